This design comes from an exercise in tuning for small area on the open sky130 flow, not from production work. At most, simulation tests tie the RTL to the original design; equivalence was not proved. Order is by start time. A run may have started before the one above it ended, and the first run may already hold edits. Not every run is shown, and edits may drop behaviour that the tests do not exercise. Only the layout flow was run in run 1; the RTL was not checked for function there. Power and IR drop assume default switching activity.

==> flow/design.v <==
module coin_rom (
    input wire [9:0] a,
    output wire [11:0] spo
);
  reg [11:0] mem [0:1023];
  initial $readmemh("coin_rom.hex", mem);
  assign spo = mem[a];
endmodule
module mario_rom (
    input wire [7:0] a,
    output wire [11:0] spo
);
  reg [11:0] mem [0:255];
  initial $readmemh("mario_rom.hex", mem);
  assign spo = mem[a];
endmodule
module mario_up_rom (
    input wire [7:0] a,
    output wire [11:0] spo
);
  reg [11:0] mem [0:255];
  initial $readmemh("mario_up_rom.hex", mem);
  assign spo = mem[a];
endmodule
module mode_rom (
    input wire [11:0] a,
    output wire [11:0] spo
);
  reg [11:0] mem [0:4095];
  initial $readmemh("mode_rom.hex", mem);
  assign spo = mem[a];
endmodule
module pipe_body_rom (
    input wire [5:0] a,
    output wire [11:0] spo
);
  reg [11:0] mem [0:63];
  initial $readmemh("pipe_body_rom.hex", mem);
  assign spo = mem[a];
endmodule
module pipe_head_rom (
    input wire [10:0] a,
    output wire [11:0] spo
);
  reg [11:0] mem [0:2047];
  initial $readmemh("pipe_head_rom.hex", mem);
  assign spo = mem[a];
endmodule
module title_rom (
    input wire [11:0] a,
    output wire [11:0] spo
);
  reg [11:0] mem [0:4095];
  initial $readmemh("title_rom.hex", mem);
  assign spo = mem[a];
endmodule
`timescale 1ps/1ps
module clk_div(
    input clk,
    input rst,
    output reg[31:0]clk_div
);
    always @(posedge clk) begin
        if(rst)
            clk_div<=32'd0;
        else
            clk_div[19:0]<=clk_div[19:0]+1;
    end
endmodule
module clkdiv (
    input clk,
    input rst,
    output reg [31:0] clkdiv
);
  always @(posedge clk) begin
    if (rst) clkdiv <= 0;
    else clkdiv <= clkdiv + 1'b1;
  end
endmodule
`timescale 1ps/1ps
module clk_100ms(clk,rst,clk_100ms,tick);
    parameter LIMIT = 32'd2047;
    input wire clk;
    input wire rst;
    output reg clk_100ms;
    output wire tick;
    reg[31:0]cnt;
    assign tick = (cnt >= LIMIT) && !clk_100ms;
    always@(posedge clk)begin
    if(rst)begin
        cnt<=0;
        clk_100ms<=0;
    end else if(cnt<LIMIT)begin
        cnt<=cnt+1'b1;
    end else begin
        cnt<=0;
        clk_100ms<=~clk_100ms;
        end
    end
endmodule
`timescale 1ns / 1ps
module vga_sync (vga_clk,rst,d_in,row_addr,col_addr,rdn,r,g,b,hs,vs);  
   input     [11:0] d_in;      
   input            vga_clk;   
   input            rst;
   output reg [8:0] row_addr;  
   output reg [9:0] col_addr;  
   output reg [3:0] r,g,b;  
   output reg       rdn;       
   output reg       hs,vs;     
   reg [9:0] h_count;  
   always @ (posedge vga_clk) begin
       if (rst) begin
           h_count <= 10'h0;
       end else if (h_count == 10'd799) begin
           h_count <= 10'h0;
       end else begin 
           h_count <= h_count + 10'h1;
       end
   end
   reg [9:0] v_count;  
   always @ (posedge vga_clk) begin
       if (rst) begin
           v_count <= 10'h0;
       end else if (h_count == 10'd799) begin
           if (v_count == 10'd524) begin
               v_count <= 10'h0;
           end else begin
               v_count <= v_count + 10'h1;
           end
       end
   end
    wire  [9:0] row    =  v_count - 10'd35;      
    wire  [9:0] col    =  h_count - 10'd143;     
    wire        h_sync = (h_count > 10'd95);     
    wire        v_sync = (v_count > 10'd1);      
    wire        read   = (h_count > 10'd142) &&  
                         (h_count < 10'd783) &&  
                         (v_count > 10'd34)  &&  
                         (v_count < 10'd515);    
    always @ (posedge vga_clk) begin
      if (rst) begin
        row_addr <= 9'h0;
        col_addr <= 10'h0;
        rdn      <= 1'b1;
        hs       <= 1'b0;
        vs       <= 1'b0;
        r        <= 4'h0;
        g        <= 4'h0;
        b        <= 4'h0;
      end else begin
        row_addr <=  row[8:0];  
        col_addr <=  col;       
        rdn      <= ~read;      
        hs       <=  h_sync;    
        vs       <=  v_sync;    
        r        <=  rdn ? 4'h0 : d_in[3:0];  
        g        <=  rdn ? 4'h0 : d_in[7:4];  
        b        <=  rdn ? 4'h0 : d_in[11:8];  
      end
    end
endmodule
module dispsync (
    input [15:0] Hexs,
    input [1:0] Scan,
    input [3:0] Point,
    input [3:0] Les,
    output reg [3:0] Hex,
    output reg p,
    output reg LE,
    output reg [3:0] AN
);
  always @* begin
    case (Scan)
      2'b00: begin
        Hex <= Hexs[3:0];
        AN  <= 4'b1110;
        p   <= Point[0];
        LE  <= Les[0];
      end
      2'b01: begin
        Hex <= Hexs[7:4];
        AN  <= 4'b1101;
        p   <= Point[1];
        LE  <= Les[1];
      end
      2'b10: begin
        Hex <= Hexs[11:8];
        AN  <= 4'b1011;
        p   <= Point[2];
        LE  <= Les[2];
      end
      2'b11: begin
        Hex <= Hexs[15:12];
        AN  <= 4'b0111;
        p   <= Point[3];
        LE  <= Les[3];
      end
    endcase
  end
endmodule
module MyMC14495 (
    D0,
    D1,
    D2,
    D3,
    point,
    LE,
    a,
    b,
    c,
    d,
    e,
    f,
    g,
    p
);
  input wire D0, D1, D2, D3, point, LE;
  output wire a, b, c, d, e, f, g, p;
  wire D0_N, D1_N, D2_N, D3_N;
  assign p = ~point;
  assign D0_N = ~D0;
  assign D1_N = ~D1;
  assign D2_N = ~D2;
  assign D3_N = ~D3;
  assign a = (D3_N & D2_N & D1_N & D0 | D3_N & D2 & D1_N & D0_N | D3 & D2_N & D1 & D0 | D3 & D2 & D1_N & D0)|LE;
  assign b = (D3_N & D2 & D1_N & D0 | D2 & D1 & D0_N | D3 & D2 & D0_N | D3 & D1 & D0) | LE;
  assign c = (D3_N & D2_N & D1 & D0_N | D3 & D2 & D0_N | D3 & D2 & D1) | LE;
  assign d = (D3_N & D2_N & D1_N& D0 | D3_N & D2 & D1_N & D0_N | D2 & D1 & D0 | D3 & D2_N & D1 & D0_N)|LE;
  assign e = (D3_N & D0 | D3_N & D2 & D1_N | D2_N & D1_N & D0) | LE;
  assign f = (D3_N & D2_N & D0 | D3_N & D2_N & D1 | D3_N & D1 & D0 | D3 & D2 & D1_N & D0) | LE;
  assign g = (D3_N & D2_N & D1_N | D3_N & D2 & D1 & D0 | D3 & D2 & D1_N & D0_N) | LE;
endmodule
`timescale 1ns / 1ps
module DispNum(
clk,
HEXS,
LES,
points,
RST,
AN,
Segment
    );
    input wire clk,RST;
    input wire[3:0]LES,points;
    output wire[3:0]AN;
    input wire[15:0] HEXS;
    output wire[7:0] Segment;
    wire[31:0]clkd;
    wire [3:0]HEX;
    wire point,LE;
    clkdiv d0(clk,RST,clkd);
    dispsync d1(HEXS,clkd[17:16],points,LES,HEX,point,LE,AN);
    MyMC14495 d2(HEX[0],HEX[1],HEX[2],HEX[3],point,LE,Segment[0],Segment[1],Segment[2],Segment[3],Segment[4],Segment[5],Segment[6],Segment[7]);
endmodule
module keyboard (
    input wire clk,   
    input wire rst,   
    input wire kb_clk,   
    input wire data,   
    output reg [7:0] keycode,   
    output reg sign   
);
  reg [1:0] state;
  reg [7:0] code_temp;
  reg [2:0] cnt;
  reg confirm;
  reg [2:0] kb_clk_old;
  always @(posedge clk) begin   
   if (rst) begin
    state <= 0;
    code_temp <= 0;
    cnt <= 0;
    confirm <= 0;
    kb_clk_old <= 0;
    keycode <= 8'h00;
    sign <= 0;
   end else begin
    kb_clk_old <= {kb_clk_old[1:0], kb_clk};   
    case (state)   
      2'b00: begin   
        if (kb_clk_old[2] & ~kb_clk_old[1]) begin
          if (!data) begin
            if ((&code_temp[7:4]) && ~(|code_temp[3:0])) begin
              sign <= 0;
            end else begin
              sign <= 1;
            end
            state   <= 2'b01;   
            confirm <= 0;
          end
        end
        keycode <= 8'h00;   
      end
      2'b01: begin   
        if (kb_clk_old[2] & ~kb_clk_old[1]) begin
          if (&cnt) begin
            state <= 2'b10;   
            cnt   <= 0;
          end else begin
            cnt <= cnt + 1;   
          end
          if (data) begin
            confirm <= ~confirm;   
          end
          code_temp <= {code_temp[6:0], data};   
        end
        keycode <= 8'h00;   
      end
      2'b10: begin   
        if (kb_clk_old[2] & ~kb_clk_old[1]) begin
          if ((confirm ^ data)) begin
            state <= 2'b11;   
          end else begin
            state <= 2'b00;   
            code_temp <= 8'h00;   
          end
        end
        keycode <= 8'h00;   
      end
      2'b11: begin   
        state <= 2'b00;   
        {keycode[0],keycode[1],keycode[2],keycode[3],keycode[4],keycode[5],keycode[6],keycode[7]} <= code_temp;  
        {code_temp[0],code_temp[1],code_temp[2],code_temp[3],code_temp[4],code_temp[5],code_temp[6],code_temp[7]} <= code_temp;  
      end
    endcase
   end
  end
endmodule
module kb_decoder (
    clk,
    rst,
    kb_clk,   
    data,   
    up,   
    down,   
    space   
);
  input wire clk;
  input wire rst;
  input wire kb_clk;
  input wire data;
  output reg up;
  output reg down;
  output reg space;
  wire [7:0] keycode;   
  wire sign;
  keyboard d_1 (   
      .clk(clk),
      .rst(rst),
      .kb_clk(kb_clk),
      .data(data),
      .keycode(keycode),
      .sign(sign)
  );
  always @(posedge clk) begin   
   if (rst) begin
    up <= 0;
    down <= 0;
    space <= 0;
   end else
    case (keycode)   
      8'h29:  
    begin
        space <= sign;   
      end
      8'h75:  
    begin
        up <= sign;   
      end
      8'h72:  
    begin
        down <= sign;   
      end
    endcase
  end
endmodule
`timescale 1ps / 1ps
module control (
    input wire clk,   
    input wire sys_rst,   
    input wire rst,   
    input up,   
    input pipe_up,
    input pipe_down,
    output reg [1:0]status,  
    output reg [15:0]score,   
    output reg [15:0]bird_y,  
    output reg [31:0]pipe1, 
    output reg [31:0]pipe2, 
    output reg [31:0]pipe3, 
    output reg [31:0]coin 
);
  wire [31:0] clk_div;
  reg [1:0]cnt;
  reg fail; 
  reg longpress;
  reg [9:0] pipe1_x;   
  reg [9:0] pipe1_y;   
  reg [9:0] pipe2_x;   
  reg [9:0] pipe2_y;   
  reg [9:0] pipe3_x;   
  reg [9:0] pipe3_y;   
  wire [9:0] bird_x = 10'd70;   
  wire [9:0] bird_width = 10'd16;   
  wire [9:0] bird_height = 10'd16;   
  wire [9:0] pipe_width = 10'd50;   
  wire [7:0] pipe_head=8'd40;
  wire [7:0] coin_length=8'd16;
  reg [7:0]gap1;   
  reg [7:0]gap2;   
  reg [7:0]gap3;   
  reg [15:0] bird_flying;   
  reg old;
  wire clk_100ms;
  wire tick;
  clk_div m0 (
      .clk(clk),
      .rst(sys_rst),
      .clk_div(clk_div)
  );   
  clk_100ms m2 (
      .clk(clk),
      .rst(sys_rst),
      .clk_100ms(clk_100ms),
      .tick(tick)
  );   
  always @(posedge clk) begin
    if (sys_rst) begin
      status <= 2'b01;
      old <= 0;
      bird_y <= 16'd240;
      pipe1_x <= 10'd210;
      pipe2_x <= 10'd420;
      pipe3_x <= 10'd630;
      cnt <= 3;
      longpress <= 0;
      fail <= 0;
      score <= 16'd0;
      bird_flying <= 16'd0;
      coin <= {1'b1, 11'd0, 10'd70, 10'd700};
      pipe1_y <= 10'd40;
      pipe2_y <= 10'd50;
      pipe3_y <= 10'd60;
      gap1 <= 8'd100;
      gap2 <= 8'd110;
      gap3 <= 8'd120;
      pipe1 <= {4'd0, 8'd100, 10'd210, 10'd40};
      pipe2 <= {4'd0, 8'd110, 10'd420, 10'd50};
      pipe3 <= {4'd0, 8'd120, 10'd630, 10'd60};
    end else if (!tick) begin
    end else if (!rst) begin
      if(status==0||status==3)status<=1;
      if(pipe_up||pipe_down) begin
        if(old==0)begin
          if(status==1)status <= 2'b10;
          else status <= 2'b01;
        end
        old <= 1;
      end
      else old <= 0;
      bird_y[14:0] <= 16'd240;   
      bird_y[15] <= 1'b0;
      pipe1_x <= 20'd210;
      pipe2_x <= 20'd420;
      pipe3_x <= 20'd630;
      cnt <= 3;
      longpress <= 0;
      fail <= 0;
      score <= 16'd0;
      bird_flying <= 16'b0000;   
      coin[31] <= 1'b1;
      coin[9:0] <= 10'd650+pipe_width+clk_div % 20;
      coin[19:10] <= 20+(clk_div+50)%(440-coin_length);
      pipe1_y <= pipe_head + clk_div % (310-pipe_head-pipe_head);   
      pipe2_y <= pipe_head + (clk_div+10) % (310-pipe_head-pipe_head);   
      pipe3_y <= pipe_head + (clk_div+20) % (310-pipe_head-pipe_head);   
      gap1 <= 100 + clk_div % 50;
      gap2 <= 100 + (clk_div+10) % 50;
      gap3 <= 100 + (clk_div+20) % 50;
      pipe1 <= {gap1,pipe1_x, pipe1_y};
      pipe2 <= {gap2,pipe2_x, pipe2_y};
      pipe3 <= {gap3,pipe3_x, pipe3_y};
    end else begin
      if(status==1)status <= 2'b00;
      if(status==2)status <= 2'b11;
      if  (pipe_up&&!fail&&status==3)begin
        case(cnt)
          1:if(pipe1_y>=pipe_head)pipe1_y<=pipe1_y-1;
          2:if(pipe2_y>=pipe_head)pipe2_y<=pipe2_y-1;
          3:if(pipe3_y>=pipe_head)pipe3_y<=pipe3_y-1;
        endcase
      end
      if (pipe_down&&!fail&&status==3)begin
        case(cnt)
          1:if(pipe1_y+pipe_head<=330)pipe1_y<=pipe1_y+1;
          2:if(pipe2_y+pipe_head<=330)pipe2_y<=pipe2_y+1;
          3:if(pipe3_y+pipe_head<=330)pipe3_y<=pipe3_y+1;
        endcase
      end
      if (up && !fail &&!longpress) begin   
        bird_flying <= 16'd10;
        bird_y[15]   <= 1'b1;
        longpress <= 1;
      end
      if ((bird_flying<=0)||fail) begin   
        bird_y[14:0] <= bird_y[14:0] + 4;
        bird_y[15] <= 1'b0;
      end
      if ((bird_flying>0)&&(!fail)) begin   
        bird_y[14:0] <= bird_y[14:0] - bird_flying;
        bird_flying <= bird_flying - 1;
        bird_y[15] <= 1'b1;
      end
      if (!up) begin
        longpress <= 0;
      end
      if (!fail) begin   
        pipe1_x <= pipe1_x - 2;
        pipe2_x <= pipe2_x - 2;
        pipe3_x <= pipe3_x - 2;
        coin[9:0] <= coin[9:0] - 2;
      end
      if (pipe1_x<= 2) begin   
        pipe1_x <= 20'd640;
        pipe1_y <= pipe_head + clk_div % (310-pipe_head-pipe_head);   
        gap1 <= 120 + clk_div % 50;
        cnt <= 1;
      end
      if (pipe2_x<= 2) begin   
        pipe2_x <= 20'd640;
        pipe2_y <= pipe_head + clk_div % (310-pipe_head-pipe_head);   
        gap2 <= 120 + clk_div % 50;
        cnt <= 2;
      end
      if (pipe3_x<= 2) begin   
        pipe3_x <= 20'd640;
        pipe3_y <= pipe_head + clk_div % (310-pipe_head-pipe_head);   
        gap3 <= 120 + clk_div % 50;
        cnt <= 3;
      end
      if(coin[31]==0||coin[9:0]<=0) begin
        coin[31] <= 1'b1;
        case(cnt)
          1:coin[9:0] <= pipe1_x+pipe_width+clk_div % 20;
          2:coin[9:0] <= pipe2_x+pipe_width+clk_div % 20;
          3:coin[9:0] <= pipe3_x+pipe_width+clk_div % 20;
        endcase 
        coin[19:10] <= 20+(clk_div+50)%(440-coin_length);
      end
      if ((((bird_y[14:0] <= pipe1_y)||(bird_y[14:0]+bird_height>=pipe1_y+gap1))&&(bird_x<=pipe1_x+pipe_width)&&(bird_x+bird_width>=pipe1_x))
                ||(((bird_y[14:0] <= pipe2_y)||(bird_y[14:0]+bird_height>=pipe2_y+gap2))&&(bird_x<=pipe2_x+pipe_width)&&(bird_x+bird_width>=pipe2_x))
                ||(((bird_y[14:0] <= pipe3_y)||(bird_y[14:0]+bird_height>=pipe3_y+gap3))&&(bird_x<=pipe3_x+pipe_width)&&(bird_x+bird_width>=pipe3_x))) begin
        fail <= 1;
      end
      if (!fail) begin
        if(bird_x==pipe1_x+pipe_width) begin
          score <= score + 1;
        end
        if(bird_x==pipe2_x+pipe_width) begin
          score <= score + 1;
        end
        if(bird_x==pipe3_x+pipe_width) begin
          score <= score + 1;
        end
      end
      if(coin[31]&&((bird_y[14:0]<=coin[19:10]+coin_length)&&(bird_y[14:0]+bird_height>=coin[19:10])&&(bird_x<=coin[9:0]+coin_length)&&(bird_x+bird_width>=coin[9:0]))) begin
        coin[31] <= 1'b0;
        score <= score + 2;
      end
      pipe1 <= {gap1,pipe1_x, pipe1_y};
      pipe2 <= {gap2,pipe2_x, pipe2_y};
      pipe3 <= {gap3,pipe3_x, pipe3_y};
    end
  end
endmodule
`timescale 1ps / 1ps
module display (
    input wire clk,   
    input wire rst,   
    input wire [1:0] status,   
    input wire [15:0] score,   
    input wire [15:0] mario,   
    input wire [31:0] pipe_1,   
    input wire [31:0] pipe_2,   
    input wire [31:0] pipe_3,   
    input wire [31:0] coin,   
    output wire [6:0] seg,   
    output wire dp,   
    output wire [3:0] AN,   
    output wire [11:0] rgb,   
    output wire hs,   
    output wire vs   
);
  wire [31:0] clk_extend;   
  wire [11:0] color_mario, color_pipe_head, color_pipe_body, color_mario_down, color_mario_up,color_coin,color_start,color_title,color_mode;   
  wire [11:0] color_back;   
  localparam [11:0] ignore = 12'h00f;
  wire [ 9:0] x;   
  wire [ 9:0] y;   
  wire video_on, rdn, f_tick;   
  wire [9:0] pipe_height, pipe_address, pipe_gap;   
  wire ishead, ispipe, isbody;   
  wire ismario, iscoin;   
  wire isstart, istitle, ishighlight, ismode;   
  wire [11:0] rgb_temp;   
  wire [16:0] score_d;   
  localparam integer
      back_width = 256,
      back_height = 192,
      display_width = 640,
      display_height = 480;   
  localparam integer
      character_width = 16,
      character_height = 16,
      character_address = 70;   
  localparam integer pipes_width = 50, pipes_head_height = 23;
  localparam integer
      coin_width = 16,
      coin_height = 16;
  reg [1:0] coin_status;
  localparam integer
      title_width = 183,   
      title_height = 14,   
      title_width_start = 45,   
      title_height_start = 80,   
      title_multi = 3;   
  localparam integer
      mode_width = 112,   
      mode_height = 32,   
      mode_width_start = 208,   
      mode_height_start = 340,   
      mode_line_height = 14,   
      mode_multi = 2;   
  assign y[9] = 1'b0;   
  assign pipe_gap[9:8] = 0;   
  DispNum d_0 (
      .clk(clk),
      .RST(rst),
      .LES(4'b0000),
      .points(4'b0000),
      .AN(AN),
      .Segment({dp, seg}),
      .HEXS(score_d)
  );
  clkdiv d_1 (
      .clk(clk),
      .rst(rst),
      .clkdiv(clk_extend)
  );
  assign color_back = 12'h08c;
  mario_rom d_3 (
      .a  (((y - mario[9:0]) * character_width + (x - character_address))),
      .spo(color_mario_down)
  );
  mario_up_rom d_6 (
      .a  (((y - mario[9:0]) * character_width + (x - character_address))),
      .spo(color_mario_up)
  );
  pipe_head_rom d_4 (
      .a((((y>=pipe_height-pipes_head_height&&y<pipe_height)?
    y-pipe_height+pipes_head_height:pipe_height+pipe_gap+pipes_head_height-2-y)*pipes_width
    +(x - pipe_address))),
      .spo(color_pipe_head)
  );
  pipe_body_rom d_5 (
      .spo(color_pipe_body),
      .a  (x - pipe_address)
  );
  coin_rom d_7 (
      .spo(color_coin),
      .a  ((y - coin[19:10]) * coin_width * 4 + coin_width * coin_status + x - coin[9:0])
  );
  title_rom d_8 (
      .spo(color_title),
      .a  ((y - title_height_start)/title_multi * title_width + (x-title_width_start)/title_multi)
  );
  mode_rom d_9 (
      .spo(color_mode),
      .a  ((y - mode_height_start) / mode_multi * mode_width + (x - mode_width_start) / mode_multi)
  );
  vga_sync vga_sync (
      .vga_clk(clk),
      .rst(rst),
      .d_in(rgb_temp),
      .hs(hs),
      .vs(vs),
      .r(rgb[11:8]),
      .g(rgb[7:4]),
      .b(rgb[3:0]),
      .rdn(rdn),
      .col_addr(x),
      .row_addr(y[8:0])
  );
  always @(posedge clk) begin
    if (rst) begin
      coin_status <= 0;
    end else if (clk_extend[17:0] != 18'h3ffff) begin
    end else if (coin_status[0] && coin_status[1]) begin
      coin_status <= 0;
    end else begin
      coin_status <= coin_status + 1;
    end
  end
  assign score_d[3:0] = score % 10;
  assign score_d[7:4] = score / 10 % 10;
  assign score_d[11:8] = score / 100 % 10;
  assign score_d[15:12] = score / 1000 % 10;
  assign isstart = (status[0] && ~status[1]) || (~status && status[1]);
  assign istitle = (x >= title_width_start && x < title_width_start + title_multi * title_width) 
                 && (y >= title_height_start && y < title_height_start + title_multi * title_height)&&(|(color_title^ignore));
  assign ismode = (x >= mode_width_start && x < mode_width_start + mode_multi * mode_width) 
                && (y >= mode_height_start && y < mode_height_start + mode_multi * mode_height)&&(|(color_mode^ignore));
  assign ishighlight = (status[0] && ~status[1] && ((x >= mode_width_start && x < mode_width_start + mode_multi * mode_width) 
                                                  && (y >= mode_height_start && y < mode_height_start + mode_line_height * mode_multi)))
                     || (~status[0] && status[1] && ((x >= mode_width_start && x < mode_width_start + mode_multi * mode_width) 
                                                      && (y >= mode_height_start + mode_multi * (mode_height - mode_line_height) 
                                                          && y < mode_height_start + mode_multi * mode_height)));
  assign {ispipe, pipe_gap[7:0], pipe_address, pipe_height} = 
    ((0 <= x - pipe_1[19:10]) && (x - pipe_1[19:10] < pipes_width)) ? {1'b1, pipe_1[27:20], pipe_1[19:10], pipe_1[9:0]} :
    ((0 <= x - pipe_2[19:10]) && (x - pipe_2[19:10] < pipes_width)) ? {1'b1, pipe_2[27:20], pipe_2[19:10], pipe_2[9:0]} :
    ((0 <= x - pipe_3[19:10]) && (x - pipe_3[19:10] < pipes_width)) ? {1'b1, pipe_3[27:20], pipe_3[19:10], pipe_3[9:0]} :
    {1'b0, 28'b0};
  assign color_mario = mario[15] ? color_mario_up : color_mario_down;
  assign ishead = (((y >= pipe_height - pipes_head_height) && (y < pipe_height)) 
                 || ((-y + pipe_height + pipe_gap + pipes_head_height - 2 >= 10'd0) 
                     && (-y + pipe_height + pipe_gap - 2 + pipes_head_height < pipes_head_height)) 
                 && (|(color_pipe_head ^ ignore))) ? 1'b1 : 1'b0;
  assign isbody = (y < pipe_height - pipes_head_height) 
                || (pipe_height + pipe_gap + pipes_head_height - 2 < y) 
                && (|(color_pipe_body ^ ignore)) ? 1'b1 : 1'b0;
  assign ismario = ((character_address <= x) && (x < character_address + character_width) 
                  && (y >= mario[9:0]) && (y < mario[9:0] + character_height) 
                  && (|(color_mario ^ ignore))) ? 1'b1 : 1'b0;
  assign iscoin = coin[31] && ((|(color_coin ^ ignore)) 
                             && (x - coin[9:0] < coin_width) 
                             && (y - coin[19:10] < coin_height) 
                             && (x - coin[9:0] >= 0) 
                             && (y - coin[19:0] >= 0));
  assign color_start = istitle ? color_title : ismode ? color_mode : ishighlight ? 12'h888 : 12'h000;
  assign rgb_temp = 
    rdn ? 12'h000 :
    isstart ? color_start :
    ismario ? color_mario :
    iscoin ? color_coin :
    ispipe && ishead ? color_pipe_head :
    ispipe && isbody ? color_pipe_body :
    color_back;
endmodule
module flappy_top (
    input wire clk,   
    input wire rst,   
    input wire clr,   
    input wire kb_clk,  
    input wire data,  
    output wire [6:0] seg,  
    output wire dp,  
    output wire [3:0] AN,  
    output wire [11:0] rgb,  
    output wire hs,  
    output wire vs
);
    wire [1:0]status;  
    wire [15:0] score;  
    wire [15:0] mario;  
    wire [31:0] pipe_1;  
    wire [31:0] pipe_2;  
    wire [31:0] pipe_3;  
    wire [31:0] coin;  
    wire space,up,down;  
    kb_decoder kb_decoder (  
        .clk(clk),
        .rst(rst),
        .kb_clk(kb_clk),
        .data(data),
        .up(up),
        .down(down),
        .space(space)
    );
    control control (  
        .clk(clk),
        .sys_rst(rst),
        .rst(clr),
        .up(space),
        .coin(coin),
        .status(status),
        .score(score),
        .bird_y(mario),
        .pipe1(pipe_1),
        .pipe2(pipe_2),
        .pipe3(pipe_3),
        .pipe_up(up),
        .pipe_down(down)
    );
    display display (  
        .clk(clk),
        .rst(rst),
        .score(score),
        .status(status),
        .mario(mario),
        .pipe_1(pipe_1),
        .pipe_2(pipe_2),
        .pipe_3(pipe_3),
        .seg(seg),
        .dp(dp),
        .AN(AN),
        .rgb(rgb),
        .hs(hs),
        .vs(vs),
        .coin(coin)
    );
endmodule
==> flow/coin_rom.hex <==
00f
00f
00f
00f
00f
00f
000
000
000
000
00f
00f
00f
00f
00f
00f
00f
00f
00f
00f
00f
00f
00f
000
000
00f
00f
00f
00f
00f
00f
00f
00f
00f
00f
00f
00f
00f
00f
000
000
00f
00f
00f
00f
00f
00f
00f
00f
00f
00f
00f
00f
00f
00f
000
000
00f
00f
00f
00f
00f
00f
00f
00f
00f
00f
00f
000
000
eef
eef
eef
eef
000
000
00f
00f
00f
00f
00f
00f
00f
00f
00f
00f
000
eef
eef
000
00f
00f
00f
00f
00f
00f
00f
00f
00f
00f
00f
00f
000
eef
eef
000
00f
00f
00f
00f
00f
00f
00f
00f
00f
00f
00f
00f
000
eef
eef
000
00f
00f
00f
00f
00f
00f
00f
00f
00f
000
eef
eef
fd1
fd1
fd1
fd1
fd1
d92
000
00f
00f
00f
00f
00f
00f
00f
00f
000
eef
ff0
eef
fd1
000
00f
00f
00f
00f
00f
00f
00f
00f
00f
00f
00f
000
fd1
fd1
000
00f
00f
00f
00f
00f
00f
00f
00f
00f
00f
00f
000
eef
fd1
fd1
d92
000
00f
00f
00f
00f
00f
00f
00f
00f
000
eef
fd1
ff0
eef
eef
ff0
fd1
d92
000
00f
00f
00f
00f
00f
00f
00f
00f
000
eef
eef
ff0
fd1
000
00f
00f
00f
00f
00f
00f
00f
00f
00f
00f
00f
000
ff0
ff0
000
00f
00f
00f
00f
00f
00f
00f
00f
00f
00f
00f
000
eef
ff0
ff0
d92
000
00f
00f
00f
00f
00f
00f
00f
000
eef
fd1
ff0
eef
ff0
fd1
000
ff0
fd1
d92
000
00f
00f
00f
00f
00f
00f
000
eef
eef
ff0
eef
ff0
fd1
000
00f
00f
00f
00f
00f
00f
00f
00f
00f
000
ff0
ff0
fd1
d92
000
00f
00f
00f
00f
00f
00f
00f
00f
00f
000
eef
fd1
eef
000
fd1
d92
000
00f
00f
00f
00f
00f
00f
000
eef
fd1
ff0
eef
ff0
fd1
000
ff0
fd1
d92
000
00f
00f
00f
00f
00f
00f
000
eef
ff0
eef
ff0
eef
fd1
000
00f
00f
00f
00f
00f
00f
00f
00f
00f
000
eef
ff0
fd1
d92
000
00f
00f
00f
00f
00f
00f
00f
00f
00f
000
eef
fd1
eef
000
fd1
d92
000
00f
00f
00f
00f
00f
00f
000
eef
fd1
ff0
eef
ff0
fd1
000
ff0
fd1
d92
000
00f
00f
00f
00f
00f
00f
000
eef
eef
ff0
eef
ff0
fd1
000
00f
00f
00f
00f
00f
00f
00f
00f
00f
000
eef
ff0
fd1
d92
000
00f
00f
00f
00f
00f
00f
00f
00f
00f
000
eef
fd1
eef
000
fd1
d92
000
00f
00f
00f
00f
00f
00f
000
eef
fd1
ff0
eef
ff0
fd1
000
ff0
fd1
d92
000
00f
00f
00f
00f
00f
00f
000
eef
ff0
eef
ff0
eef
fd1
000
00f
00f
00f
00f
00f
00f
00f
00f
00f
000
eef
ff0
fd1
d92
000
00f
00f
00f
00f
00f
00f
00f
00f
00f
000
eef
fd1
eef
000
fd1
d92
000
00f
00f
00f
00f
00f
00f
000
eef
fd1
ff0
eef
ff0
fd1
000
ff0
fd1
d92
000
00f
00f
00f
00f
00f
00f
000
eef
eef
ff0
eef
ff0
fd1
000
00f
00f
00f
00f
00f
00f
00f
00f
00f
000
eef
ff0
fd1
d92
000
00f
00f
00f
00f
00f
00f
00f
00f
00f
000
eef
fd1
eef
000
fd1
d92
000
00f
00f
00f
00f
00f
00f
000
eef
fd1
ff0
eef
ff0
fd1
000
ff0
fd1
d92
000
00f
00f
00f
00f
00f
00f
000
eef
ff0
eef
ff0
eef
fd1
000
00f
00f
00f
00f
00f
00f
00f
00f
00f
000
eef
ff0
fd1
d92
000
00f
00f
00f
00f
00f
00f
00f
00f
00f
000
eef
fd1
eef
000
fd1
d92
000
00f
00f
00f
00f
00f
00f
000
eef
fd1
ff0
eef
fd1
fd1
000
ff0
fd1
d92
000
00f
00f
00f
00f
00f
00f
000
eef
eef
ff0
eef
ff0
fd1
000
00f
00f
00f
00f
00f
00f
00f
00f
00f
000
eef
ff0
fd1
d92
000
00f
00f
00f
00f
00f
00f
00f
00f
00f
000
eef
fd1
eef
000
fd1
d92
000
00f
00f
00f
00f
00f
00f
000
eef
fd1
ff0
eef
fd1
fd1
000
ff0
fd1
d92
000
00f
00f
00f
00f
00f
00f
000
eef
ff0
eef
ff0
eef
fd1
000
00f
00f
00f
00f
00f
00f
00f
00f
00f
000
eef
ff0
fd1
d92
000
00f
00f
00f
00f
00f
00f
00f
00f
00f
000
eef
fd1
eef
000
fd1
d92
000
00f
00f
00f
00f
00f
00f
00f
000
fd1
ff0
ff0
000
000
ff0
fd1
d92
000
00f
00f
00f
00f
00f
00f
00f
00f
000
eef
ff0
eef
fd1
000
00f
00f
00f
00f
00f
00f
00f
00f
00f
00f
00f
000
ff0
ff0
000
00f
00f
00f
00f
00f
00f
00f
00f
00f
00f
00f
000
fd1
ff0
ff0
d92
000
00f
00f
00f
00f
00f
00f
00f
00f
000
fd1
fd1
fd1
fd1
fd1
fd1
d92
d92
000
00f
00f
00f
00f
00f
00f
00f
00f
000
ff0
eef
ff0
fd1
000
00f
00f
00f
00f
00f
00f
00f
00f
00f
00f
00f
000
fd1
fd1
000
00f
00f
00f
00f
00f
00f
00f
00f
00f
00f
00f
000
fd1
fd1
fd1
d92
000
00f
00f
00f
00f
00f
00f
00f
00f
00f
000
000
d92
d92
d92
d92
000
000
00f
00f
00f
00f
00f
00f
00f
00f
00f
00f
000
fd1
fd1
000
00f
00f
00f
00f
00f
00f
00f
00f
00f
00f
00f
00f
000
d92
d92
000
00f
00f
00f
00f
00f
00f
00f
00f
00f
00f
00f
00f
000
d92
d92
000
00f
00f
00f
00f
00f
00f
00f
00f
00f
00f
00f
00f
000
000
000
000
00f
00f
00f
00f
00f
00f
00f
00f
00f
00f
00f
00f
00f
000
000
00f
00f
00f
00f
00f
00f
00f
00f
00f
00f
00f
00f
00f
00f
000
000
00f
00f
00f
00f
00f
00f
00f
00f
00f
00f
00f
00f
00f
00f
000
000
00f
00f
00f
00f
00f
00f
00f
==> flow/mario_rom.hex <==
00f
00f
00f
00f
00f
00f
00f
b50
942
00f
00f
00f
00f
00f
00f
00f
00f
00f
00f
00f
00f
db1
ed0
fe0
fe0
db1
b91
00f
00f
00f
00f
00f
00f
00f
00f
00f
fd1
ff0
ff0
ff0
ff0
ff0
ff0
ed0
00f
00f
00f
00f
00f
00f
00f
fa6
fe2
ff0
ff0
ff0
ff0
ff0
ff0
ff0
ec0
00f
00f
00f
00f
00f
e85
ea7
ea6
fd2
ff0
ff0
ff0
ff0
ff0
ff0
ff0
b72
00f
00f
00f
00f
fa6
e95
e97
ea6
ec3
fe1
ff1
ed0
c90
b80
da0
da0
00f
00f
00f
c65
c65
00f
b66
e97
ea7
eb6
c83
940
810
b01
d64
e72
726
00f
00f
a43
633
00f
00f
d86
ea7
c76
812
800
b00
c12
c78
a54
612
00f
00f
621
620
212
00f
946
e96
932
922
a01
900
501
333
222
100
005
324
730
631
257
00f
613
c63
911
a23
701
000
000
211
110
000
002
215
532
269
09f
16a
843
b64
b32
a32
200
321
766
976
766
00f
00f
00f
00f
07c
18c
9aa
ecc
da9
c42
a74
110
a75
edb
b87
ca9
00f
00f
00f
00f
00f
367
dba
ffe
edd
b53
a42
211
965
b97
a74
d97
e96
00f
00f
00f
00f
059
677
ba9
a77
834
922
753
a75
642
642
863
741
105
00f
00f
00f
00f
059
468
469
16b
147
754
d96
964
321
210
003
008
00f
00f
00f
00f
00f
00f
28b
06a
00f
00f
944
b62
a52
735
00f
00f
==> flow/mario_up_rom.hex <==
00f
00f
00f
00f
00f
00f
b50
a51
00f
00f
00f
00f
00f
00f
00f
00f
00f
00f
00f
952
ec0
fe0
ff0
ff0
fe0
eb0
00f
00f
00f
00f
00f
00f
00f
00f
c81
ff0
ff0
ff0
ff0
ff0
ed0
b60
b60
832
705
815
00f
00f
00f
00f
e95
fe2
ff0
ff0
ff0
c90
810
700
800
d00
f33
fba
825
00f
00f
b54
ea7
e97
eb5
fd3
d94
810
830
a44
b01
800
100
011
000
000
00f
e84
ea7
a43
921
c76
b43
710
a44
c34
400
000
000
110
000
000
00f
e85
d75
710
730
820
910
820
a10
811
100
754
aa9
c97
78a
00f
00f
e85
a32
720
830
730
00f
00f
746
964
000
fb9
cba
853
bab
00f
00f
a35
a42
720
830
524
00f
00f
00f
b73
321
a75
a74
d96
fb8
b61
00f
727
d64
820
830
513
00f
903
a00
643
d96
753
000
110
210
103
00f
00f
c43
930
720
578
00f
c10
e00
b00
d74
d95
975
865
007
00f
00f
00f
00f
911
567
788
abc
57b
812
437
348
821
00f
00f
00f
00f
00f
00f
00f
00f
00f
610
234
09f
08f
1af
6cf
19f
00f
00f
00f
00f
00f
00f
00f
00f
211
930
257
07e
08e
4af
adf
1ae
00f
00f
00f
00f
00f
00f
00f
00f
311
853
035
00f
07b
07c
07b
00f
00f
00f
00f
00f
00f
00f
00f
00f
00f
00f
00f
00f
00f
00f
00f
00f
00f
00f
00f
00f
==> flow/mode_rom.hex <==
00f
00f
00f
00f
00f
eee
eee
eee
eee
00f
00f
00f
00f
00f
00f
00f
00f
eee
eee
eee
eee
eee
eee
eee
eee
eee
eee
eee
eee
00f
00f
00f
00f
eee
eee
eee
eee
00f
00f
00f
00f
00f
00f
00f
00f
00f
00f
00f
00f
00f
00f
eee
eee
eee
eee
eee
eee
eee
eee
eee
eee
00f
00f
00f
00f
eee
eee
eee
eee
00f
00f
00f
00f
00f
00f
eee
eee
eee
eee
00f
00f
00f
00f
00f
eee
eee
eee
eee
eee
eee
eee
eee
eee
eee
eee
eee
00f
00f
eee
eee
eee
eee
eee
eee
eee
eee
eee
eee
eee
eee
00f
00f
00f
00f
00f
00f
00f
eee
eee
eee
eee
00f
00f
00f
00f
00f
00f
00f
00f
eee
eee
eee
eee
eee
eee
eee
eee
eee
eee
eee
eee
00f
00f
00f
00f
eee
eee
eee
eee
00f
00f
00f
00f
00f
00f
00f
00f
00f
00f
00f
00f
00f
00f
eee
eee
eee
eee
eee
eee
eee
eee
eee
eee
00f
00f
00f
00f
eee
eee
eee
eee
00f
00f
00f
00f
00f
00f
eee
eee
eee
eee
00f
00f
00f
00f
00f
eee
eee
eee
eee
eee
eee
eee
eee
eee
eee
eee
eee
00f
00f
eee
eee
eee
eee
eee
eee
eee
eee
eee
eee
eee
eee
00f
00f
00f
00f
00f
eee
eee
eee
eee
eee
eee
00f
00f
00f
00f
00f
00f
00f
00f
eee
eee
eee
eee
00f
00f
00f
00f
00f
00f
eee
eee
eee
eee
00f
00f
eee
eee
eee
eee
00f
00f
00f
00f
00f
00f
00f
00f
00f
00f
00f
00f
eee
eee
eee
eee
00f
00f
00f
00f
00f
00f
eee
eee
eee
eee
00f
00f
eee
eee
eee
eee
00f
00f
00f
00f
00f
00f
eee
eee
eee
eee
00f
00f
00f
eee
eee
eee
eee
00f
00f
00f
00f
00f
00f
00f
00f
00f
00f
00f
00f
eee
eee
eee
eee
00f
00f
00f
00f
00f
00f
eee
eee
eee
eee
00f
00f
00f
eee
eee
eee
eee
eee
eee
00f
00f
00f
00f
00f
00f
00f
00f
eee
eee
eee
eee
00f
00f
00f
00f
00f
00f
eee
eee
eee
eee
00f
00f
eee
eee
eee
eee
00f
00f
00f
00f
00f
00f
00f
00f
00f
00f
00f
00f
eee
eee
eee
eee
00f
00f
00f
00f
00f
00f
eee
eee
eee
eee
00f
00f
eee
eee
eee
eee
00f
00f
00f
00f
00f
00f
eee
eee
eee
eee
00f
00f
00f
eee
eee
eee
eee
00f
00f
00f
00f
00f
00f
00f
00f
00f
00f
00f
00f
eee
eee
eee
eee
00f
00f
00f
00f
00f
00f
eee
eee
eee
eee
00f
00f
00f
00f
00f
eee
eee
eee
eee
00f
00f
00f
00f
00f
00f
00f
00f
eee
eee
eee
eee
00f
00f
00f
00f
00f
00f
eee
eee
eee
eee
00f
00f
eee
eee
eee
eee
00f
00f
00f
00f
00f
00f
00f
00f
00f
00f
00f
00f
eee
eee
eee
eee
00f
00f
00f
00f
00f
00f
eee
eee
eee
eee
00f
00f
eee
eee
eee
eee
00f
00f
00f
00f
00f
00f
eee
eee
eee
eee
00f
00f
00f
eee
eee
eee
eee
00f
00f
00f
00f
00f
00f
00f
00f
00f
00f
00f
00f
eee
eee
eee
eee
00f
00f
00f
00f
00f
00f
eee
eee
eee
eee
00f
00f
00f
00f
00f
eee
eee
eee
eee
00f
00f
00f
00f
00f
00f
00f
00f
eee
eee
eee
eee
00f
00f
00f
00f
00f
00f
eee
eee
eee
eee
00f
00f
eee
eee
eee
eee
00f
00f
00f
00f
00f
00f
00f
00f
00f
00f
00f
00f
eee
eee
eee
eee
00f
00f
00f
00f
00f
00f
eee
eee
eee
eee
00f
00f
eee
eee
eee
eee
00f
00f
00f
00f
00f
00f
eee
eee
eee
eee
00f
00f
00f
eee
eee
eee
eee
00f
00f
00f
00f
00f
00f
00f
00f
00f
00f
00f
00f
eee
eee
eee
eee
00f
00f
00f
00f
00f
00f
eee
eee
eee
eee
00f
00f
00f
00f
00f
eee
eee
eee
eee
00f
00f
00f
00f
00f
00f
00f
00f
eee
eee
eee
eee
eee
eee
eee
eee
eee
eee
eee
eee
00f
00f
00f
00f
eee
eee
eee
eee
00f
00f
00f
00f
00f
00f
00f
00f
00f
00f
00f
00f
eee
eee
eee
eee
eee
eee
eee
eee
eee
eee
eee
eee
eee
eee
00f
00f
00f
00f
eee
eee
eee
eee
eee
eee
eee
eee
eee
eee
eee
eee
00f
00f
00f
eee
eee
eee
eee
eee
eee
eee
eee
eee
eee
00f
00f
00f
00f
00f
00f
eee
eee
eee
eee
eee
eee
eee
eee
eee
eee
eee
eee
00f
00f
00f
00f
00f
00f
00f
eee
eee
eee
eee
00f
00f
00f
00f
00f
00f
00f
00f
eee
eee
eee
eee
eee
eee
eee
eee
eee
eee
eee
eee
00f
00f
00f
00f
eee
eee
eee
eee
00f
00f
00f
00f
00f
00f
00f
00f
00f
00f
00f
00f
eee
eee
eee
eee
eee
eee
eee
eee
eee
eee
eee
eee
eee
eee
00f
00f
00f
00f
eee
eee
eee
eee
eee
eee
eee
eee
eee
eee
eee
eee
00f
00f
00f
eee
eee
eee
eee
eee
eee
eee
eee
eee
eee
00f
00f
00f
00f
00f
00f
eee
eee
eee
eee
eee
eee
eee
eee
eee
eee
eee
eee
00f
00f
00f
00f
00f
00f
00f
eee
eee
eee
eee
00f
00f
00f
00f
00f
00f
00f
00f
eee
eee
eee
eee
00f
00f
00f
00f
00f
00f
00f
00f
00f
00f
00f
00f
eee
eee
eee
eee
00f
00f
00f
00f
00f
00f
00f
00f
00f
00f
00f
00f
eee
eee
eee
eee
00f
00f
00f
00f
00f
00f
eee
eee
eee
eee
00f
00f
00f
00f
00f
00f
00f
00f
00f
00f
00f
00f
eee
eee
eee
eee
00f
00f
00f
eee
eee
eee
eee
00f
00f
00f
00f
00f
00f
00f
00f
00f
00f
00f
00f
eee
eee
eee
eee
00f
00f
00f
00f
00f
00f
eee
eee
eee
eee
00f
00f
00f
00f
00f
eee
eee
eee
eee
00f
00f
00f
00f
00f
00f
00f
00f
eee
eee
eee
eee
00f
00f
00f
00f
00f
00f
00f
00f
00f
00f
00f
00f
eee
eee
eee
eee
00f
00f
00f
00f
00f
00f
00f
00f
00f
00f
00f
00f
eee
eee
eee
eee
00f
00f
00f
00f
00f
00f
eee
eee
eee
eee
00f
00f
00f
00f
00f
00f
00f
00f
00f
00f
00f
00f
eee
eee
eee
eee
00f
00f
00f
eee
eee
eee
eee
00f
00f
00f
00f
00f
00f
00f
00f
00f
00f
00f
00f
eee
eee
eee
eee
00f
00f
00f
00f
00f
00f
eee
eee
eee
eee
00f
00f
00f
00f
00f
eee
eee
eee
eee
00f
00f
00f
00f
00f
00f
00f
00f
eee
eee
eee
eee
00f
00f
00f
00f
00f
00f
00f
00f
00f
00f
00f
00f
eee
eee
eee
eee
00f
00f
00f
00f
00f
00f
00f
00f
00f
00f
00f
00f
eee
eee
eee
eee
00f
00f
00f
00f
00f
00f
eee
eee
eee
eee
00f
00f
00f
00f
00f
00f
00f
00f
00f
00f
00f
00f
eee
eee
eee
eee
00f
00f
00f
eee
eee
eee
eee
00f
00f
00f
00f
00f
00f
00f
00f
00f
00f
00f
00f
eee
eee
eee
eee
00f
00f
00f
00f
00f
00f
eee
eee
eee
eee
00f
00f
00f
00f
00f
eee
eee
eee
eee
00f
00f
00f
00f
00f
00f
00f
00f
eee
eee
eee
eee
00f
00f
00f
00f
00f
00f
00f
00f
00f
00f
00f
00f
eee
eee
eee
eee
00f
00f
00f
00f
00f
00f
00f
00f
00f
00f
00f
00f
eee
eee
eee
eee
00f
00f
00f
00f
00f
00f
eee
eee
eee
eee
00f
00f
00f
00f
00f
00f
00f
00f
00f
00f
00f
00f
eee
eee
eee
eee
00f
00f
00f
eee
eee
eee
eee
00f
00f
00f
00f
00f
00f
00f
00f
00f
00f
00f
00f
eee
eee
eee
eee
00f
00f
00f
00f
00f
00f
eee
eee
eee
eee
00f
00f
00f
00f
00f
eee
eee
eee
eee
00f
00f
00f
00f
00f
00f
00f
00f
eee
eee
eee
eee
00f
00f
00f
00f
00f
00f
00f
00f
00f
00f
00f
00f
00f
00f
eee
eee
eee
eee
eee
eee
eee
eee
eee
eee
eee
eee
00f
00f
eee
eee
eee
eee
00f
00f
00f
00f
00f
00f
eee
eee
eee
eee
00f
00f
00f
00f
eee
eee
eee
eee
eee
eee
eee
eee
eee
eee
00f
00f
00f
00f
00f
00f
00f
eee
eee
eee
eee
eee
eee
eee
eee
eee
eee
eee
eee
00f
00f
eee
eee
eee
eee
00f
00f
00f
00f
00f
00f
eee
eee
eee
eee
00f
00f
00f
00f
00f
eee
eee
eee
eee
00f
00f
00f
00f
00f
00f
00f
00f
eee
eee
eee
eee
00f
00f
00f
00f
00f
00f
00f
00f
00f
00f
00f
00f
00f
00f
eee
eee
eee
eee
eee
eee
eee
eee
eee
eee
eee
eee
00f
00f
eee
eee
eee
eee
00f
00f
00f
00f
00f
00f
eee
eee
eee
eee
00f
00f
00f
00f
eee
eee
eee
eee
eee
eee
eee
eee
eee
eee
00f
00f
00f
00f
00f
00f
00f
eee
eee
eee
eee
eee
eee
eee
eee
eee
eee
eee
eee
00f
00f
eee
eee
eee
eee
00f
00f
00f
00f
00f
00f
eee
eee
eee
eee
00f
00f
00f
00f
00f
00f
00f
00f
00f
00f
00f
00f
00f
00f
00f
00f
00f
00f
00f
00f
00f
00f
00f
00f
00f
00f
00f
00f
00f
00f
00f
00f
00f
00f
00f
00f
00f
00f
00f
00f
00f
00f
00f
00f
00f
00f
00f
00f
00f
00f
00f
00f
00f
00f
00f
00f
00f
00f
00f
00f
00f
00f
00f
00f
00f
00f
00f
00f
00f
00f
00f
00f
00f
00f
00f
00f
00f
00f
00f
00f
00f
00f
00f
00f
00f
00f
00f
00f
00f
00f
00f
00f
00f
00f
00f
00f
00f
00f
00f
00f
00f
00f
00f
00f
00f
00f
00f
00f
00f
00f
00f
00f
00f
00f
00f
00f
00f
00f
00f
00f
00f
00f
00f
00f
00f
00f
00f
00f
00f
00f
00f
00f
00f
00f
00f
00f
00f
00f
00f
00f
00f
00f
00f
00f
00f
00f
00f
00f
00f
00f
00f
00f
00f
00f
00f
00f
00f
00f
00f
00f
00f
00f
00f
00f
00f
00f
00f
00f
00f
00f
00f
00f
00f
00f
00f
00f
00f
00f
00f
00f
00f
00f
00f
00f
00f
00f
00f
00f
00f
00f
00f
00f
00f
00f
00f
00f
00f
00f
00f
00f
00f
00f
00f
00f
00f
00f
00f
00f
00f
00f
00f
00f
00f
00f
00f
00f
00f
00f
00f
00f
00f
00f
00f
00f
00f
00f
00f
00f
00f
00f
00f
00f
00f
00f
00f
00f
00f
00f
00f
00f
00f
00f
00f
00f
00f
00f
00f
00f
00f
00f
00f
00f
00f
00f
00f
00f
00f
00f
00f
00f
00f
00f
00f
00f
00f
00f
00f
00f
00f
00f
00f
00f
00f
00f
00f
00f
00f
00f
00f
00f
00f
00f
00f
00f
00f
00f
00f
00f
00f
00f
00f
00f
00f
00f
00f
00f
00f
00f
00f
00f
00f
00f
00f
00f
00f
00f
00f
00f
00f
00f
00f
00f
00f
00f
00f
00f
00f
00f
00f
00f
00f
00f
00f
00f
00f
00f
00f
00f
00f
00f
00f
00f
00f
00f
00f
00f
00f
00f
00f
00f
00f
00f
00f
00f
00f
00f
00f
00f
00f
00f
00f
00f
00f
00f
00f
00f
00f
00f
00f
00f
00f
00f
00f
00f
00f
00f
00f
00f
00f
00f
00f
00f
00f
00f
00f
00f
00f
00f
00f
00f
00f
00f
00f
00f
00f
00f
00f
00f
00f
00f
00f
00f
00f
00f
00f
00f
00f
00f
00f
00f
00f
00f
00f
00f
00f
00f
00f
00f
00f
00f
00f
00f
00f
00f
00f
00f
00f
00f
00f
00f
00f
00f
00f
00f
00f
00f
00f
00f
00f
00f
00f
00f
00f
00f
00f
00f
00f
00f
00f
00f
00f
00f
00f
00f
00f
00f
00f
00f
00f
eee
eee
eee
eee
eee
eee
eee
eee
eee
eee
00f
00f
00f
00f
00f
00f
eee
eee
eee
eee
eee
eee
eee
eee
eee
eee
eee
eee
00f
00f
00f
00f
eee
eee
eee
eee
00f
00f
00f
00f
00f
00f
00f
00f
00f
00f
00f
00f
00f
00f
eee
eee
eee
eee
eee
eee
eee
eee
eee
eee
00f
00f
00f
00f
eee
eee
eee
eee
00f
00f
00f
00f
00f
00f
eee
eee
eee
eee
00f
00f
00f
00f
00f
eee
eee
eee
eee
eee
eee
eee
eee
eee
eee
eee
eee
00f
00f
eee
eee
eee
eee
eee
eee
eee
eee
eee
eee
eee
eee
00f
00f
00f
eee
eee
eee
eee
eee
eee
eee
eee
eee
eee
00f
00f
00f
00f
00f
00f
eee
eee
eee
eee
eee
eee
eee
eee
eee
eee
eee
eee
00f
00f
00f
00f
eee
eee
eee
eee
00f
00f
00f
00f
00f
00f
00f
00f
00f
00f
00f
00f
00f
00f
eee
eee
eee
eee
eee
eee
eee
eee
eee
eee
00f
00f
00f
00f
eee
eee
eee
eee
00f
00f
00f
00f
00f
00f
eee
eee
eee
eee
00f
00f
00f
00f
00f
eee
eee
eee
eee
eee
eee
eee
eee
eee
eee
eee
eee
00f
00f
eee
eee
eee
eee
eee
eee
eee
eee
eee
eee
eee
eee
00f
00f
00f
00f
00f
00f
00f
00f
00f
00f
00f
eee
eee
eee
eee
00f
00f
00f
00f
eee
eee
eee
eee
00f
00f
00f
00f
00f
00f
eee
eee
eee
eee
00f
00f
eee
eee
eee
eee
00f
00f
00f
00f
00f
00f
00f
00f
00f
00f
00f
00f
eee
eee
eee
eee
00f
00f
00f
00f
00f
00f
eee
eee
eee
eee
00f
00f
eee
eee
eee
eee
00f
00f
00f
00f
00f
00f
eee
eee
eee
eee
00f
00f
00f
eee
eee
eee
eee
00f
00f
00f
00f
00f
00f
00f
00f
00f
00f
00f
00f
eee
eee
eee
eee
00f
00f
00f
00f
00f
00f
eee
eee
eee
eee
00f
00f
00f
00f
00f
00f
00f
00f
00f
eee
eee
eee
eee
00f
00f
00f
00f
eee
eee
eee
eee
00f
00f
00f
00f
00f
00f
eee
eee
eee
eee
00f
00f
eee
eee
eee
eee
00f
00f
00f
00f
00f
00f
00f
00f
00f
00f
00f
00f
eee
eee
eee
eee
00f
00f
00f
00f
00f
00f
eee
eee
eee
eee
00f
00f
eee
eee
eee
eee
00f
00f
00f
00f
00f
00f
eee
eee
eee
eee
00f
00f
00f
eee
eee
eee
eee
00f
00f
00f
00f
00f
00f
00f
00f
00f
00f
00f
00f
eee
eee
eee
eee
00f
00f
00f
00f
00f
00f
eee
eee
eee
eee
00f
00f
00f
00f
00f
00f
00f
00f
00f
eee
eee
eee
eee
00f
00f
00f
00f
eee
eee
eee
eee
00f
00f
00f
00f
00f
00f
eee
eee
eee
eee
00f
00f
eee
eee
eee
eee
00f
00f
00f
00f
00f
00f
00f
00f
00f
00f
00f
00f
eee
eee
eee
eee
00f
00f
00f
00f
00f
00f
eee
eee
eee
eee
00f
00f
eee
eee
eee
eee
00f
00f
00f
00f
00f
00f
eee
eee
eee
eee
00f
00f
00f
eee
eee
eee
eee
00f
00f
00f
00f
00f
00f
00f
00f
00f
00f
00f
00f
eee
eee
eee
eee
00f
00f
00f
00f
00f
00f
eee
eee
eee
eee
00f
00f
00f
00f
00f
00f
00f
00f
00f
eee
eee
eee
eee
00f
00f
00f
00f
eee
eee
eee
eee
00f
00f
00f
00f
00f
00f
eee
eee
eee
eee
00f
00f
eee
eee
eee
eee
00f
00f
00f
00f
00f
00f
00f
00f
00f
00f
00f
00f
eee
eee
eee
eee
00f
00f
00f
00f
00f
00f
eee
eee
eee
eee
00f
00f
eee
eee
eee
eee
00f
00f
00f
00f
00f
00f
eee
eee
eee
eee
00f
00f
00f
eee
eee
eee
eee
00f
00f
00f
00f
00f
00f
00f
00f
00f
00f
00f
00f
eee
eee
eee
eee
00f
00f
00f
00f
00f
00f
eee
eee
eee
eee
00f
eee
eee
eee
eee
eee
eee
eee
eee
eee
eee
00f
00f
00f
00f
00f
00f
eee
eee
eee
eee
eee
eee
eee
eee
eee
eee
eee
eee
00f
00f
00f
00f
eee
eee
eee
eee
00f
00f
00f
00f
00f
00f
00f
00f
00f
00f
00f
00f
eee
eee
eee
eee
eee
eee
eee
eee
eee
eee
eee
eee
eee
eee
00f
00f
00f
00f
eee
eee
eee
eee
eee
eee
eee
eee
eee
eee
eee
eee
00f
00f
00f
eee
eee
eee
eee
eee
eee
eee
eee
eee
eee
00f
00f
00f
00f
00f
00f
eee
eee
eee
eee
eee
eee
eee
eee
eee
eee
eee
eee
00f
00f
00f
eee
eee
eee
eee
eee
eee
eee
eee
eee
eee
00f
00f
00f
00f
00f
00f
eee
eee
eee
eee
eee
eee
eee
eee
eee
eee
eee
eee
00f
00f
00f
00f
eee
eee
eee
eee
00f
00f
00f
00f
00f
00f
00f
00f
00f
00f
00f
00f
eee
eee
eee
eee
eee
eee
eee
eee
eee
eee
eee
eee
eee
eee
00f
00f
00f
00f
eee
eee
eee
eee
eee
eee
eee
eee
eee
eee
eee
eee
00f
00f
00f
eee
eee
eee
eee
eee
eee
eee
eee
eee
eee
00f
00f
00f
00f
00f
00f
eee
eee
eee
eee
eee
eee
eee
eee
eee
eee
eee
eee
00f
00f
eee
eee
eee
00f
00f
00f
00f
00f
00f
00f
00f
00f
00f
00f
00f
00f
00f
eee
eee
eee
eee
00f
00f
00f
00f
00f
00f
00f
00f
00f
00f
00f
00f
eee
eee
eee
eee
00f
00f
00f
00f
00f
00f
00f
00f
00f
00f
00f
00f
eee
eee
eee
eee
00f
00f
00f
00f
00f
00f
eee
eee
eee
eee
00f
00f
00f
00f
00f
00f
00f
00f
00f
00f
00f
00f
eee
eee
eee
eee
00f
00f
00f
eee
eee
eee
eee
00f
00f
00f
00f
00f
00f
00f
00f
00f
00f
00f
00f
eee
eee
eee
eee
00f
00f
00f
00f
00f
00f
eee
eee
eee
eee
eee
eee
eee
00f
00f
00f
00f
00f
00f
00f
00f
00f
00f
00f
00f
00f
00f
eee
eee
eee
eee
00f
00f
00f
00f
00f
00f
00f
00f
00f
00f
00f
00f
eee
eee
eee
eee
00f
00f
00f
00f
00f
00f
00f
00f
00f
00f
00f
00f
eee
eee
eee
eee
00f
00f
00f
00f
00f
00f
eee
eee
eee
eee
00f
00f
00f
00f
00f
00f
00f
00f
00f
00f
00f
00f
eee
eee
eee
eee
00f
00f
00f
eee
eee
eee
eee
00f
00f
00f
00f
00f
00f
00f
00f
00f
00f
00f
00f
eee
eee
eee
eee
00f
00f
00f
00f
00f
00f
eee
eee
eee
eee
eee
eee
eee
00f
00f
00f
00f
00f
00f
00f
00f
00f
00f
00f
00f
00f
00f
eee
eee
eee
eee
00f
00f
00f
00f
00f
00f
00f
00f
00f
00f
00f
00f
eee
eee
eee
eee
00f
00f
00f
00f
00f
00f
00f
00f
00f
00f
00f
00f
eee
eee
eee
eee
00f
00f
00f
00f
00f
00f
eee
eee
eee
eee
00f
00f
00f
00f
00f
00f
00f
00f
00f
00f
00f
00f
eee
eee
eee
eee
00f
00f
00f
eee
eee
eee
eee
00f
00f
00f
00f
00f
00f
00f
00f
00f
00f
00f
00f
eee
eee
eee
eee
00f
00f
00f
00f
00f
00f
eee
eee
eee
eee
eee
eee
eee
00f
00f
00f
00f
00f
00f
00f
00f
00f
00f
00f
00f
00f
00f
eee
eee
eee
eee
00f
00f
00f
00f
00f
00f
00f
00f
00f
00f
00f
00f
eee
eee
eee
eee
00f
00f
00f
00f
00f
00f
00f
00f
00f
00f
00f
00f
eee
eee
eee
eee
00f
00f
00f
00f
00f
00f
eee
eee
eee
eee
00f
00f
00f
00f
00f
00f
00f
00f
00f
00f
00f
00f
eee
eee
eee
eee
00f
00f
00f
eee
eee
eee
eee
00f
00f
00f
00f
00f
00f
00f
00f
00f
00f
00f
00f
eee
eee
eee
eee
00f
00f
00f
00f
00f
00f
eee
eee
eee
eee
00f
eee
eee
eee
eee
eee
eee
eee
eee
eee
eee
eee
eee
00f
00f
00f
00f
eee
eee
eee
eee
00f
00f
00f
00f
00f
00f
00f
00f
00f
00f
00f
00f
00f
00f
eee
eee
eee
eee
eee
eee
eee
eee
eee
eee
eee
eee
00f
00f
eee
eee
eee
eee
00f
00f
00f
00f
00f
00f
eee
eee
eee
eee
00f
00f
00f
00f
eee
eee
eee
eee
eee
eee
eee
eee
eee
eee
00f
00f
00f
00f
00f
00f
00f
eee
eee
eee
eee
eee
eee
eee
eee
eee
eee
eee
eee
00f
00f
eee
eee
eee
eee
00f
00f
00f
00f
00f
00f
eee
eee
eee
eee
00f
eee
eee
eee
eee
eee
eee
eee
eee
eee
eee
eee
eee
00f
00f
00f
00f
eee
eee
eee
eee
00f
00f
00f
00f
00f
00f
00f
00f
00f
00f
00f
00f
00f
00f
eee
eee
eee
eee
eee
eee
eee
eee
eee
eee
eee
eee
00f
00f
eee
eee
eee
eee
00f
00f
00f
00f
00f
00f
eee
eee
eee
eee
00f
00f
00f
00f
eee
eee
eee
eee
eee
eee
eee
eee
eee
eee
00f
00f
00f
00f
00f
00f
00f
eee
eee
eee
eee
eee
eee
eee
eee
eee
eee
eee
eee
00f
00f
eee
eee
eee
eee
00f
00f
00f
00f
00f
00f
eee
eee
eee
eee
000
000
000
000
000
000
000
000
000
000
000
000
000
000
000
000
000
000
000
000
000
000
000
000
000
000
000
000
000
000
000
000
000
000
000
000
000
000
000
000
000
000
000
000
000
000
000
000
000
000
000
000
000
000
000
000
000
000
000
000
000
000
000
000
000
000
000
000
000
000
000
000
000
000
000
000
000
000
000
000
000
000
000
000
000
000
000
000
000
000
000
000
000
000
000
000
000
000
000
000
000
000
000
000
000
000
000
000
000
000
000
000
000
000
000
000
000
000
000
000
000
000
000
000
000
000
000
000
000
000
000
000
000
000
000
000
000
000
000
000
000
000
000
000
000
000
000
000
000
000
000
000
000
000
000
000
000
000
000
000
000
000
000
000
000
000
000
000
000
000
000
000
000
000
000
000
000
000
000
000
000
000
000
000
000
000
000
000
000
000
000
000
000
000
000
000
000
000
000
000
000
000
000
000
000
000
000
000
000
000
000
000
000
000
000
000
000
000
000
000
000
000
000
000
000
000
000
000
000
000
000
000
000
000
000
000
000
000
000
000
000
000
000
000
000
000
000
000
000
000
000
000
000
000
000
000
000
000
000
000
000
000
000
000
000
000
000
000
000
000
000
000
000
000
000
000
000
000
000
000
000
000
000
000
000
000
000
000
000
000
000
000
000
000
000
000
000
000
000
000
000
000
000
000
000
000
000
000
000
000
000
000
000
000
000
000
000
000
000
000
000
000
000
000
000
000
000
000
000
000
000
000
000
000
000
000
000
000
000
000
000
000
000
000
000
000
000
000
000
000
000
000
000
000
000
000
000
000
000
000
000
000
000
000
000
000
000
000
000
000
000
000
000
000
000
000
000
000
000
000
000
000
000
000
000
000
000
000
000
000
000
000
000
000
000
000
000
000
000
000
000
000
000
000
000
000
000
000
000
000
000
000
000
000
000
000
000
000
000
000
000
000
000
000
000
000
000
000
000
000
000
000
000
000
000
000
000
000
000
000
000
000
000
000
000
000
000
000
000
000
000
000
000
000
000
000
000
000
000
000
000
000
000
000
000
000
000
000
000
000
000
000
000
000
000
000
000
000
000
000
000
000
000
000
000
000
000
000
000
000
000
000
000
000
000
000
000
000
000
000
000
000
000
000
000
000
000
000
000
000
000
000
==> flow/pipe_body_rom.hex <==
00f
028
010
050
080
080
070
090
0b0
0c0
0d0
0f0
0f0
2f2
bfb
fef
fff
fff
9fa
1f1
0f0
0f0
0f0
0f0
0f0
0f0
0e0
0c0
0c0
0c0
0c0
0c0
0a0
080
0a0
0b0
080
070
070
080
080
080
080
050
000
000
000
000
038
00f
000
000
000
000
000
000
000
000
000
000
000
000
000
000
==> flow/pipe_head_rom.hex <==
00f
038
000
000
000
000
000
000
000
000
000
000
000
000
000
000
000
000
000
000
000
000
000
000
000
000
000
000
000
000
000
000
000
000
000
000
000
000
000
000
000
000
000
000
000
000
000
000
000
000
038
044
060
060
060
070
070
272
777
879
778
777
677
677
677
778
878
878
878
878
878
878
878
878
878
878
878
879
879
575
070
070
070
070
070
070
060
070
070
060
060
060
060
060
060
060
060
040
010
000
000
050
0b0
0c0
0d0
0e0
0f0
3f4
afb
dfd
cfd
eff
eff
eff
eff
dfe
cfd
cfd
cfd
cfd
cfd
cfd
cfd
cfd
cfd
cfd
cfd
cfd
cfd
7f8
0f0
0f0
0f0
0f0
0f0
0e0
0c0
0d0
0e0
0c0
0b0
0b0
0b0
0b0
0b0
0c0
0a0
070
020
000
000
040
090
0a0
0b0
0d0
0e0
1e1
3f3
4f4
6f7
dfe
fff
fff
fff
afb
4f4
4f4
4f4
4f4
4f4
4f4
4f4
4f4
4f4
4f4
4f4
4f4
4f4
2f2
0e0
0d0
0e0
0e0
0e0
0c0
0a0
0b0
0d0
0b0
090
090
090
090
090
0a0
070
030
000
000
000
030
070
070
090
0b0
0c0
0d0
0f0
0f0
2f2
bfc
fef
fff
fff
7f8
0f0
0f0
0f0
0f0
0f0
0f0
0f0
0f0
0f0
0f0
0f0
0f0
0f0
0e0
0c0
0c0
0c0
0c0
0c0
0a0
080
090
0b0
090
070
070
070
070
070
080
050
000
000
000
000
030
070
080
090
0c0
0c0
0d0
0f0
0f0
3f3
cfc
fef
fff
fff
8f8
0f0
0f0
0f0
0f0
0f0
0f0
0f0
0f0
0f0
0f0
0f0
0f0
0f0
0e0
0c0
0c0
0c0
0c0
0c0
0b0
080
0a0
0b0
090
070
070
070
070
080
080
050
000
000
000
000
030
070
080
090
0c0
0c0
0d0
0f0
0f0
3f3
cfc
fef
fff
fff
8f9
0f0
0f0
0f0
0f0
0f0
0f0
0f0
0f0
0f0
0f0
0f0
0f0
0f0
0e0
0c0
0c0
0c0
0c0
0c0
0b0
080
0a0
0b0
090
070
070
080
080
080
080
050
010
000
000
000
030
070
080
090
0c0
0c0
0d0
0f0
0f0
3f3
cfc
fef
fff
fff
8f9
0f0
0f0
0f0
0f0
0f0
0f0
0f0
0f0
0f0
0f0
0f0
0f0
0f0
0e0
0c0
0c0
0c0
0c0
0c0
0b0
080
0a0
0b0
090
070
070
080
080
080
080
050
010
000
000
000
030
070
080
090
0c0
0c0
0d0
0f0
0f0
3f3
cfc
fef
fff
fff
8f9
0f0
0f0
0f0
0f0
0f0
0f0
0f0
0f0
0f0
0f0
0f0
0f0
0f0
0e0
0c0
0c0
0c0
0c0
0c0
0b0
080
0a0
0b0
090
070
070
080
080
080
080
050
010
000
000
000
030
070
080
090
0c0
0c0
0d0
0f0
0f0
3f3
cfc
fef
fff
fff
8f9
0f0
0f0
0f0
0f0
0f0
0f0
0f0
0f0
0f0
0f0
0f0
0f0
0f0
0e0
0c0
0c0
0c0
0c0
0c0
0b0
080
0a0
0b0
090
070
070
080
080
080
080
050
010
000
000
000
030
070
080
090
0c0
0c0
0d0
0f0
0f0
3f3
cfc
fef
fff
fff
8f9
0f0
0f0
0f0
0f0
0f0
0f0
0f0
0f0
0f0
0f0
0f0
0f0
0f0
0e0
0c0
0c0
0c0
0c0
0c0
0b0
080
0a0
0b0
090
070
070
080
080
080
080
050
010
000
000
000
030
070
080
090
0c0
0c0
0d0
0f0
0f0
3f3
cfc
fef
fff
fff
8f9
0f0
0f0
0f0
0f0
0f0
0f0
0f0
0f0
0f0
0f0
0f0
0f0
0f0
0e0
0c0
0c0
0c0
0c0
0c0
0b0
080
0a0
0b0
090
070
070
080
080
080
080
050
010
000
000
000
030
070
080
090
0c0
0c0
0d0
0f0
0f0
3f3
cfc
fef
fff
fff
8f9
0f0
0f0
0f0
0f0
0f0
0f0
0f0
0f0
0f0
0f0
0f0
0f0
0f0
0e0
0c0
0c0
0c0
0c0
0c0
0b0
080
0a0
0b0
090
070
070
080
080
080
080
050
010
000
000
000
030
070
080
090
0c0
0c0
0d0
0f0
0f0
3f3
cfc
fef
fff
fff
8f9
0f0
0f0
0f0
0f0
0f0
0f0
0f0
0f0
0f0
0f0
0f0
0f0
0f0
0e0
0c0
0c0
0c0
0c0
0c0
0b0
080
0a0
0b0
090
070
070
080
080
080
080
050
010
000
000
000
030
070
080
090
0c0
0c0
0d0
0f0
0f0
3f3
cfc
fef
fff
fff
8f9
0f0
0f0
0f0
0f0
0f0
0f0
0f0
0f0
0f0
0f0
0f0
0f0
0f0
0e0
0c0
0c0
0c0
0c0
0c0
0b0
080
0a0
0b0
090
070
070
080
080
080
080
050
010
000
000
000
030
070
080
090
0c0
0c0
0d0
0f0
0f0
3f3
cfc
fef
fff
fff
8f9
0f0
0f0
0f0
0f0
0f0
0f0
0f0
0f0
0f0
0f0
0f0
0f0
0f0
0e0
0c0
0c0
0c0
0c0
0c0
0b0
080
0a0
0b0
090
070
070
080
080
080
080
050
010
000
000
000
030
070
080
090
0c0
0c0
0d0
0f0
0f0
3f3
cfc
fef
fff
fff
8f9
0f0
0f0
0f0
0f0
0f0
0f0
0f0
0f0
0f0
0f0
0f0
0f0
0f0
0e0
0c0
0c0
0c0
0c0
0c0
0b0
080
0a0
0b0
090
070
070
080
080
080
080
050
010
000
000
000
030
070
080
090
0c0
0c0
0d0
0f0
0f0
3f3
cfd
fef
fff
fff
8f9
0f0
0f0
0f0
0f0
0f0
0f0
0f0
0f0
0f0
0f0
0f0
0f0
0f0
0e0
0c0
0c0
0c0
0c0
0c0
0b0
080
0a0
0b0
090
070
080
080
080
080
080
050
010
000
000
000
040
080
080
0a0
0c0
0d0
0d0
0f0
0f0
3f3
dfe
fef
fef
fef
9f9
0f0
0f0
0f0
0f0
0f0
0f0
0f0
0f0
0f0
0f0
0f0
0f0
0f0
0e0
0d0
0c0
0c0
0c0
0d0
0b0
090
0a0
0c0
090
080
080
080
080
080
090
060
010
000
000
000
020
060
060
080
0b0
0c0
0d0
0f0
0f0
2f2
9fa
cfc
bfc
bfc
6f6
0f0
0f0
0f0
0f0
0f0
0f0
0f0
0f0
0f0
0f0
0f0
0f0
0f0
0e0
0c0
0b0
0b0
0c0
0c0
0a0
070
090
0a0
070
050
060
060
060
060
060
040
000
000
000
000
000
010
010
040
080
080
0a0
0c0
0d0
0d0
1f2
2f2
2f2
2f2
1e1
0d0
0c0
0d0
0d0
0d0
0d0
0d0
0d0
0d0
0d0
0d0
0d0
0d0
0b0
090
080
080
080
090
060
020
050
070
030
010
010
010
010
010
010
000
000
000
000
000
000
000
000
000
030
030
040
050
050
060
070
070
070
070
060
050
050
050
050
050
050
050
050
050
050
050
050
050
040
030
030
030
030
030
020
000
010
020
000
000
000
000
000
000
000
000
000
014
038
000
000
000
000
000
000
000
000
000
000
000
000
000
000
000
000
000
000
000
000
000
000
000
000
000
000
000
000
000
000
000
000
000
000
000
000
000
000
000
000
000
000
000
000
000
000
000
000
038
00f
000
000
000
000
000
000
000
000
000
000
000
000
000
000
000
000
000
000
000
000
000
000
000
000
000
000
000
000
000
000
000
000
000
000
000
000
000
000
000
000
000
000
000
000
000
000
000
000
000
000
000
000
000
000
000
000
000
000
000
000
000
000
000
000
000
000
000
000
000
000
000
000
000
000
000
000
000
000
000
000
000
000
000
000
000
000
000
000
000
000
000
000
000
000
000
000
000
000
000
000
000
000
000
000
000
000
000
000
000
000
000
000
000
000
000
000
000
000
000
000
000
000
000
000
000
000
000
000
000
000
000
000
000
000
000
000
000
000
000
000
000
000
000
000
000
000
000
000
000
000
000
000
000
000
000
000
000
000
000
000
000
000
000
000
000
000
000
000
000
000
000
000
000
000
000
000
000
000
000
000
000
000
000
000
000
000
000
000
000
000
000
000
000
000
000
000
000
000
000
000
000
000
000
000
000
000
000
000
000
000
000
000
000
000
000
000
000
000
000
000
000
000
000
000
000
000
000
000
000
000
000
000
000
000
000
000
000
000
000
000
000
000
000
000
000
000
000
000
000
000
000
000
000
000
000
000
000
000
000
000
000
000
000
000
000
000
000
000
000
000
000
000
000
000
000
000
000
000
000
000
000
000
000
000
000
000
000
000
000
000
000
000
000
000
000
000
000
000
000
000
000
000
000
000
000
000
000
000
000
000
000
000
000
000
000
000
000
000
000
000
000
000
000
000
000
000
000
000
000
000
000
000
000
000
000
000
000
000
000
000
000
000
000
000
000
000
000
000
000
000
000
000
000
000
000
000
000
000
000
000
000
000
000
000
000
000
000
000
000
000
000
000
000
000
000
000
000
000
000
000
000
000
000
000
000
000
000
000
000
000
000
000
000
000
000
000
000
000
000
000
000
000
000
000
000
000
000
000
000
000
000
000
000
000
000
000
000
000
000
000
000
000
000
000
000
000
000
000
000
000
000
000
000
000
000
000
000
000
000
000
000
000
000
000
000
000
000
000
000
000
000
000
000
000
000
000
000
000
000
000
000
000
000
000
000
000
000
000
000
000
000
000
000
000
000
000
000
000
000
000
000
000
000
000
000
000
000
000
000
000
000
000
000
000
000
000
000
000
000
000
000
000
000
000
000
000
000
000
000
000
000
000
000
000
000
000
000
000
000
000
000
000
000
000
000
000
000
000
000
000
000
000
000
000
000
000
000
000
000
000
000
000
000
000
000
000
000
000
000
000
000
000
000
000
000
000
000
000
000
000
000
000
000
000
000
000
000
000
000
000
000
000
000
000
000
000
000
000
000
000
000
000
000
000
000
000
000
000
000
000
000
000
000
000
000
000
000
000
000
000
000
000
000
000
000
000
000
000
000
000
000
000
000
000
000
000
000
000
000
000
000
000
000
000
000
000
000
000
000
000
000
000
000
000
000
000
000
000
000
000
000
000
000
000
000
000
000
000
000
000
000
000
000
000
000
000
000
000
000
000
000
000
000
000
000
000
000
000
000
000
000
000
000
000
000
000
000
000
000
000
000
000
000
000
000
000
000
000
000
000
000
000
000
000
000
000
000
000
000
000
000
000
000
000
000
000
000
000
000
000
000
000
000
000
000
000
000
000
000
000
000
000
000
000
000
000
000
000
000
000
000
000
000
000
000
000
000
000
000
000
000
000
000
000
000
000
000
000
000
000
000
000
000
000
000
000
000
000
000
000
000
000
000
000
000
000
000
000
000
000
000
000
000
000
000
000
000
000
000
000
000
000
000
000
000
000
000
000
000
000
000
000
000
000
000
000
000
000
000
000
000
000
000
000
000
000
000
000
000
000
000
000
000
000
000
000
000
000
000
000
000
000
000
000
000
000
000
000
000
000
000
000
000
000
000
000
000
000
000
000
000
000
000
000
000
000
000
000
000
000
000
000
000
000
000
000
000
000
000
000
000
000
000
000
000
000
000
000
000
000
000
000
000
000
000
000
000
000
000
000
000
000
000
000
000
000
000
000
000
000
000
000
000
000
000
000
000
000
==> flow/title_rom.hex <==
000
000
eee
eee
eee
eee
eee
eee
eee
eee
eee
eee
eee
eee
000
000
eee
eee
eee
eee
000
000
000
000
000
000
000
000
000
000
000
000
000
000
eee
eee
eee
eee
eee
eee
eee
eee
eee
eee
000
000
000
000
eee
eee
eee
eee
eee
eee
eee
eee
eee
eee
eee
eee
000
000
000
000
eee
eee
eee
eee
eee
eee
eee
eee
eee
eee
eee
eee
000
000
000
000
eee
eee
eee
eee
000
000
000
000
000
000
eee
eee
eee
eee
000
000
000
000
000
000
000
000
000
000
000
000
000
eee
eee
eee
eee
000
000
000
000
000
000
eee
eee
eee
eee
000
000
000
000
eee
eee
eee
eee
eee
eee
eee
eee
eee
eee
000
000
000
000
eee
eee
eee
eee
eee
eee
eee
eee
eee
eee
eee
eee
000
000
000
000
eee
eee
eee
eee
eee
eee
eee
eee
eee
eee
eee
eee
000
000
000
000
eee
eee
eee
eee
eee
eee
eee
eee
eee
eee
000
000
000
000
eee
eee
eee
eee
eee
eee
eee
eee
eee
eee
eee
eee
000
000
eee
eee
eee
eee
000
000
000
000
000
000
000
000
000
000
000
000
000
000
eee
eee
eee
eee
eee
eee
eee
eee
eee
eee
000
000
000
000
eee
eee
eee
eee
eee
eee
eee
eee
eee
eee
eee
eee
000
000
000
000
eee
eee
eee
eee
eee
eee
eee
eee
eee
eee
eee
eee
000
000
000
000
eee
eee
eee
eee
000
000
000
000
000
000
eee
eee
eee
eee
000
000
000
000
000
000
000
000
000
000
000
000
000
eee
eee
eee
eee
000
000
000
000
000
000
eee
eee
eee
eee
000
000
000
000
eee
eee
eee
eee
eee
eee
eee
eee
eee
eee
000
000
000
000
eee
eee
eee
eee
eee
eee
eee
eee
eee
eee
eee
eee
000
000
000
000
eee
eee
eee
eee
eee
eee
eee
eee
eee
eee
eee
eee
000
000
000
000
eee
eee
eee
eee
eee
eee
eee
eee
eee
eee
000
000
eee
eee
eee
eee
000
000
000
000
000
000
000
000
000
000
000
000
eee
eee
eee
eee
000
000
000
000
000
000
000
000
000
000
000
000
eee
eee
eee
eee
000
000
000
000
000
000
eee
eee
eee
eee
000
000
eee
eee
eee
eee
000
000
000
000
000
000
eee
eee
eee
eee
000
000
eee
eee
eee
eee
000
000
000
000
000
000
eee
eee
eee
eee
000
000
eee
eee
eee
eee
000
000
000
000
000
000
eee
eee
eee
eee
000
000
000
000
000
000
000
000
000
000
000
000
000
eee
eee
eee
eee
eee
eee
000
000
eee
eee
eee
eee
eee
eee
000
000
eee
eee
eee
eee
000
000
000
000
000
000
eee
eee
eee
eee
000
000
eee
eee
eee
eee
000
000
000
000
000
000
eee
eee
eee
eee
000
000
000
000
000
000
eee
eee
eee
eee
000
000
000
000
000
000
eee
eee
eee
eee
000
000
000
000
000
000
eee
eee
eee
eee
eee
eee
eee
eee
000
000
000
000
000
000
000
000
000
000
000
000
eee
eee
eee
eee
000
000
000
000
000
000
000
000
000
000
000
000
eee
eee
eee
eee
000
000
000
000
000
000
eee
eee
eee
eee
000
000
eee
eee
eee
eee
000
000
000
000
000
000
eee
eee
eee
eee
000
000
eee
eee
eee
eee
000
000
000
000
000
000
eee
eee
eee
eee
000
000
eee
eee
eee
eee
000
000
000
000
000
000
eee
eee
eee
eee
000
000
000
000
000
000
000
000
000
000
000
000
000
eee
eee
eee
eee
eee
eee
000
000
eee
eee
eee
eee
eee
eee
000
000
eee
eee
eee
eee
000
000
000
000
000
000
eee
eee
eee
eee
000
000
eee
eee
eee
eee
000
000
000
000
000
000
eee
eee
eee
eee
000
000
000
000
000
000
eee
eee
eee
eee
000
000
000
000
000
000
eee
eee
eee
eee
000
000
000
000
000
000
eee
eee
eee
eee
eee
eee
eee
eee
000
000
000
000
000
000
000
000
000
000
000
000
eee
eee
eee
eee
000
000
000
000
000
000
000
000
000
000
000
000
eee
eee
eee
eee
000
000
000
000
000
000
eee
eee
eee
eee
000
000
eee
eee
eee
eee
000
000
000
000
000
000
eee
eee
eee
eee
000
000
eee
eee
eee
eee
000
000
000
000
000
000
eee
eee
eee
eee
000
000
eee
eee
eee
eee
000
000
000
000
000
000
eee
eee
eee
eee
000
000
000
000
000
000
000
000
000
000
000
000
000
eee
eee
eee
eee
eee
eee
eee
eee
eee
eee
eee
eee
eee
eee
000
000
eee
eee
eee
eee
000
000
000
000
000
000
eee
eee
eee
eee
000
000
eee
eee
eee
eee
000
000
000
000
000
000
eee
eee
eee
eee
000
000
000
000
000
000
eee
eee
eee
eee
000
000
000
000
000
000
eee
eee
eee
eee
000
000
000
000
000
000
eee
eee
eee
eee
eee
eee
eee
eee
000
000
000
000
000
000
000
000
000
000
000
000
eee
eee
eee
eee
000
000
000
000
000
000
000
000
000
000
000
000
eee
eee
eee
eee
000
000
000
000
000
000
eee
eee
eee
eee
000
000
eee
eee
eee
eee
000
000
000
000
000
000
eee
eee
eee
eee
000
000
eee
eee
eee
eee
000
000
000
000
000
000
eee
eee
eee
eee
000
000
eee
eee
eee
eee
000
000
000
000
000
000
eee
eee
eee
eee
000
000
000
000
000
000
000
000
000
000
000
000
000
eee
eee
eee
eee
eee
eee
eee
eee
eee
eee
eee
eee
eee
eee
000
000
eee
eee
eee
eee
000
000
000
000
000
000
eee
eee
eee
eee
000
000
eee
eee
eee
eee
000
000
000
000
000
000
eee
eee
eee
eee
000
000
000
000
000
000
eee
eee
eee
eee
000
000
000
000
000
000
eee
eee
eee
eee
000
000
000
000
000
000
eee
eee
eee
eee
eee
eee
eee
eee
eee
eee
eee
eee
eee
eee
000
000
000
000
000
000
eee
eee
eee
eee
000
000
000
000
000
000
000
000
000
000
000
000
eee
eee
eee
eee
eee
eee
eee
eee
eee
eee
eee
eee
eee
eee
000
000
eee
eee
eee
eee
eee
eee
eee
eee
eee
eee
eee
eee
000
000
000
000
eee
eee
eee
eee
eee
eee
eee
eee
eee
eee
eee
eee
000
000
000
000
000
000
eee
eee
eee
eee
eee
eee
eee
eee
eee
eee
eee
eee
000
000
000
000
000
000
000
000
000
000
000
000
000
eee
eee
eee
eee
000
000
eee
eee
000
000
eee
eee
eee
eee
000
000
eee
eee
eee
eee
eee
eee
eee
eee
eee
eee
eee
eee
eee
eee
000
000
eee
eee
eee
eee
eee
eee
eee
eee
eee
eee
eee
eee
000
000
000
000
000
000
000
000
eee
eee
eee
eee
000
000
000
000
000
000
eee
eee
eee
eee
000
000
000
000
000
000
eee
eee
eee
eee
eee
eee
eee
eee
eee
eee
eee
eee
eee
eee
000
000
000
000
000
000
eee
eee
eee
eee
000
000
000
000
000
000
000
000
000
000
000
000
eee
eee
eee
eee
eee
eee
eee
eee
eee
eee
eee
eee
eee
eee
000
000
eee
eee
eee
eee
eee
eee
eee
eee
eee
eee
eee
eee
000
000
000
000
eee
eee
eee
eee
eee
eee
eee
eee
eee
eee
eee
eee
000
000
000
000
000
000
eee
eee
eee
eee
eee
eee
eee
eee
eee
eee
eee
eee
000
000
000
000
000
000
000
000
000
000
000
000
000
eee
eee
eee
eee
000
000
eee
eee
000
000
eee
eee
eee
eee
000
000
eee
eee
eee
eee
eee
eee
eee
eee
eee
eee
eee
eee
eee
eee
000
000
eee
eee
eee
eee
eee
eee
eee
eee
eee
eee
eee
eee
000
000
000
000
000
000
000
000
eee
eee
eee
eee
000
000
000
000
000
000
eee
eee
eee
eee
000
000
000
000
000
000
eee
eee
eee
eee
eee
eee
eee
eee
000
000
000
000
000
000
000
000
000
000
000
000
eee
eee
eee
eee
000
000
000
000
000
000
000
000
000
000
000
000
eee
eee
eee
eee
000
000
000
000
000
000
eee
eee
eee
eee
000
000
eee
eee
eee
eee
000
000
000
000
000
000
000
000
000
000
000
000
eee
eee
eee
eee
000
000
000
000
000
000
000
000
000
000
000
000
000
000
000
000
000
000
000
000
000
000
eee
eee
eee
eee
000
000
000
000
000
000
000
000
000
000
000
000
000
eee
eee
eee
eee
000
000
000
000
000
000
eee
eee
eee
eee
000
000
eee
eee
eee
eee
000
000
000
000
000
000
eee
eee
eee
eee
000
000
eee
eee
eee
eee
000
000
000
000
000
000
eee
eee
eee
eee
000
000
000
000
000
000
eee
eee
eee
eee
000
000
000
000
000
000
eee
eee
eee
eee
000
000
000
000
000
000
eee
eee
eee
eee
eee
eee
eee
eee
000
000
000
000
000
000
000
000
000
000
000
000
eee
eee
eee
eee
000
000
000
000
000
000
000
000
000
000
000
000
eee
eee
eee
eee
000
000
000
000
000
000
eee
eee
eee
eee
000
000
eee
eee
eee
eee
000
000
000
000
000
000
000
000
000
000
000
000
eee
eee
eee
eee
000
000
000
000
000
000
000
000
000
000
000
000
000
000
000
000
000
000
000
000
000
000
eee
eee
eee
eee
000
000
000
000
000
000
000
000
000
000
000
000
000
eee
eee
eee
eee
000
000
000
000
000
000
eee
eee
eee
eee
000
000
eee
eee
eee
eee
000
000
000
000
000
000
eee
eee
eee
eee
000
000
eee
eee
eee
eee
000
000
000
000
000
000
eee
eee
eee
eee
000
000
000
000
000
000
eee
eee
eee
eee
000
000
000
000
000
000
eee
eee
eee
eee
000
000
000
000
000
000
eee
eee
eee
eee
eee
eee
eee
eee
000
000
000
000
000
000
000
000
000
000
000
000
eee
eee
eee
eee
000
000
000
000
000
000
000
000
000
000
000
000
eee
eee
eee
eee
000
000
000
000
000
000
eee
eee
eee
eee
000
000
eee
eee
eee
eee
000
000
000
000
000
000
000
000
000
000
000
000
eee
eee
eee
eee
000
000
000
000
000
000
000
000
000
000
000
000
000
000
000
000
000
000
000
000
000
000
eee
eee
eee
eee
000
000
000
000
000
000
000
000
000
000
000
000
000
eee
eee
eee
eee
000
000
000
000
000
000
eee
eee
eee
eee
000
000
eee
eee
eee
eee
000
000
000
000
000
000
eee
eee
eee
eee
000
000
eee
eee
eee
eee
000
000
000
000
000
000
eee
eee
eee
eee
000
000
000
000
000
000
eee
eee
eee
eee
000
000
000
000
000
000
eee
eee
eee
eee
000
000
000
000
000
000
eee
eee
eee
eee
eee
eee
eee
eee
000
000
000
000
000
000
000
000
000
000
000
000
eee
eee
eee
eee
000
000
000
000
000
000
000
000
000
000
000
000
eee
eee
eee
eee
000
000
000
000
000
000
eee
eee
eee
eee
000
000
eee
eee
eee
eee
000
000
000
000
000
000
000
000
000
000
000
000
eee
eee
eee
eee
000
000
000
000
000
000
000
000
000
000
000
000
000
000
000
000
000
000
000
000
000
000
eee
eee
eee
eee
000
000
000
000
000
000
000
000
000
000
000
000
000
eee
eee
eee
eee
000
000
000
000
000
000
eee
eee
eee
eee
000
000
eee
eee
eee
eee
000
000
000
000
000
000
eee
eee
eee
eee
000
000
eee
eee
eee
eee
000
000
000
000
000
000
eee
eee
eee
eee
000
000
000
000
000
000
eee
eee
eee
eee
000
000
000
000
000
000
eee
eee
eee
eee
000
000
000
000
000
000
eee
eee
eee
eee
eee
eee
eee
eee
000
000
000
000
000
000
000
000
000
000
000
000
000
000
eee
eee
eee
eee
eee
eee
eee
eee
eee
eee
eee
eee
000
000
eee
eee
eee
eee
000
000
000
000
000
000
eee
eee
eee
eee
000
000
eee
eee
eee
eee
000
000
000
000
000
000
000
000
000
000
000
000
eee
eee
eee
eee
000
000
000
000
000
000
000
000
000
000
000
000
000
000
eee
eee
eee
eee
eee
eee
eee
eee
eee
eee
000
000
000
000
000
000
000
000
000
000
000
000
000
000
000
eee
eee
eee
eee
000
000
000
000
000
000
eee
eee
eee
eee
000
000
eee
eee
eee
eee
000
000
000
000
000
000
eee
eee
eee
eee
000
000
eee
eee
eee
eee
000
000
000
000
000
000
eee
eee
eee
eee
000
000
eee
eee
eee
eee
eee
eee
eee
eee
eee
eee
eee
eee
000
000
000
000
eee
eee
eee
eee
eee
eee
eee
eee
eee
eee
000
000
eee
eee
eee
eee
000
000
000
000
000
000
000
000
000
000
000
000
000
000
eee
eee
eee
eee
eee
eee
eee
eee
eee
eee
eee
eee
000
000
eee
eee
eee
eee
000
000
000
000
000
000
eee
eee
eee
eee
000
000
eee
eee
eee
eee
000
000
000
000
000
000
000
000
000
000
000
000
eee
eee
eee
eee
000
000
000
000
000
000
000
000
000
000
000
000
000
000
eee
eee
eee
eee
eee
eee
eee
eee
eee
eee
000
000
000
000
000
000
000
000
000
000
000
000
000
000
000
eee
eee
eee
eee
000
000
000
000
000
000
eee
eee
eee
eee
000
000
eee
eee
eee
eee
000
000
000
000
000
000
eee
eee
eee
eee
000
000
eee
eee
eee
eee
000
000
000
000
000
000
eee
eee
eee
eee
000
000
eee
eee
eee
eee
eee
eee
eee
eee
eee
eee
eee
eee
000
000
000
000
eee
eee
eee
eee
eee
eee
eee
eee
eee
eee
000
000
000
000
000
000
000
000
000
000
000
000
000
000
000
000
000
000
000
000
000
000
000
000
000
000
000
000
000
000
000
000
000
000
000
000
000
000
000
000
000
000
000
000
000
000
000
000
000
000
000
000
000
000
000
000
000
000
000
000
000
000
000
000
000
000
000
000
000
000
000
000
000
000
000
000
000
000
000
000
000
000
000
000
000
000
000
000
000
000
000
000
000
000
000
000
000
000
000
000
000
000
000
000
000
000
000
000
000
000
000
000
000
000
000
000
000
000
000
000
000
000
000
000
000
000
000
000
000
000
000
000
000
000
000
000
000
000
000
000
000
000
000
000
000
000
000
000
000
000
000
000
000
000
000
000
000
000
000
000
000
000
000
000
000
000
000
000
000
000
000
000
000
000
000
000
000
000
000
000
000
000
000
000
000
000
000
000
000
000
000
000
000
000
000
000
000
000
000
000
000
000
000
000
000
000
000
000
000
000
000
000
000
000
000
000
000
000
000
000
000
000
000
000
000
000
000
000
000
000
000
000
000
000
000
000
000
000
000
000
000
000
000
000
000
000
000
000
000
000
000
000
000
000
000
000
000
000
000
000
000
000
000
000
000
000
000
000
000
000
000
000
000
000
000
000
000
000
000
000
000
000
000
000
000
000
000
000
000
000
000
000
000
000
000
000
000
000
000
000
000
000
000
000
000
000
000
000
000
000
000
000
000
000
000
000
000
000
000
000
000
000
000
000
000
000
000
000
000
000
000
000
000
000
000
000
000
000
000
000
000
000
000
000
000
000
000
000
000
000
000
000
000
000
000
000
000
000
000
000
000
000
000
000
000
000
000
000
000
000
000
000
000
000
000
000
000
000
000
000
000
000
000
000
000
000
000
000
000
000
000
000
000
000
000
000
000
000
000
000
000
000
000
000
000
000
000
000
000
000
000
000
000
000
000
000
000
000
000
000
000
000
000
000
000
000
000
000
000
000
000
000
000
000
000
000
000
000
000
000
000
000
000
000
000
000
000
000
000
000
000
000
000
000
000
000
000
000
000
000
000
000
000
000
000
000
000
000
000
000
000
000
000
000
000
000
000
000
000
000
000
000
000
000
000
000
000
000
000
000
000
000
000
000
000
000
000
000
000
000
000
000
000
000
000
000
000
000
000
000
000
000
000
000
000
000
000
000
000
000
000
000
000
000
000
000
000
000
000
000
000
000
000
000
000
000
000
000
000
000
000
000
000
000
000
000
000
000
000
000
000
000
000
000
000
000
000
000
000
000
000
000
000
000
000
000
000
000
000
000
000
000
000
000
000
000
000
000
000
000
000
000
000
000
000
000
000
000
000
000
000
000
000
000
000
000
000
000
000
000
000
000
000
000
000
000
000
000
000
000
000
000
000
000
000
000
000
000
000
000
000
000
000
000
000
000
000
000
000
000
000
000
000
000
000
000
000
000
000
000
000
000
000
000
000
000
000
000
000
000
000
000
000
000
000
000
000
000
000
000
000
000
000
000
000
000
000
000
000
000
000
000
000
000
000
000
000
000
000
000
000
000
000
000
000
000
000
000
000
000
000
000
000
000
000
000
000
000
000
000
000
000
000
000
000
000
000
000
000
000
000
000
000
000
000
000
000
000
000
000
000
000
000
000
000
000
000
000
000
000
000
000
000
000
000
000
000
000
000
000
000
000
000
000
000
000
000
000
000
000
000
000
000
000
000
000
000
000
000
000
000
000
000
000
000
000
000
000
000
000
000
000
000
000
000
000
000
000
000
000
000
000
000
000
000
000
000
000
000
000
000
000
000
000
000
000
000
000
000
000
000
000
000
000
000
000
000
000
000
000
000
000
000
000
000
000
000
000
000
000
000
000
000
000
000
000
000
000
000
000
000
000
000
000
000
000
000
000
000
000
000
000
000
000
000
000
000
000
000
000
000
000
000
000
000
000
000
000
000
000
000
000
000
000
000
000
000
000
000
000
000
000
000
000
000
000
000
000
000
000
000
000
000
000
000
000
000
000
000
000
000
000
000
000
000
000
000
000
000
000
000
000
000
000
000
000
000
000
000
000
000
000
000
000
000
000
000
000
000
000
000
000
000
000
000
000
000
000
000
000
000
000
000
000
000
000
000
000
000
000
000
000
000
000
000
000
000
000
000
000
000
000
000
000
000
000
000
000
000
000
000
000
000
000
000
000
000
000
000
000
000
000
000
000
000
000
000
000
000
000
000
000
000
000
000
000
000
000
000
000
000
000
000
000
000
000
000
000
000
000
000
000
000
000
000
000
000
000
000
000
000
000
000
000
000
000
000
000
000
000
000
000
000
000
000
000
000
000
000
000
000
000
000
000
000
000
000
000
000
000
000
000
000
000
000
000
000
000
000
000
000
000
000
000
000
000
000
000
000
000
000
000
000
000
000
000
000
000
000
000
000
000
000
000
000
000
000
000
000
000
000
000
000
000
000
000
000
000
000
000
000
000
000
000
000
000
000
000
000
000
000
000
000
000
000
000
000
000
000
000
000
000
000
000
000
000
000
000
000
000
000
000
000
000
000
000
000
000
000
000
000
000
000
000
000
000
000
000
000
000
000
000
000
000
000
000
000
000
000
000
000
000
000
000
000
000
000
000
000
000
000
000
000
000
000
000
000
000
000
000
000
000
000
000
000
000
000
000
000
000
000
000
000
000
000
000
000
000
000
000
000
000
000
000
000
000
000
000
000
000
000
000
000
000
000
000
000
000
000
000
000
000
000
000
000
000
000
000
000
000
000
000
000
000
000
000
000
000
000
000
000
000
000
000
000
000
000
000
000
000
000
000
000
000
000
000
000
000
000
000
000
000
000
000
000
000
000
000
000
000
000
000
000
000
000
000
000
000
000
000
000
000
000
000
000
000
000
000
000
000
000
000
000
000
000
000
000
000
000
000
000
000
000
000
000
000
000
000
000
000
000
000
000
000
000
000
000
000
000
000
000
000
000
000
000
000
000
000
000
000
000
000
000
000
000
000
000
000
000
000
000
000
000
000
000
000
000
000
000
000
000
000
000
000
000
000
000
000
000
000
000
000
000
000
000
000
000
000
000
000
000
000
000
000
000
000
000
000
000
000
000
000
000
000
000
000
000
000
000
000
000
000
000
000
000
000
000
000
000
000
000
000
000
000
000
000
000
000
000
000
000
000
000
000
000
000
000
000
000
000
000
000
000
000
000
000
000
000
000
000
000
000
000
000
000
000
000
000
000
000
000
000
000
000
000
000
000
000
000
000
000
000
000
000
000
000
000
000
000
000
000
000
000
000
000
000
000
000
000
000
000
000
000
000
000
000
000
000
000
000
000
000
000
000
000
000
000
000
000
000
000
000
000
000
000
000
000
000
000
000
000
000
000
000
000
000
000
000
000
000
000
000
000
000
000
000
000
000
000
000
000
000
000
000
000
000
000
000
000
000
000
000
000
000
000
000
000
000
000
000
000
000
000
000
000
000
==> flow/run.sh <==
#!/bin/bash
# synth_recipe.tcl (not shown) runs the flow's synth.tcl, then flattens the netlist and writes it again
# the make line also repeats each setting of config.mk as NAME=value (left out here)
make -C /OpenROAD-flow-scripts/flow DESIGN_CONFIG=/design/flow/config.mk WORK_HOME=/design/flow/orfs CLKGATE_MAP_FILE= SYNTH_SCRIPT=/design/flow/synth_recipe.tcl finish
==> flow/config.mk <==
export PLATFORM = sky130hd
export DESIGN_NAME = flappy_top
export DESIGN_NICKNAME = flappy_top
export VERILOG_FILES = /design/flow/design.v
export SDC_FILE = /design/flow/constraint.sdc
export NUM_CORES = 4
export LEC_CHECK = 0
export CAP_MARGIN = 20
export CORE_MARGIN = 2
export CORE_UTILIZATION = 40
export SLEW_MARGIN = 20
export SYNTH_MEMORY_MAX_BITS = 131072
==> flow/constraint.sdc <==
create_clock -name core_clock -period 100.0 [get_ports {clk}]
set_input_delay 20.0000 -clock core_clock [delete_from_list [all_inputs] [get_ports {clk}]]
set_output_delay 20.0000 -clock core_clock [all_outputs]
set_load 0.01 [all_outputs]
==> results by group, run 1 <==
Yosys
  – Library cells used by synthesis: 160
  – Ys Warns: 24
  – Synth Cell Area: 98,900 um2
  – Cells after Synth: 14.9k
  – Average cell area after synthesis: roughly 6.7 um2
  – Ys async rst share: 0
  – Seq/Total Area, Yosys: 0.0834
  – FF+latch count, synth: approximately 410
  – Post-synth EDFFs: 0
  – Post-synth top flop: dfxtp_1

Floorplan
  – Area of the core: 246,000 um2
  – Initial Util: 0.402
  – DIE HEIGHT: 501 um
  – Top Ports: 31
  – Cell Rows: 182
  – Die W: 501 um
  – Die Area: 251,000 um2

Critical path
  – CP Capture Type: output pin
  – Crit-path max FO: 31
  – CP top delay family: simple AND/OR/NAND/NOR gates
  – CP Data Required Time: 80.00 ns
  – Slowest stage cell, crit path: a311oi_1
  – Most frequent CP cell: ha_1
  – Worst path max stage delay: 0.71 ns
  – WP buf/inv: 20
  – Crit path arrival time: between 70 and 80 ns
  – Setup CP Type: flip-flop to output pin
  – CP startpoint kind: flip-flop

Run status
  – Outcome: timing/DRC/antenna clean

Clocking
  – Setup bufs post-CTS: 0
  – Inserted Clock Buffers: 54
  – Clock insertion delay at the later pin of the skew report: 0.68 ns
  – Worst-path clk slew: 0.07 ns
  – CTS tree: yes
  – CTS H-tree depth: 2
  – Root cell of the clock tree: clkbuf_16
  – Max Root-Sink Buffers: 3
  – Sink Count: a little over 400

Final layout
  – Commonest non-fill, non-tap cell in the layout: nand2_1
  – Net count, final: 15.3k
  – Multi-input logic area: 85,700 um2
  – Most frequent cells in the layout: nand2_1 (1,633), nor2_1 (1,618), a21oi_1 (1,338)
  – Fill count: 26.1k
  – Share of layout cells above drive strength 1: 0.0554
  – Seq. cell area: about 8300 um2
  – P&R area growth vs syn: 5.51%

STA
  – Worst slew pin tran: 1.27 ns
  – Fin crit share: 0.935
  – Final hold vios: 0
  – Setup Viol. Count Final: 0
  – Sum Neg Setup Slack: 0 ns
  – RSZ-0062 raised after global routing: false
  – Worst slew margin: 0.142
  – Slew Limit Fails: 0
  – Worst Skew: ~0.047 ns
  – Period minus WS final: approximately 94 ns
  – Fmax: about 0.011 GHz
  – WHS: 0.436 ns

GRT
  – Antenna violations before repair: 5
  – Total gr overflow: 0
  – Vias in the first global route: slightly below 100k
  – Largest net degree at the start of global routing: 172
  – Total track usage: 0.269
  – Global-route wire length before repair: 559,000 um

Flow run
  – Max Cap Viol: 0

Place
  – RD Place Congestion: 1.02
  – PortBufs: 29
  – Estimated wirelength of the detail-placed design: 270,000 um

Drt
  – Drc violations: 0
  – Post-route ant nets: 0
  – Router iterations before antenna repair: 8
  – Wire per inst: just over 20 um
  – Total Wirelength: 357,000 um
  – Via Count: 109k
  – DR vias/cell: between 6 and 7
  – Starting DRT DRC Count: ~12k

Min path
  – Hold Crit Class: flip-flop to flip-flop
## cell families (layout without fill, tap and decap cells)
| logic type | after synthesis | count (layout) | synth area share |
|---|---|---|---|
| simple gates | 5665 | 5665 | 0.273 |
| compound gates | 4812 | 4812 | 0.313 |
| buf+inv | 1463 | 991 | 0.0570 |
| xor+xnor | 1276 | 1276 | 0.114 |
| fa+ha+maj | 917 | 917 | 0.122 |
| flops | 412 | 412 | 0.0834 |
| mux | 326 | 326 | 0.0388 |
| other cells | 2 | 53 | 0.0000759 |
## cells in the mapped netlist (all sizes together), types with 62 or more instances
| master | count | area share |
|---|---|---|
| o22ai | 133 | 0.0085 |
| and2 | 161 | 0.010 |
| a31oi | 250 | 0.016 |
| o21bai | 92 | 0.0070 |
| xor2 | 364 | 0.032 |
| o311ai | 64 | 0.0057 |
| mux2i | 213 | 0.022 |
| xnor2 | 911 | 0.081 |
| nand2b | 230 | 0.015 |
| a211oi | 192 | 0.016 |
| mux2 | 78 | 0.0089 |
| o31ai | 118 | 0.0092 |
| o21a | 131 | 0.010 |
| buf | 145 | 0.0070 |
| nor2 | 1631 | 0.062 |
| o211ai | 251 | 0.019 |
| nor3 | 445 | 0.023 |
| nand3 | 438 | 0.022 |
| nor2b | 197 | 0.012 |
| o21ai | 1218 | 0.062 |
| and3 | 146 | 0.0093 |
| nor4 | 125 | 0.0091 |
| inv | 616 | 0.023 |
| or2 | 99 | 0.0063 |
| nand2 | 1639 | 0.062 |
| clkbuf | 690 | 0.026 |
| a311oi | 62 | 0.0055 |
| nand4 | 139 | 0.0090 |
| a221oi | 70 | 0.0064 |
| fa | 89 | 0.018 |
| a21o | 200 | 0.015 |
| ha | 791 | 0.10 |
| a22oi | 62 | 0.0049 |
| dfxtp | 412 | 0.083 |
| or3 | 142 | 0.0091 |
| a21oi | 1347 | 0.069 |
| a21boi | 63 | 0.0049 |
## registers in the layout, summed over array words and instances (netlist names), 18 cells and up
register and flops:
control.coin 21, control.m0.clk_div 20, control.m2.cnt 32, control.pipe2 27
display.d_1.clkdiv 18, control.pipe3 27, display.d_0.d0.clkdiv 18, control.pipe1 27
## worst reg2reg max path: cells and delay by family, from the launching register on
kind / cells / cell delay (ns)
AOI/OAI and AO/OA: 31 / 11.35
DFF: 1 / 0.30
xor gates and xnor gates: 9 / 2.65
muxes: 5 / 1.71
buffers and inverters: 3 / 0.73
and+or+nand+nor: 29 / 10.30
adders and majority gates: 2 / 0.67
## path summary, 6_finish.rpt
path | startpoint | to | slack (ns) | depth (start not counted)
worst max-delay path | display.d_0.d0.clkdiv[17] | seg[6] | 6.46 | 290
worst min-delay path | kb_decoder.d_1.kb_clk_old[0] | kb_decoder.d_1.kb_clk_old[1] | 0.44 | 1
worst max register to register | control.m0.clk_div[9] | control.gap3[6] | 72.19 | 79
worst min register to register | kb_decoder.d_1.kb_clk_old[0] | kb_decoder.d_1.kb_clk_old[1] | 0.44 | 1
## final cells by class
| type | instances | area share |
|---|---|---|
| diodes | 1 | 0.0000240 |
| clock buffers | 68 | 0.0144 |
| clock inverters | 33 | 0.00477 |
| inverters | 628 | 0.0226 |
| multi-input cells | 13000 | 0.821 |
| flip-flops and latches | 412 | 0.0791 |
| well taps | 3220 | 0.0386 |
| repair buffers | 262 | 0.0198 |
## through the flow
step | cell area, um2 | cells | util | setup WS (ns)
after floorplan | 99100 | 14900 | - | 16.06
after global placement | 102000 | 17600 | 0.416 | 8.57
after detailed placement | 102000 | 17600 | 0.416 | 7.32
after CTS | 104000 | 17700 | 0.424 | 6.30
after global routing | 104000 | 17700 | 0.424 | 0.00688
final | 104000 | 17700 | 0.424 | 6.46
## routing by layer
| layer | share of wire | GRT usage | up-vias |
|---|---|---|---|
| li1 | - | - | 53200 |
| met1 | 0.45 | 0.370 | 50500 |
| met2 | 0.43 | 0.422 | 4667 |
| met3 | 0.079 | 0.0341 | 893 |
| met4 | 0.045 | 0.107 | 2 |
| met5 | 0.000036 | 0 | - |
## what timing repair did
item                       CTS  global route
hold buffers                 0             0
resized for setup            0             4
setup endpoints to repair    0             7
Power of run 1 is left out: the tool's default activity adds up to more than one toggle a clock period on the data nets, which glitch-free logic cannot reach.
## Run 2: large edit since run 1, in outline
flow/design.v: 812 -> 9361 lines; modules unchanged: 0
  mario_rom: edited, 8 -> 519 lines
  coin_rom: edited, 8 -> 1031 lines, not shown
  pipe_head_rom: edited, 8 -> 1157 lines, not shown
  pipe_body_rom: edited, 8 -> 57 lines
  title_rom: edited, 8 -> 2569 lines, not shown
  mode_rom: edited, 8 -> 3591 lines, shown in part
  keyboard: edited, 74 -> 60 lines
  kb_decoder: edited, 48 -> 32 lines
  control: edited, 198 -> 181 lines
  display: edited, 172 -> 117 lines
  flappy_top: edited, 63 -> 47 lines
  removed: mario_up_rom, clk_div, clkdiv, clk_100ms, vga_sync, dispsync, MyMC14495, DispNum
  code outside the modules changed too, not shown
==> module mario_rom as of run 2 <==
module mario_rom (input wire [8:0] a, output reg [11:0] d);
  always @* begin
    case (a)
      9'd0: d = 12'hf;
      9'd1: d = 12'hf;
      9'd2: d = 12'hf;
      9'd3: d = 12'hf;
      9'd4: d = 12'hf;
      9'd5: d = 12'hf;
      9'd6: d = 12'hf;
      9'd7: d = 12'hb50;
      9'd8: d = 12'h942;
      9'd9: d = 12'hf;
      9'd10: d = 12'hf;
      9'd11: d = 12'hf;
      9'd12: d = 12'hf;
      9'd13: d = 12'hf;
      9'd14: d = 12'hf;
      9'd15: d = 12'hf;
      9'd16: d = 12'hf;
      9'd17: d = 12'hf;
      9'd18: d = 12'hf;
      9'd19: d = 12'hf;
      9'd20: d = 12'hf;
      9'd21: d = 12'hdb1;
      9'd22: d = 12'hed0;
      9'd23: d = 12'hfe0;
      9'd24: d = 12'hfe0;
      9'd25: d = 12'hdb1;
      9'd26: d = 12'hb91;
      9'd27: d = 12'hf;
      9'd28: d = 12'hf;
      9'd29: d = 12'hf;
      9'd30: d = 12'hf;
      9'd31: d = 12'hf;
      9'd32: d = 12'hf;
      9'd33: d = 12'hf;
      9'd34: d = 12'hf;
      9'd35: d = 12'hf;
      9'd36: d = 12'hfd1;
      9'd37: d = 12'hff0;
      9'd38: d = 12'hff0;
      9'd39: d = 12'hff0;
      9'd40: d = 12'hff0;
      9'd41: d = 12'hff0;
      9'd42: d = 12'hff0;
      9'd43: d = 12'hed0;
      9'd44: d = 12'hf;
      9'd45: d = 12'hf;
      9'd46: d = 12'hf;
      9'd47: d = 12'hf;
      9'd48: d = 12'hf;
      9'd49: d = 12'hf;
      9'd50: d = 12'hf;
      9'd51: d = 12'hfa6;
      9'd52: d = 12'hfe2;
      9'd53: d = 12'hff0;
      9'd54: d = 12'hff0;
      9'd55: d = 12'hff0;
      9'd56: d = 12'hff0;
      9'd57: d = 12'hff0;
      9'd58: d = 12'hff0;
      9'd59: d = 12'hff0;
      9'd60: d = 12'hec0;
      9'd61: d = 12'hf;
      9'd62: d = 12'hf;
      9'd63: d = 12'hf;
      9'd64: d = 12'hf;
      9'd65: d = 12'hf;
      9'd66: d = 12'he85;
      9'd67: d = 12'hea7;
      9'd68: d = 12'hea6;
      9'd69: d = 12'hfd2;
      9'd70: d = 12'hff0;
      9'd71: d = 12'hff0;
      9'd72: d = 12'hff0;
      9'd73: d = 12'hff0;
      9'd74: d = 12'hff0;
      9'd75: d = 12'hff0;
      9'd76: d = 12'hff0;
      9'd77: d = 12'hb72;
      9'd78: d = 12'hf;
      9'd79: d = 12'hf;
      9'd80: d = 12'hf;
      9'd81: d = 12'hf;
      9'd82: d = 12'hfa6;
      9'd83: d = 12'he95;
      9'd84: d = 12'he97;
      9'd85: d = 12'hea6;
      9'd86: d = 12'hec3;
      9'd87: d = 12'hfe1;
      9'd88: d = 12'hff1;
      9'd89: d = 12'hed0;
      9'd90: d = 12'hc90;
      9'd91: d = 12'hb80;
      9'd92: d = 12'hda0;
      9'd93: d = 12'hda0;
      9'd94: d = 12'hf;
      9'd95: d = 12'hf;
      9'd96: d = 12'hf;
      9'd97: d = 12'hc65;
      9'd98: d = 12'hc65;
      9'd99: d = 12'hf;
      9'd100: d = 12'hb66;
      9'd101: d = 12'he97;
      9'd102: d = 12'hea7;
      9'd103: d = 12'heb6;
      9'd104: d = 12'hc83;
      9'd105: d = 12'h940;
      9'd106: d = 12'h810;
      9'd107: d = 12'hb01;
      9'd108: d = 12'hd64;
      9'd109: d = 12'he72;
      9'd110: d = 12'h726;
      9'd111: d = 12'hf;
      9'd112: d = 12'hf;
      9'd113: d = 12'ha43;
      9'd114: d = 12'h633;
      9'd115: d = 12'hf;
      9'd116: d = 12'hf;
      9'd117: d = 12'hd86;
      9'd118: d = 12'hea7;
      9'd119: d = 12'hc76;
      9'd120: d = 12'h812;
      9'd121: d = 12'h800;
      9'd122: d = 12'hb00;
      9'd123: d = 12'hc12;
      9'd124: d = 12'hc78;
      9'd125: d = 12'ha54;
      9'd126: d = 12'h612;
      9'd127: d = 12'hf;
      9'd128: d = 12'hf;
      9'd129: d = 12'h621;
      9'd130: d = 12'h620;
      9'd131: d = 12'h212;
      9'd132: d = 12'hf;
      9'd133: d = 12'h946;
      9'd134: d = 12'he96;
      9'd135: d = 12'h932;
      9'd136: d = 12'h922;
      9'd137: d = 12'ha01;
      9'd138: d = 12'h900;
      9'd139: d = 12'h501;
      9'd140: d = 12'h333;
      9'd141: d = 12'h222;
      9'd142: d = 12'h100;
      9'd143: d = 12'h5;
      9'd144: d = 12'h324;
      9'd145: d = 12'h730;
      9'd146: d = 12'h631;
      9'd147: d = 12'h257;
      9'd148: d = 12'hf;
      9'd149: d = 12'h613;
      9'd150: d = 12'hc63;
      9'd151: d = 12'h911;
      9'd152: d = 12'ha23;
      9'd153: d = 12'h701;
      9'd154: d = 12'h0;
      9'd155: d = 12'h0;
      9'd156: d = 12'h211;
      9'd157: d = 12'h110;
      9'd158: d = 12'h0;
      9'd159: d = 12'h2;
      9'd160: d = 12'h215;
      9'd161: d = 12'h532;
      9'd162: d = 12'h269;
      9'd163: d = 12'h9f;
      9'd164: d = 12'h16a;
      9'd165: d = 12'h843;
      9'd166: d = 12'hb64;
      9'd167: d = 12'hb32;
      9'd168: d = 12'ha32;
      9'd169: d = 12'h200;
      9'd170: d = 12'h321;
      9'd171: d = 12'h766;
      9'd172: d = 12'h976;
      9'd173: d = 12'h766;
      9'd174: d = 12'hf;
      9'd175: d = 12'hf;
      9'd176: d = 12'hf;
      9'd177: d = 12'hf;
      9'd178: d = 12'h7c;
      9'd179: d = 12'h18c;
      9'd180: d = 12'h9aa;
      9'd181: d = 12'hecc;
      9'd182: d = 12'hda9;
      9'd183: d = 12'hc42;
      9'd184: d = 12'ha74;
      9'd185: d = 12'h110;
      9'd186: d = 12'ha75;
      9'd187: d = 12'hedb;
      9'd188: d = 12'hb87;
      9'd189: d = 12'hca9;
      9'd190: d = 12'hf;
      9'd191: d = 12'hf;
      9'd192: d = 12'hf;
      9'd193: d = 12'hf;
      9'd194: d = 12'hf;
      9'd195: d = 12'h367;
      9'd196: d = 12'hdba;
      9'd197: d = 12'hffe;
      9'd198: d = 12'hedd;
      9'd199: d = 12'hb53;
      9'd200: d = 12'ha42;
      9'd201: d = 12'h211;
      9'd202: d = 12'h965;
      9'd203: d = 12'hb97;
      9'd204: d = 12'ha74;
      9'd205: d = 12'hd97;
      9'd206: d = 12'he96;
      9'd207: d = 12'hf;
      9'd208: d = 12'hf;
      9'd209: d = 12'hf;
      9'd210: d = 12'hf;
      9'd211: d = 12'h59;
      9'd212: d = 12'h677;
      9'd213: d = 12'hba9;
      9'd214: d = 12'ha77;
      9'd215: d = 12'h834;
      9'd216: d = 12'h922;
      9'd217: d = 12'h753;
      9'd218: d = 12'ha75;
      9'd219: d = 12'h642;
      9'd220: d = 12'h642;
      9'd221: d = 12'h863;
      9'd222: d = 12'h741;
      9'd223: d = 12'h105;
      9'd224: d = 12'hf;
      9'd225: d = 12'hf;
      9'd226: d = 12'hf;
      9'd227: d = 12'hf;
      9'd228: d = 12'h59;
      9'd229: d = 12'h468;
      9'd230: d = 12'h469;
      9'd231: d = 12'h16b;
      9'd232: d = 12'h147;
      9'd233: d = 12'h754;
      9'd234: d = 12'hd96;
      9'd235: d = 12'h964;
      9'd236: d = 12'h321;
      9'd237: d = 12'h210;
      9'd238: d = 12'h3;
      9'd239: d = 12'h8;
      9'd240: d = 12'hf;
      9'd241: d = 12'hf;
      9'd242: d = 12'hf;
      9'd243: d = 12'hf;
      9'd244: d = 12'hf;
      9'd245: d = 12'hf;
      9'd246: d = 12'h28b;
      9'd247: d = 12'h6a;
      9'd248: d = 12'hf;
      9'd249: d = 12'hf;
      9'd250: d = 12'h944;
      9'd251: d = 12'hb62;
      9'd252: d = 12'ha52;
      9'd253: d = 12'h735;
      9'd254: d = 12'hf;
      9'd255: d = 12'hf;
      9'd256: d = 12'hf;
      9'd257: d = 12'hf;
      9'd258: d = 12'hf;
      9'd259: d = 12'hf;
      9'd260: d = 12'hf;
      9'd261: d = 12'hf;
      9'd262: d = 12'hb50;
      9'd263: d = 12'ha51;
      9'd264: d = 12'hf;
      9'd265: d = 12'hf;
      9'd266: d = 12'hf;
      9'd267: d = 12'hf;
      9'd268: d = 12'hf;
      9'd269: d = 12'hf;
      9'd270: d = 12'hf;
      9'd271: d = 12'hf;
      9'd272: d = 12'hf;
      9'd273: d = 12'hf;
      9'd274: d = 12'hf;
      9'd275: d = 12'h952;
      9'd276: d = 12'hec0;
      9'd277: d = 12'hfe0;
      9'd278: d = 12'hff0;
      9'd279: d = 12'hff0;
      9'd280: d = 12'hfe0;
      9'd281: d = 12'heb0;
      9'd282: d = 12'hf;
      9'd283: d = 12'hf;
      9'd284: d = 12'hf;
      9'd285: d = 12'hf;
      9'd286: d = 12'hf;
      9'd287: d = 12'hf;
      9'd288: d = 12'hf;
      9'd289: d = 12'hf;
      9'd290: d = 12'hc81;
      9'd291: d = 12'hff0;
      9'd292: d = 12'hff0;
      9'd293: d = 12'hff0;
      9'd294: d = 12'hff0;
      9'd295: d = 12'hff0;
      9'd296: d = 12'hed0;
      9'd297: d = 12'hb60;
      9'd298: d = 12'hb60;
      9'd299: d = 12'h832;
      9'd300: d = 12'h705;
      9'd301: d = 12'h815;
      9'd302: d = 12'hf;
      9'd303: d = 12'hf;
      9'd304: d = 12'hf;
      9'd305: d = 12'hf;
      9'd306: d = 12'he95;
      9'd307: d = 12'hfe2;
      9'd308: d = 12'hff0;
      9'd309: d = 12'hff0;
      9'd310: d = 12'hff0;
      9'd311: d = 12'hc90;
      9'd312: d = 12'h810;
      9'd313: d = 12'h700;
      9'd314: d = 12'h800;
      9'd315: d = 12'hd00;
      9'd316: d = 12'hf33;
      9'd317: d = 12'hfba;
      9'd318: d = 12'h825;
      9'd319: d = 12'hf;
      9'd320: d = 12'hf;
      9'd321: d = 12'hb54;
      9'd322: d = 12'hea7;
      9'd323: d = 12'he97;
      9'd324: d = 12'heb5;
      9'd325: d = 12'hfd3;
      9'd326: d = 12'hd94;
      9'd327: d = 12'h810;
      9'd328: d = 12'h830;
      9'd329: d = 12'ha44;
      9'd330: d = 12'hb01;
      9'd331: d = 12'h800;
      9'd332: d = 12'h100;
      9'd333: d = 12'h11;
      9'd334: d = 12'h0;
      9'd335: d = 12'h0;
      9'd336: d = 12'hf;
      9'd337: d = 12'he84;
      9'd338: d = 12'hea7;
      9'd339: d = 12'ha43;
      9'd340: d = 12'h921;
      9'd341: d = 12'hc76;
      9'd342: d = 12'hb43;
      9'd343: d = 12'h710;
      9'd344: d = 12'ha44;
      9'd345: d = 12'hc34;
      9'd346: d = 12'h400;
      9'd347: d = 12'h0;
      9'd348: d = 12'h0;
      9'd349: d = 12'h110;
      9'd350: d = 12'h0;
      9'd351: d = 12'h0;
      9'd352: d = 12'hf;
      9'd353: d = 12'he85;
      9'd354: d = 12'hd75;
      9'd355: d = 12'h710;
      9'd356: d = 12'h730;
      9'd357: d = 12'h820;
      9'd358: d = 12'h910;
      9'd359: d = 12'h820;
      9'd360: d = 12'ha10;
      9'd361: d = 12'h811;
      9'd362: d = 12'h100;
      9'd363: d = 12'h754;
      9'd364: d = 12'haa9;
      9'd365: d = 12'hc97;
      9'd366: d = 12'h78a;
      9'd367: d = 12'hf;
      9'd368: d = 12'hf;
      9'd369: d = 12'he85;
      9'd370: d = 12'ha32;
      9'd371: d = 12'h720;
      9'd372: d = 12'h830;
      9'd373: d = 12'h730;
      9'd374: d = 12'hf;
      9'd375: d = 12'hf;
      9'd376: d = 12'h746;
      9'd377: d = 12'h964;
      9'd378: d = 12'h0;
      9'd379: d = 12'hfb9;
      9'd380: d = 12'hcba;
      9'd381: d = 12'h853;
      9'd382: d = 12'hbab;
      9'd383: d = 12'hf;
      9'd384: d = 12'hf;
      9'd385: d = 12'ha35;
      9'd386: d = 12'ha42;
      9'd387: d = 12'h720;
      9'd388: d = 12'h830;
      9'd389: d = 12'h524;
      9'd390: d = 12'hf;
      9'd391: d = 12'hf;
      9'd392: d = 12'hf;
      9'd393: d = 12'hb73;
      9'd394: d = 12'h321;
      9'd395: d = 12'ha75;
      9'd396: d = 12'ha74;
      9'd397: d = 12'hd96;
      9'd398: d = 12'hfb8;
      9'd399: d = 12'hb61;
      9'd400: d = 12'hf;
      9'd401: d = 12'h727;
      9'd402: d = 12'hd64;
      9'd403: d = 12'h820;
      9'd404: d = 12'h830;
      9'd405: d = 12'h513;
      9'd406: d = 12'hf;
      9'd407: d = 12'h903;
      9'd408: d = 12'ha00;
      9'd409: d = 12'h643;
      9'd410: d = 12'hd96;
      9'd411: d = 12'h753;
      9'd412: d = 12'h0;
      9'd413: d = 12'h110;
      9'd414: d = 12'h210;
      9'd415: d = 12'h103;
      9'd416: d = 12'hf;
      9'd417: d = 12'hf;
      9'd418: d = 12'hc43;
      9'd419: d = 12'h930;
      9'd420: d = 12'h720;
      9'd421: d = 12'h578;
      9'd422: d = 12'hf;
      9'd423: d = 12'hc10;
      9'd424: d = 12'he00;
      9'd425: d = 12'hb00;
      9'd426: d = 12'hd74;
      9'd427: d = 12'hd95;
      9'd428: d = 12'h975;
      9'd429: d = 12'h865;
      9'd430: d = 12'h7;
      9'd431: d = 12'hf;
      9'd432: d = 12'hf;
      9'd433: d = 12'hf;
      9'd434: d = 12'hf;
      9'd435: d = 12'h911;
      9'd436: d = 12'h567;
      9'd437: d = 12'h788;
      9'd438: d = 12'habc;
      9'd439: d = 12'h57b;
      9'd440: d = 12'h812;
      9'd441: d = 12'h437;
      9'd442: d = 12'h348;
      9'd443: d = 12'h821;
      9'd444: d = 12'hf;
      9'd445: d = 12'hf;
      9'd446: d = 12'hf;
      9'd447: d = 12'hf;
      9'd448: d = 12'hf;
      9'd449: d = 12'hf;
      9'd450: d = 12'hf;
      9'd451: d = 12'hf;
      9'd452: d = 12'hf;
      9'd453: d = 12'h610;
      9'd454: d = 12'h234;
      9'd455: d = 12'h9f;
      9'd456: d = 12'h8f;
      9'd457: d = 12'h1af;
      9'd458: d = 12'h6cf;
      9'd459: d = 12'h19f;
      9'd460: d = 12'hf;
      9'd461: d = 12'hf;
      9'd462: d = 12'hf;
      9'd463: d = 12'hf;
      9'd464: d = 12'hf;
      9'd465: d = 12'hf;
      9'd466: d = 12'hf;
      9'd467: d = 12'hf;
      9'd468: d = 12'h211;
      9'd469: d = 12'h930;
      9'd470: d = 12'h257;
      9'd471: d = 12'h7e;
      9'd472: d = 12'h8e;
      9'd473: d = 12'h4af;
      9'd474: d = 12'hadf;
      9'd475: d = 12'h1ae;
      9'd476: d = 12'hf;
      9'd477: d = 12'hf;
      9'd478: d = 12'hf;
      9'd479: d = 12'hf;
      9'd480: d = 12'hf;
      9'd481: d = 12'hf;
      9'd482: d = 12'hf;
      9'd483: d = 12'hf;
      9'd484: d = 12'h311;
      9'd485: d = 12'h853;
      9'd486: d = 12'h35;
      9'd487: d = 12'hf;
      9'd488: d = 12'h7b;
      9'd489: d = 12'h7c;
      9'd490: d = 12'h7b;
      9'd491: d = 12'hf;
      9'd492: d = 12'hf;
      9'd493: d = 12'hf;
      9'd494: d = 12'hf;
      9'd495: d = 12'hf;
      9'd496: d = 12'hf;
      9'd497: d = 12'hf;
      9'd498: d = 12'hf;
      9'd499: d = 12'hf;
      9'd500: d = 12'hf;
      9'd501: d = 12'hf;
      9'd502: d = 12'hf;
      9'd503: d = 12'hf;
      9'd504: d = 12'hf;
      9'd505: d = 12'hf;
      9'd506: d = 12'hf;
      9'd507: d = 12'hf;
      9'd508: d = 12'hf;
      9'd509: d = 12'hf;
      9'd510: d = 12'hf;
      9'd511: d = 12'hf;
      default: d = 12'h0;
    endcase
  end
endmodule
==> module pipe_body_rom as of run 2 <==
module pipe_body_rom (input wire [5:0] a, output reg [11:0] d);
  always @* begin
    case (a)
      6'd0: d = 12'hf;
      6'd1: d = 12'h28;
      6'd2: d = 12'h10;
      6'd3: d = 12'h50;
      6'd4: d = 12'h80;
      6'd5: d = 12'h80;
      6'd6: d = 12'h70;
      6'd7: d = 12'h90;
      6'd8: d = 12'hb0;
      6'd9: d = 12'hc0;
      6'd10: d = 12'hd0;
      6'd11: d = 12'hf0;
      6'd12: d = 12'hf0;
      6'd13: d = 12'h2f2;
      6'd14: d = 12'hbfb;
      6'd15: d = 12'hfef;
      6'd16: d = 12'hfff;
      6'd17: d = 12'hfff;
      6'd18: d = 12'h9fa;
      6'd19: d = 12'h1f1;
      6'd20: d = 12'hf0;
      6'd21: d = 12'hf0;
      6'd22: d = 12'hf0;
      6'd23: d = 12'hf0;
      6'd24: d = 12'hf0;
      6'd25: d = 12'hf0;
      6'd26: d = 12'he0;
      6'd27: d = 12'hc0;
      6'd28: d = 12'hc0;
      6'd29: d = 12'hc0;
      6'd30: d = 12'hc0;
      6'd31: d = 12'hc0;
      6'd32: d = 12'ha0;
      6'd33: d = 12'h80;
      6'd34: d = 12'ha0;
      6'd35: d = 12'hb0;
      6'd36: d = 12'h80;
      6'd37: d = 12'h70;
      6'd38: d = 12'h70;
      6'd39: d = 12'h80;
      6'd40: d = 12'h80;
      6'd41: d = 12'h80;
      6'd42: d = 12'h80;
      6'd43: d = 12'h50;
      6'd44: d = 12'h0;
      6'd45: d = 12'h0;
      6'd46: d = 12'h0;
      6'd47: d = 12'h0;
      6'd48: d = 12'h38;
      6'd49: d = 12'hf;
      default: d = 12'h0;
    endcase
  end
endmodule
==> module mode_rom, changes in run 2, first 72 of 3599 lines <==
@@ -1,8 +1,3591 @@
-module mode_rom (
-    input wire [11:0] a,
-    output wire [11:0] spo
-);
-  reg [11:0] mem [0:4095];
-  initial $readmemh("mode_rom.hex", mem);
-  assign spo = mem[a];
+module mode_rom (input wire [11:0] a, output reg [0:0] d);
+  always @* begin
+    case (a)
+      12'd0: d = 1'h0;
+      12'd1: d = 1'h0;
+      12'd2: d = 1'h0;
+      12'd3: d = 1'h0;
+      12'd4: d = 1'h0;
+      12'd5: d = 1'h1;
+      12'd6: d = 1'h1;
+      12'd7: d = 1'h1;
+      12'd8: d = 1'h1;
+      12'd9: d = 1'h0;
+      12'd10: d = 1'h0;
+      12'd11: d = 1'h0;
+      12'd12: d = 1'h0;
+      12'd13: d = 1'h0;
+      12'd14: d = 1'h0;
+      12'd15: d = 1'h0;
+      12'd16: d = 1'h0;
+      12'd17: d = 1'h1;
+      12'd18: d = 1'h1;
+      12'd19: d = 1'h1;
+      12'd20: d = 1'h1;
+      12'd21: d = 1'h1;
+      12'd22: d = 1'h1;
+      12'd23: d = 1'h1;
+      12'd24: d = 1'h1;
+      12'd25: d = 1'h1;
+      12'd26: d = 1'h1;
+      12'd27: d = 1'h1;
+      12'd28: d = 1'h1;
+      12'd29: d = 1'h0;
+      12'd30: d = 1'h0;
+      12'd31: d = 1'h0;
+      12'd32: d = 1'h0;
+      12'd33: d = 1'h1;
+      12'd34: d = 1'h1;
+      12'd35: d = 1'h1;
+      12'd36: d = 1'h1;
+      12'd37: d = 1'h0;
+      12'd38: d = 1'h0;
+      12'd39: d = 1'h0;
+      12'd40: d = 1'h0;
+      12'd41: d = 1'h0;
+      12'd42: d = 1'h0;
+      12'd43: d = 1'h0;
+      12'd44: d = 1'h0;
+      12'd45: d = 1'h0;
+      12'd46: d = 1'h0;
+      12'd47: d = 1'h0;
+      12'd48: d = 1'h0;
+      12'd49: d = 1'h0;
+      12'd50: d = 1'h0;
+      12'd51: d = 1'h1;
+      12'd52: d = 1'h1;
+      12'd53: d = 1'h1;
+      12'd54: d = 1'h1;
+      12'd55: d = 1'h1;
+      12'd56: d = 1'h1;
+      12'd57: d = 1'h1;
+      12'd58: d = 1'h1;
+      12'd59: d = 1'h1;
+      12'd60: d = 1'h1;
==> module keyboard as of run 2 <==
module keyboard (
    input wire clk,
    input wire rst,
    input wire kb_clk,
    input wire data,
    output reg [7:0] code_temp,
    output reg kv,
    output reg sign
);
  reg [1:0] state;
  reg [2:0] cnt;
  reg confirm;
  reg [2:0] kb_clk_old;
  wire fall = kb_clk_old[2] & ~kb_clk_old[1];
  always @(posedge clk) begin
    if (rst) begin
      state <= 0;
      code_temp <= 0;
      cnt <= 0;
      confirm <= 0;
      kb_clk_old <= 0;
      kv <= 0;
      sign <= 0;
    end else begin
      kb_clk_old <= {kb_clk_old[1:0], kb_clk};
      kv <= (state == 2'b11);
      case (state)
        2'b00: begin
          if (fall && !data) begin
            sign <= ~((&code_temp[7:4]) && ~(|code_temp[3:0]));
            state <= 2'b01;
            confirm <= 0;
          end
        end
        2'b01: begin
          if (fall) begin
            if (&cnt) state <= 2'b10;
            cnt <= cnt + 1'b1;
            if (data) confirm <= ~confirm;
            code_temp <= {code_temp[6:0], data};
          end
        end
        2'b10: begin
          if (fall) begin
            if (confirm ^ data) state <= 2'b11;
            else begin
              state <= 2'b00;
              code_temp <= 8'h00;
            end
          end
        end
        2'b11: begin
          state <= 2'b00;
          code_temp <= {code_temp[0], code_temp[1], code_temp[2], code_temp[3],
                        code_temp[4], code_temp[5], code_temp[6], code_temp[7]};
        end
      endcase
    end
  end
endmodule
==> module kb_decoder as of run 2 <==
module kb_decoder (
    input wire clk,
    input wire rst,
    input wire kb_clk,
    input wire data,
    output reg up,
    output reg down,
    output reg space
);
  wire [7:0] code;
  wire kv, sign;
  keyboard d_1 (
      .clk(clk),
      .rst(rst),
      .kb_clk(kb_clk),
      .data(data),
      .code_temp(code),
      .kv(kv),
      .sign(sign)
  );
  always @(posedge clk) begin
    if (rst) begin
      up <= 0;
      down <= 0;
      space <= 0;
    end else if (kv) begin
      if (code == 8'h29) space <= sign;
      if (code == 8'h75) up <= sign;
      if (code == 8'h72) down <= sign;
    end
  end
endmodule
==> module control as of run 2 <==
module control (
    input wire clk,
    input wire sys_rst,
    input wire rst,             
    input wire up,              
    input wire pipe_up,
    input wire pipe_down,
    input wire tick,
    input wire kzero,           
    input wire klast,           
    output reg [1:0] status,
    output reg [15:0] score_d,  
    output reg [14:0] bird_y,
    output reg bird_up,
    output reg [8:0] p1x, p2x, p3x,    
    output reg [8:0] p1y, p2y, p3y,
    output reg [7:0] p1g, p2g, p3g,
    output reg coin_on,
    output reg [8:0] coin_y,
    output reg [9:0] coin_x
);
  reg [7:0] r230;    
  reg [5:0] r50;     
  reg [4:0] q20;     
  reg [8:0] q424;    
  reg clr_p, up_p, down_p, fail_p, st3_p;
  reg [1:0] cnt_p;
  reg old, longpress, fail;
  reg [3:0] bird_flying;
  reg [2:0] score_hi;       
  wire [7:0] r230_10 = (r230 >= 8'd220) ? r230 - 8'd220 : r230 + 8'd10;
  wire [7:0] r230_20 = (r230 >= 8'd210) ? r230 - 8'd210 : r230 + 8'd20;
  wire [5:0] r50_10 = (r50 >= 6'd40) ? r50 - 6'd40 : r50 + 6'd10;
  wire [5:0] r50_20 = (r50 >= 6'd30) ? r50 - 6'd30 : r50 + 6'd20;
  wire [8:0] ry0 = 9'd40 + r230;
  wire [8:0] ry1 = 9'd40 + r230_10;
  wire [8:0] ry2 = 9'd40 + r230_20;
  wire [7:0] rg0 = 8'd100 + r50;
  wire [7:0] rg1 = 8'd100 + r50_10;
  wire [7:0] rg2 = 8'd100 + r50_20;
  wire [7:0] rgs = 8'd120 + r50;
  wire mv = !fail_p && st3_p;
  function [26:0] rebuild;   
    input [8:0] lx; input [8:0] ly; input [7:0] lg;
    input [8:0] menu_x; input [8:0] menu_y; input [7:0] menu_g;
    input sel;
    reg [8:0] y;
    begin
      if (!clr_p) rebuild = {menu_x, menu_y, menu_g};
      else if (lx <= 9'd1) rebuild = {9'd320, ry0, rgs};
      else begin
        y = ly;
        if (up_p && mv && sel && ly >= 9'd40) y = ly - 1'b1;
        if (down_p && mv && sel && ly <= 9'd290) y = ly + 1'b1;
        rebuild = {fail_p ? lx : lx - 1'b1, y, lg};
      end
    end
  endfunction
  wire [8:0] g1x, g2x, g3x, g1y, g2y, g3y;
  wire [7:0] g1g, g2g, g3g;
  assign {g1x, g1y, g1g} = rebuild(p1x, p1y, p1g, 9'd105, ry0, rg0, cnt_p == 2'd1);
  assign {g2x, g2y, g2g} = rebuild(p2x, p2y, p2g, 9'd210, ry1, rg1, cnt_p == 2'd2);
  assign {g3x, g3y, g3g} = rebuild(p3x, p3y, p3g, 9'd315, ry2, rg2, cnt_p == 2'd3);
  wire [1:0] cnt = !clr_p ? 2'd3 : (p3x <= 9'd1) ? 2'd3 : (p2x <= 9'd1) ? 2'd2 :
                   (p1x <= 9'd1) ? 2'd1 : cnt_p;
  wire [14:0] by16 = bird_y + 15'd16;
  function hit;
    input [8:0] x; input [8:0] y; input [7:0] g;
    hit = ((bird_y <= {6'd0, y}) || (by16 >= {5'd0, y} + {7'd0, g})) &&
          (x >= 9'd10) && (x <= 9'd43);
  endfunction
  wire collide = hit(g1x, g1y, g1g) || hit(g2x, g2y, g2g) || hit(g3x, g3y, g3g);
  wire [9:0] cx16 = coin_x + 10'd16;
  wire coin_hit = coin_on && (bird_y <= {6'd0, coin_y} + 15'd16) && (by16 >= {6'd0, coin_y}) &&
                  (cx16 >= 10'd70) && (coin_x <= 10'd86);
  wire pass = (g1x == 9'd10) || (g2x == 9'd10) || (g3x == 9'd10);
  wire inc2 = coin_hit;
  wire [3:0] s0 = score_d[3:0], s1 = score_d[7:4], s2 = score_d[11:8], s3 = score_d[15:12];
  wire [4:0] a0 = s0 + (inc2 ? 4'd2 : 4'd1);
  wire c0 = a0 >= 5'd10;
  wire [3:0] n0 = c0 ? a0 - 5'd10 : a0[3:0];
  wire c1 = c0 && (s1 == 4'd9);
  wire [3:0] n1 = c0 ? (c1 ? 4'd0 : s1 + 1'b1) : s1;
  wire c2 = c1 && (s2 == 4'd9);
  wire [3:0] n2 = c1 ? (c2 ? 4'd0 : s2 + 1'b1) : s2;
  wire c3 = c2 && (s3 == 4'd9);
  wire [3:0] n3 = c2 ? (c3 ? 4'd0 : s3 + 1'b1) : s3;
  wire wrap = (score_hi == 3'd6) && (s3 == 4'd5) && (s2 == 4'd5) && (s1 == 4'd3) &&
              ((s0 == 4'd5) || (s0 == 4'd4 && inc2));
  wire [15:0] score_inc = wrap ? {15'd0, (s0 == 4'd5) && inc2} : {n3, n2, n1, n0};
  wire [2:0] hi_inc = wrap ? 3'd0 : score_hi + c3;
  always @(posedge clk) begin
    if (sys_rst) begin
      r230 <= 0;
      r50 <= 0;
      q20 <= 5'd7;
      q424 <= 9'd401;
      clr_p <= 1;
      up_p <= 0;
      down_p <= 0;
      fail_p <= 1;
      st3_p <= 0;
      cnt_p <= 2'd3;
      status <= 2'b01;
      old <= 0;
      bird_y <= 15'd240;
      bird_up <= 0;
      longpress <= 0;
      fail <= 0;
      bird_flying <= 0;
      score_d <= 0;
      score_hi <= 0;
      coin_on <= 1;
      coin_y <= 9'd70;
      coin_x <= 10'd700;
      p1x <= 9'd105; p1y <= 9'd40; p1g <= 8'd100;
      p2x <= 9'd210; p2y <= 9'd50; p2g <= 8'd110;
      p3x <= 9'd315; p3y <= 9'd60; p3g <= 8'd120;
    end else if (tick) begin
      r230 <= kzero ? 8'd207 : (r230 >= 8'd44) ? r230 - 8'd44 : r230 + 8'd186;
      r50 <= kzero ? 6'd47 : (r50 >= 6'd4) ? r50 - 6'd4 : r50 + 6'd46;
      q20 <= klast ? 5'd7 : (q20 >= 5'd4) ? q20 - 5'd4 : q20 + 5'd16;
      q424 <= klast ? 9'd401 : (q424 >= 9'd144) ? q424 - 9'd144 : q424 + 9'd280;
      clr_p <= rst;
      up_p <= pipe_up;
      down_p <= pipe_down;
      fail_p <= fail;
      st3_p <= (status == 2'd3);
      cnt_p <= cnt;
      {p1x, p1y, p1g} <= {g1x, g1y, g1g};
      {p2x, p2y, p2g} <= {g2x, g2y, g2g};
      {p3x, p3y, p3g} <= {g3x, g3y, g3g};
      if (!rst) begin
        if (pipe_up || pipe_down) begin
          old <= 1;
          if (!old) status <= (status == 2'd1) ? 2'd2 : 2'd1;
          else if (status == 2'd0 || status == 2'd3) status <= 2'd1;
        end else begin
          old <= 0;
          if (status == 2'd0 || status == 2'd3) status <= 2'd1;
        end
        bird_y <= 15'd240;
        bird_up <= 0;
        longpress <= 0;
        fail <= 0;
        bird_flying <= 0;
        score_d <= 0;
        score_hi <= 0;
        coin_on <= 1;
        coin_x <= 10'd700 + q20;
        coin_y <= 9'd20 + q424;
      end else begin
        if (status == 2'd1) status <= 2'd0;
        if (status == 2'd2) status <= 2'd3;
        longpress <= up & (longpress | !fail);
        if (bird_flying == 0 || fail) bird_y <= bird_y + 15'd4;
        else bird_y <= bird_y - bird_flying;
        bird_up <= (bird_flying != 0) && !fail;
        if (!fail && bird_flying != 0) bird_flying <= bird_flying - 1'b1;
        else if (up && !fail && !longpress) bird_flying <= 4'd10;
        if (collide) fail <= 1;
        if (coin_hit || (!fail && pass)) begin
          score_d <= score_inc;
          score_hi <= hi_inc;
        end
        if (!fail) coin_x <= coin_x - 10'd2;
        if (!coin_on || coin_x == 0) begin
          coin_on <= 1;
          case (cnt)
            2'd1: coin_x <= {g1x, 1'b0} + 10'd50 + q20;
            2'd2: coin_x <= {g2x, 1'b0} + 10'd50 + q20;
            2'd3: coin_x <= {g3x, 1'b0} + 10'd50 + q20;
            default: ;
          endcase
          coin_y <= 9'd20 + q424;
        end
        if (coin_hit) coin_on <= 0;
      end
    end
  end
endmodule
==> module display as of run 2 <==
module display (
    input wire clk,
    input wire rst,
    input wire [19:0] t,           
    input wire [1:0] status,
    input wire [15:0] score_d,
    input wire [14:0] bird_y,
    input wire bird_up,
    input wire [8:0] p1x, p2x, p3x,
    input wire [8:0] p1y, p2y, p3y,
    input wire [7:0] p1g, p2g, p3g,
    input wire coin_on,
    input wire [8:0] coin_y,
    input wire [9:0] coin_x,
    output wire [6:0] seg,
    output wire dp,
    output wire [3:0] AN,
    output reg [11:0] rgb,
    output wire hs,
    output wire vs
);
  reg [9:0] x, y;
  always @(posedge clk) begin
    if (rst) begin
      x <= 10'd880;
      y <= 10'd989;
    end else if (x == 10'd656) begin
      x <= 10'd881;
      y <= (y == 10'd489) ? 10'd989 : y + 1'b1;
    end else begin
      x <= x + 1'b1;
    end
  end
  assign hs = !(x >= 10'd880 && x <= 10'd976);
  assign vs = !(y == 10'd989 || y == 10'd990);
  wire rd = (x < 10'd640) && (y < 10'd480);
  wire in_tx = (x >= 10'd45) && (x < 10'd594);
  wire in_ty = (y >= 10'd80) && (y < 10'd122);
  wire [9:0] tx = x - 10'd45;
  wire [5:0] ty = y[5:0] - 6'd16;    
  wire [7:0] tcol = tx / 2'd3;
  wire [3:0] trow = ty / 2'd3;
  wire tbit;
  title_rom d_8 (.a({trow, tcol}), .d(tbit));
  wire in_mx = (x >= 10'd208) && (x < 10'd432);
  wire in_my = (y >= 10'd340) && (y < 10'd404);
  wire [9:0] mx = x - 10'd208;
  wire [9:0] my = y - 10'd340;
  wire mbit;
  mode_rom d_9 (.a({my[5:1], mx[7:1]}), .d(mbit));
  wire hl = in_mx && ((status == 2'd1 && y >= 10'd340 && y < 10'd368) ||
                      (status == 2'd2 && y >= 10'd376 && y < 10'd404));
  wire [11:0] color_start = (in_tx && in_ty) ? (tbit ? 12'heee : 12'h000) :
                            (in_mx && in_my && mbit) ? 12'heee :
                            hl ? 12'h888 : 12'h000;
  wire isstart = (status == 2'd1) || (status == 2'd2);
  wire [9:0] bdy = y - bird_y[9:0];
  wire [9:0] bdx = x - 10'd70;
  wire [11:0] color_mario;
  mario_rom d_3 (.a({bird_up, bdy[3:0], bdx[3:0]}), .d(color_mario));
  wire ismario = (x >= 10'd70) && (x < 10'd86) && (y >= bird_y[9:0]) &&
                 ({1'b0, y} < {1'b0, bird_y[9:0]} + 11'd16) && (color_mario != 12'h00f);
  wire [10:0] cdx = {1'b0, x} - {1'b0, coin_x};
  wire [9:0] cdy = y - {1'b0, coin_y};
  wire [11:0] color_coin;
  coin_rom d_7 (.a({cdy[3:0], t[19:18], cdx[3:0]}), .d(color_coin));
  wire iscoin = coin_on && (cdx < 11'd16) && (y >= {1'b0, coin_y}) && (cdy < 10'd16) &&
                (color_coin != 12'h00f);
  wire [10:0] d1 = {1'b0, x} - {1'b0, p1x, 1'b0};
  wire [10:0] d2 = {1'b0, x} - {1'b0, p2x, 1'b0};
  wire [10:0] d3 = {1'b0, x} - {1'b0, p3x, 1'b0};
  wire i1 = d1 < 11'd50, i2 = d2 < 11'd50, i3 = d3 < 11'd50;
  wire ispipe = i1 | i2 | i3;
  wire [5:0] pdx = i1 ? d1[5:0] : i2 ? d2[5:0] : d3[5:0];
  wire [8:0] py = i1 ? p1y : i2 ? p2y : p3y;
  wire [7:0] pg = i1 ? p1g : i2 ? p2g : p3g;
  wire [10:0] e = {1'b0, y} + 11'd23 - {2'b0, py};              
  wire [10:0] f = {2'b0, py} + {3'b0, pg} + 11'd21 - {1'b0, y};  
  wire top = e < 11'd23;
  wire bot = f < 11'd23;
  wire [4:0] hrow = top ? e[4:0] : f[4:0];
  wire [11:0] color_head, color_body;
  pipe_head_rom d_4 (.a({hrow, pdx}), .d(color_head));
  pipe_body_rom d_5 (.a(pdx), .d(color_body));
  wire ishead = top || (bot && color_head != 12'h00f);
  wire isbody = e[10] || (f[10] && color_body != 12'h00f);
  wire [11:0] c = isstart ? color_start :
                  ismario ? color_mario :
                  iscoin ? color_coin :
                  (ispipe && ishead) ? color_head :
                  (ispipe && isbody) ? color_body : 12'h08c;
  always @(posedge clk) begin
    if (rst || !rd) rgb <= 12'h000;
    else rgb <= {c[3:0], c[7:4], c[11:8]};
  end
  wire [1:0] scan = t[17:16];
  wire [3:0] D = scan == 2'd0 ? score_d[3:0] : scan == 2'd1 ? score_d[7:4] :
                 scan == 2'd2 ? score_d[11:8] : score_d[15:12];
  assign AN = ~(4'b0001 << scan);
  assign dp = 1'b1;
  reg [6:0] sg;   
  always @* begin
    case (D)
      4'd0: sg = 7'b1000000;
      4'd1: sg = 7'b1111001;
      4'd2: sg = 7'b0100100;
      4'd3: sg = 7'b0110000;
      4'd4: sg = 7'b0011001;
      4'd5: sg = 7'b0010010;
      4'd6: sg = 7'b0000010;
      4'd7: sg = 7'b1111000;
      4'd8: sg = 7'b0000000;
      default: sg = 7'b0010000;
    endcase
  end
  assign seg = sg;
endmodule
==> module flappy_top as of run 2 <==
module flappy_top (
    input wire clk,
    input wire rst,
    input wire clr,
    input wire kb_clk,
    input wire data,
    output wire [6:0] seg,
    output wire dp,
    output wire [3:0] AN,
    output wire [11:0] rgb,
    output wire hs,
    output wire vs
);
  reg [19:0] t;
  always @(posedge clk) begin
    if (rst) t <= 20'd0;
    else t <= t + 1'b1;
  end
  wire tick = (t[11:0] == 12'h7ff);
  wire kzero = (t[19:12] == 8'd0);
  wire klast = (&t[19:12]);
  wire up, down, space;
  kb_decoder kb_decoder (
      .clk(clk), .rst(rst), .kb_clk(kb_clk), .data(data),
      .up(up), .down(down), .space(space));
  wire [1:0] status;
  wire [15:0] score_d;
  wire [14:0] bird_y;
  wire bird_up, coin_on;
  wire [8:0] p1x, p2x, p3x, p1y, p2y, p3y, coin_y;
  wire [7:0] p1g, p2g, p3g;
  wire [9:0] coin_x;
  control control (
      .clk(clk), .sys_rst(rst), .rst(clr), .up(space), .pipe_up(up), .pipe_down(down),
      .tick(tick), .kzero(kzero), .klast(klast),
      .status(status), .score_d(score_d), .bird_y(bird_y), .bird_up(bird_up),
      .p1x(p1x), .p2x(p2x), .p3x(p3x), .p1y(p1y), .p2y(p2y), .p3y(p3y),
      .p1g(p1g), .p2g(p2g), .p3g(p3g),
      .coin_on(coin_on), .coin_y(coin_y), .coin_x(coin_x));
  display display (
      .clk(clk), .rst(rst), .t(t), .status(status), .score_d(score_d),
      .bird_y(bird_y), .bird_up(bird_up),
      .p1x(p1x), .p2x(p2x), .p3x(p3x), .p1y(p1y), .p2y(p2y), .p3y(p3y),
      .p1g(p1g), .p2g(p2g), .p3g(p3g),
      .coin_on(coin_on), .coin_y(coin_y), .coin_x(coin_x),
      .seg(seg), .dp(dp), .AN(AN), .rgb(rgb), .hs(hs), .vs(vs));
endmodule
removed: flow/coin_rom.hex
removed: flow/mario_rom.hex
removed: flow/mario_up_rom.hex
removed: flow/mode_rom.hex
removed: flow/pipe_body_rom.hex
removed: flow/pipe_head_rom.hex
removed: flow/title_rom.hex
--- a/flow/config.mk
+++ b/flow/config.mk
@@ -6,4 +6,5 @@
 export NUM_CORES = 4
 export LEC_CHECK = 0
+export ABC_AREA = 1
 export CAP_MARGIN = 20
 export CORE_MARGIN = 2
==> run 2 against run 1 <==
  * Die area decreased by 63%
  * Cell area is 63% lower
  * Utilization up 0.80 points
  * Worst hold slack worse by 0.0081 ns
  * Maximum frequency grew to 4.0 times the previous value
  * Sequential cell count down 167
  * Non-clock buffer count decreased by 153
  * Wire length is 50% lower
  * Critical path depth shrank 283
  * Global-route usage grew 10 points
  * First-iteration DRC count is 55% lower
  * Critical endpoint is now hs
==> results by group, run 2 <==
Run status
  – Outcome: timing/DRC/antenna clean

Power and ir drop
  – Max VDD drop: 0.0132 mV
  – Pwr Density: 7.70 nW/um2
  – Leak pwr: 18.1 nW
  – Tot Pwr: between 300 and 400 uW

Clocking
  – Clock insertion delay at the later pin of the skew report: 0.63 ns (-0.05 ns)
  – Inserted Clock Buffers: 31 (-43%)
  – CTS Hold Buffers Added: 0 (unchanged)
  – Max Root-Sink Buffers: 3 (unchanged)
  – CTS tree: yes
  – Sink Count: 245 (-41%)
  – CTS H-tree depth: 1 (-1)
  – Worst-path clk slew: 0.07 ns (about the same)
  – Setup bufs post-CTS: 0 (unchanged)
  – Root cell of the clock tree: clkbuf_16
  – Post-CTS sizing: 0 (unchanged)

Drt
  – Drc violations: 0 (unchanged)
  – Total Wirelength: 180,000 um (-50%)
  – Starting DRT DRC Count: 5,231 (-55%)
  – Wire per inst: 25.1 um (+24%)
  – DR vias/cell: 6.14 (-0.67%)
  – Post-route ant nets: 0 (unchanged)
  – Via Count: 44.2k (-60%)
  – Router iterations before antenna repair: 10 (+2)

Yosys
  – Mux cell area share after synthesis: 0.000274 (-0.0385)
  – Post-synthesis compound-gate area fraction: 0.279 (-0.0335)
  – FF+latch count, synth: 245 (-41%)
  – Post-synth EDFFs: 0 (unchanged)
  – Synthesized-area fraction occupied by adder cells: 0.152 (+0.0306)
  – Cells after Synth: 6,089 (-59%)
  – Area contributors post-synth: ha_1 (14%), dfxtp_1 (13%), nand2_1 (12%), o21ai_0 (8.7%), inv_1 (8.5%)
  – Ys async rst share: 0 (unchanged)
  – Share of the synthesized area in the top cell type: 0.143 (+0.0425)
  – Most frequent cell after synthesis: nand2_1
  – Library cells used by synthesis: 76 (-53%)
  – Seq/Total Area, Yosys: 0.134 (+0.0510)
  – Ys Warns: 11 (-54%)
  – Main combinational cell family by area after synthesis: compound AO/OA/AOI/OAI gates
  – Yosys top cell by area: ha_1
  – Fraction of the mapped netlist area in simple logic gates: 0.278 (+0.00513)
  – Average cell area after synthesis: 6.00 um2 (-9.9%)
  – Post-synth top flop: dfxtp_1
  – Xor-xnor portion of the synthesized cell area: 0.0393 (-0.0743)
  – Post-synth top cells: nand2_1 (1,158), inv_1 (828), o21ai_0 (636)
  – Synth Cell Area: 36,500 um2 (-63%)

Final layout
  – Top Registers: t x20, control.score_d x16, control.bird_y x15
  – Net count, final: 6,430 (-58%)
  – Design area: 39,000 um2 (-63%)
  – Biggest register: t
  – Most frequent cells in the layout: nand2_1 (1,158), inv_1 (827), o21ai_0 (635)
  – Fin util: 0.432 (+0.00798)
  – Share of layout cells above drive strength 1: 0.0427 (-0.0127)
  – Max reg flops: 20 (-38%)
  – P&R area growth vs syn: 6.94%
  – Commonest non-fill, non-tap cell in the layout: nand2_1

Min path
  – Hold Crit Class: flip-flop to flip-flop

Place
  – RD Place Congestion: 1.07 (+5.1%)
  – Estimated wirelength of the detail-placed design: 138,000 um (-49%)
  – DP Area: 37,900 um2 (-63%)
  – PortBufs: 29 (unchanged)

STA
  – Worst slew margin: 0.102 (-0.0406)
  – Fmax: 0.0424 GHz (+300%)
  – WHS: 0.428 ns (-0.00814 ns)
  – Sum Neg Setup Slack: 0 ns (unchanged)
  – Period minus WS final: 23.57 ns (-69.97 ns)
  – RSZ-0062 raised after global routing: false
  – Worst Skew: 0.0192 ns (-0.0282 ns)
  – Fin crit share: 0.236 (-0.700)
  – Final hold vios: 0 (unchanged)
  – Slew Limit Fails: 0 (unchanged)
  – Setup Viol. Count Final: 0 (unchanged)
  – Worst slew pin tran: 1.34 ns (+0.0721 ns)

GRT
  – Total gr overflow: 0 (unchanged)
  – Antenna violations before repair: 3 (-2)
  – Largest net degree at the start of global routing: 74 (-57%)
  – Total track usage: 0.369 (+0.100)
  – Vias in the first global route: 41.1k (-58%)
  – Global-route wire length before repair: 264,000 um (-53%)

Critical path
  – CP startpoint kind: flip-flop
  – Crit-path max FO: 18 (-42%)
  – CP Capture Type: output pin
  – Slowest stage cell, crit path: dfxtp_1
  – CP Data Required Time: 80.00 ns (about the same)
  – Crit path arrival time: 3.57 ns (-69.97 ns)
  – Setup CP Type: flip-flop to output pin
  – Worst-path cell chain: clkinv_1 > buf_4 > ha_1 > inv_1 > nor4_1 > o2111ai_1 > clkdlybuf4s50_1
  – Worst path max stage delay: 0.80 ns (+0.09 ns)

Floorplan
  – Die W: 306 um (-39%)
  – Cell Rows: 110 (-40%)
  – Top Ports: 31 (unchanged)
  – Die Area: 93,700 um2 (-63%)
  – DIE HEIGHT: 306 um (-39%)
  – Initial Util: 0.404 (+0.00209)
  – Area of the core: 90,300 um2 (-63%)

Flow run
  – Max Cap Viol: 0 (unchanged)
==> run 2: worst paths after layout <==
check | startpoint | endpoint | slack [ns] | cells past startpoint
max | display.x[1] | hs | 76.43 | 7
min | kb_decoder.d_1.kb_clk_old[0] | kb_decoder.d_1.kb_clk_old[1] | 0.43 | 2
max reg2reg | display.x[1] | display.rgb[9] | 88.85 | 46
min reg2reg | kb_decoder.d_1.kb_clk_old[0] | kb_decoder.d_1.kb_clk_old[1] | 0.43 | 2
==> run 2: cell type report <==
type                            instances  area (um2)
Multi-Input combinational cell       4734       27400
Clock inverter                         20         264
Antenna cell                            1        2.50
Sequential cell                       245        4900
Fill cell                            9891       51200
Inverter                              870        3270
Tap cell                             1176        1470
Clock buffer                           36         805
Timing Repair Buffer                  109         901
==> run 2: layer usage <==
| layer | global-route usage | part of all wire | up-vias |
|---|---|---|---|
| li1 | - | - | 20600 |
| met1 | 0.450 | 0.39 | 20500 |
| met2 | 0.590 | 0.44 | 2440 |
| met3 | 0.0619 | 0.087 | 702 |
| met4 | 0.263 | 0.085 | 4 |
| met5 | 0 | 0.00017 | - |
==> run 2: where the power goes <==
part | internal [mW] | switching, mW | total [mW] | leakage (nW)
Sequential | 0.0979 | 0.000487 | 0.0984 | 1.98
Combinational | 0.0194 | 0.0608 | 0.0803 | 15.6
Clock | 0.0708 | 0.0510 | 0.122 | 0.512
==> run 2: kinds of logic after synthesis <==
group / Yosys count
compound gates: 1739
flops: 245
mux: 1
simple gates: 2395
other cells: 1
xor+xnor: 164
buf+inv: 1110
fa+ha+maj: 434
==> run 2: stage by stage <==
step / cells / worst slack [ns]
2_1_floorplan: 6089 / 78.00
3_3_place_gp: 7133 / 77.25
3_5_place_dp: 7133 / 77.14
4_1_cts: 7189 / 76.47
5_1_grt: 7190 / 76.32
6_report: 7191 / 76.43
==> run 2: critical path, delay by kind of cell (launching register included) <==
| family | cells | cell delay, ns |
|---|---|---|
| and+or+nand+nor | 1 | 0.09 |
| DFF | 1 | 0.80 |
| buffers and inverters | 4 | 1.20 |
| AOI/OAI and AO/OA | 1 | 0.53 |
| adders and majority gates | 1 | 0.31 |
==> run 3: changes to the inputs <==
--- a/flow/design.v
+++ b/flow/design.v
@@ -8960,5 +8960,5 @@
           if (fall) begin
             if (&cnt) state <= 2'b10;
-            cnt <= cnt + 1'b1;
+            cnt <= {cnt[2] ^ (cnt[1] & cnt[0]), cnt[1] ^ cnt[0], ~cnt[0]};
             if (data) confirm <= ~confirm;
             code_temp <= {code_temp[6:0], data};
@@ -9036,8 +9036,35 @@
     output reg [9:0] coin_x
 );
-  reg [7:0] r230;    
-  reg [5:0] r50;     
+  function [19:0] ADD;
+    input [19:0] a, b;
+    input ci;
+    integer i;
+    reg c;
+    begin
+      c = ci;
+      for (i = 0; i < 20; i = i + 1) begin
+        ADD[i] = a[i] ^ b[i] ^ c;
+        c = (a[i] & b[i]) | (c & (a[i] ^ b[i]));
+      end
+    end
+  endfunction
+  function [19:0] SUB;   
+    input [19:0] a, b;
+    SUB = ADD(a, ~b, 1'b1);
+  endfunction
+  function GE;   
+    input [19:0] a, b;
+    integer i;
+    reg c;
+    begin
+      c = 1'b1;
+      for (i = 0; i < 20; i = i + 1) c = (a[i] & ~b[i]) | (c & (a[i] | ~b[i]));
+      GE = c;
+    end
+  endfunction
+  reg [8:0] ry;      
+  reg [7:0] rg;      
   reg [4:0] q20;     
-  reg [8:0] q424;    
+  reg [8:0] qy;      
   reg clr_p, up_p, down_p, fail_p, st3_p;
   reg [1:0] cnt_p;
@@ -9045,15 +9072,11 @@
   reg [3:0] bird_flying;
   reg [2:0] score_hi;       
-  wire [7:0] r230_10 = (r230 >= 8'd220) ? r230 - 8'd220 : r230 + 8'd10;
-  wire [7:0] r230_20 = (r230 >= 8'd210) ? r230 - 8'd210 : r230 + 8'd20;
-  wire [5:0] r50_10 = (r50 >= 6'd40) ? r50 - 6'd40 : r50 + 6'd10;
-  wire [5:0] r50_20 = (r50 >= 6'd30) ? r50 - 6'd30 : r50 + 6'd20;
-  wire [8:0] ry0 = 9'd40 + r230;
-  wire [8:0] ry1 = 9'd40 + r230_10;
-  wire [8:0] ry2 = 9'd40 + r230_20;
-  wire [7:0] rg0 = 8'd100 + r50;
-  wire [7:0] rg1 = 8'd100 + r50_10;
-  wire [7:0] rg2 = 8'd100 + r50_20;
-  wire [7:0] rgs = 8'd120 + r50;
+  wire [8:0] ry0 = ry;
+  wire [8:0] ry1 = GE(ry, 260) ? SUB(ry, 220) : ADD(ry, 10, 1'b0);
+  wire [8:0] ry2 = GE(ry, 250) ? SUB(ry, 210) : ADD(ry, 20, 1'b0);
+  wire [7:0] rg0 = rg;
+  wire [7:0] rg1 = GE(rg, 140) ? SUB(rg, 40) : ADD(rg, 10, 1'b0);
+  wire [7:0] rg2 = GE(rg, 130) ? SUB(rg, 30) : ADD(rg, 20, 1'b0);
+  wire [7:0] rgs = ADD(rg, 20, 1'b0);
   wire mv = !fail_p && st3_p;
   function [26:0] rebuild;   
@@ -9064,10 +9087,10 @@
     begin
       if (!clr_p) rebuild = {menu_x, menu_y, menu_g};
-      else if (lx <= 9'd1) rebuild = {9'd320, ry0, rgs};
+      else if (lx[8:1] == 8'd0) rebuild = {9'd320, ry0, rgs};
       else begin
         y = ly;
-        if (up_p && mv && sel && ly >= 9'd40) y = ly - 1'b1;
-        if (down_p && mv && sel && ly <= 9'd290) y = ly + 1'b1;
-        rebuild = {fail_p ? lx : lx - 1'b1, y, lg};
+        if (up_p && mv && sel && GE(ly, 40)) y = SUB(ly, 1);
+        if (down_p && mv && sel && !GE(ly, 291)) y = ADD(ly, 1, 1'b0);
+        rebuild = {fail_p ? lx : SUB(lx, 1), y, lg};
       end
     end
@@ -9078,38 +9101,37 @@
   assign {g2x, g2y, g2g} = rebuild(p2x, p2y, p2g, 9'd210, ry1, rg1, cnt_p == 2'd2);
   assign {g3x, g3y, g3g} = rebuild(p3x, p3y, p3g, 9'd315, ry2, rg2, cnt_p == 2'd3);
-  wire [1:0] cnt = !clr_p ? 2'd3 : (p3x <= 9'd1) ? 2'd3 : (p2x <= 9'd1) ? 2'd2 :
-                   (p1x <= 9'd1) ? 2'd1 : cnt_p;
-  wire [14:0] by16 = bird_y + 15'd16;
+  wire [1:0] cnt = !clr_p ? 2'd3 : (p3x[8:1] == 8'd0) ? 2'd3 : (p2x[8:1] == 8'd0) ? 2'd2 :
+                   (p1x[8:1] == 8'd0) ? 2'd1 : cnt_p;
+  wire [14:0] by16 = ADD(bird_y, 16, 1'b0);
   function hit;
     input [8:0] x; input [8:0] y; input [7:0] g;
-    hit = ((bird_y <= {6'd0, y}) || (by16 >= {5'd0, y} + {7'd0, g})) &&
-          (x >= 9'd10) && (x <= 9'd43);
+    hit = (GE(y, bird_y) || GE(by16, ADD(y, g, 1'b0))) &&
+          GE(x, 10) && !GE(x, 44);
   endfunction
   wire collide = hit(g1x, g1y, g1g) || hit(g2x, g2y, g2g) || hit(g3x, g3y, g3g);
-  wire [9:0] cx16 = coin_x + 10'd16;
-  wire coin_hit = coin_on && (bird_y <= {6'd0, coin_y} + 15'd16) && (by16 >= {6'd0, coin_y}) &&
-                  (cx16 >= 10'd70) && (coin_x <= 10'd86);
+  wire [9:0] cx16 = ADD(coin_x, 16, 1'b0);
+  wire coin_hit = coin_on && GE(ADD(coin_y, 16, 1'b0), bird_y) && GE(by16, coin_y) &&
+                  GE(cx16, 70) && !GE(coin_x, 87);
   wire pass = (g1x == 9'd10) || (g2x == 9'd10) || (g3x == 9'd10);
+  wire [8:0] cpx = (cnt == 2'd1) ? g1x : (cnt == 2'd2) ? g2x : g3x;
   wire inc2 = coin_hit;
   wire [3:0] s0 = score_d[3:0], s1 = score_d[7:4], s2 = score_d[11:8], s3 = score_d[15:12];
-  wire [4:0] a0 = s0 + (inc2 ? 4'd2 : 4'd1);
-  wire c0 = a0 >= 5'd10;
-  wire [3:0] n0 = c0 ? a0 - 5'd10 : a0[3:0];
+  wire [4:0] a0 = ADD(s0, {inc2, !inc2}, 1'b0);
+  wire c0 = GE(a0, 10);
+  wire [3:0] n0 = c0 ? SUB(a0, 10) : a0[3:0];
   wire c1 = c0 && (s1 == 4'd9);
-  wire [3:0] n1 = c0 ? (c1 ? 4'd0 : s1 + 1'b1) : s1;
+  wire [3:0] n1 = c0 ? (c1 ? 4'd0 : ADD(s1, 1, 1'b0)) : s1;
   wire c2 = c1 && (s2 == 4'd9);
-  wire [3:0] n2 = c1 ? (c2 ? 4'd0 : s2 + 1'b1) : s2;
+  wire [3:0] n2 = c1 ? (c2 ? 4'd0 : ADD(s2, 1, 1'b0)) : s2;
   wire c3 = c2 && (s3 == 4'd9);
-  wire [3:0] n3 = c2 ? (c3 ? 4'd0 : s3 + 1'b1) : s3;
+  wire [3:0] n3 = c2 ? (c3 ? 4'd0 : ADD(s3, 1, 1'b0)) : s3;
   wire wrap = (score_hi == 3'd6) && (s3 == 4'd5) && (s2 == 4'd5) && (s1 == 4'd3) &&
               ((s0 == 4'd5) || (s0 == 4'd4 && inc2));
   wire [15:0] score_inc = wrap ? {15'd0, (s0 == 4'd5) && inc2} : {n3, n2, n1, n0};
-  wire [2:0] hi_inc = wrap ? 3'd0 : score_hi + c3;
+  wire [2:0] hi_inc = wrap ? 3'd0 : ADD(score_hi, c3, 1'b0);
   always @(posedge clk) begin
     if (sys_rst) begin
-      r230 <= 0;
-      r50 <= 0;
       q20 <= 5'd7;
-      q424 <= 9'd401;
+      qy <= 9'd421;
       clr_p <= 1;
       up_p <= 0;
@@ -9134,8 +9156,8 @@
       p3x <= 9'd315; p3y <= 9'd60; p3g <= 8'd120;
     end else if (tick) begin
-      r230 <= kzero ? 8'd207 : (r230 >= 8'd44) ? r230 - 8'd44 : r230 + 8'd186;
-      r50 <= kzero ? 6'd47 : (r50 >= 6'd4) ? r50 - 6'd4 : r50 + 6'd46;
-      q20 <= klast ? 5'd7 : (q20 >= 5'd4) ? q20 - 5'd4 : q20 + 5'd16;
-      q424 <= klast ? 9'd401 : (q424 >= 9'd144) ? q424 - 9'd144 : q424 + 9'd280;
+      ry <= kzero ? 9'd247 : GE(ry, 84) ? SUB(ry, 44) : ADD(ry, 186, 1'b0);
+      rg <= kzero ? 8'd147 : GE(rg, 104) ? SUB(rg, 4) : ADD(rg, 46, 1'b0);
+      q20 <= klast ? 5'd7 : GE(q20, 4) ? SUB(q20, 4) : ADD(q20, 16, 1'b0);
+      qy <= klast ? 9'd421 : GE(qy, 164) ? SUB(qy, 144) : ADD(qy, 280, 1'b0);
       clr_p <= rst;
       up_p <= pipe_up;
@@ -9164,14 +9186,14 @@
         score_hi <= 0;
         coin_on <= 1;
-        coin_x <= 10'd700 + q20;
-        coin_y <= 9'd20 + q424;
+        coin_x <= ADD(700, q20, 1'b0);
+        coin_y <= qy;
       end else begin
         if (status == 2'd1) status <= 2'd0;
         if (status == 2'd2) status <= 2'd3;
         longpress <= up & (longpress | !fail);
-        if (bird_flying == 0 || fail) bird_y <= bird_y + 15'd4;
-        else bird_y <= bird_y - bird_flying;
+        if (bird_flying == 0 || fail) bird_y <= ADD(bird_y, 4, 1'b0);
+        else bird_y <= SUB(bird_y, bird_flying);
         bird_up <= (bird_flying != 0) && !fail;
-        if (!fail && bird_flying != 0) bird_flying <= bird_flying - 1'b1;
+        if (!fail && bird_flying != 0) bird_flying <= SUB(bird_flying, 1);
         else if (up && !fail && !longpress) bird_flying <= 4'd10;
         if (collide) fail <= 1;
@@ -9180,14 +9202,9 @@
           score_hi <= hi_inc;
         end
-        if (!fail) coin_x <= coin_x - 10'd2;
+        if (!fail) coin_x <= SUB(coin_x, 2);
         if (!coin_on || coin_x == 0) begin
           coin_on <= 1;
-          case (cnt)
-            2'd1: coin_x <= {g1x, 1'b0} + 10'd50 + q20;
-            2'd2: coin_x <= {g2x, 1'b0} + 10'd50 + q20;
-            2'd3: coin_x <= {g3x, 1'b0} + 10'd50 + q20;
-            default: ;
-          endcase
-          coin_y <= 9'd20 + q424;
+          if (cnt != 2'd0) coin_x <= ADD({cpx, 1'b0}, ADD(50, q20, 1'b0), 1'b0);
+          coin_y <= qy;
         end
         if (coin_hit) coin_on <= 0;
@@ -9217,4 +9234,47 @@
     output wire vs
 );
+  function [19:0] ADD;
+    input [19:0] a, b;
+    input ci;
+    integer i;
+    reg c;
+    begin
+      c = ci;
+      for (i = 0; i < 20; i = i + 1) begin
+        ADD[i] = a[i] ^ b[i] ^ c;
+        c = (a[i] & b[i]) | (c & (a[i] ^ b[i]));
+      end
+    end
+  endfunction
+  function [19:0] SUB;   
+    input [19:0] a, b;
+    SUB = ADD(a, ~b, 1'b1);
+  endfunction
+  function GE;   
+    input [19:0] a, b;
+    integer i;
+    reg c;
+    begin
+      c = 1'b1;
+      for (i = 0; i < 20; i = i + 1) c = (a[i] & ~b[i]) | (c & (a[i] | ~b[i]));
+      GE = c;
+    end
+  endfunction
+  function [9:0] DIV3;   
+    input [9:0] a;
+    integer i;
+    reg [2:0] v;
+    reg [1:0] r;
+    reg q;
+    begin
+      r = 2'd0;
+      for (i = 9; i >= 0; i = i - 1) begin
+        v = {r, a[i]};
+        q = v[2] | (v[1] & v[0]);
+        DIV3[i] = q;
+        r = q ? {v[2] & v[0], v[2] & ~v[0]} : v[1:0];
+      end
+    end
+  endfunction
   reg [9:0] x, y;
   always @(posedge clk) begin
@@ -9224,56 +9284,55 @@
     end else if (x == 10'd656) begin
       x <= 10'd881;
-      y <= (y == 10'd489) ? 10'd989 : y + 1'b1;
+      y <= (y == 10'd489) ? 10'd989 : ADD(y, 1, 1'b0);
     end else begin
-      x <= x + 1'b1;
+      x <= ADD(x, 1, 1'b0);
     end
   end
-  assign hs = !(x >= 10'd880 && x <= 10'd976);
+  assign hs = !(GE(x, 880) && !GE(x, 977));
   assign vs = !(y == 10'd989 || y == 10'd990);
-  wire rd = (x < 10'd640) && (y < 10'd480);
-  wire in_tx = (x >= 10'd45) && (x < 10'd594);
-  wire in_ty = (y >= 10'd80) && (y < 10'd122);
-  wire [9:0] tx = x - 10'd45;
-  wire [5:0] ty = y[5:0] - 6'd16;    
-  wire [7:0] tcol = tx / 2'd3;
-  wire [3:0] trow = ty / 2'd3;
+  wire rd = !GE(x, 640) && !GE(y, 480);
+  wire in_tx = GE(x, 45) && !GE(x, 594);
+  wire in_ty = GE(y, 80) && !GE(y, 122);
+  wire [9:0] tx = SUB(x, 45);
+  wire [5:0] ty = SUB(y[5:0], 16);    
+  wire [7:0] tcol = DIV3(tx);
+  wire [3:0] trow = DIV3(ty);
   wire tbit;
   title_rom d_8 (.a({trow, tcol}), .d(tbit));
-  wire in_mx = (x >= 10'd208) && (x < 10'd432);
-  wire in_my = (y >= 10'd340) && (y < 10'd404);
-  wire [9:0] mx = x - 10'd208;
-  wire [9:0] my = y - 10'd340;
+  wire in_mx = GE(x, 208) && !GE(x, 432);
+  wire in_my = GE(y, 340) && !GE(y, 404);
+  wire [9:0] mx = SUB(x, 208);
+  wire [9:0] my = SUB(y, 340);
   wire mbit;
   mode_rom d_9 (.a({my[5:1], mx[7:1]}), .d(mbit));
-  wire hl = in_mx && ((status == 2'd1 && y >= 10'd340 && y < 10'd368) ||
-                      (status == 2'd2 && y >= 10'd376 && y < 10'd404));
+  wire hl = in_mx && ((status == 2'd1 && GE(y, 340) && !GE(y, 368)) ||
+                      (status == 2'd2 && GE(y, 376) && !GE(y, 404)));
   wire [11:0] color_start = (in_tx && in_ty) ? (tbit ? 12'heee : 12'h000) :
                             (in_mx && in_my && mbit) ? 12'heee :
                             hl ? 12'h888 : 12'h000;
   wire isstart = (status == 2'd1) || (status == 2'd2);
-  wire [9:0] bdy = y - bird_y[9:0];
-  wire [9:0] bdx = x - 10'd70;
+  wire [10:0] bdy = SUB(y, bird_y[9:0]);
+  wire [9:0] bdx = SUB(x, 70);
   wire [11:0] color_mario;
   mario_rom d_3 (.a({bird_up, bdy[3:0], bdx[3:0]}), .d(color_mario));
-  wire ismario = (x >= 10'd70) && (x < 10'd86) && (y >= bird_y[9:0]) &&
-                 ({1'b0, y} < {1'b0, bird_y[9:0]} + 11'd16) && (color_mario != 12'h00f);
-  wire [10:0] cdx = {1'b0, x} - {1'b0, coin_x};
-  wire [9:0] cdy = y - {1'b0, coin_y};
+  wire ismario = GE(x, 70) && !GE(x, 86) && !GE(bdy, 16) && (color_mario != 12'h00f);
+  wire [10:0] cdx = SUB(x, coin_x);
+  wire [10:0] cdy = SUB(y, coin_y);
   wire [11:0] color_coin;
   coin_rom d_7 (.a({cdy[3:0], t[19:18], cdx[3:0]}), .d(color_coin));
-  wire iscoin = coin_on && (cdx < 11'd16) && (y >= {1'b0, coin_y}) && (cdy < 10'd16) &&
+  wire iscoin = coin_on && !GE(cdx, 16) && !GE(cdy, 16) &&
                 (color_coin != 12'h00f);
-  wire [10:0] d1 = {1'b0, x} - {1'b0, p1x, 1'b0};
-  wire [10:0] d2 = {1'b0, x} - {1'b0, p2x, 1'b0};
-  wire [10:0] d3 = {1'b0, x} - {1'b0, p3x, 1'b0};
-  wire i1 = d1 < 11'd50, i2 = d2 < 11'd50, i3 = d3 < 11'd50;
+  wire [10:0] d1 = SUB(x, {p1x, 1'b0});
+  wire [10:0] d2 = SUB(x, {p2x, 1'b0});
+  wire [10:0] d3 = SUB(x, {p3x, 1'b0});
+  wire i1 = !GE(d1, 50), i2 = !GE(d2, 50), i3 = !GE(d3, 50);
   wire ispipe = i1 | i2 | i3;
   wire [5:0] pdx = i1 ? d1[5:0] : i2 ? d2[5:0] : d3[5:0];
   wire [8:0] py = i1 ? p1y : i2 ? p2y : p3y;
   wire [7:0] pg = i1 ? p1g : i2 ? p2g : p3g;
-  wire [10:0] e = {1'b0, y} + 11'd23 - {2'b0, py};              
-  wire [10:0] f = {2'b0, py} + {3'b0, pg} + 11'd21 - {1'b0, y};  
-  wire top = e < 11'd23;
-  wire bot = f < 11'd23;
+  wire [10:0] e = SUB(ADD(y, 23, 1'b0), py);    
+  wire [10:0] f = SUB(ADD(py, ADD(pg, 21, 1'b0), 1'b0), y);    
+  wire top = !GE(e, 23);
+  wire bot = !GE(f, 23);
   wire [4:0] hrow = top ? e[4:0] : f[4:0];
   wire [11:0] color_head, color_body;
@@ -9326,8 +9385,35 @@
     output wire vs
 );
+  function [19:0] ADD;
+    input [19:0] a, b;
+    input ci;
+    integer i;
+    reg c;
+    begin
+      c = ci;
+      for (i = 0; i < 20; i = i + 1) begin
+        ADD[i] = a[i] ^ b[i] ^ c;
+        c = (a[i] & b[i]) | (c & (a[i] ^ b[i]));
+      end
+    end
+  endfunction
+  function [19:0] SUB;   
+    input [19:0] a, b;
+    SUB = ADD(a, ~b, 1'b1);
+  endfunction
+  function GE;   
+    input [19:0] a, b;
+    integer i;
+    reg c;
+    begin
+      c = 1'b1;
+      for (i = 0; i < 20; i = i + 1) c = (a[i] & ~b[i]) | (c & (a[i] | ~b[i]));
+      GE = c;
+    end
+  endfunction
   reg [19:0] t;
   always @(posedge clk) begin
     if (rst) t <= 20'd0;
-    else t <= t + 1'b1;
+    else t <= ADD(t, 1, 1'b0);
   end
   wire tick = (t[11:0] == 12'h7ff);
==> flow/flow/run.sh (new file) <==
#!/bin/bash
# Layout flow: the standard synthesis, then the combinational logic between
# the standard synthesis's registers is re-mapped by ABC with an area-oriented
# script (registers, their names and cell types are kept as they are), then
# the standard layout from floorplan to finish.
set -euo pipefail
W=$PWD
F=$W/flow
R=$W/orfs/results/$FLOW_PLATFORM/flappy_top/base
LIB=$FLOW_HOME/platforms/$FLOW_PLATFORM/lib/sky130_fd_sc_hd__tt_025C_1v80.lib
YOSYS=$(command -v yosys || echo /OpenROAD-flow-scripts/tools/install/yosys/bin/yosys)

bash standard.sh synth > $W/std_synth.log 2>&1
cp $R/1_2_yosys.v $W/std_1_2_yosys.v

DU=""
for c in $(cat $F/dontuse.txt); do DU="$DU -dont_use $c"; done
sed -e "s|@LIB@|$LIB|g" -e "s|@DU@|$DU|g" -e "s|@IN@|$W/std_1_2_yosys.v|g" \
    -e "s|@OUT@|$W/reopt.v|g" -e "s|@ABC@|$F/area.abc|g" $F/reopt.ys > $W/reopt.ys
if $YOSYS -q -l $W/reopt.log -s $W/reopt.ys > $W/reopt.out 2>&1 && [[ -s $W/reopt.v ]]; then
  cp $W/reopt.v $R/1_2_yosys.v
  echo "re-mapped netlist used" > $W/reopt.status
else
  echo "re-mapping failed or not proven; standard netlist kept" > $W/reopt.status
fi
rm -f $R/1_synth.odb $R/1_synth.sdc
touch $R/1_2_yosys.v
bash standard.sh > $W/std_layout.log 2>&1
==> flow/flow/area.abc (new file) <==
strash; &get -n; &deepsyn -T 120; &put; &get -n; &dch -f; &nf -a; &put
==> flow/flow/dontuse.txt (new file) <==
sky130_fd_sc_hd__probe_p_8
sky130_fd_sc_hd__probec_p_8
sky130_fd_sc_hd__lpflow_bleeder_1
sky130_fd_sc_hd__lpflow_clkbufkapwr_1
sky130_fd_sc_hd__lpflow_clkbufkapwr_16
sky130_fd_sc_hd__lpflow_clkbufkapwr_2
sky130_fd_sc_hd__lpflow_clkbufkapwr_4
sky130_fd_sc_hd__lpflow_clkbufkapwr_8
sky130_fd_sc_hd__lpflow_clkinvkapwr_1
sky130_fd_sc_hd__lpflow_clkinvkapwr_16
sky130_fd_sc_hd__lpflow_clkinvkapwr_2
sky130_fd_sc_hd__lpflow_clkinvkapwr_4
sky130_fd_sc_hd__lpflow_clkinvkapwr_8
sky130_fd_sc_hd__lpflow_decapkapwr_12
sky130_fd_sc_hd__lpflow_decapkapwr_3
sky130_fd_sc_hd__lpflow_decapkapwr_4
sky130_fd_sc_hd__lpflow_decapkapwr_6
sky130_fd_sc_hd__lpflow_decapkapwr_8
sky130_fd_sc_hd__lpflow_inputiso0n_1
sky130_fd_sc_hd__lpflow_inputiso0p_1
sky130_fd_sc_hd__lpflow_inputiso1n_1
sky130_fd_sc_hd__lpflow_inputiso1p_1
sky130_fd_sc_hd__lpflow_inputisolatch_1
sky130_fd_sc_hd__lpflow_isobufsrc_1
sky130_fd_sc_hd__lpflow_isobufsrc_16
sky130_fd_sc_hd__lpflow_isobufsrc_2
sky130_fd_sc_hd__lpflow_isobufsrc_4
sky130_fd_sc_hd__lpflow_isobufsrc_8
sky130_fd_sc_hd__lpflow_isobufsrckapwr_16
sky130_fd_sc_hd__lpflow_lsbuf_lh_hl_isowell_tap_1
sky130_fd_sc_hd__lpflow_lsbuf_lh_hl_isowell_tap_2
sky130_fd_sc_hd__lpflow_lsbuf_lh_hl_isowell_tap_4
sky130_fd_sc_hd__lpflow_lsbuf_lh_isowell_4
sky130_fd_sc_hd__lpflow_lsbuf_lh_isowell_tap_1
sky130_fd_sc_hd__lpflow_lsbuf_lh_isowell_tap_2
sky130_fd_sc_hd__lpflow_lsbuf_lh_isowell_tap_4
==> flow/flow/reopt.ys (new file) <==
read_liberty -ignore_miss_func @LIB@
setattr -mod -set keep_hierarchy 1 */sky130_fd_sc_hd__*df* */sky130_fd_sc_hd__*dl*
read_verilog @IN@
hierarchy -top flappy_top
flatten
opt -purge
abc -liberty @LIB@ @DU@ -script @ABC@
opt_clean -purge
splitnets
opt_clean -purge
hilomap -singleton -hicell sky130_fd_sc_hd__conb_1 HI -locell sky130_fd_sc_hd__conb_1 LO
insbuf -buf sky130_fd_sc_hd__buf_4 A X
rename -hide w:*$func$*
opt_clean -purge
tee -o @OUT@.stat stat -liberty @LIB@
select flappy_top
write_verilog -noattr -nohex -nodec -selected @OUT@
==> flow/standard.sh (new file) <==
#!/bin/bash
# synth_recipe.tcl (not shown) runs the flow's synth.tcl, then flattens the netlist and writes it again
# the make line also repeats each setting of config.mk as NAME=value (left out here)
make -C /OpenROAD-flow-scripts/flow DESIGN_CONFIG=/design/flow/config.mk WORK_HOME=/design/flow/orfs CLKGATE_MAP_FILE= SYNTH_SCRIPT=/design/flow/synth_recipe.tcl "${@:-finish}"
removed: flow/run.sh
==> run 3 against run 2 <==
  * The flow now stops in netlist read-in after synthesis
==> results by group, run 3 <==
Yosys
  – Ys Warns: 11 (unchanged)

Run status
  – Error msg: [ERROR STA-0171] /design/flow/orfs/results/sky130hd/flappy_top/base/1_2_yosys.v line 3321, syntax error
  – Failed at: netlist read-in after synthesis
  – Outcome: stopped before the end
==> run 4: changes to the inputs <==
--- a/flow/design.v
+++ b/flow/design.v
@@ -9029,5 +9029,5 @@
     output reg [14:0] bird_y,
     output reg bird_up,
-    output reg [8:0] p1x, p2x, p3x,    
+    output reg [8:0] p1x,              
     output reg [8:0] p1y, p2y, p3y,
     output reg [7:0] p1g, p2g, p3g,
@@ -9080,39 +9080,48 @@
   wire [7:0] rgs = ADD(rg, 20, 1'b0);
   wire mv = !fail_p && st3_p;
+  wire rs1 = (p1x == 9'd1);
+  wire rs2 = (p1x == 9'd216);
+  wire rs3 = (p1x == 9'd111);
+  wire [8:0] ly_sel = (cnt_p == 2'd1) ? p1y : (cnt_p == 2'd2) ? p2y : p3y;
+  wire do_dn = down_p && !GE(ly_sel, 291);
+  wire do_up = up_p && GE(ly_sel, 40);
+  wire [8:0] ymv = (do_dn || do_up) ? ADD(ly_sel, {{8{~do_dn}}, 1'b1}, 1'b0) : ly_sel;
   function [26:0] rebuild;   
     input [8:0] lx; input [8:0] ly; input [7:0] lg;
     input [8:0] menu_x; input [8:0] menu_y; input [7:0] menu_g;
     input sel;
+    input rs;
     reg [8:0] y;
     begin
       if (!clr_p) rebuild = {menu_x, menu_y, menu_g};
-      else if (lx[8:1] == 8'd0) rebuild = {9'd320, ry0, rgs};
+      else if (rs) rebuild = {9'd320, ry0, rgs};
       else begin
-        y = ly;
-        if (up_p && mv && sel && GE(ly, 40)) y = SUB(ly, 1);
-        if (down_p && mv && sel && !GE(ly, 291)) y = ADD(ly, 1, 1'b0);
+        y = (mv && sel) ? ymv : ly;
         rebuild = {fail_p ? lx : SUB(lx, 1), y, lg};
       end
     end
   endfunction
-  wire [8:0] g1x, g2x, g3x, g1y, g2y, g3y;
+  wire [8:0] g1x, g2x_u, g3x_u, g1y, g2y, g3y;
   wire [7:0] g1g, g2g, g3g;
-  assign {g1x, g1y, g1g} = rebuild(p1x, p1y, p1g, 9'd105, ry0, rg0, cnt_p == 2'd1);
-  assign {g2x, g2y, g2g} = rebuild(p2x, p2y, p2g, 9'd210, ry1, rg1, cnt_p == 2'd2);
-  assign {g3x, g3y, g3g} = rebuild(p3x, p3y, p3g, 9'd315, ry2, rg2, cnt_p == 2'd3);
-  wire [1:0] cnt = !clr_p ? 2'd3 : (p3x[8:1] == 8'd0) ? 2'd3 : (p2x[8:1] == 8'd0) ? 2'd2 :
+  assign {g1x, g1y, g1g} = rebuild(p1x, p1y, p1g, 9'd105, ry0, rg0, cnt_p == 2'd1, rs1);
+  assign {g2x_u, g2y, g2g} = rebuild(9'd2, p2y, p2g, 9'd210, ry1, rg1, cnt_p == 2'd2, rs2);
+  assign {g3x_u, g3y, g3g} = rebuild(9'd2, p3y, p3g, 9'd315, ry2, rg2, cnt_p == 2'd3, rs3);
+  wire [1:0] cnt = !clr_p ? 2'd3 : rs3 ? 2'd3 : rs2 ? 2'd2 :
                    (p1x[8:1] == 8'd0) ? 2'd1 : cnt_p;
   wire [14:0] by16 = ADD(bird_y, 16, 1'b0);
-  function hit;
-    input [8:0] x; input [8:0] y; input [7:0] g;
-    hit = (GE(y, bird_y) || GE(by16, ADD(y, g, 1'b0))) &&
-          GE(x, 10) && !GE(x, 44);
-  endfunction
-  wire collide = hit(g1x, g1y, g1g) || hit(g2x, g2y, g2g) || hit(g3x, g3y, g3g);
-  wire [9:0] cx16 = ADD(coin_x, 16, 1'b0);
-  wire coin_hit = coin_on && GE(ADD(coin_y, 16, 1'b0), bird_y) && GE(by16, coin_y) &&
-                  GE(cx16, 70) && !GE(coin_x, 87);
-  wire pass = (g1x == 9'd10) || (g2x == 9'd10) || (g3x == 9'd10);
-  wire [8:0] cpx = (cnt == 2'd1) ? g1x : (cnt == 2'd2) ? g2x : g3x;
+  wire fall = (bird_flying == 4'd0) || fail;
+  wire lev1 = GE(g1x, 10) && !GE(g1x, 44);
+  wire lev2 = GE(g1x, 225) && !GE(g1x, 259);
+  wire lev3 = GE(g1x, 120) && !GE(g1x, 154);
+  wire [8:0] ny = lev1 ? g1y : lev2 ? g2y : g3y;
+  wire [7:0] ng = lev1 ? g1g : lev2 ? g2g : g3g;
+  wire collide = (lev1 || lev2 || lev3) && (GE(ny, bird_y) || GE(by16, ADD(ny, ng, 1'b0)));
+  wire [10:0] cdy = SUB(ADD(bird_y[8:0], 16, 1'b0), coin_y);
+  wire coin_hit = coin_on && (bird_y[14:9] == 6'd0) && !cdy[10] && !GE(cdy, 33) &&
+                  GE(coin_x, 54) && !GE(coin_x, 87);
+  wire pass = (g1x == 9'd10) || (g1x == 9'd225) || (g1x == 9'd120);
+  wire [9:0] coff = (cnt == 2'd1) ? 10'd50 :
+                    (cnt == 2'd2) ? (GE(g1x, 216) ? 10'd644 : 10'd260) :
+                                    (GE(g1x, 111) ? 10'd854 : 10'd470);
   wire inc2 = coin_hit;
   wire [3:0] s0 = score_d[3:0], s1 = score_d[7:4], s2 = score_d[11:8], s3 = score_d[15:12];
@@ -9153,6 +9162,6 @@
       coin_x <= 10'd700;
       p1x <= 9'd105; p1y <= 9'd40; p1g <= 8'd100;
-      p2x <= 9'd210; p2y <= 9'd50; p2g <= 8'd110;
-      p3x <= 9'd315; p3y <= 9'd60; p3g <= 8'd120;
+      p2y <= 9'd50; p2g <= 8'd110;
+      p3y <= 9'd60; p3g <= 8'd120;
     end else if (tick) begin
       ry <= kzero ? 9'd247 : GE(ry, 84) ? SUB(ry, 44) : ADD(ry, 186, 1'b0);
@@ -9167,6 +9176,6 @@
       cnt_p <= cnt;
       {p1x, p1y, p1g} <= {g1x, g1y, g1g};
-      {p2x, p2y, p2g} <= {g2x, g2y, g2g};
-      {p3x, p3y, p3g} <= {g3x, g3y, g3g};
+      {p2y, p2g} <= {g2y, g2g};
+      {p3y, p3g} <= {g3y, g3g};
       if (!rst) begin
         if (pipe_up || pipe_down) begin
@@ -9192,6 +9201,5 @@
         if (status == 2'd2) status <= 2'd3;
         longpress <= up & (longpress | !fail);
-        if (bird_flying == 0 || fail) bird_y <= ADD(bird_y, 4, 1'b0);
-        else bird_y <= SUB(bird_y, bird_flying);
+        bird_y <= ADD(bird_y, fall ? 15'd4 : ~{11'd0, bird_flying}, !fall);
         bird_up <= (bird_flying != 0) && !fail;
         if (!fail && bird_flying != 0) bird_flying <= SUB(bird_flying, 1);
@@ -9205,5 +9213,5 @@
         if (!coin_on || coin_x == 0) begin
           coin_on <= 1;
-          if (cnt != 2'd0) coin_x <= ADD({cpx, 1'b0}, ADD(50, q20, 1'b0), 1'b0);
+          if (cnt != 2'd0) coin_x <= ADD({g1x, 1'b0}, ADD(coff, q20, 1'b0), 1'b0);
           coin_y <= qy;
         end
@@ -9221,5 +9229,5 @@
     input wire [14:0] bird_y,
     input wire bird_up,
-    input wire [8:0] p1x, p2x, p3x,
+    input wire [8:0] p1x,
     input wire [8:0] p1y, p2y, p3y,
     input wire [7:0] p1g, p2g, p3g,
@@ -9323,4 +9331,6 @@
   wire iscoin = coin_on && !GE(cdx, 16) && !GE(cdy, 16) &&
                 (color_coin != 12'h00f);
+  wire [8:0] p2x = GE(p1x, 216) ? SUB(p1x, 215) : ADD(p1x, 105, 1'b0);
+  wire [8:0] p3x = GE(p1x, 111) ? SUB(p1x, 110) : ADD(p1x, 210, 1'b0);
   wire [10:0] d1 = SUB(x, {p1x, 1'b0});
   wire [10:0] d2 = SUB(x, {p2x, 1'b0});
@@ -9428,5 +9438,5 @@
   wire [14:0] bird_y;
   wire bird_up, coin_on;
-  wire [8:0] p1x, p2x, p3x, p1y, p2y, p3y, coin_y;
+  wire [8:0] p1x, p1y, p2y, p3y, coin_y;
   wire [7:0] p1g, p2g, p3g;
   wire [9:0] coin_x;
@@ -9435,5 +9445,5 @@
       .tick(tick), .kzero(kzero), .klast(klast),
       .status(status), .score_d(score_d), .bird_y(bird_y), .bird_up(bird_up),
-      .p1x(p1x), .p2x(p2x), .p3x(p3x), .p1y(p1y), .p2y(p2y), .p3y(p3y),
+      .p1x(p1x), .p1y(p1y), .p2y(p2y), .p3y(p3y),
       .p1g(p1g), .p2g(p2g), .p3g(p3g),
       .coin_on(coin_on), .coin_y(coin_y), .coin_x(coin_x));
@@ -9441,5 +9451,5 @@
       .clk(clk), .rst(rst), .t(t), .status(status), .score_d(score_d),
       .bird_y(bird_y), .bird_up(bird_up),
-      .p1x(p1x), .p2x(p2x), .p3x(p3x), .p1y(p1y), .p2y(p2y), .p3y(p3y),
+      .p1x(p1x), .p1y(p1y), .p2y(p2y), .p3y(p3y),
       .p1g(p1g), .p2g(p2g), .p3g(p3g),
       .coin_on(coin_on), .coin_y(coin_y), .coin_x(coin_x),
==> flow/run.sh (new file) <==
#!/bin/bash
# synth_recipe.tcl (not shown) runs the flow's synth.tcl, then flattens the netlist and writes it again
# the make line also repeats each setting of config.mk as NAME=value (left out here)
make -C /OpenROAD-flow-scripts/flow DESIGN_CONFIG=/design/flow/config.mk WORK_HOME=/design/flow/orfs CLKGATE_MAP_FILE= SYNTH_SCRIPT=/design/flow/synth_recipe.tcl finish
removed: flow/flow/run.sh
removed: flow/flow/area.abc
removed: flow/flow/dontuse.txt
removed: flow/flow/reopt.ys
removed: flow/standard.sh
==> run 4 against run 3 <==
  * Now clean on timing, DRC and antenna
==> results by group, run 4 <==
Critical path
  – Setup CP Type: flip-flop to output pin
  – CP Capture Type: output pin
  – Crit-path max FO: 19
  – CP Data Required Time: around 80 ns
  – CP startpoint kind: flip-flop
  – Crit path arrival time: 3.71 ns

Final layout
  – Net count, final: 5,394
  – Top Registers: t x20, control.score_d x16, control.bird_y x15
  – Share of layout cells above drive strength 1: 0.0474
  – P&R area growth vs syn: 6.86%
  – Max reg flops: 20
  – Most frequent cells in the layout: nand2_1 (1,020), inv_1 (737), o21ai_0 (525)
  – Biggest register: t
  – Commonest non-fill, non-tap cell in the layout: nand2_1

Floorplan
  – Cell Rows: 103
  – Initial Util: 0.402
  – Area of the core: ~79,000 um2
  – Die Area: 81,200 um2
  – DIE HEIGHT: 285 um
  – Die W: 285 um
  – Top Ports: 31

Clocking
  – Clock insertion delay at the later pin of the skew report: 0.59 ns
  – Inserted Clock Buffers: 28
  – CTS Hold Buffers Added: 0
  – Worst-path clk slew: 0.07 ns
  – Sink Count: 230
  – Root cell of the clock tree: clkbuf_16
  – Post-CTS sizing: 0
  – Max Root-Sink Buffers: 3
  – CTS H-tree depth: 1
  – Setup bufs post-CTS: 0
  – CTS tree: yes

Yosys
  – Seq/Total Area, Yosys: 0.151
  – Most frequent cell after synthesis: nand2_1
  – Cells after Synth: 5,071
  – Post-synth top flop: dfxtp_1
  – Yosys top cell by area: dfxtp_1
  – Average cell area after synthesis: 6.23 um2
  – Area contributors post-synth: dfxtp_1 (14%), nand2_1 (12%), ha_1 (11%), inv_1 (8.8%), o21ai_0 (8.4%)
  – Library cells used by synthesis: 75
  – Synth Cell Area: 31,600 um2
  – Post-synth EDFFs: 15
  – Post-synth top cells: nand2_1 (1,020), inv_1 (740), o21ai_0 (528)
  – Share of the synthesized area in the top cell type: 0.136
  – FF+latch count, synth: 230
  – Ys async rst share: 0
  – Ys Warns: 11 (unchanged)

Power and ir drop
  – Max VDD drop: 0.0120 mV
  – Tot Pwr: 283 uW
  – Pwr Density: between 8 and 9 nW/um2
  – Leak pwr: 15.6 nW

GRT
  – Global-route wire length before repair: 222,000 um
  – Largest net degree at the start of global routing: 70
  – Total track usage: 0.356
  – Total gr overflow: 0
  – Antenna violations before repair: 1
  – Vias in the first global route: roughly 35k

STA
  – Worst slew pin tran: 1.23 ns
  – Fmax: between 0.04 and 0.05 GHz
  – Sum Neg Setup Slack: 0 ns
  – Slew Limit Fails: 0
  – Period minus WS final: 23.71 ns
  – Fin crit share: 0.237
  – Worst Skew: 0.0222 ns
  – Worst slew margin: 0.177
  – Setup Viol. Count Final: 0
  – RSZ-0062 raised after global routing: false
  – Final hold vios: 0

Drt
  – Drc violations: 0
  – DR vias/cell: 6.09
  – Total Wirelength: 150,000 um
  – Post-route ant nets: 0
  – Wire per inst: approximately 25 um
  – Router iterations before antenna repair: 7
  – Via Count: 36.9k
  – Starting DRT DRC Count: ~4.9k

Run status
  – Outcome: timing/DRC/antenna clean

Min path
  – Hold Crit Class: flip-flop to flip-flop

Place
  – Estimated wirelength of the detail-placed design: 113,000 um
  – RD Place Congestion: around 1.1
  – PortBufs: 29

Flow run
  – Max Cap Viol: 0
[run 4: cell families after synthesis]
family,share of synthesized area
simple gates,0.262
other cells,0.000119
buf+inv,0.122
compound gates,0.267
flops,0.151
xor+xnor,0.00800
fa+ha+maj,0.190
mux,0.000317
[run 4: final timing paths]
path	cells past startpoint	end	start	slack, ns
max	7	hs	display.x[1]	76.29
min	2	kb_decoder.d_1.kb_clk_old[1]	kb_decoder.d_1.kb_clk_old[0]	0.40
max reg2reg	53	display.rgb[5]	display.x[1]	86.39
min reg2reg	2	kb_decoder.d_1.kb_clk_old[1]	kb_decoder.d_1.kb_clk_old[0]	0.40
[run 4: worst max-delay path: stages, from the launching register on]
cell and delay [ns]:
dfxtp_1 0.80, inv_1 0.48, ha_1 0.46, ha_1 0.24, a21oi_1 0.15, o211ai_1 0.10, nand3_1 0.27, clkdlybuf4s50_1 0.61
[run 4: per-layer routing]
layer / track usage / up-vias / wire length (um)
met5: 0 / - / 0
met4: 0.195 / 0 / 9890
met3: 0.0620 / 502 / 13900
met2: 0.574 / 2145 / 66900
met1: 0.451 / 17300 / 59000
li1: - / 16900 / -
[run 4: where the power goes]
group	internal, mW	total, mW	switching [mW]
Sequential	0.0928	0.0934	0.000566
Combinational	0.0197	0.0818	0.0620
Clock	0.0621	0.107	0.0453
Total	0.175	0.283	0.108
[run 4: layout make-up]
cell class                      instances  area [um2]
Clock buffer                           33         761
Fill cell                            8603       44900
Timing Repair Buffer                   97         796
Multi-Input combinational cell       3844       23000
Inverter                              782        2940
Sequential cell                       230        4750
Tap cell                             1050        1310
Antenna cell                            1        2.50
Clock inverter                         19         186
[run 4: per-stage QoR]
step	setup WS (ns)	instance area [um2]	instances	hold WS [ns]	utilization
after floorplan	78.07	31600	5071	0.388	-
after global placement	77.14	32800	6002	0.393	0.417
after detailed placement	77.00	32800	6002	0.397	0.417
after CTS	76.37	33700	6054	0.406	0.429
after global routing	76.07	33800	6055	0.448	0.429
final	76.29	33800	6056	0.403	0.429
==> run 5: changes to the inputs <==
--- a/flow/design.v
+++ b/flow/design.v
@@ -518,4 +518,523 @@
   end
 endmodule
+module mario_t (input wire [8:0] a, output reg [0:0] d);
+  always @* begin
+    case (a)
+      9'd0: d = 1'h1;
+      9'd1: d = 1'h1;
+      9'd2: d = 1'h1;
+      9'd3: d = 1'h1;
+      9'd4: d = 1'h1;
+      9'd5: d = 1'h1;
+      9'd6: d = 1'h1;
+      9'd7: d = 1'h0;
+      9'd8: d = 1'h0;
+      9'd9: d = 1'h1;
+      9'd10: d = 1'h1;
+      9'd11: d = 1'h1;
+      9'd12: d = 1'h1;
+      9'd13: d = 1'h1;
+      9'd14: d = 1'h1;
+      9'd15: d = 1'h1;
+      9'd16: d = 1'h1;
+      9'd17: d = 1'h1;
+      9'd18: d = 1'h1;
+      9'd19: d = 1'h1;
+      9'd20: d = 1'h1;
+      9'd21: d = 1'h0;
+      9'd22: d = 1'h0;
+      9'd23: d = 1'h0;
+      9'd24: d = 1'h0;
+      9'd25: d = 1'h0;
+      9'd26: d = 1'h0;
+      9'd27: d = 1'h1;
+      9'd28: d = 1'h1;
+      9'd29: d = 1'h1;
+      9'd30: d = 1'h1;
+      9'd31: d = 1'h1;
+      9'd32: d = 1'h1;
+      9'd33: d = 1'h1;
+      9'd34: d = 1'h1;
+      9'd35: d = 1'h1;
+      9'd36: d = 1'h0;
+      9'd37: d = 1'h0;
+      9'd38: d = 1'h0;
+      9'd39: d = 1'h0;
+      9'd40: d = 1'h0;
+      9'd41: d = 1'h0;
+      9'd42: d = 1'h0;
+      9'd43: d = 1'h0;
+      9'd44: d = 1'h1;
+      9'd45: d = 1'h1;
+      9'd46: d = 1'h1;
+      9'd47: d = 1'h1;
+      9'd48: d = 1'h1;
+      9'd49: d = 1'h1;
+      9'd50: d = 1'h1;
+      9'd51: d = 1'h0;
+      9'd52: d = 1'h0;
+      9'd53: d = 1'h0;
+      9'd54: d = 1'h0;
+      9'd55: d = 1'h0;
+      9'd56: d = 1'h0;
+      9'd57: d = 1'h0;
+      9'd58: d = 1'h0;
+      9'd59: d = 1'h0;
+      9'd60: d = 1'h0;
+      9'd61: d = 1'h1;
+      9'd62: d = 1'h1;
+      9'd63: d = 1'h1;
+      9'd64: d = 1'h1;
+      9'd65: d = 1'h1;
+      9'd66: d = 1'h0;
+      9'd67: d = 1'h0;
+      9'd68: d = 1'h0;
+      9'd69: d = 1'h0;
+      9'd70: d = 1'h0;
+      9'd71: d = 1'h0;
+      9'd72: d = 1'h0;
+      9'd73: d = 1'h0;
+      9'd74: d = 1'h0;
+      9'd75: d = 1'h0;
+      9'd76: d = 1'h0;
+      9'd77: d = 1'h0;
+      9'd78: d = 1'h1;
+      9'd79: d = 1'h1;
+      9'd80: d = 1'h1;
+      9'd81: d = 1'h1;
+      9'd82: d = 1'h0;
+      9'd83: d = 1'h0;
+      9'd84: d = 1'h0;
+      9'd85: d = 1'h0;
+      9'd86: d = 1'h0;
+      9'd87: d = 1'h0;
+      9'd88: d = 1'h0;
+      9'd89: d = 1'h0;
+      9'd90: d = 1'h0;
+      9'd91: d = 1'h0;
+      9'd92: d = 1'h0;
+      9'd93: d = 1'h0;
+      9'd94: d = 1'h1;
+      9'd95: d = 1'h1;
+      9'd96: d = 1'h1;
+      9'd97: d = 1'h0;
+      9'd98: d = 1'h0;
+      9'd99: d = 1'h1;
+      9'd100: d = 1'h0;
+      9'd101: d = 1'h0;
+      9'd102: d = 1'h0;
+      9'd103: d = 1'h0;
+      9'd104: d = 1'h0;
+      9'd105: d = 1'h0;
+      9'd106: d = 1'h0;
+      9'd107: d = 1'h0;
+      9'd108: d = 1'h0;
+      9'd109: d = 1'h0;
+      9'd110: d = 1'h0;
+      9'd111: d = 1'h1;
+      9'd112: d = 1'h1;
+      9'd113: d = 1'h0;
+      9'd114: d = 1'h0;
+      9'd115: d = 1'h1;
+      9'd116: d = 1'h1;
+      9'd117: d = 1'h0;
+      9'd118: d = 1'h0;
+      9'd119: d = 1'h0;
+      9'd120: d = 1'h0;
+      9'd121: d = 1'h0;
+      9'd122: d = 1'h0;
+      9'd123: d = 1'h0;
+      9'd124: d = 1'h0;
+      9'd125: d = 1'h0;
+      9'd126: d = 1'h0;
+      9'd127: d = 1'h1;
+      9'd128: d = 1'h1;
+      9'd129: d = 1'h0;
+      9'd130: d = 1'h0;
+      9'd131: d = 1'h0;
+      9'd132: d = 1'h1;
+      9'd133: d = 1'h0;
+      9'd134: d = 1'h0;
+      9'd135: d = 1'h0;
+      9'd136: d = 1'h0;
+      9'd137: d = 1'h0;
+      9'd138: d = 1'h0;
+      9'd139: d = 1'h0;
+      9'd140: d = 1'h0;
+      9'd141: d = 1'h0;
+      9'd142: d = 1'h0;
+      9'd143: d = 1'h0;
+      9'd144: d = 1'h0;
+      9'd145: d = 1'h0;
+      9'd146: d = 1'h0;
+      9'd147: d = 1'h0;
+      9'd148: d = 1'h1;
+      9'd149: d = 1'h0;
+      9'd150: d = 1'h0;
+      9'd151: d = 1'h0;
+      9'd152: d = 1'h0;
+      9'd153: d = 1'h0;
+      9'd154: d = 1'h0;
+      9'd155: d = 1'h0;
+      9'd156: d = 1'h0;
+      9'd157: d = 1'h0;
+      9'd158: d = 1'h0;
+      9'd159: d = 1'h0;
+      9'd160: d = 1'h0;
+      9'd161: d = 1'h0;
+      9'd162: d = 1'h0;
+      9'd163: d = 1'h0;
+      9'd164: d = 1'h0;
+      9'd165: d = 1'h0;
+      9'd166: d = 1'h0;
+      9'd167: d = 1'h0;
+      9'd168: d = 1'h0;
+      9'd169: d = 1'h0;
+      9'd170: d = 1'h0;
+      9'd171: d = 1'h0;
+      9'd172: d = 1'h0;
+      9'd173: d = 1'h0;
+      9'd174: d = 1'h1;
+      9'd175: d = 1'h1;
+      9'd176: d = 1'h1;
+      9'd177: d = 1'h1;
+      9'd178: d = 1'h0;
+      9'd179: d = 1'h0;
+      9'd180: d = 1'h0;
+      9'd181: d = 1'h0;
+      9'd182: d = 1'h0;
+      9'd183: d = 1'h0;
+      9'd184: d = 1'h0;
+      9'd185: d = 1'h0;
+      9'd186: d = 1'h0;
+      9'd187: d = 1'h0;
+      9'd188: d = 1'h0;
+      9'd189: d = 1'h0;
+      9'd190: d = 1'h1;
+      9'd191: d = 1'h1;
+      9'd192: d = 1'h1;
+      9'd193: d = 1'h1;
+      9'd194: d = 1'h1;
+      9'd195: d = 1'h0;
+      9'd196: d = 1'h0;
+      9'd197: d = 1'h0;
+      9'd198: d = 1'h0;
+      9'd199: d = 1'h0;
+      9'd200: d = 1'h0;
+      9'd201: d = 1'h0;
+      9'd202: d = 1'h0;
+      9'd203: d = 1'h0;
+      9'd204: d = 1'h0;
+      9'd205: d = 1'h0;
+      9'd206: d = 1'h0;
+      9'd207: d = 1'h1;
+      9'd208: d = 1'h1;
+      9'd209: d = 1'h1;
+      9'd210: d = 1'h1;
+      9'd211: d = 1'h0;
+      9'd212: d = 1'h0;
+      9'd213: d = 1'h0;
+      9'd214: d = 1'h0;
+      9'd215: d = 1'h0;
+      9'd216: d = 1'h0;
+      9'd217: d = 1'h0;
+      9'd218: d = 1'h0;
+      9'd219: d = 1'h0;
+      9'd220: d = 1'h0;
+      9'd221: d = 1'h0;
+      9'd222: d = 1'h0;
+      9'd223: d = 1'h0;
+      9'd224: d = 1'h1;
+      9'd225: d = 1'h1;
+      9'd226: d = 1'h1;
+      9'd227: d = 1'h1;
+      9'd228: d = 1'h0;
+      9'd229: d = 1'h0;
+      9'd230: d = 1'h0;
+      9'd231: d = 1'h0;
+      9'd232: d = 1'h0;
+      9'd233: d = 1'h0;
+      9'd234: d = 1'h0;
+      9'd235: d = 1'h0;
+      9'd236: d = 1'h0;
+      9'd237: d = 1'h0;
+      9'd238: d = 1'h0;
+      9'd239: d = 1'h0;
+      9'd240: d = 1'h1;
+      9'd241: d = 1'h1;
+      9'd242: d = 1'h1;
+      9'd243: d = 1'h1;
+      9'd244: d = 1'h1;
+      9'd245: d = 1'h1;
+      9'd246: d = 1'h0;
+      9'd247: d = 1'h0;
+      9'd248: d = 1'h1;
+      9'd249: d = 1'h1;
+      9'd250: d = 1'h0;
+      9'd251: d = 1'h0;
+      9'd252: d = 1'h0;
+      9'd253: d = 1'h0;
+      9'd254: d = 1'h1;
+      9'd255: d = 1'h1;
+      9'd256: d = 1'h1;
+      9'd257: d = 1'h1;
+      9'd258: d = 1'h1;
+      9'd259: d = 1'h1;
+      9'd260: d = 1'h1;
+      9'd261: d = 1'h1;
+      9'd262: d = 1'h0;
+      9'd263: d = 1'h0;
+      9'd264: d = 1'h1;
+      9'd265: d = 1'h1;
+      9'd266: d = 1'h1;
+      9'd267: d = 1'h1;
+      9'd268: d = 1'h1;
+      9'd269: d = 1'h1;
+      9'd270: d = 1'h1;
+      9'd271: d = 1'h1;
+      9'd272: d = 1'h1;
+      9'd273: d = 1'h1;
+      9'd274: d = 1'h1;
+      9'd275: d = 1'h0;
+      9'd276: d = 1'h0;
+      9'd277: d = 1'h0;
+      9'd278: d = 1'h0;
+      9'd279: d = 1'h0;
+      9'd280: d = 1'h0;
+      9'd281: d = 1'h0;
+      9'd282: d = 1'h1;
+      9'd283: d = 1'h1;
+      9'd284: d = 1'h1;
+      9'd285: d = 1'h1;
+      9'd286: d = 1'h1;
+      9'd287: d = 1'h1;
+      9'd288: d = 1'h1;
+      9'd289: d = 1'h1;
+      9'd290: d = 1'h0;
+      9'd291: d = 1'h0;
+      9'd292: d = 1'h0;
+      9'd293: d = 1'h0;
+      9'd294: d = 1'h0;
+      9'd295: d = 1'h0;
+      9'd296: d = 1'h0;
+      9'd297: d = 1'h0;
+      9'd298: d = 1'h0;
+      9'd299: d = 1'h0;
+      9'd300: d = 1'h0;
+      9'd301: d = 1'h0;
+      9'd302: d = 1'h1;
+      9'd303: d = 1'h1;
+      9'd304: d = 1'h1;
+      9'd305: d = 1'h1;
+      9'd306: d = 1'h0;
+      9'd307: d = 1'h0;
+      9'd308: d = 1'h0;
+      9'd309: d = 1'h0;
+      9'd310: d = 1'h0;
+      9'd311: d = 1'h0;
+      9'd312: d = 1'h0;
+      9'd313: d = 1'h0;
+      9'd314: d = 1'h0;
+      9'd315: d = 1'h0;
+      9'd316: d = 1'h0;
+      9'd317: d = 1'h0;
+      9'd318: d = 1'h0;
+      9'd319: d = 1'h1;
+      9'd320: d = 1'h1;
+      9'd321: d = 1'h0;
+      9'd322: d = 1'h0;
+      9'd323: d = 1'h0;
+      9'd324: d = 1'h0;
+      9'd325: d = 1'h0;
+      9'd326: d = 1'h0;
+      9'd327: d = 1'h0;
+      9'd328: d = 1'h0;
+      9'd329: d = 1'h0;
+      9'd330: d = 1'h0;
+      9'd331: d = 1'h0;
+      9'd332: d = 1'h0;
+      9'd333: d = 1'h0;
+      9'd334: d = 1'h0;
+      9'd335: d = 1'h0;
+      9'd336: d = 1'h1;
+      9'd337: d = 1'h0;
+      9'd338: d = 1'h0;
+      9'd339: d = 1'h0;
+      9'd340: d = 1'h0;
+      9'd341: d = 1'h0;
+      9'd342: d = 1'h0;
+      9'd343: d = 1'h0;
+      9'd344: d = 1'h0;
+      9'd345: d = 1'h0;
+      9'd346: d = 1'h0;
+      9'd347: d = 1'h0;
+      9'd348: d = 1'h0;
+      9'd349: d = 1'h0;
+      9'd350: d = 1'h0;
+      9'd351: d = 1'h0;
+      9'd352: d = 1'h1;
+      9'd353: d = 1'h0;
+      9'd354: d = 1'h0;
+      9'd355: d = 1'h0;
+      9'd356: d = 1'h0;
+      9'd357: d = 1'h0;
+      9'd358: d = 1'h0;
+      9'd359: d = 1'h0;
+      9'd360: d = 1'h0;
+      9'd361: d = 1'h0;
+      9'd362: d = 1'h0;
+      9'd363: d = 1'h0;
+      9'd364: d = 1'h0;
+      9'd365: d = 1'h0;
+      9'd366: d = 1'h0;
+      9'd367: d = 1'h1;
+      9'd368: d = 1'h1;
+      9'd369: d = 1'h0;
+      9'd370: d = 1'h0;
+      9'd371: d = 1'h0;
+      9'd372: d = 1'h0;
+      9'd373: d = 1'h0;
+      9'd374: d = 1'h1;
+      9'd375: d = 1'h1;
+      9'd376: d = 1'h0;
+      9'd377: d = 1'h0;
+      9'd378: d = 1'h0;
+      9'd379: d = 1'h0;
+      9'd380: d = 1'h0;
+      9'd381: d = 1'h0;
+      9'd382: d = 1'h0;
+      9'd383: d = 1'h1;
+      9'd384: d = 1'h1;
+      9'd385: d = 1'h0;
+      9'd386: d = 1'h0;
+      9'd387: d = 1'h0;
+      9'd388: d = 1'h0;
+      9'd389: d = 1'h0;
+      9'd390: d = 1'h1;
+      9'd391: d = 1'h1;
+      9'd392: d = 1'h1;
+      9'd393: d = 1'h0;
+      9'd394: d = 1'h0;
+      9'd395: d = 1'h0;
+      9'd396: d = 1'h0;
+      9'd397: d = 1'h0;
+      9'd398: d = 1'h0;
+      9'd399: d = 1'h0;
+      9'd400: d = 1'h1;
+      9'd401: d = 1'h0;
+      9'd402: d = 1'h0;
+      9'd403: d = 1'h0;
+      9'd404: d = 1'h0;
+      9'd405: d = 1'h0;
+      9'd406: d = 1'h1;
+      9'd407: d = 1'h0;
+      9'd408: d = 1'h0;
+      9'd409: d = 1'h0;
+      9'd410: d = 1'h0;
+      9'd411: d = 1'h0;
+      9'd412: d = 1'h0;
+      9'd413: d = 1'h0;
+      9'd414: d = 1'h0;
+      9'd415: d = 1'h0;
+      9'd416: d = 1'h1;
+      9'd417: d = 1'h1;
+      9'd418: d = 1'h0;
+      9'd419: d = 1'h0;
+      9'd420: d = 1'h0;
+      9'd421: d = 1'h0;
+      9'd422: d = 1'h1;
+      9'd423: d = 1'h0;
+      9'd424: d = 1'h0;
+      9'd425: d = 1'h0;
+      9'd426: d = 1'h0;
+      9'd427: d = 1'h0;
+      9'd428: d = 1'h0;
+      9'd429: d = 1'h0;
+      9'd430: d = 1'h0;
+      9'd431: d = 1'h1;
+      9'd432: d = 1'h1;
+      9'd433: d = 1'h1;
+      9'd434: d = 1'h1;
+      9'd435: d = 1'h0;
+      9'd436: d = 1'h0;
+      9'd437: d = 1'h0;
+      9'd438: d = 1'h0;
+      9'd439: d = 1'h0;
+      9'd440: d = 1'h0;
+      9'd441: d = 1'h0;
+      9'd442: d = 1'h0;
+      9'd443: d = 1'h0;
+      9'd444: d = 1'h1;
+      9'd445: d = 1'h1;
+      9'd446: d = 1'h1;
+      9'd447: d = 1'h1;
+      9'd448: d = 1'h1;
+      9'd449: d = 1'h1;
+      9'd450: d = 1'h1;
+      9'd451: d = 1'h1;
+      9'd452: d = 1'h1;
+      9'd453: d = 1'h0;
+      9'd454: d = 1'h0;
+      9'd455: d = 1'h0;
+      9'd456: d = 1'h0;
+      9'd457: d = 1'h0;
+      9'd458: d = 1'h0;
+      9'd459: d = 1'h0;
+      9'd460: d = 1'h1;
+      9'd461: d = 1'h1;
+      9'd462: d = 1'h1;
+      9'd463: d = 1'h1;
+      9'd464: d = 1'h1;
+      9'd465: d = 1'h1;
+      9'd466: d = 1'h1;
+      9'd467: d = 1'h1;
+      9'd468: d = 1'h0;
+      9'd469: d = 1'h0;
+      9'd470: d = 1'h0;
+      9'd471: d = 1'h0;
+      9'd472: d = 1'h0;
+      9'd473: d = 1'h0;
+      9'd474: d = 1'h0;
+      9'd475: d = 1'h0;
+      9'd476: d = 1'h1;
+      9'd477: d = 1'h1;
+      9'd478: d = 1'h1;
+      9'd479: d = 1'h1;
+      9'd480: d = 1'h1;
+      9'd481: d = 1'h1;
+      9'd482: d = 1'h1;
+      9'd483: d = 1'h1;
+      9'd484: d = 1'h0;
+      9'd485: d = 1'h0;
+      9'd486: d = 1'h0;
+      9'd487: d = 1'h1;
+      9'd488: d = 1'h0;
+      9'd489: d = 1'h0;
+      9'd490: d = 1'h0;
+      9'd491: d = 1'h1;
+      9'd492: d = 1'h1;
+      9'd493: d = 1'h1;
+      9'd494: d = 1'h1;
+      9'd495: d = 1'h1;
+      9'd496: d = 1'h1;
+      9'd497: d = 1'h1;
+      9'd498: d = 1'h1;
+      9'd499: d = 1'h1;
+      9'd500: d = 1'h1;
+      9'd501: d = 1'h1;
+      9'd502: d = 1'h1;
+      9'd503: d = 1'h1;
+      9'd504: d = 1'h1;
+      9'd505: d = 1'h1;
+      9'd506: d = 1'h1;
+      9'd507: d = 1'h1;
+      9'd508: d = 1'h1;
+      9'd509: d = 1'h1;
+      9'd510: d = 1'h1;
+      9'd511: d = 1'h1;
+      default: d = 1'h0;
+    endcase
+  end
+endmodule
 module coin_rom (input wire [9:0] a, output reg [11:0] d);
   always @* begin
@@ -1549,4 +2068,1035 @@
   end
 endmodule
+module coin_t (input wire [9:0] a, output reg [0:0] d);
+  always @* begin
+    case (a)
+      10'd0: d = 1'h1;
+      10'd1: d = 1'h1;
+      10'd2: d = 1'h1;
+      10'd3: d = 1'h1;
+      10'd4: d = 1'h1;
+      10'd5: d = 1'h1;
+      10'd6: d = 1'h0;
+      10'd7: d = 1'h0;
+      10'd8: d = 1'h0;
+      10'd9: d = 1'h0;
+      10'd10: d = 1'h1;
+      10'd11: d = 1'h1;
+      10'd12: d = 1'h1;
+      10'd13: d = 1'h1;
+      10'd14: d = 1'h1;
+      10'd15: d = 1'h1;
+      10'd16: d = 1'h1;
+      10'd17: d = 1'h1;
+      10'd18: d = 1'h1;
+      10'd19: d = 1'h1;
+      10'd20: d = 1'h1;
+      10'd21: d = 1'h1;
+      10'd22: d = 1'h1;
+      10'd23: d = 1'h0;
+      10'd24: d = 1'h0;
+      10'd25: d = 1'h1;
+      10'd26: d = 1'h1;
+      10'd27: d = 1'h1;
+      10'd28: d = 1'h1;
+      10'd29: d = 1'h1;
+      10'd30: d = 1'h1;
+      10'd31: d = 1'h1;
+      10'd32: d = 1'h1;
+      10'd33: d = 1'h1;
+      10'd34: d = 1'h1;
+      10'd35: d = 1'h1;
+      10'd36: d = 1'h1;
+      10'd37: d = 1'h1;
+      10'd38: d = 1'h1;
+      10'd39: d = 1'h0;
+      10'd40: d = 1'h0;
+      10'd41: d = 1'h1;
+      10'd42: d = 1'h1;
+      10'd43: d = 1'h1;
+      10'd44: d = 1'h1;
+      10'd45: d = 1'h1;
+      10'd46: d = 1'h1;
+      10'd47: d = 1'h1;
+      10'd48: d = 1'h1;
+      10'd49: d = 1'h1;
+      10'd50: d = 1'h1;
+      10'd51: d = 1'h1;
+      10'd52: d = 1'h1;
+      10'd53: d = 1'h1;
+      10'd54: d = 1'h1;
+      10'd55: d = 1'h0;
+      10'd56: d = 1'h0;
+      10'd57: d = 1'h1;
+      10'd58: d = 1'h1;
+      10'd59: d = 1'h1;
+      10'd60: d = 1'h1;
+      10'd61: d = 1'h1;
+      10'd62: d = 1'h1;
+      10'd63: d = 1'h1;
+      10'd64: d = 1'h1;
+      10'd65: d = 1'h1;
+      10'd66: d = 1'h1;
+      10'd67: d = 1'h1;
+      10'd68: d = 1'h0;
+      10'd69: d = 1'h0;
+      10'd70: d = 1'h0;
+      10'd71: d = 1'h0;
+      10'd72: d = 1'h0;
+      10'd73: d = 1'h0;
+      10'd74: d = 1'h0;
+      10'd75: d = 1'h0;
+      10'd76: d = 1'h1;
+      10'd77: d = 1'h1;
+      10'd78: d = 1'h1;
+      10'd79: d = 1'h1;
+      10'd80: d = 1'h1;
+      10'd81: d = 1'h1;
+      10'd82: d = 1'h1;
+      10'd83: d = 1'h1;
+      10'd84: d = 1'h1;
+      10'd85: d = 1'h1;
+      10'd86: d = 1'h0;
+      10'd87: d = 1'h0;
+      10'd88: d = 1'h0;
+      10'd89: d = 1'h0;
+      10'd90: d = 1'h1;
+      10'd91: d = 1'h1;
+      10'd92: d = 1'h1;
+      10'd93: d = 1'h1;
+      10'd94: d = 1'h1;
+      10'd95: d = 1'h1;
+      10'd96: d = 1'h1;
+      10'd97: d = 1'h1;
+      10'd98: d = 1'h1;
+      10'd99: d = 1'h1;
+      10'd100: d = 1'h1;
+      10'd101: d = 1'h1;
+      10'd102: d = 1'h0;
+      10'd103: d = 1'h0;
+      10'd104: d = 1'h0;
+      10'd105: d = 1'h0;
+      10'd106: d = 1'h1;
+      10'd107: d = 1'h1;
+      10'd108: d = 1'h1;
+      10'd109: d = 1'h1;
+      10'd110: d = 1'h1;
+      10'd111: d = 1'h1;
+      10'd112: d = 1'h1;
+      10'd113: d = 1'h1;
+      10'd114: d = 1'h1;
+      10'd115: d = 1'h1;
+      10'd116: d = 1'h1;
+      10'd117: d = 1'h1;
+      10'd118: d = 1'h0;
+      10'd119: d = 1'h0;
+      10'd120: d = 1'h0;
+      10'd121: d = 1'h0;
+      10'd122: d = 1'h1;
+      10'd123: d = 1'h1;
+      10'd124: d = 1'h1;
+      10'd125: d = 1'h1;
+      10'd126: d = 1'h1;
+      10'd127: d = 1'h1;
+      10'd128: d = 1'h1;
+      10'd129: d = 1'h1;
+      10'd130: d = 1'h1;
+      10'd131: d = 1'h0;
+      10'd132: d = 1'h0;
+      10'd133: d = 1'h0;
+      10'd134: d = 1'h0;
+      10'd135: d = 1'h0;
+      10'd136: d = 1'h0;
+      10'd137: d = 1'h0;
+      10'd138: d = 1'h0;
+      10'd139: d = 1'h0;
+      10'd140: d = 1'h0;
+      10'd141: d = 1'h1;
+      10'd142: d = 1'h1;
+      10'd143: d = 1'h1;
+      10'd144: d = 1'h1;
+      10'd145: d = 1'h1;
+      10'd146: d = 1'h1;
+      10'd147: d = 1'h1;
+      10'd148: d = 1'h1;
+      10'd149: d = 1'h0;
+      10'd150: d = 1'h0;
+      10'd151: d = 1'h0;
+      10'd152: d = 1'h0;
+      10'd153: d = 1'h0;
+      10'd154: d = 1'h0;
+      10'd155: d = 1'h1;
+      10'd156: d = 1'h1;
+      10'd157: d = 1'h1;
+      10'd158: d = 1'h1;
+      10'd159: d = 1'h1;
+      10'd160: d = 1'h1;
+      10'd161: d = 1'h1;
+      10'd162: d = 1'h1;
+      10'd163: d = 1'h1;
+      10'd164: d = 1'h1;
+      10'd165: d = 1'h1;
+      10'd166: d = 1'h0;
+      10'd167: d = 1'h0;
+      10'd168: d = 1'h0;
+      10'd169: d = 1'h0;
+      10'd170: d = 1'h1;
+      10'd171: d = 1'h1;
+      10'd172: d = 1'h1;
+      10'd173: d = 1'h1;
+      10'd174: d = 1'h1;
+      10'd175: d = 1'h1;
+      10'd176: d = 1'h1;
+      10'd177: d = 1'h1;
+      10'd178: d = 1'h1;
+      10'd179: d = 1'h1;
+      10'd180: d = 1'h1;
+      10'd181: d = 1'h0;
+      10'd182: d = 1'h0;
+      10'd183: d = 1'h0;
+      10'd184: d = 1'h0;
+      10'd185: d = 1'h0;
+      10'd186: d = 1'h0;
+      10'd187: d = 1'h1;
+      10'd188: d = 1'h1;
+      10'd189: d = 1'h1;
+      10'd190: d = 1'h1;
+      10'd191: d = 1'h1;
+      10'd192: d = 1'h1;
+      10'd193: d = 1'h1;
+      10'd194: d = 1'h1;
+      10'd195: d = 1'h0;
+      10'd196: d = 1'h0;
+      10'd197: d = 1'h0;
+      10'd198: d = 1'h0;
+      10'd199: d = 1'h0;
+      10'd200: d = 1'h0;
+      10'd201: d = 1'h0;
+      10'd202: d = 1'h0;
+      10'd203: d = 1'h0;
+      10'd204: d = 1'h0;
+      10'd205: d = 1'h1;
+      10'd206: d = 1'h1;
+      10'd207: d = 1'h1;
+      10'd208: d = 1'h1;
+      10'd209: d = 1'h1;
+      10'd210: d = 1'h1;
+      10'd211: d = 1'h1;
+      10'd212: d = 1'h1;
+      10'd213: d = 1'h0;
+      10'd214: d = 1'h0;
+      10'd215: d = 1'h0;
+      10'd216: d = 1'h0;
+      10'd217: d = 1'h0;
+      10'd218: d = 1'h0;
+      10'd219: d = 1'h1;
+      10'd220: d = 1'h1;
+      10'd221: d = 1'h1;
+      10'd222: d = 1'h1;
+      10'd223: d = 1'h1;
+      10'd224: d = 1'h1;
+      10'd225: d = 1'h1;
+      10'd226: d = 1'h1;
+      10'd227: d = 1'h1;
+      10'd228: d = 1'h1;
+      10'd229: d = 1'h1;
+      10'd230: d = 1'h0;
+      10'd231: d = 1'h0;
+      10'd232: d = 1'h0;
+      10'd233: d = 1'h0;
+      10'd234: d = 1'h1;
+      10'd235: d = 1'h1;
+      10'd236: d = 1'h1;
+      10'd237: d = 1'h1;
+      10'd238: d = 1'h1;
+      10'd239: d = 1'h1;
+      10'd240: d = 1'h1;
+      10'd241: d = 1'h1;
+      10'd242: d = 1'h1;
+      10'd243: d = 1'h1;
+      10'd244: d = 1'h1;
+      10'd245: d = 1'h0;
+      10'd246: d = 1'h0;
+      10'd247: d = 1'h0;
+      10'd248: d = 1'h0;
+      10'd249: d = 1'h0;
+      10'd250: d = 1'h0;
+      10'd251: d = 1'h1;
+      10'd252: d = 1'h1;
+      10'd253: d = 1'h1;
+      10'd254: d = 1'h1;
+      10'd255: d = 1'h1;
+      10'd256: d = 1'h1;
+      10'd257: d = 1'h1;
+      10'd258: d = 1'h0;
+      10'd259: d = 1'h0;
+      10'd260: d = 1'h0;
+      10'd261: d = 1'h0;
+      10'd262: d = 1'h0;
+      10'd263: d = 1'h0;
+      10'd264: d = 1'h0;
+      10'd265: d = 1'h0;
+      10'd266: d = 1'h0;
+      10'd267: d = 1'h0;
+      10'd268: d = 1'h0;
+      10'd269: d = 1'h0;
+      10'd270: d = 1'h1;
+      10'd271: d = 1'h1;
+      10'd272: d = 1'h1;
+      10'd273: d = 1'h1;
+      10'd274: d = 1'h1;
+      10'd275: d = 1'h1;
+      10'd276: d = 1'h0;
+      10'd277: d = 1'h0;
+      10'd278: d = 1'h0;
+      10'd279: d = 1'h0;
+      10'd280: d = 1'h0;
+      10'd281: d = 1'h0;
+      10'd282: d = 1'h0;
+      10'd283: d = 1'h0;
+      10'd284: d = 1'h1;
+      10'd285: d = 1'h1;
+      10'd286: d = 1'h1;
+      10'd287: d = 1'h1;
+      10'd288: d = 1'h1;
+      10'd289: d = 1'h1;
+      10'd290: d = 1'h1;
+      10'd291: d = 1'h1;
+      10'd292: d = 1'h1;
+      10'd293: d = 1'h0;
+      10'd294: d = 1'h0;
+      10'd295: d = 1'h0;
+      10'd296: d = 1'h0;
+      10'd297: d = 1'h0;
+      10'd298: d = 1'h0;
+      10'd299: d = 1'h1;
+      10'd300: d = 1'h1;
+      10'd301: d = 1'h1;
+      10'd302: d = 1'h1;
+      10'd303: d = 1'h1;
+      10'd304: d = 1'h1;
+      10'd305: d = 1'h1;
+      10'd306: d = 1'h1;
+      10'd307: d = 1'h1;
+      10'd308: d = 1'h0;
+      10'd309: d = 1'h0;
+      10'd310: d = 1'h0;
+      10'd311: d = 1'h0;
+      10'd312: d = 1'h0;
+      10'd313: d = 1'h0;
+      10'd314: d = 1'h0;
+      10'd315: d = 1'h0;
+      10'd316: d = 1'h1;
+      10'd317: d = 1'h1;
+      10'd318: d = 1'h1;
+      10'd319: d = 1'h1;
+      10'd320: d = 1'h1;
+      10'd321: d = 1'h1;
+      10'd322: d = 1'h0;
+      10'd323: d = 1'h0;
+      10'd324: d = 1'h0;
+      10'd325: d = 1'h0;
+      10'd326: d = 1'h0;
+      10'd327: d = 1'h0;
+      10'd328: d = 1'h0;
+      10'd329: d = 1'h0;
+      10'd330: d = 1'h0;
+      10'd331: d = 1'h0;
+      10'd332: d = 1'h0;
+      10'd333: d = 1'h0;
+      10'd334: d = 1'h1;
+      10'd335: d = 1'h1;
+      10'd336: d = 1'h1;
+      10'd337: d = 1'h1;
+      10'd338: d = 1'h1;
+      10'd339: d = 1'h1;
+      10'd340: d = 1'h0;
+      10'd341: d = 1'h0;
+      10'd342: d = 1'h0;
+      10'd343: d = 1'h0;
+      10'd344: d = 1'h0;
+      10'd345: d = 1'h0;
+      10'd346: d = 1'h0;
+      10'd347: d = 1'h0;
+      10'd348: d = 1'h1;
+      10'd349: d = 1'h1;
+      10'd350: d = 1'h1;
+      10'd351: d = 1'h1;
+      10'd352: d = 1'h1;
+      10'd353: d = 1'h1;
+      10'd354: d = 1'h1;
+      10'd355: d = 1'h1;
+      10'd356: d = 1'h1;
+      10'd357: d = 1'h0;
+      10'd358: d = 1'h0;
+      10'd359: d = 1'h0;
+      10'd360: d = 1'h0;
+      10'd361: d = 1'h0;
+      10'd362: d = 1'h0;
+      10'd363: d = 1'h1;
+      10'd364: d = 1'h1;
+      10'd365: d = 1'h1;
+      10'd366: d = 1'h1;
+      10'd367: d = 1'h1;
+      10'd368: d = 1'h1;
+      10'd369: d = 1'h1;
+      10'd370: d = 1'h1;
+      10'd371: d = 1'h1;
+      10'd372: d = 1'h0;
+      10'd373: d = 1'h0;
+      10'd374: d = 1'h0;
+      10'd375: d = 1'h0;
+      10'd376: d = 1'h0;
+      10'd377: d = 1'h0;
+      10'd378: d = 1'h0;
+      10'd379: d = 1'h0;
+      10'd380: d = 1'h1;
+      10'd381: d = 1'h1;
+      10'd382: d = 1'h1;
+      10'd383: d = 1'h1;
+      10'd384: d = 1'h1;
+      10'd385: d = 1'h1;
+      10'd386: d = 1'h0;
+      10'd387: d = 1'h0;
+      10'd388: d = 1'h0;
+      10'd389: d = 1'h0;
+      10'd390: d = 1'h0;
+      10'd391: d = 1'h0;
+      10'd392: d = 1'h0;
+      10'd393: d = 1'h0;
+      10'd394: d = 1'h0;
+      10'd395: d = 1'h0;
+      10'd396: d = 1'h0;
+      10'd397: d = 1'h0;
+      10'd398: d = 1'h1;
+      10'd399: d = 1'h1;
+      10'd400: d = 1'h1;
+      10'd401: d = 1'h1;
+      10'd402: d = 1'h1;
+      10'd403: d = 1'h1;
+      10'd404: d = 1'h0;
+      10'd405: d = 1'h0;
+      10'd406: d = 1'h0;
+      10'd407: d = 1'h0;
+      10'd408: d = 1'h0;
+      10'd409: d = 1'h0;
+      10'd410: d = 1'h0;
+      10'd411: d = 1'h0;
+      10'd412: d = 1'h1;
+      10'd413: d = 1'h1;
+      10'd414: d = 1'h1;
+      10'd415: d = 1'h1;
+      10'd416: d = 1'h1;
+      10'd417: d = 1'h1;
+      10'd418: d = 1'h1;
+      10'd419: d = 1'h1;
+      10'd420: d = 1'h1;
+      10'd421: d = 1'h0;
+      10'd422: d = 1'h0;
+      10'd423: d = 1'h0;
+      10'd424: d = 1'h0;
+      10'd425: d = 1'h0;
+      10'd426: d = 1'h0;
+      10'd427: d = 1'h1;
+      10'd428: d = 1'h1;
+      10'd429: d = 1'h1;
+      10'd430: d = 1'h1;
+      10'd431: d = 1'h1;
+      10'd432: d = 1'h1;
+      10'd433: d = 1'h1;
+      10'd434: d = 1'h1;
+      10'd435: d = 1'h1;
+      10'd436: d = 1'h0;
+      10'd437: d = 1'h0;
+      10'd438: d = 1'h0;
+      10'd439: d = 1'h0;
+      10'd440: d = 1'h0;
+      10'd441: d = 1'h0;
+      10'd442: d = 1'h0;
+      10'd443: d = 1'h0;
+      10'd444: d = 1'h1;
+      10'd445: d = 1'h1;
+      10'd446: d = 1'h1;
+      10'd447: d = 1'h1;
+      10'd448: d = 1'h1;
+      10'd449: d = 1'h1;
+      10'd450: d = 1'h0;
+      10'd451: d = 1'h0;
+      10'd452: d = 1'h0;
+      10'd453: d = 1'h0;
+      10'd454: d = 1'h0;
+      10'd455: d = 1'h0;
+      10'd456: d = 1'h0;
+      10'd457: d = 1'h0;
+      10'd458: d = 1'h0;
+      10'd459: d = 1'h0;
+      10'd460: d = 1'h0;
+      10'd461: d = 1'h0;
+      10'd462: d = 1'h1;
+      10'd463: d = 1'h1;
+      10'd464: d = 1'h1;
+      10'd465: d = 1'h1;
+      10'd466: d = 1'h1;
+      10'd467: d = 1'h1;
+      10'd468: d = 1'h0;
+      10'd469: d = 1'h0;
+      10'd470: d = 1'h0;
+      10'd471: d = 1'h0;
+      10'd472: d = 1'h0;
+      10'd473: d = 1'h0;
+      10'd474: d = 1'h0;
+      10'd475: d = 1'h0;
+      10'd476: d = 1'h1;
+      10'd477: d = 1'h1;
+      10'd478: d = 1'h1;
+      10'd479: d = 1'h1;
+      10'd480: d = 1'h1;
+      10'd481: d = 1'h1;
+      10'd482: d = 1'h1;
+      10'd483: d = 1'h1;
+      10'd484: d = 1'h1;
+      10'd485: d = 1'h0;
+      10'd486: d = 1'h0;
+      10'd487: d = 1'h0;
+      10'd488: d = 1'h0;
+      10'd489: d = 1'h0;
+      10'd490: d = 1'h0;
+      10'd491: d = 1'h1;
+      10'd492: d = 1'h1;
+      10'd493: d = 1'h1;
+      10'd494: d = 1'h1;
+      10'd495: d = 1'h1;
+      10'd496: d = 1'h1;
+      10'd497: d = 1'h1;
+      10'd498: d = 1'h1;
+      10'd499: d = 1'h1;
+      10'd500: d = 1'h0;
+      10'd501: d = 1'h0;
+      10'd502: d = 1'h0;
+      10'd503: d = 1'h0;
+      10'd504: d = 1'h0;
+      10'd505: d = 1'h0;
+      10'd506: d = 1'h0;
+      10'd507: d = 1'h0;
+      10'd508: d = 1'h1;
+      10'd509: d = 1'h1;
+      10'd510: d = 1'h1;
+      10'd511: d = 1'h1;
+      10'd512: d = 1'h1;
+      10'd513: d = 1'h1;
+      10'd514: d = 1'h0;
+      10'd515: d = 1'h0;
+      10'd516: d = 1'h0;
+      10'd517: d = 1'h0;
+      10'd518: d = 1'h0;
+      10'd519: d = 1'h0;
+      10'd520: d = 1'h0;
+      10'd521: d = 1'h0;
+      10'd522: d = 1'h0;
+      10'd523: d = 1'h0;
+      10'd524: d = 1'h0;
+      10'd525: d = 1'h0;
+      10'd526: d = 1'h1;
+      10'd527: d = 1'h1;
+      10'd528: d = 1'h1;
+      10'd529: d = 1'h1;
+      10'd530: d = 1'h1;
+      10'd531: d = 1'h1;
+      10'd532: d = 1'h0;
+      10'd533: d = 1'h0;
+      10'd534: d = 1'h0;
+      10'd535: d = 1'h0;
+      10'd536: d = 1'h0;
+      10'd537: d = 1'h0;
+      10'd538: d = 1'h0;
+      10'd539: d = 1'h0;
+      10'd540: d = 1'h1;
+      10'd541: d = 1'h1;
+      10'd542: d = 1'h1;
+      10'd543: d = 1'h1;
+      10'd544: d = 1'h1;
+      10'd545: d = 1'h1;
+      10'd546: d = 1'h1;
+      10'd547: d = 1'h1;
+      10'd548: d = 1'h1;
+      10'd549: d = 1'h0;
+      10'd550: d = 1'h0;
+      10'd551: d = 1'h0;
+      10'd552: d = 1'h0;
+      10'd553: d = 1'h0;
+      10'd554: d = 1'h0;
+      10'd555: d = 1'h1;
+      10'd556: d = 1'h1;
+      10'd557: d = 1'h1;
+      10'd558: d = 1'h1;
+      10'd559: d = 1'h1;
+      10'd560: d = 1'h1;
+      10'd561: d = 1'h1;
+      10'd562: d = 1'h1;
+      10'd563: d = 1'h1;
+      10'd564: d = 1'h0;
+      10'd565: d = 1'h0;
+      10'd566: d = 1'h0;
+      10'd567: d = 1'h0;
+      10'd568: d = 1'h0;
+      10'd569: d = 1'h0;
+      10'd570: d = 1'h0;
+      10'd571: d = 1'h0;
+      10'd572: d = 1'h1;
+      10'd573: d = 1'h1;
+      10'd574: d = 1'h1;
+      10'd575: d = 1'h1;
+      10'd576: d = 1'h1;
+      10'd577: d = 1'h1;
+      10'd578: d = 1'h0;
+      10'd579: d = 1'h0;
+      10'd580: d = 1'h0;
+      10'd581: d = 1'h0;
+      10'd582: d = 1'h0;
+      10'd583: d = 1'h0;
+      10'd584: d = 1'h0;
+      10'd585: d = 1'h0;
+      10'd586: d = 1'h0;
+      10'd587: d = 1'h0;
+      10'd588: d = 1'h0;
+      10'd589: d = 1'h0;
+      10'd590: d = 1'h1;
+      10'd591: d = 1'h1;
+      10'd592: d = 1'h1;
+      10'd593: d = 1'h1;
+      10'd594: d = 1'h1;
+      10'd595: d = 1'h1;
+      10'd596: d = 1'h0;
+      10'd597: d = 1'h0;
+      10'd598: d = 1'h0;
+      10'd599: d = 1'h0;
+      10'd600: d = 1'h0;
+      10'd601: d = 1'h0;
+      10'd602: d = 1'h0;
+      10'd603: d = 1'h0;
+      10'd604: d = 1'h1;
+      10'd605: d = 1'h1;
+      10'd606: d = 1'h1;
+      10'd607: d = 1'h1;
+      10'd608: d = 1'h1;
+      10'd609: d = 1'h1;
+      10'd610: d = 1'h1;
+      10'd611: d = 1'h1;
+      10'd612: d = 1'h1;
+      10'd613: d = 1'h0;
+      10'd614: d = 1'h0;
+      10'd615: d = 1'h0;
+      10'd616: d = 1'h0;
+      10'd617: d = 1'h0;
+      10'd618: d = 1'h0;
+      10'd619: d = 1'h1;
+      10'd620: d = 1'h1;
+      10'd621: d = 1'h1;
+      10'd622: d = 1'h1;
+      10'd623: d = 1'h1;
+      10'd624: d = 1'h1;
+      10'd625: d = 1'h1;
+      10'd626: d = 1'h1;
+      10'd627: d = 1'h1;
+      10'd628: d = 1'h0;
+      10'd629: d = 1'h0;
+      10'd630: d = 1'h0;
+      10'd631: d = 1'h0;
+      10'd632: d = 1'h0;
+      10'd633: d = 1'h0;
+      10'd634: d = 1'h0;
+      10'd635: d = 1'h0;
+      10'd636: d = 1'h1;
+      10'd637: d = 1'h1;
+      10'd638: d = 1'h1;
+      10'd639: d = 1'h1;
+      10'd640: d = 1'h1;
+      10'd641: d = 1'h1;
+      10'd642: d = 1'h0;
+      10'd643: d = 1'h0;
+      10'd644: d = 1'h0;
+      10'd645: d = 1'h0;
+      10'd646: d = 1'h0;
+      10'd647: d = 1'h0;
+      10'd648: d = 1'h0;
+      10'd649: d = 1'h0;
+      10'd650: d = 1'h0;
+      10'd651: d = 1'h0;
+      10'd652: d = 1'h0;
+      10'd653: d = 1'h0;
+      10'd654: d = 1'h1;
+      10'd655: d = 1'h1;
+      10'd656: d = 1'h1;
+      10'd657: d = 1'h1;
+      10'd658: d = 1'h1;
+      10'd659: d = 1'h1;
+      10'd660: d = 1'h0;
+      10'd661: d = 1'h0;
+      10'd662: d = 1'h0;
+      10'd663: d = 1'h0;
+      10'd664: d = 1'h0;
+      10'd665: d = 1'h0;
+      10'd666: d = 1'h0;
+      10'd667: d = 1'h0;
+      10'd668: d = 1'h1;
+      10'd669: d = 1'h1;
+      10'd670: d = 1'h1;
+      10'd671: d = 1'h1;
+      10'd672: d = 1'h1;
+      10'd673: d = 1'h1;
+      10'd674: d = 1'h1;
+      10'd675: d = 1'h1;
+      10'd676: d = 1'h1;
+      10'd677: d = 1'h0;
+      10'd678: d = 1'h0;
+      10'd679: d = 1'h0;
+      10'd680: d = 1'h0;
+      10'd681: d = 1'h0;
+      10'd682: d = 1'h0;
+      10'd683: d = 1'h1;
+      10'd684: d = 1'h1;
+      10'd685: d = 1'h1;
+      10'd686: d = 1'h1;
+      10'd687: d = 1'h1;
+      10'd688: d = 1'h1;
+      10'd689: d = 1'h1;
+      10'd690: d = 1'h1;
+      10'd691: d = 1'h1;
+      10'd692: d = 1'h0;
+      10'd693: d = 1'h0;
+      10'd694: d = 1'h0;
+      10'd695: d = 1'h0;
+      10'd696: d = 1'h0;
+      10'd697: d = 1'h0;
+      10'd698: d = 1'h0;
+      10'd699: d = 1'h0;
+      10'd700: d = 1'h1;
+      10'd701: d = 1'h1;
+      10'd702: d = 1'h1;
+      10'd703: d = 1'h1;
+      10'd704: d = 1'h1;
+      10'd705: d = 1'h1;
+      10'd706: d = 1'h0;
+      10'd707: d = 1'h0;
+      10'd708: d = 1'h0;
+      10'd709: d = 1'h0;
+      10'd710: d = 1'h0;
+      10'd711: d = 1'h0;
+      10'd712: d = 1'h0;
+      10'd713: d = 1'h0;
+      10'd714: d = 1'h0;
+      10'd715: d = 1'h0;
+      10'd716: d = 1'h0;
+      10'd717: d = 1'h0;
+      10'd718: d = 1'h1;
+      10'd719: d = 1'h1;
+      10'd720: d = 1'h1;
+      10'd721: d = 1'h1;
+      10'd722: d = 1'h1;
+      10'd723: d = 1'h1;
+      10'd724: d = 1'h0;
+      10'd725: d = 1'h0;
+      10'd726: d = 1'h0;
+      10'd727: d = 1'h0;
+      10'd728: d = 1'h0;
+      10'd729: d = 1'h0;
+      10'd730: d = 1'h0;
+      10'd731: d = 1'h0;
+      10'd732: d = 1'h1;
+      10'd733: d = 1'h1;
+      10'd734: d = 1'h1;
+      10'd735: d = 1'h1;
+      10'd736: d = 1'h1;
+      10'd737: d = 1'h1;
+      10'd738: d = 1'h1;
+      10'd739: d = 1'h1;
+      10'd740: d = 1'h1;
+      10'd741: d = 1'h0;
+      10'd742: d = 1'h0;
+      10'd743: d = 1'h0;
+      10'd744: d = 1'h0;
+      10'd745: d = 1'h0;
+      10'd746: d = 1'h0;
+      10'd747: d = 1'h1;
+      10'd748: d = 1'h1;
+      10'd749: d = 1'h1;
+      10'd750: d = 1'h1;
+      10'd751: d = 1'h1;
+      10'd752: d = 1'h1;
+      10'd753: d = 1'h1;
+      10'd754: d = 1'h1;
+      10'd755: d = 1'h1;
+      10'd756: d = 1'h0;
+      10'd757: d = 1'h0;
+      10'd758: d = 1'h0;
+      10'd759: d = 1'h0;
+      10'd760: d = 1'h0;
+      10'd761: d = 1'h0;
+      10'd762: d = 1'h0;
+      10'd763: d = 1'h0;
+      10'd764: d = 1'h1;
+      10'd765: d = 1'h1;
+      10'd766: d = 1'h1;
+      10'd767: d = 1'h1;
+      10'd768: d = 1'h1;
+      10'd769: d = 1'h1;
+      10'd770: d = 1'h1;
+      10'd771: d = 1'h0;
+      10'd772: d = 1'h0;
+      10'd773: d = 1'h0;
+      10'd774: d = 1'h0;
+      10'd775: d = 1'h0;
+      10'd776: d = 1'h0;
+      10'd777: d = 1'h0;
+      10'd778: d = 1'h0;
+      10'd779: d = 1'h0;
+      10'd780: d = 1'h0;
+      10'd781: d = 1'h1;
+      10'd782: d = 1'h1;
+      10'd783: d = 1'h1;
+      10'd784: d = 1'h1;
+      10'd785: d = 1'h1;
+      10'd786: d = 1'h1;
+      10'd787: d = 1'h1;
+      10'd788: d = 1'h1;
+      10'd789: d = 1'h0;
+      10'd790: d = 1'h0;
+      10'd791: d = 1'h0;
+      10'd792: d = 1'h0;
+      10'd793: d = 1'h0;
+      10'd794: d = 1'h0;
+      10'd795: d = 1'h1;
+      10'd796: d = 1'h1;
+      10'd797: d = 1'h1;
+      10'd798: d = 1'h1;
+      10'd799: d = 1'h1;
+      10'd800: d = 1'h1;
+      10'd801: d = 1'h1;
+      10'd802: d = 1'h1;
+      10'd803: d = 1'h1;
+      10'd804: d = 1'h1;
+      10'd805: d = 1'h1;
+      10'd806: d = 1'h0;
+      10'd807: d = 1'h0;
+      10'd808: d = 1'h0;
+      10'd809: d = 1'h0;
+      10'd810: d = 1'h1;
+      10'd811: d = 1'h1;
+      10'd812: d = 1'h1;
+      10'd813: d = 1'h1;
+      10'd814: d = 1'h1;
+      10'd815: d = 1'h1;
+      10'd816: d = 1'h1;
+      10'd817: d = 1'h1;
+      10'd818: d = 1'h1;
+      10'd819: d = 1'h1;
+      10'd820: d = 1'h1;
+      10'd821: d = 1'h0;
+      10'd822: d = 1'h0;
+      10'd823: d = 1'h0;
+      10'd824: d = 1'h0;
+      10'd825: d = 1'h0;
+      10'd826: d = 1'h0;
+      10'd827: d = 1'h1;
+      10'd828: d = 1'h1;
+      10'd829: d = 1'h1;
+      10'd830: d = 1'h1;
+      10'd831: d = 1'h1;
+      10'd832: d = 1'h1;
+      10'd833: d = 1'h1;
+      10'd834: d = 1'h1;
+      10'd835: d = 1'h0;
+      10'd836: d = 1'h0;
+      10'd837: d = 1'h0;
+      10'd838: d = 1'h0;
+      10'd839: d = 1'h0;
+      10'd840: d = 1'h0;
+      10'd841: d = 1'h0;
+      10'd842: d = 1'h0;
+      10'd843: d = 1'h0;
+      10'd844: d = 1'h0;
+      10'd845: d = 1'h1;
+      10'd846: d = 1'h1;
+      10'd847: d = 1'h1;
+      10'd848: d = 1'h1;
+      10'd849: d = 1'h1;
+      10'd850: d = 1'h1;
+      10'd851: d = 1'h1;
+      10'd852: d = 1'h1;
+      10'd853: d = 1'h0;
+      10'd854: d = 1'h0;
+      10'd855: d = 1'h0;
+      10'd856: d = 1'h0;
+      10'd857: d = 1'h0;
+      10'd858: d = 1'h0;
+      10'd859: d = 1'h1;
+      10'd860: d = 1'h1;
+      10'd861: d = 1'h1;
+      10'd862: d = 1'h1;
+      10'd863: d = 1'h1;
+      10'd864: d = 1'h1;
+      10'd865: d = 1'h1;
+      10'd866: d = 1'h1;
+      10'd867: d = 1'h1;
+      10'd868: d = 1'h1;
+      10'd869: d = 1'h1;
+      10'd870: d = 1'h0;
+      10'd871: d = 1'h0;
+      10'd872: d = 1'h0;
+      10'd873: d = 1'h0;
+      10'd874: d = 1'h1;
+      10'd875: d = 1'h1;
+      10'd876: d = 1'h1;
+      10'd877: d = 1'h1;
+      10'd878: d = 1'h1;
+      10'd879: d = 1'h1;
+      10'd880: d = 1'h1;
+      10'd881: d = 1'h1;
+      10'd882: d = 1'h1;
+      10'd883: d = 1'h1;
+      10'd884: d = 1'h1;
+      10'd885: d = 1'h0;
+      10'd886: d = 1'h0;
+      10'd887: d = 1'h0;
+      10'd888: d = 1'h0;
+      10'd889: d = 1'h0;
+      10'd890: d = 1'h0;
+      10'd891: d = 1'h1;
+      10'd892: d = 1'h1;
+      10'd893: d = 1'h1;
+      10'd894: d = 1'h1;
+      10'd895: d = 1'h1;
+      10'd896: d = 1'h1;
+      10'd897: d = 1'h1;
+      10'd898: d = 1'h1;
+      10'd899: d = 1'h1;
+      10'd900: d = 1'h0;
+      10'd901: d = 1'h0;
+      10'd902: d = 1'h0;
+      10'd903: d = 1'h0;
+      10'd904: d = 1'h0;
+      10'd905: d = 1'h0;
+      10'd906: d = 1'h0;
+      10'd907: d = 1'h0;
+      10'd908: d = 1'h1;
+      10'd909: d = 1'h1;
+      10'd910: d = 1'h1;
+      10'd911: d = 1'h1;
+      10'd912: d = 1'h1;
+      10'd913: d = 1'h1;
+      10'd914: d = 1'h1;
+      10'd915: d = 1'h1;
+      10'd916: d = 1'h1;
+      10'd917: d = 1'h1;
+      10'd918: d = 1'h0;
+      10'd919: d = 1'h0;
+      10'd920: d = 1'h0;
+      10'd921: d = 1'h0;
+      10'd922: d = 1'h1;
+      10'd923: d = 1'h1;
+      10'd924: d = 1'h1;
+      10'd925: d = 1'h1;
+      10'd926: d = 1'h1;
+      10'd927: d = 1'h1;
+      10'd928: d = 1'h1;
+      10'd929: d = 1'h1;
+      10'd930: d = 1'h1;
+      10'd931: d = 1'h1;
+      10'd932: d = 1'h1;
+      10'd933: d = 1'h1;
+      10'd934: d = 1'h0;
+      10'd935: d = 1'h0;
+      10'd936: d = 1'h0;
+      10'd937: d = 1'h0;
+      10'd938: d = 1'h1;
+      10'd939: d = 1'h1;
+      10'd940: d = 1'h1;
+      10'd941: d = 1'h1;
+      10'd942: d = 1'h1;
+      10'd943: d = 1'h1;
+      10'd944: d = 1'h1;
+      10'd945: d = 1'h1;
+      10'd946: d = 1'h1;
+      10'd947: d = 1'h1;
+      10'd948: d = 1'h1;
+      10'd949: d = 1'h1;
+      10'd950: d = 1'h0;
+      10'd951: d = 1'h0;
+      10'd952: d = 1'h0;
+      10'd953: d = 1'h0;
+      10'd954: d = 1'h1;
+      10'd955: d = 1'h1;
+      10'd956: d = 1'h1;
+      10'd957: d = 1'h1;
+      10'd958: d = 1'h1;
+      10'd959: d = 1'h1;
+      10'd960: d = 1'h1;
+      10'd961: d = 1'h1;
+      10'd962: d = 1'h1;
+      10'd963: d = 1'h1;
+      10'd964: d = 1'h1;
+      10'd965: d = 1'h1;
+      10'd966: d = 1'h0;
+      10'd967: d = 1'h0;
+      10'd968: d = 1'h0;
+      10'd969: d = 1'h0;
+      10'd970: d = 1'h1;
+      10'd971: d = 1'h1;
+      10'd972: d = 1'h1;
+      10'd973: d = 1'h1;
+      10'd974: d = 1'h1;
+      10'd975: d = 1'h1;
+      10'd976: d = 1'h1;
+      10'd977: d = 1'h1;
+      10'd978: d = 1'h1;
+      10'd979: d = 1'h1;
+      10'd980: d = 1'h1;
+      10'd981: d = 1'h1;
+      10'd982: d = 1'h1;
+      10'd983: d = 1'h0;
+      10'd984: d = 1'h0;
+      10'd985: d = 1'h1;
+      10'd986: d = 1'h1;
+      10'd987: d = 1'h1;
+      10'd988: d = 1'h1;
+      10'd989: d = 1'h1;
+      10'd990: d = 1'h1;
+      10'd991: d = 1'h1;
+      10'd992: d = 1'h1;
+      10'd993: d = 1'h1;
+      10'd994: d = 1'h1;
+      10'd995: d = 1'h1;
+      10'd996: d = 1'h1;
+      10'd997: d = 1'h1;
+      10'd998: d = 1'h1;
+      10'd999: d = 1'h0;
+      10'd1000: d = 1'h0;
+      10'd1001: d = 1'h1;
+      10'd1002: d = 1'h1;
+      10'd1003: d = 1'h1;
+      10'd1004: d = 1'h1;
+      10'd1005: d = 1'h1;
+      10'd1006: d = 1'h1;
+      10'd1007: d = 1'h1;
+      10'd1008: d = 1'h1;
+      10'd1009: d = 1'h1;
+      10'd1010: d = 1'h1;
+      10'd1011: d = 1'h1;
+      10'd1012: d = 1'h1;
+      10'd1013: d = 1'h1;
+      10'd1014: d = 1'h1;
+      10'd1015: d = 1'h0;
+      10'd1016: d = 1'h0;
+      10'd1017: d = 1'h1;
+      10'd1018: d = 1'h1;
+      10'd1019: d = 1'h1;
+      10'd1020: d = 1'h1;
+      10'd1021: d = 1'h1;
+      10'd1022: d = 1'h1;
+      10'd1023: d = 1'h1;
+      default: d = 1'h0;
+    endcase
+  end
+endmodule
 module pipe_head_rom (input wire [10:0] a, output reg [11:0] d);
   always @* begin
@@ -9116,5 +10666,8 @@
   wire [8:0] ny = lev1 ? g1y : lev2 ? g2y : g3y;
   wire [7:0] ng = lev1 ? g1g : lev2 ? g2g : g3g;
-  wire collide = (lev1 || lev2 || lev3) && (GE(ny, bird_y) || GE(by16, ADD(ny, ng, 1'b0)));
+  wire [9:0] q = ADD(bird_y[8:0], ~{1'b0, ny}, 1'b0);    
+  wire clear = (bird_y[14:9] == 6'd0) && !GE(q, SUB(ng, 17));
+  wire wrapzone = (bird_y[14:4] == 11'h7ff);
+  wire collide = (lev1 || lev2 || lev3) && !clear && !wrapzone;
   wire [10:0] cdy = SUB(ADD(bird_y[8:0], 16, 1'b0), coin_y);
   wire coin_hit = coin_on && (bird_y[14:9] == 6'd0) && !cdy[10] && !GE(cdy, 33) &&
@@ -9323,24 +10876,26 @@
   wire [9:0] bdx = SUB(x, 70);
   wire [11:0] color_mario;
+  wire mario_tr, coin_tr;
   mario_rom d_3 (.a({bird_up, bdy[3:0], bdx[3:0]}), .d(color_mario));
-  wire ismario = GE(x, 70) && !GE(x, 86) && !GE(bdy, 16) && (color_mario != 12'h00f);
+  mario_t d_3t (.a({bird_up, bdy[3:0], bdx[3:0]}), .d(mario_tr));
+  wire ismario = GE(x, 70) && !GE(x, 86) && !GE(bdy, 16) && !mario_tr;
   wire [10:0] cdx = SUB(x, coin_x);
   wire [10:0] cdy = SUB(y, coin_y);
   wire [11:0] color_coin;
   coin_rom d_7 (.a({cdy[3:0], t[19:18], cdx[3:0]}), .d(color_coin));
+  coin_t d_7t (.a({cdy[3:0], t[19:18], cdx[3:0]}), .d(coin_tr));
   wire iscoin = coin_on && !GE(cdx, 16) && !GE(cdy, 16) &&
-                (color_coin != 12'h00f);
-  wire [8:0] p2x = GE(p1x, 216) ? SUB(p1x, 215) : ADD(p1x, 105, 1'b0);
-  wire [8:0] p3x = GE(p1x, 111) ? SUB(p1x, 110) : ADD(p1x, 210, 1'b0);
+                !coin_tr;
   wire [10:0] d1 = SUB(x, {p1x, 1'b0});
-  wire [10:0] d2 = SUB(x, {p2x, 1'b0});
-  wire [10:0] d3 = SUB(x, {p3x, 1'b0});
-  wire i1 = !GE(d1, 50), i2 = !GE(d2, 50), i3 = !GE(d3, 50);
-  wire ispipe = i1 | i2 | i3;
-  wire [5:0] pdx = i1 ? d1[5:0] : i2 ? d2[5:0] : d3[5:0];
-  wire [8:0] py = i1 ? p1y : i2 ? p2y : p3y;
-  wire [7:0] pg = i1 ? p1g : i2 ? p2g : p3g;
-  wire [10:0] e = SUB(ADD(y, 23, 1'b0), py);    
-  wire [10:0] f = SUB(ADD(py, ADD(pg, 21, 1'b0), 1'b0), y);    
+  wire [9:0] m = d1[10] ? ADD(d1[9:0], 640, 1'b0) : d1[9:0];
+  wire k1 = !GE(m, 50);
+  wire k2 = GE(m, 210) && !GE(m, 260);
+  wire k3 = GE(m, 420) && !GE(m, 470);
+  wire [5:0] pdx = SUB(m[5:0], k2 ? 6'd18 : k3 ? 6'd36 : 6'd0);
+  wire ispipe = (k1 | k2 | k3) && GE(x, ADD(pdx, 1, 1'b0));
+  wire [8:0] py = k2 ? p2y : k3 ? p3y : p1y;
+  wire [7:0] pg = k2 ? p2g : k3 ? p3g : p1g;
+  wire [10:0] e = SUB(ADD(y, 23, 1'b0), py);      
+  wire [10:0] f = SUB(ADD(pg, 44, 1'b0), e);       
   wire top = !GE(e, 23);
   wire bot = !GE(f, 23);
@@ -9349,6 +10904,8 @@
   pipe_head_rom d_4 (.a({hrow, pdx}), .d(color_head));
   pipe_body_rom d_5 (.a(pdx), .d(color_body));
-  wire ishead = top || (bot && color_head != 12'h00f);
-  wire isbody = e[10] || (f[10] && color_body != 12'h00f);
+  wire head_t = (f[4:0] == 5'd0 && pdx == 6'd0) || (f[4:0] == 5'd22 && pdx == 6'd49);
+  wire body_t = (pdx == 6'd0) || (pdx == 6'd49);
+  wire ishead = top || (bot && !head_t);
+  wire isbody = e[10] || (f[10] && !body_t);
   wire [11:0] c = isstart ? color_start :
                   ismario ? color_mario :
==> flow/flow/run.sh (new file) <==
#!/bin/bash
# Layout flow: the standard synthesis, then the combinational logic between
# the standard synthesis's registers is re-mapped by ABC with an area-oriented
# script (registers, their names and cell types are kept as they are), then
# the standard layout from floorplan to finish.
set -euo pipefail
W=$PWD
F=$W/flow
R=$W/orfs/results/$FLOW_PLATFORM/flappy_top/base
LIB=$FLOW_HOME/platforms/$FLOW_PLATFORM/lib/sky130_fd_sc_hd__tt_025C_1v80.lib
YOSYS=$(command -v yosys || echo /OpenROAD-flow-scripts/tools/install/yosys/bin/yosys)

bash standard.sh synth > $W/std_synth.log 2>&1
cp $R/1_2_yosys.v $W/std_1_2_yosys.v

DU=""
for c in $(cat $F/dontuse.txt); do DU="$DU -dont_use $c"; done
sed -e "s|@LIB@|$LIB|g" -e "s|@DU@|$DU|g" -e "s|@IN@|$W/std_1_2_yosys.v|g" \
    -e "s|@OUT@|$W/reopt.v|g" -e "s|@ABC@|$F/area.abc|g" $F/reopt.ys > $W/reopt.ys
nff() { grep -cE '^ *sky130_fd_sc_hd__[a-z]*df[a-z0-9_]* ' "$1" || true; }
if $YOSYS -q -l $W/reopt.log -s $W/reopt.ys > $W/reopt.out 2>&1 && [[ -s $W/reopt.v ]] && \
   ! grep -qE '^ *reg |always *@' $W/reopt.v && \
   [[ $(nff $W/reopt.v) -eq $(nff $W/std_1_2_yosys.v) && $(nff $W/reopt.v) -gt 0 ]]; then
  cp $W/reopt.v $R/1_2_yosys.v
  echo "re-mapped netlist used" > $W/reopt.status
else
  echo "re-mapping failed or not proven; standard netlist kept" > $W/reopt.status
fi
rm -f $R/1_synth.odb $R/1_synth.sdc
touch $R/1_2_yosys.v
bash standard.sh > $W/std_layout.log 2>&1
==> flow/flow/area.abc (new file) <==
strash; &get -n; &deepsyn -T 120; &put; &get -n; &dch -f; &nf -a; &put
==> flow/flow/dontuse.txt (new file) <==
sky130_fd_sc_hd__probe_p_8
sky130_fd_sc_hd__probec_p_8
sky130_fd_sc_hd__lpflow_bleeder_1
sky130_fd_sc_hd__lpflow_clkbufkapwr_1
sky130_fd_sc_hd__lpflow_clkbufkapwr_16
sky130_fd_sc_hd__lpflow_clkbufkapwr_2
sky130_fd_sc_hd__lpflow_clkbufkapwr_4
sky130_fd_sc_hd__lpflow_clkbufkapwr_8
sky130_fd_sc_hd__lpflow_clkinvkapwr_1
sky130_fd_sc_hd__lpflow_clkinvkapwr_16
sky130_fd_sc_hd__lpflow_clkinvkapwr_2
sky130_fd_sc_hd__lpflow_clkinvkapwr_4
sky130_fd_sc_hd__lpflow_clkinvkapwr_8
sky130_fd_sc_hd__lpflow_decapkapwr_12
sky130_fd_sc_hd__lpflow_decapkapwr_3
sky130_fd_sc_hd__lpflow_decapkapwr_4
sky130_fd_sc_hd__lpflow_decapkapwr_6
sky130_fd_sc_hd__lpflow_decapkapwr_8
sky130_fd_sc_hd__lpflow_inputiso0n_1
sky130_fd_sc_hd__lpflow_inputiso0p_1
sky130_fd_sc_hd__lpflow_inputiso1n_1
sky130_fd_sc_hd__lpflow_inputiso1p_1
sky130_fd_sc_hd__lpflow_inputisolatch_1
sky130_fd_sc_hd__lpflow_isobufsrc_1
sky130_fd_sc_hd__lpflow_isobufsrc_16
sky130_fd_sc_hd__lpflow_isobufsrc_2
sky130_fd_sc_hd__lpflow_isobufsrc_4
sky130_fd_sc_hd__lpflow_isobufsrc_8
sky130_fd_sc_hd__lpflow_isobufsrckapwr_16
sky130_fd_sc_hd__lpflow_lsbuf_lh_hl_isowell_tap_1
sky130_fd_sc_hd__lpflow_lsbuf_lh_hl_isowell_tap_2
sky130_fd_sc_hd__lpflow_lsbuf_lh_hl_isowell_tap_4
sky130_fd_sc_hd__lpflow_lsbuf_lh_isowell_4
sky130_fd_sc_hd__lpflow_lsbuf_lh_isowell_tap_1
sky130_fd_sc_hd__lpflow_lsbuf_lh_isowell_tap_2
sky130_fd_sc_hd__lpflow_lsbuf_lh_isowell_tap_4
==> flow/flow/reopt.ys (new file) <==
read_liberty -ignore_miss_func @LIB@
setattr -mod -set keep_hierarchy 1 sky130_fd_sc_hd__*df* sky130_fd_sc_hd__*dl*
read_verilog @IN@
hierarchy -top flappy_top
flatten
opt -purge
abc -liberty @LIB@ @DU@ -script @ABC@
opt_clean -purge
splitnets
opt_clean -purge
hilomap -singleton -hicell sky130_fd_sc_hd__conb_1 HI -locell sky130_fd_sc_hd__conb_1 LO
insbuf -buf sky130_fd_sc_hd__buf_4 A X
rename -hide w:*$func$*
opt_clean -purge
tee -o @OUT@.stat stat -liberty @LIB@
select flappy_top
write_verilog -noattr -nohex -nodec -selected @OUT@
==> flow/standard.sh (new file) <==
#!/bin/bash
# synth_recipe.tcl (not shown) runs the flow's synth.tcl, then flattens the netlist and writes it again
# the make line also repeats each setting of config.mk as NAME=value (left out here)
make -C /OpenROAD-flow-scripts/flow DESIGN_CONFIG=/design/flow/config.mk WORK_HOME=/design/flow/orfs CLKGATE_MAP_FILE= SYNTH_SCRIPT=/design/flow/synth_recipe.tcl "${@:-finish}"
--- a/flow/config.mk
+++ b/flow/config.mk
@@ -10,4 +10,6 @@
 export CORE_MARGIN = 2
 export CORE_UTILIZATION = 40
+export CTS_BUF_LIST = sky130_fd_sc_hd__clkbuf_4
+export GPL_TIMING_DRIVEN = 0
 export SLEW_MARGIN = 20
 export SYNTH_MEMORY_MAX_BITS = 131072
removed: flow/run.sh
==> run 5 against run 4 <==
  * Worst setup slack got worse by 0.41 ns
  * Area after synthesis shrank 27%
  * Largest cell class unchanged
  * Final cell count shrank 27%
  * Critical endpoint unchanged
  * Sequential power rose by 0.4%
  * Total power down 18%
  * Cell area is 23% lower
==> results by group, run 5 <==
Run status
  – Outcome: timing/DRC/antenna clean

Clocking
  – Worst-path clk slew: 0.06 ns (about the same)
  – Clock insertion delay at the later pin of the skew report: 0.83 ns (+0.24 ns)
  – Post-CTS sizing: 0 (unchanged)
  – CTS Hold Buffers Added: 0 (unchanged)
  – CTS tree: yes
  – Root cell of the clock tree: clkbuf_4
  – Max Root-Sink Buffers: 3 (unchanged)
  – Sink Count: 230 (unchanged)
  – CTS H-tree depth: 3 (+2)
  – Inserted Clock Buffers: 70 (+150%)
  – Setup bufs post-CTS: 0 (unchanged)

Yosys
  – Ys Warns: 13 (+2)
  – Average cell area after synthesis: 6.66 um2 (+7.0%)
  – Cells after Synth: 3,471 (-32%)
  – Synth Cell Area: 23,100 um2 (-27%)

STA
  – Worst slew pin tran: 1.24 ns (+0.00631 ns)
  – Setup Viol. Count Final: 0 (unchanged)
  – RSZ-0062 raised after global routing: false
  – Final hold vios: 0 (unchanged)
  – Period minus WS final: 24.12 ns (+0.409 ns)
  – Slew Limit Fails: 0 (unchanged)
  – Sum Neg Setup Slack: 0 ns (unchanged)
  – Fmax: 0.0415 GHz (-1.7%)
  – Worst Skew: 0.0505 ns (+0.0283 ns)
  – WHS: 0.454 ns (+0.0507 ns)
  – Fin crit share: 0.241 (+0.00409)
  – Worst slew margin: 0.168 (-0.00878)

Floorplan
  – Initial Util: 0.402 (+0.000603)
  – Top Ports: 31 (unchanged)
  – DIE HEIGHT: 244 um (-14%)
  – Die Area: 59,800 um2 (-26%)
  – Die W: 244 um (-14%)
  – Cell Rows: 88 (-15%)
  – Area of the core: 57,500 um2 (-27%)

Critical path
  – R2R Setup Slk: 87.92 ns (+1.53 ns)
  – CP startpoint kind: flip-flop
  – WP buf/inv: 1 (-1)
  – Worst-path cell chain: nand2_1 > o21ai_0 > nor3_1 > a21oi_1 > clkdlybuf4s50_1
  – CP top delay family: compound AO/OA/AOI/OAI gates
  – Setup CP Type: flip-flop to output pin
  – Worst path max stage delay: 1.05 ns (+0.25 ns)
  – Crit path arrival time: 4.12 ns (+0.41 ns)
  – Crit-path max FO: 26 (+7)
  – Slowest stage cell, crit path: dfxtp_1
  – CP Data Required Time: 80.00 ns (about the same)
  – CP Capture Type: output pin

Drt
  – Starting DRT DRC Count: 4,381 (-11%)
  – Total Wirelength: 125,000 um (-16%)
  – Post-route ant nets: 0 (unchanged)
  – Drc violations: 0 (unchanged)
  – Via Count: 30.8k (-17%)
  – DR vias/cell: 6.96 (+14%)
  – Wire per inst: 28.3 um (+15%)
  – Router iterations before antenna repair: 8 (+1)

GRT
  – Total gr overflow: 0 (unchanged)
  – Largest net degree at the start of global routing: 61 (-13%)
  – Antenna violations before repair: 4 (+3)
  – Vias in the first global route: 27.8k (-20%)
  – Global-route wire length before repair: 185,000 um (-17%)
  – Total track usage: 0.404 (+0.0485)

Power and ir drop
  – Leak pwr: 8.78 nW (-44%)
  – Max VDD drop: 0.00883 mV (-26%)
  – Pwr Density: 8.91 nW/um2 (+6.4%)

Place
  – PortBufs: 29 (unchanged)
  – Placed Cells: 4,299 (-28%)
  – Estimated wirelength of the detail-placed design: 91,600 um (-19%)
  – RD Place Congestion: 1.13 (+4.3%)
  – DP Area: 25,200 um2 (-23%)

Final layout
  – Commonest non-fill, non-tap cell in the layout: nand2_1
  – Non-filler cells, final: 4,421 (-27%)
  – Most frequent cells in the layout: nand2_1 (486), nor2_1 (461), a21oi_1 (334)
  – P&R area growth vs syn: 12.6%
  – Net count, final: 3,611 (-33%)
  – Fin util: 0.453 (+0.0239)
  – Biggest register: t
  – Design area: 26,100 um2 (-23%)
  – Share of layout cells above drive strength 1: 0.0517 (+0.00437)
  – Max reg flops: 20 (unchanged)
  – Top Registers: t x20, control.score_d x16, control.bird_y x15

Min path
  – Hold Crit Class: flip-flop to flip-flop

Flow run
  – Max Cap Viol: 0 (unchanged)
==> run 5: cell type report <==
| type | count | area [um2] |
|---|---|---|
| inverters | 69 | 262 |
| clock inverters | 25 | 134 |
| repair buffers | 63 | 838 |
| clock buffers | 95 | 713 |
| fillers | 6216 | 31400 |
| flip-flops and latches | 230 | 4770 |
| well taps | 765 | 957 |
| multi-input cells | 3171 | 18400 |
| diodes | 2 | 5.00 |
| plain buffers | 1 | 7.51 |
==> run 5: report_power, final <==
part / switching, mW / total (mW) / leakage, nW / internal (mW)
combinational: 0.0349 / 0.0467 / 6.40 / 0.0118
clock: 0.0467 / 0.0916 / 0.501 / 0.0448
sequential: 0.00118 / 0.0938 / 1.87 / 0.0926
total: 0.0828 / 0.232 / 8.78 / 0.149
==> run 5: routing by layer <==
metal,routed length [um],vias up,GRT usage
li1,-,13600,-
met1,49300,14400,0.516
met4,8610,6,0.235
met3,13500,537,0.0936
met2,53700,2170,0.622
met5,40,-,0
==> run 5: path summary, 6_finish.rpt <==
kind,to,from,depth (start not counted)
max,hs,display.x[6],5
min reg2reg,kb_decoder.d_1.kb_clk_old[1],kb_decoder.d_1.kb_clk_old[0],1
min,kb_decoder.d_1.kb_clk_old[1],kb_decoder.d_1.kb_clk_old[0],1
max reg2reg,display.rgb[4],display.x[3],28
==> run 5: metrics by stage <==
step,setup slack [ns],total power [mW]
2_1_floorplan,76.89,0.121
3_3_place_gp,71.31,0.139
3_5_place_dp,76.77,0.139
4_1_cts,75.95,0.231
5_1_grt,75.81,0.240
6_report,75.88,0.232
==> run 6: changes to the inputs <==
--- a/flow/config.mk
+++ b/flow/config.mk
@@ -10,6 +10,4 @@
 export CORE_MARGIN = 2
 export CORE_UTILIZATION = 40
-export CTS_BUF_LIST = sky130_fd_sc_hd__clkbuf_4
-export GPL_TIMING_DRIVEN = 0
 export SLEW_MARGIN = 20
 export SYNTH_MEMORY_MAX_BITS = 131072
==> run 6 against run 5 <==
  * Clock skew down 0.029 ns
  * Wire length fell by 0.15%
  * Global-route usage decreased by 0.32 points
  * First-iteration DRC count rose by 4.9%
  * Total power is 14% higher
  * Worst hold slack lost 0.014 ns
  * Cell area grew 1.7%
  * Register-to-register slack improved by 1.4 ns
  * Sequential share of layout area shrank 0.36 points
  * Non-clock buffer count increased by 70
  * Critical path type unchanged
==> results by group, run 6 <==
STA
  – Worst slew pin tran: 1.23 ns (-0.0109 ns)
  – Fmax: 0.0434 GHz (+4.6%)
  – Worst slew margin: 0.177 (+0.00930)
  – Sum Neg Setup Slack: 0 ns (unchanged)
  – Period minus WS final: 23.05 ns (-1.06 ns)
  – Worst Skew: 0.0217 ns (-0.0288 ns)
  – Final worst slack: 76.95 ns (+1.06 ns)
  – Final hold vios: 0 (unchanged)
  – Setup Viol. Count Final: 0 (unchanged)
  – Fin crit share: 0.231 (-0.0106)
  – RSZ-0062 raised after global routing: false
  – Slew Limit Fails: 0 (unchanged)

GRT
  – Antenna violations before repair: 6 (+2)
  – Busiest metal layer after global routing: met2
  – Vias in the first global route: 28.3k (+2.0%)
  – Global-route wire length before repair: 185,000 um (+0.43%)
  – Met3 Use GR: 0.0837 (-0.00991)
  – Grt met2 use: 0.617 (-0.00534)
  – Total track usage: 0.401 (-0.00325)
  – Met1 Usage GRT: 0.515 (-0.000938)
  – Total gr overflow: 0 (unchanged)
  – Largest net degree at the start of global routing: 60 (-1.6%)

Place
  – RD Place Congestion: 1.08 (-4.6%)
  – Estimated wirelength of the detail-placed design: 90,600 um (-1.1%)
  – PortBufs: 29 (unchanged)
  – Dpl ws: 77.07 ns (+0.291 ns)

Min path
  – WHS Endpoint: kb_decoder.d_1.kb_clk_old[1]
  – Hold path startpoint: kb_decoder.d_1.kb_clk_old[0]
  – Hold Crit Class: flip-flop to flip-flop
  – Hold Path Stages: 1 (unchanged)

Drt
  – Starting DRT DRC Count: 4,594 (+4.9%)
  – Post-route ant nets: 0 (unchanged)
  – Drc violations: 0 (unchanged)
  – DR vias/cell: 6.90 (-0.86%)
  – Wire per inst: 27.9 um (-1.5%)
  – Via Count: 30.9k (+0.49%)
  – Total Wirelength: 125,000 um (-0.15%)
  – Router iterations before antenna repair: 8 (unchanged)

Floorplan
  – Die Area: 60,300 um2 (+0.82%)
  – Die W: 245 um (+0.41%)
  – Initial Util: 0.404 (+0.00183)
  – Top Ports: 31 (unchanged)
  – Cell Rows: 88 (unchanged)
  – Area of the core: 57,700 um2 (+0.38%)
  – DIE HEIGHT: 245 um (+0.41%)

Clocking
  – Setup bufs post-CTS: 0 (unchanged)
  – Post-CTS sizing: 0 (unchanged)
  – Sink Count: 230 (unchanged)
  – Root cell of the clock tree: clkbuf_16
  – CTS tree: yes
  – Clock insertion delay at the later pin of the skew report: 0.59 ns (-0.24 ns)
  – Worst-path clk slew: 0.06 ns (about the same)
  – Inserted Clock Buffers: 29 (-59%)
  – CTS H-tree depth: 1 (-2)
  – Max Root-Sink Buffers: 3 (unchanged)
  – CTS Hold Buffers Added: 0 (unchanged)

Yosys
  – Average cell area after synthesis: 6.61 um2 (-0.76%)
  – Cells after Synth: 3,527 (+1.6%)
  – Ys Warns: 13 (unchanged)
  – Synth Cell Area: 23,300 um2 (+0.84%)

Power and ir drop
  – Leak pwr: 9.10 nW (+3.7%)
  – Max VDD drop: 0.0144 mV (+63%)
  – Tot Pwr: 265 uW (+14%)
  – Pwr Density: 9.99 nW/um2 (+12%)

Critical path
  – Setup CP Type: flip-flop to output pin
  – Worst path max stage delay: 0.56 ns (-0.49 ns)
  – Reg2reg end: display.rgb[5]
  – RR Startpoint: control.p1x[0]
  – CP Capture Type: output pin
  – Worst-path cell chain: nand2b_1 > nor2_1 > or3_1 > xnor2_1 > a221oi_1 > nand2_1 > o21ai_0 > clkdlybuf4s50_1
  – CP Data Required Time: 80.00 ns (about the same)
  – R2R Setup Slk: 89.32 ns (+1.40 ns)
  – Crit-path max FO: 9 (-65%)
  – Crit path arrival time: 3.05 ns (-1.07 ns)
  – R2r worst-path depth: 32 (+14%)
  – Slowest stage cell, crit path: clkdlybuf4s50_1
  – CP startpoint kind: flip-flop

Flow run
  – Max Cap Viol: 0 (unchanged)

Final layout
  – Biggest register: t
  – P&R area growth vs syn: 13.6%
  – Share of layout cells above drive strength 1: 0.0479 (-0.00380)
  – Commonest non-fill, non-tap cell in the layout: nor2_1
  – Max reg flops: 20 (unchanged)
  – Net count, final: 3,696 (+2.4%)
  – Most frequent cells in the layout: nor2_1 (515), nand2_1 (452), a21oi_1 (376)
  – Top Registers: t x20, control.score_d x16, control.bird_y x15

Run status
  – Outcome: timing/DRC/antenna clean
==> run 6: area by class of cell <==
cell class,instances,area [um2]
fill,6151,31200
tap,765,957
inverter,83,312
multi-input combinational,3213,18400
sequential,230,4760
clock buffer,43,880
timing repair buffer,134,1090
clock inverter,11,134
antenna,2,5.00
==> run 6: how the worst max path moves through the flow <==
stage | start | to | slack [ns] | cells after the start
6_report | t[16] | seg[6] | 76.95 | 8
5_1_grt | t[16] | seg[6] | 76.63 | 8
4_1_cts | t[16] | seg[6] | 76.90 | 8
3_5_place_dp | rst | display.rgb[6] | 77.07 | 9
3_3_place_gp | rst | display.rgb[6] | 77.23 | 9
2_1_floorplan | rst | control.bird_y[13] | 76.72 | 7
==> run 6: report_power, final <==
part           total [mW]  internal [mW]  switching, mW
clock               0.111         0.0663         0.0446
combinational      0.0605         0.0157         0.0448
sequential         0.0935         0.0928       0.000729
==> run 6: per-stage QoR <==
step                       util  instances  cell area (um2)  hold slack (ns)
after floorplan               -       3527            23300            0.414
after global placement    0.441       4424            25500            0.427
after detailed placement  0.441       4424            25500            0.434
after CTS                 0.459       4478            26500            0.448
after global routing      0.459       4479            26500            0.455
final                     0.459       4481            26500            0.440
==> run 6: critical path: cells and delay by family (launching register included) <==
| family | cells | cell delay [ns] |
|---|---|---|
| AO/OA/AOI/OAI | 2 | 0.47 |
| XOR/XNOR | 1 | 0.17 |
| buffers and inverters | 1 | 0.56 |
| flip-flops | 1 | 0.45 |
| AND/OR/NAND/NOR | 4 | 0.82 |
==> run 6: per-layer routing <==
layer  wire length (um)  part of all wire
met1              49200              0.39
met2              53400              0.43
met3              13400              0.11
met4               9060             0.072
met5                 46           0.00037

==> re-timing with driven ports <==
How much do the figures lean on ideal ports? The routed layouts below were timed once more, with nothing changed but the port constraints.
Step 1, drivers: a clkbuf_16 drives clk and a buf_2 each remaining input, both assumed.
Step 2 times the ports against the registers' clock, not the clock port: input delays grow and output delays shrink by t, the midpoint of the rising clock arrivals with the driver on.
a / b / c = ideal / step 1 / step 2; a / b = the first two.
run | shift t [ns] | setup slack, ns | slew at the worst register clock pin (ns) | worst slew at a driven data input, ns
run 1 | 0.724 | 6.461 / 6.396 / 7.121 | 0.07 / 0.07 | 0.08
run 2 | 0.691 | 76.430 / 76.356 / 77.047 | 0.07 / 0.07 | 0.18
run 4 | 0.642 | 76.294 / 76.233 / 76.875 | 0.07 / 0.07 | 0.05
run 5 | 0.853 | 75.884 / 75.829 / 76.682 | 0.07 / 0.07 | 0.03
run 6 | 0.638 | 76.947 / 76.886 / 76.903 | 0.06 / 0.06 | 0.04
After both steps setup and hold are still met in every run listed. For run 6, which loses most, drivers alone change the setup slack by -0.061 ns; drivers and shift together by -0.044 ns.
